From an optimization exercise on the open Yosys and OpenROAD flow, aimed at a short achievable clock period and few clock cycles; shortcuts taken in it are not production practice. Only simulation tests tie the RTL to the original design; equivalence was not proved. The runs stand in the order in which they began. Some may have run side by side, so a run need not build on the results above it, and the first need not be the original design. Some runs may be left out. An edit can pass the tests and still lose a function that they never use.

**constraint.sdc**
```tcl
create_clock -name core_clock -period 12.0 [get_ports {clk}]
set_input_delay 2.4000 -clock core_clock [delete_from_list [all_inputs] [get_ports {clk}]]
set_output_delay 2.4000 -clock core_clock [all_outputs]
set_load 0.01 [all_outputs]
```
**config.mk**
```make
export PLATFORM = sky130hd
export DESIGN_NAME = core
export DESIGN_NICKNAME = core
export VERILOG_FILES = /design/flow/design.v
export SDC_FILE = /design/flow/constraint.sdc
export NUM_CORES = 4
export LEC_CHECK = 0
export CAP_MARGIN = 20
export CORE_MARGIN = 2
export CORE_UTILIZATION = 40
export PLACE_DENSITY = 0.6
export SLEW_MARGIN = 20
```
**design.v**
```verilog
module adder (
    input wire  [31:0] inA,
    input wire  [31:0] inB,
    output wire [31:0] out
);
wire [32:0] result;
assign result = inA + inB;
assign out    = result[31:0];
endmodule
module mux2x1(
    input               sel,
    input       [31:0]  inA,
    input       [31:0]  inB,
    output  reg [31:0]  out
);
always @* begin
    case (sel)
        1'b0: out = inA;
        1'b1: out = inB;
    endcase
end
endmodule
module mux3x1(
    input        [1:0]  sel,
    input       [31:0]  inA,
    input       [31:0]  inB,
    input       [31:0]  inC,
    output  reg [31:0]  out
);
always @* begin
    case (sel)
        2'b00: out = inA;
        2'b01: out = inB;
        2'b10: out = inC;
        default: out = inA;
    endcase
end
endmodule
module mux4x1(
    input       [1:0]   sel,
    input       [31:0]  inA,
    input       [31:0]  inB,
    input       [31:0]  inC,
    input       [31:0]  inD,
    output reg  [31:0]  out
);
always @* begin
    case (sel)
        2'b00: out = inA;
        2'b01: out = inB;
        2'b10: out = inC;
        2'b11: out = inD;
    endcase
end
endmodule
module ALU (
    input wire  [31:0]      srcA,
    input wire  [31:0]      srcB,
    input wire  [3:0]       ALUControl,
    output reg  [31:0]      ALUResult,
    output wire [3:0]       flags
);
localparam ADD  = 4'b0000;
localparam SUB  = 4'b0001;
localparam AND  = 4'b0010;
localparam OR   = 4'b0011;
localparam SLT  = 4'b0100;
localparam SLL  = 4'b0101;
localparam SLTU = 4'b0110;
localparam XOR  = 4'b0111;
localparam SRL  = 4'b1000;
localparam SRA  = 4'b1001;
wire flag_N;
wire flag_Z;
wire flag_C;
wire flag_V;
wire [32:0] a_sum_b;
wire carry_out;
wire [32:0] a_sub_b;
wire borrow_in;
wire [31:0] a_and_b;
wire [31:0] a_or_b;
wire [31:0] a_slt_b;
wire [31:0] a_sll_b;
wire [31:0] a_sltu_b;
wire [31:0] a_xor_b;
wire [31:0] a_srl_b;
wire [31:0] a_sra_b;
assign a_sum_b      = srcA + srcB;
assign carry_out    = a_sum_b[32];
assign a_sub_b      = {1'b1, srcA} + {1'b0, ~srcB} + 32'h00000001;
assign borrow_in    = a_sub_b[32];
assign a_and_b      = srcA & srcB;
assign a_or_b       = srcA | srcB;
assign a_slt_b      = {{31{1'b0}}, (a_sub_b[31] ^ ((srcA[31] ^ srcB[31]) & (srcA[31] ^ a_sub_b[31])))};
assign a_sll_b      = srcA << srcB[4:0];
assign a_sltu_b     = {{31{1'b0}}, borrow_in};
assign a_xor_b      = srcA ^ srcB;
assign a_srl_b      = srcA >> srcB[4:0];
assign a_sra_b      = $signed(srcA) >>> srcB[4:0];
always @* begin
    case (ALUControl)
        ADD     : ALUResult = a_sum_b[31:0];
        SUB     : ALUResult = a_sub_b[31:0];
        AND     : ALUResult = a_and_b;
        OR      : ALUResult = a_or_b;
        SLT     : ALUResult = a_slt_b;
        SLL     : ALUResult = a_sll_b;
        SLTU    : ALUResult = a_sltu_b;
        XOR     : ALUResult = a_xor_b;
        SRL     : ALUResult = a_srl_b;
        SRA     : ALUResult = a_sra_b;
        default : ALUResult = 32'h00000000;
    endcase
end
assign flag_N       = (ALUControl == ADD) ? ALUResult[31] :
                      (ALUControl == SUB) ? ALUResult[31] :
                      (ALUControl == SLT) ? ALUResult[31] :
                      (ALUControl == SRA) ? ALUResult[31] : 1'b0;
assign flag_Z       = &(~ALUResult);
assign flag_C       = (ALUControl == ADD) ? carry_out :
                      (ALUControl == SUB) ? ~borrow_in : 1'b0;
assign flag_V       = (~ALUControl[1]) & (srcA[31] ^ ALUResult[31]) & (~(ALUControl[0] ^ srcA[31] ^ srcB[31]));
assign flags        = {flag_N, flag_Z, flag_C, flag_V};
endmodule
module ALUDecoder (
    input       [1:0]   ALUOp,
    input       [2:0]   funct3,
    input               funct75,
    input               OPCode5,
    output  reg [3:0]   ALUControl
);
localparam ALU_ADD  = 4'b0000;  
localparam ALU_SUB  = 4'b0001;  
localparam ALU_AND  = 4'b0010;  
localparam ALU_OR   = 4'b0011;  
localparam ALU_SLT  = 4'b0100;  
localparam ALU_SLL  = 4'b0101;  
localparam ALU_SLTU = 4'b0110;  
localparam ALU_XOR  = 4'b0111;  
localparam ALU_SRL  = 4'b1000;  
localparam ALU_SRA  = 4'b1001;  
wire [1:0] op5funct75 = {OPCode5, funct75};
always @* begin
    case (ALUOp)
        2'b00: 
            ALUControl = ALU_ADD;
        2'b01: 
            ALUControl = ALU_SUB;
        2'b10: begin
            case (funct3)
                3'b000: 
                begin
                    if (op5funct75 == 2'b11) begin
                        ALUControl = ALU_SUB;
                    end
                    else begin
                        ALUControl = ALU_ADD;
                    end
                end
                3'b001: 
                    ALUControl = ALU_SLL;
                3'b010: 
                    ALUControl = ALU_SLT;
                3'b011: 
                    ALUControl = ALU_SLTU;
                3'b100: 
                    ALUControl = ALU_XOR;
                3'b101: 
                begin
                    if (op5funct75 == 2'b00) begin
                        ALUControl = ALU_SRL; 
                    end
                    else if (op5funct75 == 2'b01) begin 
                        ALUControl = ALU_SRA;
                    end
                    else if (op5funct75 == 2'b11) begin
                        ALUControl = ALU_SRA;
                    end
                    else begin
                        ALUControl = ALU_SRL;
                    end
                end
                3'b110: 
                    ALUControl = ALU_OR;
                3'b111: 
                    ALUControl = ALU_AND;
                default: 
                    ALUControl = ALU_ADD;
            endcase
        end
        default: 
            ALUControl = ALU_ADD;
    endcase
end
endmodule
module mainDecoder(
    input   [6:0]           OPCode,
    input   [2:0]           funct3,
    output reg [5:0]        branch,
    output wire             jump,
    output wire             regWrite,
    output wire [2:0]       immSrc,
    output wire             ASrc,
    output wire             BSrc,
    output wire [1:0]       resultSrc,
    output wire             memWrite,
    output wire             PCTargetSrc,
    output wire [1:0]       ALUOp,
    output wire [1:0]       DQM
);
localparam OPCode_I_LW         = 7'b0000011;  
localparam OPCode_I_IMM        = 7'b0010011;  
localparam OPCode_U_AUI        = 7'b0010111;  
localparam OPCode_S_STORE      = 7'b0100011;  
localparam OPCode_R_TYPE       = 7'b0110011;  
localparam OPCode_U_LUI        = 7'b0110111;  
localparam OPCode_B_BRANCH     = 7'b1100011;  
localparam OPCode_I_JALR       = 7'b1100111;  
localparam OPCode_J_JAL        = 7'b1101111;  
assign jump   = (OPCode == OPCode_I_JALR)     ? 1'b1 : 
                (OPCode == OPCode_J_JAL)      ? 1'b1 : 1'b0;
localparam branchBEQ    = 3'b000;
localparam branchBNE    = 3'b001;
localparam branchBLT    = 3'b100;
localparam branchBGE    = 3'b101;
localparam branchBLTU   = 3'b110;
localparam branchBGEU   = 3'b111;
always @* begin
    if (OPCode == OPCode_B_BRANCH) begin
        case (funct3)
            branchBEQ : branch = 6'b100000;
            branchBNE : branch = 6'b010000;
            branchBLT : branch = 6'b001000;
            branchBGE : branch = 6'b000100;
            branchBLTU: branch = 6'b000010;
            branchBGEU: branch = 6'b000001;
            default   : branch = 6'b000000;
        endcase
    end
    else begin
        branch = 6'b000000;
    end
end
assign memWrite     = (OPCode == OPCode_S_STORE)    ? 1'b1 : 1'b0;
assign PCTargetSrc  = (OPCode == OPCode_B_BRANCH)   ? 1'b1 : 
                      (OPCode == OPCode_J_JAL)      ? 1'b1 : 1'b0;
assign regWrite     = (OPCode == OPCode_S_STORE)    ? 1'b0 :
                      (OPCode == OPCode_B_BRANCH)   ? 1'b0 : 1'b1;
assign resultSrc    = (OPCode == OPCode_I_LW)       ? 2'b01 :
                      (OPCode == OPCode_R_TYPE)     ? 2'b00 :
                      (OPCode == OPCode_I_IMM)      ? 2'b00 :
                      (OPCode == OPCode_U_AUI)      ? 2'b00 :
                      (OPCode == OPCode_U_LUI)      ? 2'b10 :
                      (OPCode == OPCode_J_JAL)      ? 2'b11 :
                      (OPCode == OPCode_I_JALR)     ? 2'b11 : 2'b00 ;
assign ASrc         = (OPCode == OPCode_U_AUI)      ? 1'b0 : 1'b1;
assign BSrc         = (OPCode == OPCode_R_TYPE)     ? 1'b0 :
                      (OPCode == OPCode_B_BRANCH)   ? 1'b0 : 1'b1;
assign immSrc       = (OPCode == OPCode_I_LW)       ? 3'b000 :
                      (OPCode == OPCode_S_STORE)    ? 3'b001 :
                      (OPCode == OPCode_I_IMM)      ? 3'b000 :
                      (OPCode == OPCode_U_AUI)      ? 3'b100 :
                      (OPCode == OPCode_U_LUI)      ? 3'b100 :
                      (OPCode == OPCode_B_BRANCH)   ? 3'b010 :
                      (OPCode == OPCode_I_JALR)     ? 3'b000 :
                      (OPCode == OPCode_J_JAL)      ? 3'b011 : 3'b000;
assign ALUOp        = (OPCode == OPCode_I_LW)       ? 2'b00 :
                      (OPCode == OPCode_S_STORE)    ? 2'b00 :
                      (OPCode == OPCode_R_TYPE)     ? 2'b10 :
                      (OPCode == OPCode_I_IMM)      ? 2'b10 :
                      (OPCode == OPCode_U_AUI)      ? 2'b00 :
                      (OPCode == OPCode_B_BRANCH)   ? 2'b01 :
                      (OPCode == OPCode_I_JALR)     ? 2'b00 : 2'b00;
assign DQM          = (funct3 == 3'b000)            ? 2'b00 :
                      (funct3 == 3'b001)            ? 2'b01 :
                      (funct3 == 3'b010)            ? 2'b10 : 2'b00;
endmodule
module controlUnit (
    input wire  [6:0]   OPCode,
    input wire  [2:0]   funct3,
    input wire          funct75,
    output wire [5:0]   branch,
    output wire         jump,
    output wire         regWrite,
    output wire [2:0]   immSrc,
    output wire         ASrc,
    output wire         BSrc,
    output wire         PCTargetSrc,
    output wire [3:0]   ALUControl,
    output wire         memWrite,
    output wire [1:0]   resultSrc,
    output wire [1:0]   DQM
);
wire [1:0] ALUOp;
wire OPCode5 = OPCode[5];
mainDecoder mainDecoder (
    .OPCode         (OPCode),
    .funct3         (funct3),
    .branch         (branch),
    .jump           (jump),
    .regWrite       (regWrite),
    .immSrc         (immSrc),
    .ASrc           (ASrc),
    .BSrc           (BSrc),
    .resultSrc      (resultSrc),
    .memWrite       (memWrite),
    .PCTargetSrc    (PCTargetSrc),
    .ALUOp          (ALUOp),
    .DQM            (DQM)
);
ALUDecoder ALUDecoder (
    .ALUOp          (ALUOp),
    .funct3         (funct3),
    .funct75        (funct75),
    .OPCode5        (OPCode5),
    .ALUControl     (ALUControl)
);
endmodule
module branchJump (
    input [5:0] branch,
    input       jump,
    input [3:0] ALUFlags,
    output wire PCNextSrc
);
wire negative_flag  = ALUFlags[3];
wire zero_flag      = ALUFlags[2];
wire carry_flag     = ALUFlags[1];
wire overflow_flag  = ALUFlags[0];
wire beq    = zero_flag & branch[5];
wire bne    = ((zero_flag == 1'b0) ? 1'b1 : 1'b0) & branch[4];
wire blt    = (negative_flag ^ overflow_flag) & branch[3];
wire bge    = (~(negative_flag ^ overflow_flag)) & branch[2];
wire bltu   = (~carry_flag) & branch[1];
wire bgeu   = (carry_flag) & branch[0];
wire jalr   = jump;
wire jal    = jump;
assign PCNextSrc = beq | bne | blt | bge | bltu | bgeu | jalr | jal ;
endmodule
module immExt (
    input       [2:0]   immSrc,
    input       [31:0]  instr,
    output  reg [31:0]  immOut
);
localparam I_TYPE   = 3'b000;  
localparam S_TYPE   = 3'b001;  
localparam B_TYPE   = 3'b010;  
localparam J_TYPE   = 3'b011;  
localparam U_TYPE   = 3'b100;  
always @* begin
    case (immSrc)
        I_TYPE : immOut = {{20{instr[31]}}, instr[31:20]};
        S_TYPE : immOut = {{20{instr[31]}}, instr[31:25] , instr[11:7]};
        B_TYPE : immOut = {{20{instr[31]}}, instr[7]     , instr[30:25], instr[11:8], 1'b0};
        J_TYPE : immOut = {{12{instr[31]}}, instr[19:12] , instr[20]   , instr[30:21], 1'b0};
        U_TYPE : immOut = {instr[31:12], {12{1'b0}}};
        default: immOut = 32'h00000000;
    endcase
end
endmodule
module load(
    input       [2:0]   funct3,
    input       [31:0]  dataIn,
    output  reg [31:0]  dataOut
);
localparam LB       =   3'b000; 
localparam LH       =   3'b001; 
localparam LW       =   3'b010; 
localparam LBU      =   3'b100; 
localparam LHU      =   3'b101;
always @* begin
    case (funct3)
        LB : dataOut = {{24{dataIn[7]}}, dataIn[7:0]};
        LH : dataOut = {{16{dataIn[15]}}, dataIn[15:0]};
        LW : dataOut = {dataIn[31:0]};
        LBU : dataOut = {{24{1'b0}}, dataIn[7:0]};
        LHU : dataOut = {{16{1'b0}}, dataIn[15:0]};
        default : dataOut = dataIn[31:0];
    endcase
end
endmodule
module store(
    input   [2:0]   funct3,
    input   [31:0]  dataIn,
    output  [31:0]  dataOut
);
localparam SB   = 3'b000; 
localparam SH   = 3'b001;
localparam SW   = 3'b010;
assign dataOut  = (funct3 == SB) ? {{24{1'b0}}, dataIn[7:0]}    :
                  (funct3 == SH) ? {{16{1'b0}}, dataIn[15:0]}   : 
                  (funct3 == SW) ? dataIn[31:0]                 : 32'h00000000;
endmodule
module programCounter (
    input wire          clk,
    input wire          rst,
    input wire          en,
    input wire [31:0]   PCNext,
    output reg [31:0]   PC
);
always @(posedge clk or posedge rst) begin
    if (rst == 1'b1) begin
        PC <= 32'h00000000;
    end else if (en == 1'b1) begin
        PC <= PC;
    end else begin
        PC <= PCNext;
    end
end
endmodule
module registerFile (
    input               clk,
    input               rst,
    input               writeEnable,
    input wire  [4:0]   readAddress1,
    input wire  [4:0]   readAddress2,
    input wire  [4:0]   writeAddress,
    input wire  [31:0]  writeData,
    output wire [31:0]  readData1,
    output wire [31:0]  readData2
);
reg [31:0] registers [1:31];
wire bypass1 = writeEnable & (writeAddress != 5'd0) & (writeAddress == readAddress1);
wire bypass2 = writeEnable & (writeAddress != 5'd0) & (writeAddress == readAddress2);
assign readData1 = (readAddress1 == 5'd0) ? 32'h00000000 :
                   bypass1 ? writeData : registers[readAddress1];
assign readData2 = (readAddress2 == 5'd0) ? 32'h00000000 :
                   bypass2 ? writeData : registers[readAddress2];
integer i;
always @(posedge clk or posedge rst) begin
    if (rst == 1'b1) begin
        for (i = 1 ; i < 32 ; i = i + 1 ) begin
            registers[i] <= 32'h00000000;
        end
    end
    else if ((writeEnable == 1'b1) && (writeAddress != 5'd0)) begin
        registers[writeAddress] <= writeData;
    end
end
endmodule
module hazardUnit (
    input [4:0]         readAddress1_ID,
    input [4:0]         readAddress2_ID,
    input               PCNextSrc_EX,
    input [4:0]         readAddress1_EX,
    input [4:0]         readAddress2_EX,
    input [4:0]         writeAddress_EX,
    input [1:0]         resultSrc_EX,
    input [4:0]         writeAddress_MEM,
    input               regWrite_MEM,
    input [4:0]         writeAddress_WB,
    input               regWrite_WB,
    output wire         stall_IF,
    output wire         flush_ID,
    output wire         stall_ID,
    output wire         flush_EX,
    output reg [1:0]    AFwdSrc_EX,
    output reg [1:0]    BFwdSrc_EX
);
always @* begin
    if (((readAddress1_EX == writeAddress_MEM) & regWrite_MEM) & (readAddress1_EX != 0)) begin
        AFwdSrc_EX = 2'b01;
    end
    else if (((readAddress1_EX == writeAddress_WB) & regWrite_WB) & (readAddress1_EX != 0)) begin
        AFwdSrc_EX = 2'b10;
    end
    else begin 
        AFwdSrc_EX = 2'b00;
    end
end
always @* begin
    if (((readAddress2_EX == writeAddress_MEM) & regWrite_MEM) & (readAddress2_EX != 0)) begin
        BFwdSrc_EX = 2'b01;
    end
    else if (((readAddress2_EX == writeAddress_WB) & regWrite_WB) & (readAddress2_EX != 0)) begin
        BFwdSrc_EX = 2'b10;
    end
    else begin 
        BFwdSrc_EX = 2'b00;
    end
end
reg lwStall;
always @(*) begin
    if ((resultSrc_EX == 2'b01) & ((readAddress1_ID == writeAddress_EX)|(readAddress2_ID == writeAddress_EX))) begin
        lwStall = 1'b1;
    end
    else begin
        lwStall = 1'b0;
    end
end
assign stall_IF = lwStall;
assign stall_ID = lwStall;
assign flush_ID = PCNextSrc_EX;
assign flush_EX = lwStall | PCNextSrc_EX;
endmodule
module regFetchDecode (
    input              clk,
    input              rst,
    input              en,
    input              clr,
    input       [31:0] instr_IF,
    input       [31:0] PC_IF,
    input       [31:0] PCPlus4_IF,
    output wire [31:0] instr_ID,
    output wire [31:0] PC_ID,
    output wire [31:0] PCPlus4_ID
);
reg [31:0] instr;
reg [31:0] PC;
reg [31:0] PCPlus4;
always @(posedge clk or posedge rst) begin
    if (rst == 1'b1) begin
        instr   <= 32'h00000000;
        PC      <= 32'h00000000;
        PCPlus4 <= 32'h00000000;
    end
    else if (clr == 1'b1) begin
        instr   <= 32'h00000000;
        PC      <= 32'h00000000;
        PCPlus4 <= 32'h00000000;
    end
    else begin
        if (en == 1'b1) begin
            instr   <= instr;
            PC      <= PC;
            PCPlus4 <= PCPlus4;
        end
        else begin
            instr   <= instr_IF;
            PC      <= PC_IF;
            PCPlus4 <= PCPlus4_IF;
        end
    end
end
assign instr_ID     = instr;
assign PC_ID        = PC;
assign PCPlus4_ID   = PCPlus4;
endmodule
module regDecodeExecute (
    input              clk,
    input              rst,
    input              clr,
    input        [5:0] branch_ID,
    input              jump_ID,
    input              regWrite_ID,
    input              ASrc_ID,
    input              BSrc_ID,
    input              PCTargetSrc_ID,
    input        [3:0] ALUControl_ID,
    input              memWrite_ID,
    input        [1:0] resultSrc_ID,
    input        [1:0] DQM_ID,
    input        [2:0] funct3_ID,
    input       [31:0] readData1_ID,
    input       [31:0] readData2_ID,
    input       [31:0] immOut_ID,
    input        [4:0] readAddress1_ID,
    input        [4:0] readAddress2_ID,
    input        [4:0] writeAddress_ID,
    input       [31:0] PC_ID,
    input       [31:0] PCPlus4_ID,
    output wire  [5:0] branch_EX,
    output wire        jump_EX,
    output wire        regWrite_EX,
    output wire        ASrc_EX,
    output wire        BSrc_EX,
    output wire        PCTargetSrc_EX,
    output wire  [3:0] ALUControl_EX,
    output wire        memWrite_EX,
    output wire  [1:0] resultSrc_EX,
    output wire  [1:0] DQM_EX,
    output wire  [2:0] funct3_EX,
    output wire [31:0] readData1_EX,
    output wire [31:0] readData2_EX,
    output wire [31:0] immOut_EX,
    output wire  [4:0] readAddress1_EX,
    output wire  [4:0] readAddress2_EX,
    output wire  [4:0] writeAddress_EX,
    output wire [31:0] PC_EX,
    output wire [31:0] PCPlus4_EX
);
reg  [5:0] branch;
reg        jump;
reg        regWrite;
reg        ASrc;
reg        BSrc;
reg        PCTargetSrc;
reg  [3:0] ALUControl;
reg        memWrite;
reg  [1:0] resultSrc;
reg  [1:0] DQM;
reg  [2:0] funct3;
reg [31:0] readData1;
reg [31:0] readData2;
reg [31:0] immOut;
reg  [4:0] readAddress1;
reg  [4:0] readAddress2;
reg  [4:0] writeAddress;
reg [31:0] PC;
reg [31:0] PCPlus4;
always @(posedge clk or posedge rst) begin
    if (rst == 1'b1) begin
        branch          <= 6'b000000;
        jump            <= 1'b0;
        regWrite        <= 1'b0;
        ASrc            <= 1'b0;
        BSrc            <= 1'b0;
        PCTargetSrc     <= 1'b0;
        ALUControl      <= 4'b0000;
        memWrite        <= 1'b0;
        resultSrc       <= 2'b00;
        DQM             <= 2'b00;
        funct3          <= 3'b000;
        readData1       <= 32'h00000000;
        readData2       <= 32'h00000000;
        immOut          <= 32'h00000000;
        readAddress1    <= 5'b00000;
        readAddress2    <= 5'b00000;
        writeAddress    <= 5'b00000;
        PC              <= 32'h00000000;
        PCPlus4         <= 32'h00000000;
    end else begin
    if (clr == 1'b1) begin
        branch          <= 6'b00000;
        jump            <= 1'b0;
        regWrite        <= 1'b0;
        ASrc            <= 1'b0;
        BSrc            <= 1'b0;
        PCTargetSrc     <= 1'b0;
        ALUControl      <= 4'b0000;
        memWrite        <= 1'b0;
        resultSrc       <= 2'b00;
        DQM             <= 2'b00;
        funct3          <= 3'b000;
        readData1       <= 32'h00000000;
        readData2       <= 32'h00000000;
        immOut          <= 32'h00000000;
        readAddress1    <= 5'b00000;
        readAddress2    <= 5'b00000;
        writeAddress    <= 5'b00000;
        PC              <= 32'h00000000;
        PCPlus4         <= 32'h00000000;
    end else begin
        branch          <= branch_ID;
        jump            <= jump_ID;
        regWrite        <= regWrite_ID;
        ASrc            <= ASrc_ID;
        BSrc            <= BSrc_ID;
        PCTargetSrc     <= PCTargetSrc_ID;
        ALUControl      <= ALUControl_ID;
        memWrite        <= memWrite_ID;
        resultSrc       <= resultSrc_ID;
        DQM             <= DQM_ID;
        funct3          <= funct3_ID;
        readData1       <= readData1_ID;
        readData2       <= readData2_ID;
        immOut          <= immOut_ID;
        readAddress1    <= readAddress1_ID;
        readAddress2    <= readAddress2_ID;
        writeAddress    <= writeAddress_ID;
        PC              <= PC_ID;
        PCPlus4         <= PCPlus4_ID;
    end
end
end
assign branch_EX        = branch;
assign jump_EX          = jump;
assign regWrite_EX      = regWrite;
assign ASrc_EX          = ASrc;
assign BSrc_EX          = BSrc;
assign PCTargetSrc_EX   = PCTargetSrc;
assign ALUControl_EX    = ALUControl;
assign memWrite_EX      = memWrite;
assign resultSrc_EX     = resultSrc;
assign DQM_EX           = DQM;
assign funct3_EX        = funct3;
assign readData1_EX     = readData1;
assign readData2_EX     = readData2;
assign immOut_EX        = immOut;
assign readAddress1_EX  = readAddress1;
assign readAddress2_EX  = readAddress2;
assign writeAddress_EX  = writeAddress;
assign PC_EX            = PC;
assign PCPlus4_EX       = PCPlus4;
endmodule
module regExecuteMemory (
    input                clk,
    input                rst,
    input                regWrite_EX,
    input                memWrite_EX,
    input        [1:0]   resultSrc_EX,
    input        [1:0]   DQM_EX,
    input        [2:0]   funct3_EX,
    input       [31:0]   ALUResult_EX,
    input       [31:0]   storeOut_EX,
    input       [31:0]   immOut_EX,
    input        [4:0]   writeAddress_EX,
    input       [31:0]   PCPlus4_EX,
    output wire          regWrite_MEM,
    output wire          memWrite_MEM,
    output wire  [1:0]   resultSrc_MEM,
    output wire  [1:0]   DQM_MEM,
    output wire  [2:0]   funct3_MEM,
    output wire [31:0]   ALUResult_MEM,
    output wire [31:0]   storeOut_MEM,
    output wire [31:0]   immOut_MEM,
    output wire  [4:0]   writeAddress_MEM,
    output wire [31:0]   PCPlus4_MEM
);
reg         regWrite;
reg         memWrite;
reg  [1:0]  resultSrc;
reg  [1:0]  DQM;
reg  [2:0]  funct3;
reg [31:0]  ALUResult;
reg [31:0]  storeOut;
reg [31:0]  immOut;
reg  [4:0]  writeAddress;
reg [31:0]  PCPlus4;
always @(posedge clk or posedge rst) begin
    if (rst == 1'b1) begin
        regWrite        <= 1'b0;
        memWrite        <= 1'b0;
        resultSrc       <= 2'b00;
        DQM             <= 2'b00;
        funct3          <= 3'b000;
        ALUResult       <= 32'h00000000;
        storeOut        <= 32'h00000000;
        immOut          <= 32'h00000000;
        writeAddress    <= 5'b00000;
        PCPlus4         <= 32'h00000000;
    end else begin
    regWrite        <= regWrite_EX;
    memWrite        <= memWrite_EX;
    resultSrc       <= resultSrc_EX;
    DQM             <= DQM_EX;
    funct3          <= funct3_EX;
    ALUResult       <= ALUResult_EX;
    storeOut        <= storeOut_EX;
    immOut          <= immOut_EX;
    writeAddress    <= writeAddress_EX;
    PCPlus4         <= PCPlus4_EX;
end
end
assign regWrite_MEM        = regWrite;
assign memWrite_MEM        = memWrite;
assign resultSrc_MEM       = resultSrc;
assign DQM_MEM             = DQM;
assign funct3_MEM          = funct3;
assign ALUResult_MEM       = ALUResult;
assign storeOut_MEM        = storeOut;
assign immOut_MEM          = immOut;
assign writeAddress_MEM    = writeAddress;
assign PCPlus4_MEM         = PCPlus4;
endmodule
module regMemoryWriteback (
    input                clk,
    input                rst,
    input                regWrite_MEM,
    input        [1:0]   resultSrc_MEM,
    input       [31:0]   ALUResult_MEM,
    input       [31:0]   loadOut_MEM,
    input       [31:0]   immOut_MEM,
    input       [31:0]   PCPlus4_MEM,
    input        [4:0]   writeAddress_MEM,
    output wire          regWrite_WB,
    output wire  [1:0]   resultSrc_WB,
    output wire [31:0]   ALUResult_WB,
    output wire [31:0]   loadOut_WB,
    output wire [31:0]   immOut_WB,
    output wire [31:0]   PCPlus4_WB,
    output wire  [4:0]   writeAddress_WB
);
reg        regWrite;
reg  [1:0] resultSrc;
reg [31:0] ALUResult;
reg [31:0] loadOut;
reg [31:0] immOut;
reg [31:0] PCPlus4;
reg  [4:0] writeAddress;
always @(posedge clk or posedge rst) begin
    if (rst == 1'b1) begin
        regWrite        <= 1'b0;
        resultSrc       <= 2'b00;
        ALUResult       <= 32'h00000000;
        loadOut         <= 32'h00000000;
        immOut          <= 32'h00000000;
        PCPlus4         <= 32'h00000000;
        writeAddress    <= 5'b00000;
    end else begin
    regWrite        <= regWrite_MEM;
    resultSrc       <= resultSrc_MEM;
    ALUResult       <= ALUResult_MEM;
    loadOut         <= loadOut_MEM;
    immOut          <= immOut_MEM;
    PCPlus4         <= PCPlus4_MEM;
    writeAddress    <= writeAddress_MEM;
end
end
assign regWrite_WB      = regWrite;
assign resultSrc_WB     = resultSrc;
assign ALUResult_WB     = ALUResult;
assign loadOut_WB       = loadOut;
assign immOut_WB        = immOut;
assign PCPlus4_WB       = PCPlus4;
assign writeAddress_WB  = writeAddress;
endmodule
module core (
    input  wire         clk,
    input  wire         rst,
    output wire [31:0]  imem_addr,
    input  wire [31:0]  imem_rdata,
    output wire [31:0]  dmem_addr,
    output wire         dmem_we,
    output wire [31:0]  dmem_wdata,
    output wire  [1:0]  dmem_dqm,
    input  wire [31:0]  dmem_rdata
);
wire [31:0] PCPlus4_IF;
wire [31:0] PCNext_IF;
wire [31:0] PC_IF;
wire [31:0] instr_IF;
wire [31:0] instr_ID;
wire [2:0]  funct3_ID           = instr_ID[14:12];
wire [6:0]  OPCode_ID           = instr_ID[6:0];
wire        funct75_ID          = instr_ID[30];
wire [4:0]  readAddress1_ID     = instr_ID[19:15];
wire [4:0]  readAddress2_ID     = instr_ID[24:20];
wire [4:0]  writeAddress_ID     = instr_ID[11:7];
wire [31:0] readData1_ID;
wire [31:0] readData2_ID;
wire [31:0] immOut_ID;
wire [31:0] PC_ID;
wire [31:0] PCPlus4_ID;
wire [5:0]  branch_ID;
wire        jump_ID;
wire        regWrite_ID;
wire [2:0]  immSrc_ID;
wire        ASrc_ID;
wire        BSrc_ID;
wire        PCTargetSrc_ID;
wire [3:0]  ALUControl_ID;
wire        memWrite_ID;
wire [1:0]  resultSrc_ID;
wire [1:0]  DQM_ID;
wire        PCNextSrc_EX;
wire  [5:0] branch_EX;
wire        jump_EX;
wire        regWrite_EX;
wire        ASrc_EX;
wire        BSrc_EX;
wire        PCTargetSrc_EX;
wire  [3:0] ALUControl_EX;
wire        memWrite_EX;
wire  [1:0] resultSrc_EX;
wire  [1:0] DQM_EX;
wire  [2:0] funct3_EX;
wire [31:0] readData1_EX;
wire [31:0] readData2_EX;
wire [31:0] immOut_EX;
wire  [4:0] readAddress1_EX;
wire  [4:0] readAddress2_EX;
wire  [4:0] writeAddress_EX;
wire [31:0] PC_EX;
wire [31:0] PCPlus4_EX;
wire [31:0] ALUResult_EX;
wire  [3:0] ALUFlags_EX;
wire [31:0] storeOut_EX;
wire [31:0] PCTarget_EX;
wire [31:0] PCTargetOP_EX;
wire        regWrite_MEM;
wire        memWrite_MEM;
wire [1:0]  resultSrc_MEM;
wire [1:0]  DQM_MEM;
wire [2:0]  funct3_MEM;
wire [31:0] ALUResult_MEM;
wire [31:0] storeOut_MEM;
wire [31:0] immOut_MEM;
wire  [4:0] writeAddress_MEM;
wire [31:0] PCPlus4_MEM;
wire [31:0] memoryData_MEM;
wire [31:0] loadOut_MEM;
wire        regWrite_WB;
wire  [1:0] resultSrc_WB;
wire [31:0] ALUResult_WB;
wire [31:0] loadOut_WB;
wire [31:0] immOut_WB;
wire [31:0] PCPlus4_WB;
wire [31:0] writeDataRegister_WB;
wire  [4:0] writeAddress_WB;
wire stall_IF;
wire stall_ID;
wire flush_ID;
wire flush_EX;
wire [1:0] AFwdSrc_EX;
wire [1:0] BFwdSrc_EX;
mux2x1 PCNextMux (
    .sel            (PCNextSrc_EX),
    .inA            (PCPlus4_IF),
    .inB            (PCTarget_EX),
    .out            (PCNext_IF)
);
programCounter programCounter (
    .clk            (clk),
    .rst            (rst),
    .en             (stall_IF),
    .PCNext         (PCNext_IF),
    .PC             (PC_IF)
);
assign imem_addr = PC_IF;
assign instr_IF  = imem_rdata;
wire [31:0] constant4 = 32'b00000000_00000000_00000000_00000001;
adder PCPlus4Adder (
    .inA            (PC_IF),
    .inB            (constant4),
    .out            (PCPlus4_IF)
);
regFetchDecode regFetchDecode (
    .clk            (clk),
    .rst            (rst),
    .en             (stall_ID),
    .clr            (flush_ID),
    .instr_IF       (instr_IF),
    .PC_IF          (PC_IF),
    .PCPlus4_IF     (PCPlus4_IF),
    .instr_ID       (instr_ID),
    .PC_ID          (PC_ID),
    .PCPlus4_ID     (PCPlus4_ID)
);
controlUnit controlUnit (
    .OPCode         (OPCode_ID), 
    .funct3         (funct3_ID),
    .funct75        (funct75_ID),
    .branch         (branch_ID),
    .jump           (jump_ID),
    .regWrite       (regWrite_ID),
    .immSrc         (immSrc_ID),
    .ASrc           (ASrc_ID),
    .BSrc           (BSrc_ID),
    .PCTargetSrc    (PCTargetSrc_ID),
    .ALUControl     (ALUControl_ID),
    .memWrite       (memWrite_ID),
    .resultSrc      (resultSrc_ID),
    .DQM            (DQM_ID)  
);
registerFile registerFile (
    .clk            (clk),
    .rst            (rst),
    .writeEnable    (regWrite_WB),
    .readAddress1   (readAddress1_ID),
    .readAddress2   (readAddress2_ID),
    .writeAddress   (writeAddress_WB),
    .writeData      (writeDataRegister_WB),
    .readData1      (readData1_ID),
    .readData2      (readData2_ID)
);
immExt immExt (
    .immSrc         (immSrc_ID),
    .instr          (instr_ID),
    .immOut         (immOut_ID)
);
regDecodeExecute regDecodeExecute (
    .clk                (clk),
    .rst                (rst),
    .clr                (flush_EX),
    .branch_ID          (branch_ID),
    .jump_ID            (jump_ID),
    .regWrite_ID        (regWrite_ID),
    .ASrc_ID            (ASrc_ID),
    .BSrc_ID            (BSrc_ID),
    .PCTargetSrc_ID     (PCTargetSrc_ID),
    .ALUControl_ID      (ALUControl_ID),
    .memWrite_ID        (memWrite_ID),
    .resultSrc_ID       (resultSrc_ID),
    .DQM_ID             (DQM_ID),
    .funct3_ID          (funct3_ID),
    .readData1_ID       (readData1_ID),
    .readData2_ID       (readData2_ID),
    .immOut_ID          (immOut_ID),
    .readAddress1_ID    (readAddress1_ID),
    .readAddress2_ID    (readAddress2_ID),
    .writeAddress_ID    (writeAddress_ID),
    .PC_ID              (PC_ID),
    .PCPlus4_ID         (PCPlus4_ID),
    .branch_EX          (branch_EX),
    .jump_EX            (jump_EX),
    .regWrite_EX        (regWrite_EX),
    .ASrc_EX            (ASrc_EX),
    .BSrc_EX            (BSrc_EX),
    .PCTargetSrc_EX     (PCTargetSrc_EX),
    .ALUControl_EX      (ALUControl_EX),
    .memWrite_EX        (memWrite_EX),
    .resultSrc_EX       (resultSrc_EX),
    .DQM_EX             (DQM_EX),
    .funct3_EX          (funct3_EX),
    .readData1_EX       (readData1_EX),
    .readData2_EX       (readData2_EX),
    .immOut_EX          (immOut_EX),
    .readAddress1_EX    (readAddress1_EX),
    .readAddress2_EX    (readAddress2_EX),
    .writeAddress_EX    (writeAddress_EX),
    .PC_EX              (PC_EX),
    .PCPlus4_EX         (PCPlus4_EX)
);
branchJump branchJump (
    .branch         (branch_EX),
    .jump           (jump_EX),
    .ALUFlags       (ALUFlags_EX),
    .PCNextSrc      (PCNextSrc_EX)
);
wire [31:0] resultFwd_MEM;
mux4x1 resultFwdMux (
    .sel            (resultSrc_MEM),
    .inA            (ALUResult_MEM),
    .inB            (loadOut_MEM),
    .inC            (immOut_MEM),
    .inD            (PCPlus4_MEM),
    .out            (resultFwd_MEM)
);
wire [31:0] AFwdOut_EX;
mux3x1 AFwdMux (
    .sel            (AFwdSrc_EX),
    .inA            (readData1_EX),
    .inB            (resultFwd_MEM),
    .inC            (writeDataRegister_WB),
    .out            (AFwdOut_EX)
);
wire [31:0] BFwdOut_EX;
mux3x1 BFwdMux (
    .sel            (BFwdSrc_EX),
    .inA            (readData2_EX),
    .inB            (resultFwd_MEM),
    .inC            (writeDataRegister_WB),
    .out            (BFwdOut_EX)
);
wire [31:0] ALUDataA_EX;
mux2x1 ASrcmux (
    .sel            (ASrc_EX),
    .inA            (PC_EX),
    .inB            (AFwdOut_EX),
    .out            (ALUDataA_EX)
);
wire [31:0] ALUDataB_EX;
mux2x1 BSrcmux (
    .sel            (BSrc_EX),
    .inA            (BFwdOut_EX),
    .inB            (immOut_EX),
    .out            (ALUDataB_EX)
);
mux2x1 PCTargetMux (
    .sel            (PCTargetSrc_EX),
    .inA            (AFwdOut_EX),
    .inB            (PC_EX),
    .out            (PCTargetOP_EX)
);
ALU ALU (
    .srcA           (ALUDataA_EX),
    .srcB           (ALUDataB_EX),
    .ALUControl     (ALUControl_EX),
    .ALUResult      (ALUResult_EX),
    .flags          (ALUFlags_EX)
);
store store (
    .funct3         (funct3_EX),
    .dataIn         (BFwdOut_EX),
    .dataOut        (storeOut_EX)
);
adder PCTargetAdder (
    .inA            (PCTargetOP_EX),
    .inB            (immOut_EX),
    .out            (PCTarget_EX)
);
regExecuteMemory regExecuteMemory (
    .clk                (clk),
    .rst                (rst),
    .regWrite_EX        (regWrite_EX),
    .memWrite_EX        (memWrite_EX),
    .resultSrc_EX       (resultSrc_EX),
    .DQM_EX             (DQM_EX),
    .funct3_EX          (funct3_EX),
    .ALUResult_EX       (ALUResult_EX),
    .storeOut_EX        (storeOut_EX),
    .immOut_EX          (immOut_EX),
    .writeAddress_EX    (writeAddress_EX),
    .PCPlus4_EX         (PCPlus4_EX),
    .regWrite_MEM       (regWrite_MEM),
    .memWrite_MEM       (memWrite_MEM),
    .resultSrc_MEM      (resultSrc_MEM),
    .DQM_MEM            (DQM_MEM),
    .funct3_MEM         (funct3_MEM),
    .ALUResult_MEM      (ALUResult_MEM),
    .storeOut_MEM       (storeOut_MEM),
    .immOut_MEM         (immOut_MEM),
    .writeAddress_MEM   (writeAddress_MEM),
    .PCPlus4_MEM        (PCPlus4_MEM)
);
assign dmem_addr      = ALUResult_MEM;
assign dmem_we        = memWrite_MEM;
assign dmem_wdata     = storeOut_MEM;
assign dmem_dqm       = DQM_MEM;
assign memoryData_MEM = dmem_rdata;
load load (
    .funct3         (funct3_MEM),
    .dataIn         (memoryData_MEM),
    .dataOut        (loadOut_MEM)
);
regMemoryWriteback regMemoryWriteback (
    .clk                    (clk),
    .rst                    (rst),
    .regWrite_MEM           (regWrite_MEM),
    .resultSrc_MEM          (resultSrc_MEM),
    .ALUResult_MEM          (ALUResult_MEM),
    .loadOut_MEM            (loadOut_MEM),
    .immOut_MEM             (immOut_MEM),
    .PCPlus4_MEM            (PCPlus4_MEM),
    .writeAddress_MEM       (writeAddress_MEM),
    .regWrite_WB            (regWrite_WB),
    .resultSrc_WB           (resultSrc_WB),
    .ALUResult_WB           (ALUResult_WB),
    .loadOut_WB             (loadOut_WB),
    .immOut_WB              (immOut_WB),
    .PCPlus4_WB             (PCPlus4_WB),
    .writeAddress_WB        (writeAddress_WB)
);
mux4x1 resultSrcMux (
    .sel            (resultSrc_WB),
    .inA            (ALUResult_WB),
    .inB            (loadOut_WB),
    .inC            (immOut_WB),
    .inD            (PCPlus4_WB),
    .out            (writeDataRegister_WB)
);
hazardUnit hazardUnit (
    .readAddress1_ID    (readAddress1_ID),
    .readAddress2_ID    (readAddress2_ID),
    .PCNextSrc_EX       (PCNextSrc_EX),
    .readAddress1_EX    (readAddress1_EX),
    .readAddress2_EX    (readAddress2_EX),
    .writeAddress_EX    (writeAddress_EX),
    .resultSrc_EX       (resultSrc_EX),
    .writeAddress_MEM   (writeAddress_MEM),
    .regWrite_MEM       (regWrite_MEM),
    .writeAddress_WB    (writeAddress_WB),
    .regWrite_WB        (regWrite_WB),
    .stall_IF           (stall_IF),
    .flush_ID           (flush_ID),
    .stall_ID           (stall_ID),
    .flush_EX           (flush_EX),
    .AFwdSrc_EX         (AFwdSrc_EX),
    .BFwdSrc_EX         (BFwdSrc_EX)
);
endmodule
```
**run.sh**
```bash
#!/bin/bash
# synth_recipe.tcl (not shown) runs the flow's synth.tcl, then flattens the netlist and writes it again
# the make line also repeats each setting of config.mk as NAME=value (left out here)
make -C /OpenROAD-flow-scripts/flow DESIGN_CONFIG=/design/flow/config.mk WORK_HOME=/design/flow/orfs CLKGATE_MAP_FILE= SYNTH_SCRIPT=/design/flow/synth_recipe.tcl finish
```
==> summary.md, run 1 <==
| Metric | Value |
|---|---|
| DRT antenna net count | 0 |
| Drt total wl | around 420000 µm |
| Leading area contributor after synthesis | dfrtp_1 |
| Drt wl/cell | around 36 µm |
| Hold Path Origin | regDecodeExecute.PCPlus4[21]$_DFF_PP0_ |
| MaxCap Viol Count | 0 |
| CORE AREA | about 0.20 mm² |
| Hold Crit Depth | 0 |
| # setup viols final | 0 |
| #FFs+latches synth | ~1600 |
| Maximum fanout along the worst path | 47 |
| Pin count of the biggest net entering global routing | between 150 and 200 |
| H-tree Lvls | 4 |
| Die Height | approximately 460 µm |
| RSZ-0062 raised after global routing | no |
| Worst setup path class | in2reg |
| Skew-Pair Late Insertion Delay | 0.88 ns |
| Min cycle time layout | between 10 and 15 ns |
| Root buf cell | clkbuf_16 |
| Internal reg-to-reg setup slack | ~1.3 ns |
| Final slew viol count | 0 |
| Top FF cell, synth | dfrtp_1 |
| CTS Hold Bufs | 0 |
| Gr ovfl total | 0 |
| IO Count | 165 |
| Status | no timing/DRC/antenna violations |
| Number of synthesized flops with an enable pin | 0 |
| Global-route wire length before repair | between 500000 and 600000 µm |
| DP Wirelength | between 200000 and 300000 µm |
| Hold endpoint | regExecuteMemory.PCPlus4[21]$_DFF_PP0_ |
| Fin nets | roughly 9000 |
| Area contributors post-synth | dfrtp_1, o21ai_0, nand2_1 |
| Reg2reg end | regDecodeExecute.immOut[9]$_DFF_PP0_ |
| Post-route setup TNS | 0 ns |
| Die Footprint | 0.2077 mm² |
| Row count | ~170 |
| Mapped Avg Cell Area | approximately 9.3 µm² |
| FMAX | ~92 MHz |
| Placer Congestion | 1.038 |
| Routed vias/inst | ~7 |
| Clock Tree Buf Depth | 3 |
| DRT iter0 DRCs | ~15000 |
| Syn Nets | roughly 9000 |
| Postcts setup bufs | 0 |
| RR Startpoint | regMemoryWriteback.resultSrc[0]$_DFF_PP0_ |
| Clock buffer count from CTS | 173 |
| Final Hold Fails | 0 |
| Clock Sinks | about 1600 |
| Vias in the first global route | 73490 |
| Type of the worst min-delay path | reg2reg |
| Vias | between 70000 and 80000 |
| CTS tree | built |
| Largest register FFs | ~990 |
| Worst-Margin Slew | roughly 1.3 ns |
| Port buffer count | approximately 160 |
| Critical path endpoint category | flop |
| Largest Register | registerFile.registers |
| Worst-path clk slew | approximately 0.06 ns |
| P&R area growth vs syn | 13.76% |
| Residual DRC | 0 |
| Netlist cell types | 88 |
| Seq/Total Area, Yosys | 0.4892 |
| Die span in x | approximately 460 µm |
| Worst R2R Path Depth | 26 |
| Relative slew slack | 0.09882 |
| Tot GR Track Use | 0.3890 |
| Crit path launch type | input pin |
| Synth top area share | 0.4892 |
| Post-Syn Area | ~0.08 mm² |
| Share of layout cells above drive strength 1 | 0.1020 |
| Initial antenna violation count | 40 |
| Asr flop ratio synth | 1.000 |
| Final period utilization | 0.9043 |
| Yosys Warn Count | 16 |
| Critical path data arrival time | 11.64 ns |
| Post-Syn Instances | roughly 8800 |
| Initial Util | 0.4031 |
| DRT Pass-1 Iters | 11 |
| Clk_skew | approximately 0.066 ns |
| Post_cts resized | 0 |
| Worst EP required | about 13 ns |
-- worst max path at each step --
stage,from,end
global route,dmem_rdata[7],regDecodeExecute.ALUControl[2]$_DFF_PP0_
finish,dmem_rdata[7],regDecodeExecute.immOut[9]$_DFF_PP0_
detailed placement,dmem_rdata[7],regDecodeExecute.immOut[10]$_DFF_PP0_
CTS,dmem_rdata[7],regDecodeExecute.immOut[5]$_DFF_PP0_
floorplan,rst,programCounter.PC[0]$_DFFE_PP0N_
global placement,dmem_rdata[7],regDecodeExecute.immOut[9]$_DFF_PP0_
-- layout by cell type (no fill, tap or decap), types with 70 or more instances in the layout --
master           count
xnor2_1             80
nor2_1             312
a221oi_1           429
o22ai_1             70
mux2i_1            212
and2_1              99
a22oi_1            116
nand4_1            144
nand3_1             78
nor3_1             111
ha_1               133
clkdlybuf4s50_1    164
a21oi_1            288
o21ai_0           1231
a22o_1             362
buf_4              251
mux2_2             133
clkbuf_16          175
dfrtp_1           1589
inv_1              112
nand2_1           1574
-- cell type report --
| class | instances | area, µm² |
|---|---|---|
| flip-flops and latches | 1596 | 39950 |
| multi-input cells | 6269 | 39270 |
| clock buffers | 239 | 4910 |
| well taps | 2672 | 3343 |
| repair buffers | 430 | 3810 |
| diodes | 31 | 77.57 |
| clock inverters | 78 | 1061 |
| fillers | 19140 | 109700 |
| inverters | 117 | 442.9 |
-- cell usage after synthesis (48+ instances only) --
library cell,count
inv_1,113
nand4_1,144
o22ai_1,74
a22oi_1,116
xnor2_1,80
nor3_1,112
o31ai_1,57
and2_1,100
nand2_1,1597
a222oi_1,66
mux2i_1,213
nor2b_1,48
dfrtp_1,1596
mux2_2,133
nand3_1,86
a21oi_1,288
ha_1,133
a22o_1,362
a211oi_1,53
o21ai_0,1236
clkbuf_1,692
a221oi_1,429
nor2_1,371
-- kinds of logic after synthesis --
family | Yosys count | synth area share
AO/OA/AOI/OAI | 3008 | 0.2464
XOR/XNOR | 117 | 0.01255
adder cells (fa/ha/maj) | 137 | 0.02137
buffers and inverters | 894 | 0.04216
flip-flops | 1596 | 0.4892
multiplexers | 355 | 0.04681
AND/OR/NAND/NOR | 2652 | 0.1415
-- critical path, cell delays in order --
cell	delay, ns
clkdlybuf4s50_1	0.58
or4b_2	0.42
nand2_1	0.10
a21oi_1	0.27
nor2_1	0.10
a221oi_2	0.69
inv_1	0.14
ha_1	0.49
nand4_1	0.27
a2111oi_0	1.15
or4b_2	0.30
a31oi_1	0.24
o31ai_1	0.38
a41o_1	0.25
and2_1	0.15
nor3_1	0.05
or3b_1	0.38
or4b_1	0.58
or4_1	0.51
nor2_1	0.41
buf_4	0.22
mux2i_4	0.11
buf_12	0.19
nor2_4	0.70
buf_4	0.33
and3_1	0.18
-- through the flow --
stage	util	worst slack (ns)	hold WS, ns	cell area (µm²)	instances
after floorplan	-	-12.51	0.3312	81640	8759
after global placement	0.4280	0.5129	0.3320	86680	11080
after detailed placement	0.4280	0.5314	0.3347	86690	11080
after CTS	0.4575	1.381	0.3451	92660	11400
after global routing	0.4582	0.9177	0.3526	92790	11400
final	0.4585	1.148	0.3384	92870	11430
-- metal layers --
| layer | up-vias | GRT usage | wire, µm |
|---|---|---|---|
| met4 | 24 | 0.2314 | 31880 |
| met1 | 38700 | 0.5230 | 159100 |
| met5 | - | 0 | 158 |
| met2 | 6940 | 0.5212 | 162500 |
| met3 | 1844 | 0.1558 | 62710 |
| li1 | 31690 | - | - |
Testbench counts, summed over its fixed seeds: cycles 47,641.
Power of run 1 is not shown: the default activity estimate is doubtful for this run.
==> run 2, diff against run 1 <==
==> design.v (replaced) <==
module core (
    input  wire         clk,
    input  wire         rst,
    output wire [31:0]  imem_addr,
    input  wire [31:0]  imem_rdata,
    output wire [31:0]  dmem_addr,
    output wire         dmem_we,
    output wire [31:0]  dmem_wdata,
    output wire  [1:0]  dmem_dqm,
    input  wire [31:0]  dmem_rdata
);
reg  [31:0] pc_f;
reg  [31:0] ir_d;
reg  [31:0] pc_d;
reg         v_d;
reg  [31:0] a_e, b_e, s_e, tgt_e, link_e;
reg         fa_m, fa_w, fa_n;
reg         fb_m, fb_w, fb_n;
reg         fs_m, fs_w, fs_n;
reg         r_add, r_sub, r_sll, r_slt, r_sltu, r_xor, r_sr, r_or, r_and, r_link;
reg         sra_e;
reg         c_eq, c_ne, c_lt, c_ge, c_ltu, c_geu, j_e, jalr_e;
reg         wen_e, load_e, store_e;
reg  [4:0]  rd_e;
reg  [2:0]  f3_e;
reg  [31:0] res_m, sd_m;
reg         wen_m, load_m, store_m;
reg  [4:0]  rd_m;
reg  [2:0]  f3_m;
reg  [1:0]  dqm_m;
reg  [31:0] res_w;
reg         wen_w;
reg  [4:0]  rd_w;
reg  [31:0] rf [1:31];
reg  [31:1] rfv;
wire [6:0]  op   = ir_d[6:0];
wire [2:0]  f3   = ir_d[14:12];
wire        f7b  = ir_d[30];
wire [4:0]  rd   = ir_d[11:7];
wire [4:0]  rs1  = ir_d[19:15];
wire [4:0]  rs2  = ir_d[24:20];
wire is_lui   = (op[6:2] == 5'b01101);
wire is_auipc = (op[6:2] == 5'b00101);
wire is_jal   = (op[6:2] == 5'b11011);
wire is_jalr  = (op[6:2] == 5'b11001);
wire is_br    = (op[6:2] == 5'b11000);
wire is_load  = (op[6:2] == 5'b00000);
wire is_store = (op[6:2] == 5'b01000);
wire is_opi   = (op[6:2] == 5'b00100);
wire is_op    = (op[6:2] == 5'b01100);
wire [31:0] imm_i = {{20{ir_d[31]}}, ir_d[31:20]};
wire [31:0] imm_s = {{20{ir_d[31]}}, ir_d[31:25], ir_d[11:7]};
wire [31:0] imm_b = {{20{ir_d[31]}}, ir_d[7], ir_d[30:25], ir_d[11:8], 1'b0};
wire [31:0] imm_u = {ir_d[31:12], 12'b0};
wire [31:0] imm_j = {{12{ir_d[31]}}, ir_d[19:12], ir_d[20], ir_d[30:21], 1'b0};
wire [31:0] imm   = is_store ? imm_s : (is_lui | is_auipc) ? imm_u : imm_i;
wire uses_rs1 = ~(is_lui | is_auipc | is_jal);
wire uses_rs2 = is_op | is_br | is_store;
wire b_reg    = is_op | is_br;
wire writes   = ~(is_br | is_store) & (rd != 5'd0);
wire [31:0] rf1 = (wen_w & (rd_w == rs1)) ? res_w :
                  (rs1 == 5'd0) ? 32'd0 : (rfv[rs1] ? rf[rs1] : 32'd0);
wire [31:0] rf2 = (wen_w & (rd_w == rs2)) ? res_w :
                  (rs2 == 5'd0) ? 32'd0 : (rfv[rs2] ? rf[rs2] : 32'd0);
wire a_hit_e = wen_e & (rd_e == rs1);
wire a_hit_m = wen_m & (rd_m == rs1);
wire b_hit_e = wen_e & (rd_e == rs2);
wire b_hit_m = wen_m & (rd_m == rs2);
wire stall = v_d & load_e & wen_e &
             ((uses_rs1 & (rd_e == rs1)) | (uses_rs2 & (rd_e == rs2)));
wire [31:0] A = ({32{fa_m}} & res_m) | ({32{fa_w}} & res_w) | ({32{fa_n}} & a_e);
wire [31:0] B = ({32{fb_m}} & res_m) | ({32{fb_w}} & res_w) | ({32{fb_n}} & b_e);
wire [31:0] S = ({32{fs_m}} & res_m) | ({32{fs_w}} & res_w) | ({32{fs_n}} & s_e);
wire [31:0] sum_add = A + B;
wire [31:0] sum_sub = A - B;
wire        eq  = (A == B);
wire        lt  = ($signed(A) < $signed(B));
wire        ltu = (A < B);
wire [31:0] sll = A << B[4:0];
wire [32:0] sra_in = {sra_e & A[31], A};
wire [32:0] sr33 = $signed(sra_in) >>> B[4:0];
wire [31:0] res_e = ({32{r_add}}  & sum_add)
                  | ({32{r_sub}}  & sum_sub)
                  | ({32{r_sll}}  & sll)
                  | ({32{r_slt}}  & {31'd0, lt})
                  | ({32{r_sltu}} & {31'd0, ltu})
                  | ({32{r_xor}}  & (A ^ B))
                  | ({32{r_sr}}   & sr33[31:0])
                  | ({32{r_or}}   & (A | B))
                  | ({32{r_and}}  & (A & B))
                  | ({32{r_link}} & link_e);
wire taken = (c_eq & eq) | (c_ne & ~eq) | (c_lt & lt) | (c_ge & ~lt) |
             (c_ltu & ltu) | (c_geu & ~ltu) | j_e;
wire [31:0] target = jalr_e ? sum_add : tgt_e;
wire [31:0] sd_e = (f3_e[1:0] == 2'b00) ? {24'd0, S[7:0]} :
                   (f3_e[1:0] == 2'b01) ? {16'd0, S[15:0]} :
                   (f3_e[1:0] == 2'b10) ? S : 32'd0;
assign dmem_addr  = res_m;
assign dmem_we    = store_m;
assign dmem_wdata = sd_m;
assign dmem_dqm   = dqm_m;
reg [31:0] ld_m;
always @* begin
    case (f3_m)
        3'b000:  ld_m = {{24{dmem_rdata[7]}}, dmem_rdata[7:0]};
        3'b001:  ld_m = {{16{dmem_rdata[15]}}, dmem_rdata[15:0]};
        3'b100:  ld_m = {24'd0, dmem_rdata[7:0]};
        3'b101:  ld_m = {16'd0, dmem_rdata[15:0]};
        default: ld_m = dmem_rdata;
    endcase
end
assign imem_addr = pc_f;
always @(posedge clk or posedge rst) begin
    if (rst) begin
        pc_f <= 32'd0;
        v_d  <= 1'b0;
    end else if (taken) begin
        pc_f <= target;
        v_d  <= 1'b0;
    end else if (!stall) begin
        pc_f <= pc_f + 32'd1;
        v_d  <= 1'b1;
    end
end
always @(posedge clk) begin
    if (!stall) begin
        ir_d <= imem_rdata;
        pc_d <= pc_f;
    end
end
wire go = v_d & ~stall & ~taken;
always @(posedge clk or posedge rst) begin
    if (rst) begin
        r_add <= 1'b0; r_sub <= 1'b0; r_sll <= 1'b0; r_slt <= 1'b0; r_sltu <= 1'b0;
        r_xor <= 1'b0; r_sr <= 1'b0; r_or <= 1'b0; r_and <= 1'b0; r_link <= 1'b0;
        c_eq <= 1'b0; c_ne <= 1'b0; c_lt <= 1'b0; c_ge <= 1'b0; c_ltu <= 1'b0; c_geu <= 1'b0;
        j_e <= 1'b0; jalr_e <= 1'b0;
        wen_e <= 1'b0; load_e <= 1'b0; store_e <= 1'b0;
    end else begin
        r_add  <= go & (is_lui | is_auipc | is_load | is_store |
                        ((is_op | is_opi) & (f3 == 3'b000) & ~(is_op & f7b)));
        r_sub  <= go & is_op & (f3 == 3'b000) & f7b;
        r_sll  <= go & (is_op | is_opi) & (f3 == 3'b001);
        r_slt  <= go & (is_op | is_opi) & (f3 == 3'b010);
        r_sltu <= go & (is_op | is_opi) & (f3 == 3'b011);
        r_xor  <= go & (is_op | is_opi) & (f3 == 3'b100);
        r_sr   <= go & (is_op | is_opi) & (f3 == 3'b101);
        r_or   <= go & (is_op | is_opi) & (f3 == 3'b110);
        r_and  <= go & (is_op | is_opi) & (f3 == 3'b111);
        r_link <= go & (is_jal | is_jalr);
        c_eq   <= go & is_br & (f3 == 3'b000);
        c_ne   <= go & is_br & (f3 == 3'b001);
        c_lt   <= go & is_br & (f3 == 3'b100);
        c_ge   <= go & is_br & (f3 == 3'b101);
        c_ltu  <= go & is_br & (f3 == 3'b110);
        c_geu  <= go & is_br & (f3 == 3'b111);
        j_e    <= go & (is_jal | is_jalr);
        jalr_e <= go & is_jalr;
        wen_e  <= go & writes;
        load_e <= go & is_load;
        store_e <= go & is_store;
    end
end
always @(posedge clk) begin
    a_e    <= is_lui ? 32'd0 : is_auipc ? pc_d : rf1;
    b_e    <= b_reg ? rf2 : imm;
    s_e    <= rf2;
    tgt_e  <= pc_d + (is_jal ? imm_j : imm_b);
    link_e <= pc_d + 32'd1;
    fa_m   <= uses_rs1 & a_hit_e;
    fa_w   <= uses_rs1 & ~a_hit_e & a_hit_m;
    fa_n   <= ~(uses_rs1 & (a_hit_e | a_hit_m));
    fb_m   <= b_reg & b_hit_e;
    fb_w   <= b_reg & ~b_hit_e & b_hit_m;
    fb_n   <= ~(b_reg & (b_hit_e | b_hit_m));
    fs_m   <= b_hit_e;
    fs_w   <= ~b_hit_e & b_hit_m;
    fs_n   <= ~(b_hit_e | b_hit_m);
    sra_e  <= f7b;
    rd_e   <= rd;
    f3_e   <= f3;
end
always @(posedge clk or posedge rst) begin
    if (rst) begin
        wen_m   <= 1'b0;
        load_m  <= 1'b0;
        store_m <= 1'b0;
        wen_w   <= 1'b0;
    end else begin
        wen_m   <= wen_e;
        load_m  <= load_e;
        store_m <= store_e;
        wen_w   <= wen_m;
    end
end
always @(posedge clk) begin
    res_m <= res_e;
    sd_m  <= sd_e;
    rd_m  <= rd_e;
    f3_m  <= f3_e;
    dqm_m <= (f3_e == 3'b001) ? 2'b01 : (f3_e == 3'b010) ? 2'b10 : 2'b00;
    res_w <= load_m ? ld_m : res_m;
    rd_w  <= rd_m;
end
always @(posedge clk) begin
    if (wen_w)
        rf[rd_w] <= res_w;
end
always @(posedge clk or posedge rst) begin
    if (rst)
        rfv <= 31'd0;
    else if (wen_w)
        rfv[rd_w] <= 1'b1;
end
endmodule
--- a/config.mk
+++ b/config.mk
@@ -5,8 +5,10 @@
 export SDC_FILE = /design/flow/constraint.sdc
 export NUM_CORES = 4
 export LEC_CHECK = 0
+export ABC_CLOCK_PERIOD_IN_PS = 2500
 export CAP_MARGIN = 20
 export CORE_MARGIN = 2
 export CORE_UTILIZATION = 40
 export PLACE_DENSITY = 0.6
+export SETUP_SLACK_MARGIN = 5
 export SLEW_MARGIN = 20
==> run 2 against run 1 <==
Net effect:
- area after synthesis down 10%
- non-clock buffer count down 106
- count of clock-buffer cells in the layout shrank 29
- sequential share of layout area is 5.1 points higher
- still clean on timing, DRC and antenna
- highest routed layer unchanged
==> summary.md, run 2 <==
| Metric | Value |
|---|---|
| Area of the multi-input gates | 0.03155 mm² |
| Post-route setup TNS | 0 ns |
| Syn Nets | between 5000 and 6000 |
| Top FF cell, synth | edfxtp_1 |
| Share of layout cells above drive strength 1 | 0.2184 |
| Final period utilization | 0.5022 |
| Worst R2R Path Depth | 14 |
| Clock buffer count from CTS | between 150 and 200 |
| RSZ-0062 raised after global routing | no |
| Fin nets | approximately 5500 |
| Drt total wl | roughly 260000 µm |
| Path length in cells of the critical path | 14 |
| Post-Syn Instances | slightly above 5000 |
| Gr ovfl total | 0 |
| Largest register FFs | about 1000 |
| MaxCap Viol Count | 0 |
| Worst setup path startpoint | fb_m$_DFF_P_ |
| FMAX | between 150 and 200 MHz |
| Worst-path clk slew | 0.06 ns |
| CTS Hold Bufs | 0 |
| Initial Util | 0.4036 |
| Drt wl/cell | around 33 µm |
| H-tree Lvls | 4 |
| DRT antenna net count | 0 |
| Vias in the first global route | a little under 50000 |
| Worst setup path class | reg2reg |
| Root buf cell | clkbuf_16 |
| CP max-delay cell | a222oi_1 |
| Tot GR Track Use | 0.2717 |
| Area contributors post-synth | edfxtp_1, mux4_2, dfxtp_1 |
| Relative slew slack | 0.1593 |
| Type of the worst min-delay path | reg2reg |
| # setup viols final | 0 |
| #FFs+latches synth | 1441 |
| Commonest non-fill, non-tap cell in the layout | edfxtp_1 |
| Pin count of the biggest net entering global routing | approximately 120 |
| IO Count | between 150 and 200 |
| Die Footprint | between 0.15 and 0.2 mm² |
| CORE AREA | roughly 0.18 mm² |
| Seq/Total Area, Yosys | 0.5449 |
| Postcts setup bufs | 0 |
| DP Wirelength | between 150000 and 200000 µm |
| Status | no timing/DRC/antenna violations |
| Worst-Margin Slew | 1.261 ns |
| P&R area growth vs syn | 13.42% |
| Commonest non-fill, non-tap cells in the layout | edfxtp_1, mux4_2, nand2_1 |
| Internal reg-to-reg setup slack | between 5 and 6 ns |
| Final slew viol count | 0 |
| Skew-Pair Late Insertion Delay | between 0.8 and 0.9 ns |
| Crit path largest cell delay | between 1 and 1.5 ns |
| Leading area contributor after synthesis | edfxtp_1 |
| Placed Cells | around 7500 |
| Clk_skew | around 0.039 ns |
| Reg2reg end | store_e$_DFF_PP0_ |
| DRT iter0 DRCs | between 6000 and 7000 |
| Worst EP required | between 10 and 15 ns |
| Crit path launch type | flop |
| Buf/Inv on CP | 4 |
| DRT Pass-1 Iters | 10 |
| Number of synthesized flops with an enable pin | 1054 |
| Routed vias/inst | 6.376 |
| Die Height | 431.5 µm |
| Clock Sinks | roughly 1400 |
| Hold Crit Depth | 0 |
| Largest Register | rf |
| Min cycle time layout | about 6 ns |
| Global-route wire length before repair | 361500 µm |
| Die span in x | approximately 430 µm |
| Register Area | ~0.040 mm² |
| Maximum fanout along the worst path | 54 |
| Critical path endpoint category | flop |
| Port buffer count | 162 |
| Hold endpoint | store_m$_DFF_PP0_ |
| RR Startpoint | fb_m$_DFF_P_ |
| CTS tree | built |
| Final Hold Fails | 0 |
| Placer Congestion | 0.9792 |
| Mapped Avg Cell Area | 14.15 µm² |
| Post-Syn Area | approximately 0.073 mm² |
| Row count | 156 |
| Critical path data arrival time | between 6 and 7 ns |
| Cell Count, Final, Fillers Out | 7767 |
| Number of fill cells | ~16000 |
| Residual DRC | 0 |
| Clock Tree Buf Depth | 3 |
| Most frequent cell after synthesis | edfxtp_1 |
| Synth top cells by count | edfxtp_1, mux4_2, nor2_1, nand2_1, dfxtp_1 |
| Post_cts resized | 0 |
| Netlist cell types | 92 |
| Asr flop ratio synth | 0.06107 |
| Hold Path Origin | store_e$_DFF_PP0_ |
| CP top delay family | simple AND/OR/NAND/NOR gates |
| Yosys Warn Count | 1 |
| Initial antenna violation count | 8 |
| Vias | roughly 50000 |
| Synth top area share | 0.4329 |
| Crit-path cells | buf_4 -> a222oi_1 -> inv_1 -> ha_1 -> or4_1 -> nor2_1 -> inv_1 -> nor3_1 -> a21boi_2 -> nor3_1 -> nand4bb_2 -> buf_4 -> or2_1 -> nor4_1 |
[run 2: cell types whose count changed after synthesis, sizes merged, moves of 441 or more]
| cell | previous run | this run |
|---|---|---|
| dfrtp | 1596 | 88 |
| mux4 | 8 | 592 |
| o21ai | 1261 | 193 |
| clkbuf | 692 | 251 |
| nand2 | 1597 | 310 |
| edfxtp | 0 | 1054 |
[run 2: kinds of logic after synthesis]
| logic type | after synthesis | share of synthesized area |
|---|---|---|
| xor gates and xnor gates | 164 | 0.01975 |
| DFF | 1441 | 0.5449 |
| adders and majority gates | 149 | 0.02581 |
| muxes | 901 | 0.2264 |
| AOI/OAI and AO/OA | 987 | 0.09137 |
| and+or+nand+nor | 1013 | 0.06435 |
| buffers and inverters | 510 | 0.02745 |
[run 2: worst max-delay path by stage]
stage | slack [ns] | end
global placement | 6.04 | store_e$_DFF_PP0_
CTS | 6.06 | store_e$_DFF_PP0_
global route | 5.87 | c_geu$_DFF_PP0_
finish | 5.97 | store_e$_DFF_PP0_
detailed placement | 6.06 | store_e$_DFF_PP0_
floorplan | 7.32 | c_eq$_DFF_PP0_
[run 2: per-layer routing]
| metal | GRT usage | vias up | share of wire |
|---|---|---|---|
| li1 | - | 20770 | - |
| met1 | 0.3461 | 25550 | 0.38 |
| met2 | 0.4396 | 2601 | 0.48 |
| met3 | 0.04780 | 596 | 0.082 |
| met4 | 0.1526 | 6 | 0.064 |
| met5 | 0 | - | 0.00013 |
[run 2: worst register-to-register path: stages, from the launching register on]
cell and delay, ns:
dfxtp_1 0.29, buf_4 0.24, a222oi_1 1.04, inv_1 0.11, ha_1 0.54, or4_1 0.63, nor2_1 0.21, inv_1 0.12
nor3_1 0.61, a21boi_2 0.36, nor3_1 0.08, nand4bb_2 0.26, buf_4 0.32, or2_1 0.62, nor4_1 0.43
[run 2: final cells by class]
type	instances	share of cell area
inverter	127	0.005779
multi-input combinational	3214	0.3805
sequential	1441	0.4809
clock buffer	210	0.05165
tap	2370	0.03576
antenna	3	0.00009053
timing repair buffer	324	0.03507
clock inverter	78	0.01026
[run 2: stage by stage]
step | util | worst slack (ns) | cell area [µm²] | hold WS (ns)
after floorplan | - | 7.321 | 73110 | 0.3312
after global placement | 0.4292 | 6.036 | 77750 | 0.3690
after detailed placement | 0.4293 | 6.061 | 77750 | 0.3825
after CTS | 0.4576 | 6.063 | 82890 | 0.3948
after global routing | 0.4578 | 5.869 | 82920 | 0.4041
final | 0.4578 | 5.974 | 82920 | 0.3847
Testbench counts for the RTL of run 2, summed over its fixed seeds: cycles 47,524.
Power of run 2 is not shown: the default activity estimate is doubtful for this run.
==> run 3, diff against run 2 <==
--- a/design.v
+++ b/design.v
@@ -13,13 +13,15 @@
 reg  [31:0] ir_d;
 reg  [31:0] pc_d;
 reg         v_d;
+reg         pred_d;
+reg         kill_q;      
 reg  [31:0] a_e, b_e, s_e, tgt_e, link_e;
 reg         fa_m, fa_w, fa_n;
 reg         fb_m, fb_w, fb_n;
 reg         fs_m, fs_w, fs_n;
 reg         r_add, r_sub, r_sll, r_slt, r_sltu, r_xor, r_sr, r_or, r_and, r_link;
 reg         sra_e;
-reg         c_eq, c_ne, c_lt, c_ge, c_ltu, c_geu, j_e, jalr_e;
+reg         c_eq, c_ne, c_lt, c_ge, c_ltu, c_geu, j_e, jalr_e, pt_e;
 reg         wen_e, load_e, store_e;
 reg  [4:0]  rd_e;
 reg  [2:0]  f3_e;
@@ -31,6 +33,11 @@
 reg  [31:0] res_w;
 reg         wen_w;
 reg  [4:0]  rd_w;
+localparam BTB_BITS = 4;
+localparam BTB_N    = 1 << BTB_BITS;
+reg  [31:BTB_BITS] btb_tag [0:BTB_N-1];
+reg  [31:0]        btb_tgt [0:BTB_N-1];
+reg  [BTB_N-1:0]   btb_v;
 reg  [31:0] rf [1:31];
 reg  [31:1] rfv;
 wire [6:0]  op   = ir_d[6:0];
@@ -58,16 +65,23 @@
 wire uses_rs2 = is_op | is_br | is_store;
 wire b_reg    = is_op | is_br;
 wire writes   = ~(is_br | is_store) & (rd != 5'd0);
+wire vd       = v_d & ~kill_q;
+wire wen_ex   = wen_e & ~kill_q;
+wire load_ex  = load_e & ~kill_q;
+wire store_ex = store_e & ~kill_q;
 wire [31:0] rf1 = (wen_w & (rd_w == rs1)) ? res_w :
                   (rs1 == 5'd0) ? 32'd0 : (rfv[rs1] ? rf[rs1] : 32'd0);
 wire [31:0] rf2 = (wen_w & (rd_w == rs2)) ? res_w :
                   (rs2 == 5'd0) ? 32'd0 : (rfv[rs2] ? rf[rs2] : 32'd0);
-wire a_hit_e = wen_e & (rd_e == rs1);
+wire a_hit_e = wen_ex & (rd_e == rs1);
 wire a_hit_m = wen_m & (rd_m == rs1);
-wire b_hit_e = wen_e & (rd_e == rs2);
+wire b_hit_e = wen_ex & (rd_e == rs2);
 wire b_hit_m = wen_m & (rd_m == rs2);
-wire stall = v_d & load_e & wen_e &
+wire stall = vd & load_ex & wen_ex &
              ((uses_rs1 & (rd_e == rs1)) | (uses_rs2 & (rd_e == rs2)));
+wire [31:0] tgt_d  = pc_d + (is_jal ? imm_j : imm_b);
+wire        pred_j = is_jal | (is_br & ir_d[31]);
+wire        red_d  = vd & ~pred_d & pred_j & ~stall;
 wire [31:0] A = ({32{fa_m}} & res_m) | ({32{fa_w}} & res_w) | ({32{fa_n}} & a_e);
 wire [31:0] B = ({32{fb_m}} & res_m) | ({32{fb_w}} & res_w) | ({32{fb_n}} & b_e);
 wire [31:0] S = ({32{fs_m}} & res_m) | ({32{fs_w}} & res_w) | ({32{fs_n}} & s_e);
@@ -89,9 +103,10 @@
                   | ({32{r_or}}   & (A | B))
                   | ({32{r_and}}  & (A & B))
                   | ({32{r_link}} & link_e);
-wire taken = (c_eq & eq) | (c_ne & ~eq) | (c_lt & lt) | (c_ge & ~lt) |
+wire cond  = (c_eq & eq) | (c_ne & ~eq) | (c_lt & lt) | (c_ge & ~lt) |
              (c_ltu & ltu) | (c_geu & ~ltu) | j_e;
-wire [31:0] target = jalr_e ? sum_add : tgt_e;
+wire taken = ((cond ^ pt_e) | jalr_e) & ~kill_q;
+wire [31:0] target = pt_e ? link_e : jalr_e ? sum_add : tgt_e;
 wire [31:0] sd_e = (f3_e[1:0] == 2'b00) ? {24'd0, S[7:0]} :
                    (f3_e[1:0] == 2'b01) ? {16'd0, S[15:0]} :
                    (f3_e[1:0] == 2'b10) ? S : 32'd0;
@@ -110,16 +125,24 @@
     endcase
 end
 assign imem_addr = pc_f;
+wire [BTB_BITS-1:0] bi_f = pc_f[BTB_BITS-1:0];
+wire        hit_f = btb_v[bi_f] & (btb_tag[bi_f] == pc_f[31:BTB_BITS]);
 always @(posedge clk or posedge rst) begin
     if (rst) begin
-        pc_f <= 32'd0;
-        v_d  <= 1'b0;
-    end else if (taken) begin
-        pc_f <= target;
-        v_d  <= 1'b0;
-    end else if (!stall) begin
-        pc_f <= pc_f + 32'd1;
-        v_d  <= 1'b1;
+        pc_f   <= 32'd0;
+        v_d    <= 1'b0;
+        pred_d <= 1'b0;
+        kill_q <= 1'b0;
+    end else begin
+        kill_q <= taken;
+        if (taken)
+            pc_f <= target;
+        else if (!stall)
+            pc_f <= red_d ? tgt_d : hit_f ? btb_tgt[bi_f] : pc_f + 32'd1;
+        if (!stall) begin
+            v_d    <= ~red_d;
+            pred_d <= ~red_d & hit_f;
+        end
     end
 end
 always @(posedge clk) begin
@@ -128,13 +151,25 @@
         pc_d <= pc_f;
     end
 end
-wire go = v_d & ~stall & ~taken;
+always @(posedge clk or posedge rst) begin
+    if (rst)
+        btb_v <= {BTB_N{1'b0}};
+    else if (red_d)
+        btb_v[pc_d[BTB_BITS-1:0]] <= 1'b1;
+end
+always @(posedge clk) begin
+    if (red_d) begin
+        btb_tag[pc_d[BTB_BITS-1:0]] <= pc_d[31:BTB_BITS];
+        btb_tgt[pc_d[BTB_BITS-1:0]] <= tgt_d;
+    end
+end
+wire go = vd & ~stall;
 always @(posedge clk or posedge rst) begin
     if (rst) begin
         r_add <= 1'b0; r_sub <= 1'b0; r_sll <= 1'b0; r_slt <= 1'b0; r_sltu <= 1'b0;
         r_xor <= 1'b0; r_sr <= 1'b0; r_or <= 1'b0; r_and <= 1'b0; r_link <= 1'b0;
         c_eq <= 1'b0; c_ne <= 1'b0; c_lt <= 1'b0; c_ge <= 1'b0; c_ltu <= 1'b0; c_geu <= 1'b0;
-        j_e <= 1'b0; jalr_e <= 1'b0;
+        j_e <= 1'b0; jalr_e <= 1'b0; pt_e <= 1'b0;
         wen_e <= 1'b0; load_e <= 1'b0; store_e <= 1'b0;
     end else begin
         r_add  <= go & (is_lui | is_auipc | is_load | is_store |
@@ -156,6 +191,7 @@
         c_geu  <= go & is_br & (f3 == 3'b111);
         j_e    <= go & (is_jal | is_jalr);
         jalr_e <= go & is_jalr;
+        pt_e   <= go & (pred_d | red_d);
         wen_e  <= go & writes;
         load_e <= go & is_load;
         store_e <= go & is_store;
@@ -187,9 +223,9 @@
         store_m <= 1'b0;
         wen_w   <= 1'b0;
     end else begin
-        wen_m   <= wen_e;
-        load_m  <= load_e;
-        store_m <= store_e;
+        wen_m   <= wen_ex;
+        load_m  <= load_ex;
+        store_m <= store_ex;
         wen_w   <= wen_m;
     end
 end
==> flow/run.sh (new file) <==
#!/bin/bash
set -euo pipefail
MARGIN=${MARGIN:-8.5}
sed "s/SETUP_SLACK_MARGIN=[0-9.]*/SETUP_SLACK_MARGIN=${MARGIN}/" standard.sh > standard_margin.sh
grep -q "SETUP_SLACK_MARGIN=${MARGIN}" standard_margin.sh
bash standard_margin.sh > flow_make.log 2>&1
==> standard.sh (new file) <==
#!/bin/bash
# synth_recipe.tcl (not shown) runs the flow's synth.tcl, then flattens the netlist and writes it again
# the make line also repeats each setting of config.mk as NAME=value (left out here)
make -C /OpenROAD-flow-scripts/flow DESIGN_CONFIG=/design/flow/config.mk WORK_HOME=/design/flow/orfs CLKGATE_MAP_FILE= SYNTH_SCRIPT=/design/flow/synth_recipe.tcl "${@:-finish}"
removed: run.sh
==> run 3 against run 2 <==
Net effect:
- global-route usage increased by 2.1 points
- critical path depth rose by 2
- area after synthesis grew 53%
- final area is 72% higher
- clock skew grew 0.060 ns
- routed wire length grew 75%
- non-clock buffer count rose by 815
- synthesized cell count rose by 38%
- critical endpoint is now pc_f[17]$_DFFE_PP0P_
- setup slack improved by 1.1 ns
- still clean
==> summary.md, run 3 <==
| Metric | Value |
|---|---|
| Top FF cell, synth | edfxtp_1 |
| Crit path launch type | flop |
| # setup viols final | 0 |
| Share of layout cells above drive strength 1 | 0.3676 |
| Status | no timing/DRC/antenna violations |
| Vias | 77580 |
| Clock Sinks | ~2400 |
| RSZ-0062 raised after global routing | yes |
| IO Count | around 170 |
| Pin count of the biggest net entering global routing | between 90 and 100 |
| Die Footprint | 0.2840 mm² |
| Synth top cells by count | edfxtp_1, mux4_2, nor2_1, a21oi_1, nand2_1 |
| DRT Pass-1 Iters | 14 |
| Number of fill cells | 22270 |
| Gr ovfl total | 0 |
| Final worst slack | 7.104 ns |
| Worst EP required | approximately 13 ns |
| Critical path endpoint category | flop |
| Largest register FFs | about 990 |
| DRT iter0 DRCs | roughly 12000 |
| Worst setup path class | reg2reg |
| Skew-Pair Late Insertion Delay | 0.96 ns |
| Worst-Margin Slew | around 1.2 ns |
| Most frequent cell after synthesis | edfxtp_1 |
| Tot GR Track Use | 0.2925 |
| Initial Util | 0.4013 |
| Row count | slightly below 200 |
| Yosys Warn Count | 1 |
| Port buffer count | around 160 |
| P&R area growth vs syn | 27.25% |
| Clk_skew | approximately 0.099 ns |
| H-tree Lvls | 4 |
| Die Height | about 530 µm |
| CTS Hold Bufs | 0 |
| Residual DRC | 0 |
| Relative slew slack | 0.1807 |
| Post-route setup TNS | 0 ns |
| Area contributors post-synth | edfxtp_1, mux4_2, dfxtp_1 |
| Mapped Avg Cell Area | 15.71 µm² |
| Synth top area share | 0.5404 |
| Syn Nets | roughly 7300 |
| Seq/Total Area, Yosys | 0.6178 |
| Vias in the first global route | 73480 |
| Drt total wl | about 450000 µm |
| Worst-path clk slew | around 0.07 ns |
| Die span in x | 533.0 µm |
| Global-route wire length before repair | 585300 µm |
| Final Cell Area | ~0.14 mm² |
| Setup WS pre-CTS | ~6 ns |
| Final slew viol count | 0 |
| Type of the worst min-delay path | reg2reg |
| Drt wl/cell | about 37 µm |
| Commonest non-fill, non-tap cells in the layout | edfxtp_1, mux4_2, buf_4 |
| CORE AREA | about 0.28 mm² |
| FMAX | 204.2 MHz |
| Post-Syn Instances | between 7000 and 8000 |
| Final period utilization | 0.4080 |
| Post-Syn Area | approximately 0.11 mm² |
| Fin nets | approximately 8300 |
| Critical path data arrival time | around 5.7 ns |
| DRT antenna net count | 0 |
| Clock Tree Buf Depth | 4 |
| Clock buffer count from CTS | between 200 and 250 |
| Netlist cell types | 108 |
| Leading area contributor after synthesis | edfxtp_1 |
| Number of synthesized flops with an enable pin | between 2000 and 2500 |
| #FFs+latches synth | between 2000 and 2500 |
| Root buf cell | clkbuf_16 |
| DP Area | between 0.1 and 0.15 mm² |
| CTS tree | built |
| Asr flop ratio synth | 0.04421 |
| Largest Register | rf |
| MaxCap Viol Count | 0 |
| Final Hold Fails | 0 |
| Min cycle time layout | approximately 5 ns |
| Routed vias/inst | approximately 6.5 |
| Placer Congestion | between 1 and 1.5 |
| Initial antenna violation count | between 40 and 50 |
| Commonest non-fill, non-tap cell in the layout | edfxtp_1 |
| Maximum fanout along the worst path | 8 |
| DP Wirelength | 241800 µm |
## run 3: worst max-delay path, cell delays in order (launching register included)
cell and delay [ns]:
dfxtp_4 0.37, buf_12 0.14, a222oi_1 0.83, inv_1 0.19, ha_4 0.28, or4_4 0.55
or3_4 0.38, o221ai_4 0.29, o21ai_4 0.12, mux2i_4 0.25, mux2i_4 0.29, nor2_4 0.08
buf_12 0.16, buf_12 0.13, or2_4 0.30, o21ai_1 0.22, a221o_1 0.20
## run 3: final timing paths
path,startpoint,to,slack (ns),cells after the start
min,rd_m[0]$_DFF_P_,rd_w[0]$_DFF_P_,0.36,0
max in group asynchronous,rst,pc_f[9]$_DFFE_PP0P_,8.77,3
max,fb_w$_DFF_P_,pc_f[17]$_DFFE_PP0P_,7.10,16
min reg2reg,rd_m[0]$_DFF_P_,rd_w[0]$_DFF_P_,0.36,0
min in group asynchronous,rst,rfv[20]$_DFFE_PP0P_,1.97,2
max reg2reg,fb_w$_DFF_P_,pc_f[17]$_DFFE_PP0P_,7.10,16
## run 3: stage by stage
step,hold WS [ns],cells,utilization
after CTS,0.3441,11710,0.4926
after global routing,0.3694,11970,0.5106
final,0.3550,11970,0.5106
after floorplan,0.3515,7123,-
after global placement,0.3824,10720,0.4263
after detailed placement,0.3834,10720,0.4264
## run 3: area by class of cell
type / count / area, µm² / share of cell area
diodes: 12 / 30.03 / 0.0002109
clock buffers: 310 / 6705 / 0.04708
clock inverters: 146 / 1546 / 0.01086
inverters: 149 / 598.1 / 0.004200
multi-input cells: 4073 / 44180 / 0.3102
flip-flops and latches: 2420 / 69460 / 0.4877
well taps: 3724 / 4659 / 0.03272
repair buffers: 1139 / 15240 / 0.1070
## run 3: cells by family (layout without fill, tap and decap cells)
logic type | count (synthesis) | in the layout | share of synthesized area
flip-flops | 2420 | 2420 | 0.6178
AND/OR/NAND/NOR | 1275 | 1287 | 0.05259
AO/OA/AOI/OAI | 1263 | 1265 | 0.07422
multiplexers | 1194 | 1194 | 0.2012
buffers and inverters | 650 | 1744 | 0.02369
XOR/XNOR | 168 | 174 | 0.01321
adder cells (fa/ha/maj) | 153 | 153 | 0.01731
other | 0 | 12 | 0
## run 3: layer usage
metal / up-vias / global-route usage / part of all wire
li1: 30570 / - / -
met1: 39910 / 0.3591 / 0.34
met2: 5480 / 0.4689 / 0.46
met3: 1596 / 0.06651 / 0.11
met4: 20 / 0.1845 / 0.085
met5: - / 0 / 0.00033
## run 3: timing repair
item | CTS | global route
buffers inserted | 448 | 170
setup endpoints to repair | 1922 | 1733
resized for setup | 1374 | 394
pin swaps | 186 | 159
cloned | 89 | 77
Testbench counts for the RTL of run 3, summed over its fixed seeds: cycles 44,340.
Power of run 3 is not shown: the default activity estimate is doubtful for this run.
==> run 4, diff against run 3 <==
--- a/design.v
+++ b/design.v
@@ -33,11 +33,6 @@
 reg  [31:0] res_w;
 reg         wen_w;
 reg  [4:0]  rd_w;
-localparam BTB_BITS = 4;
-localparam BTB_N    = 1 << BTB_BITS;
-reg  [31:BTB_BITS] btb_tag [0:BTB_N-1];
-reg  [31:0]        btb_tgt [0:BTB_N-1];
-reg  [BTB_N-1:0]   btb_v;
 reg  [31:0] rf [1:31];
 reg  [31:1] rfv;
 wire [6:0]  op   = ir_d[6:0];
@@ -79,9 +74,6 @@
 wire b_hit_m = wen_m & (rd_m == rs2);
 wire stall = vd & load_ex & wen_ex &
              ((uses_rs1 & (rd_e == rs1)) | (uses_rs2 & (rd_e == rs2)));
-wire [31:0] tgt_d  = pc_d + (is_jal ? imm_j : imm_b);
-wire        pred_j = is_jal | (is_br & ir_d[31]);
-wire        red_d  = vd & ~pred_d & pred_j & ~stall;
 wire [31:0] A = ({32{fa_m}} & res_m) | ({32{fa_w}} & res_w) | ({32{fa_n}} & a_e);
 wire [31:0] B = ({32{fb_m}} & res_m) | ({32{fb_w}} & res_w) | ({32{fb_n}} & b_e);
 wire [31:0] S = ({32{fs_m}} & res_m) | ({32{fs_w}} & res_w) | ({32{fs_n}} & s_e);
@@ -125,8 +117,12 @@
     endcase
 end
 assign imem_addr = pc_f;
-wire [BTB_BITS-1:0] bi_f = pc_f[BTB_BITS-1:0];
-wire        hit_f = btb_v[bi_f] & (btb_tag[bi_f] == pc_f[31:BTB_BITS]);
+wire [31:0] fi      = imem_rdata;
+wire        f_jal   = (fi[6:2] == 5'b11011);
+wire        f_bb    = (fi[6:2] == 5'b11000) & fi[31];
+wire [31:0] tgt_fj  = pc_f + {{12{fi[31]}}, fi[19:12], fi[20], fi[30:21], 1'b0};
+wire [31:0] tgt_fb  = pc_f + {{20{fi[31]}}, fi[7], fi[30:25], fi[11:8], 1'b0};
+wire [31:0] pc_inc  = pc_f + 32'd1;
 always @(posedge clk or posedge rst) begin
     if (rst) begin
         pc_f   <= 32'd0;
@@ -138,10 +134,10 @@
         if (taken)
             pc_f <= target;
         else if (!stall)
-            pc_f <= red_d ? tgt_d : hit_f ? btb_tgt[bi_f] : pc_f + 32'd1;
+            pc_f <= f_jal ? tgt_fj : f_bb ? tgt_fb : pc_inc;
         if (!stall) begin
-            v_d    <= ~red_d;
-            pred_d <= ~red_d & hit_f;
+            v_d    <= 1'b1;
+            pred_d <= f_jal | f_bb;
         end
     end
 end
@@ -149,18 +145,6 @@
     if (!stall) begin
         ir_d <= imem_rdata;
         pc_d <= pc_f;
-    end
-end
-always @(posedge clk or posedge rst) begin
-    if (rst)
-        btb_v <= {BTB_N{1'b0}};
-    else if (red_d)
-        btb_v[pc_d[BTB_BITS-1:0]] <= 1'b1;
-end
-always @(posedge clk) begin
-    if (red_d) begin
-        btb_tag[pc_d[BTB_BITS-1:0]] <= pc_d[31:BTB_BITS];
-        btb_tgt[pc_d[BTB_BITS-1:0]] <= tgt_d;
     end
 end
 wire go = vd & ~stall;
@@ -191,7 +175,7 @@
         c_geu  <= go & is_br & (f3 == 3'b111);
         j_e    <= go & (is_jal | is_jalr);
         jalr_e <= go & is_jalr;
-        pt_e   <= go & (pred_d | red_d);
+        pt_e   <= go & pred_d;
         wen_e  <= go & writes;
         load_e <= go & is_load;
         store_e <= go & is_store;
==> run 4 against run 3 <==
Net effect:
- still clean
- final cell count down 26%
- sequential cell count decreased by 976
- count of clock-buffer cells in the layout down 102
- synthesized cell count decreased by 18%
- hold slack better by 0.025 ns
- first-iteration DRC count is 37% lower
- fmax increased by 1.8%
- global-route usage is 0.31 points lower
- clock skew shrank 0.040 ns
- setup slack improved by 0.089 ns
- highest routed layer unchanged
==> summary.md, run 4 <==
| Metric | Value |
|---|---|
| Maximum fanout along the worst path | 32 |
| Largest Register | rf |
| Root buf cell | clkbuf_16 |
| MaxCap Viol Count | 0 |
| H-tree Lvls | 4 |
| Buf/Inv on CP | 5 |
| Yosys Warn Count | 1 |
| DP Area | a little over 0.08 mm² |
| Vias in the first global route | 55110 |
| Initial Util | 0.4030 |
| Die Height | 441.7 µm |
| DRT antenna net count | 0 |
| Worst setup path class | reg2reg |
| #FFs+latches synth | around 1400 |
| Number of fill cells | ~16000 |
| Global-route wire length before repair | ~410000 µm |
| FMAX | 208.0 MHz |
| Routed vias/inst | approximately 6.4 |
| Tot GR Track Use | 0.2895 |
| Setup WS pre-CTS | between 5 and 6 ns |
| Netlist cell types | 92 |
| Status | no timing/DRC/antenna violations |
| Final worst slack | around 7.2 ns |
| Final period utilization | 0.4006 |
| Clock Sinks | approximately 1400 |
| Area contributors post-synth | edfxtp_1, mux4_2, dfxtp_1 |
| Number of synthesized flops with an enable pin | ~1100 |
| Placer Congestion | about 0.98 |
| Final Cell Area | 0.09270 mm² |
| Syn Nets | 6106 |
| Top FF cell, synth | edfxtp_1 |
| Asr flop ratio synth | 0.06302 |
| Crit-path cells | buf_12 -> a222oi_1 -> buf_4 -> inv_1 -> ha_4 -> or4_4 -> nor4_4 -> nor4b_4 -> mux2i_1 -> nand2b_1 -> or4_4 -> o31ai_4 -> buf_12 -> a21oi_4 -> or3_4 -> buf_12 -> mux2_4 |
| Clock Tree Buf Depth | 3 |
| Clock buffer count from CTS | 158 |
| Share of layout cells above drive strength 1 | 0.3078 |
| Post-Syn Instances | slightly below 6000 |
| Most frequent cell after synthesis | edfxtp_1 |
| Crit path largest cell delay | roughly 0.57 ns |
| RSZ-0062 raised after global routing | yes |
| Post-route setup TNS | 0 ns |
| CTS tree | built |
| CTS Hold Bufs | 0 |
| CP max-delay cell | or4_4 |
| Pin count of the biggest net entering global routing | 96 |
| Area of the multi-input gates | 0.03694 mm² |
| Synth top area share | 0.4130 |
| Vias | ~57000 |
| Final slew viol count | 0 |
| Worst-Margin Slew | between 1 and 1.5 ns |
| Register Area | approximately 0.040 mm² |
| Gr ovfl total | 0 |
| Leading area contributor after synthesis | edfxtp_1 |
| IO Count | between 150 and 200 |
| Final Hold Fails | 0 |
| Post-layout util | 0.4874 |
| Drt total wl | just under 300000 µm |
| Clk_skew | between 0.05 and 0.06 ns |
| Critical path endpoint category | flop |
| Crit path launch type | flop |
| Skew-Pair Late Insertion Delay | about 0.84 ns |
| DRT Pass-1 Iters | 9 |
| P&R area growth vs syn | 20.96% |
| Type of the worst min-delay path | reg2reg |
| Row count | between 150 and 200 |
| Mapped Avg Cell Area | between 10 and 15 µm² |
| # setup viols final | 0 |
| CP dominant cell by count | buf_12 |
| Initial antenna violation count | 8 |
| DRT iter0 DRCs | between 7000 and 8000 |
| Worst EP required | around 13 ns |
| Min cycle time layout | roughly 4.8 ns |
| Die Footprint | between 0.15 and 0.2 mm² |
| Commonest non-fill, non-tap cells in the layout | edfxtp_1, mux4_2, nor2_1 |
| Worst-path clk slew | roughly 0.07 ns |
| Relative slew slack | 0.3050 |
| Fin nets | 6518 |
| Die span in x | 441.7 µm |
| Seq/Total Area, Yosys | 0.5208 |
| Post-Syn Area | 0.07664 mm² |
| Port buffer count | around 160 |
| Synth top cells by count | edfxtp_1, mux4_2, nor2_1, a21oi_1, nand2_1 |
| Residual DRC | 0 |
| Critical path data arrival time | between 5 and 6 ns |
| DP Wirelength | 182300 µm |
| CORE AREA | about 0.19 mm² |
| CP top delay family | simple AND/OR/NAND/NOR gates |
| Largest register FFs | 992 |
| Commonest non-fill, non-tap cell in the layout | edfxtp_1 |
| Drt wl/cell | between 30 and 40 µm |
==> run 4: cell count changes in the layout (fill, tap and decap cells not counted), moves of 38 or more <==
cell	change
edfxtp_1	-960
a21oi_1	+74
buf_6	-86
mux4_2	-247
buf_4	-87
clkbuf_16	-145
o21ai_0	+38
buf_16	-68
buf_12	-139
==> run 4: worst register-to-register path, cell delays in order, from the launching register on <==
cell and delay [ns]:
dfxtp_2 0.32, buf_12 0.16, a222oi_1 0.37, buf_4 0.21, inv_1 0.14, ha_4 0.28
or4_4 0.57, nor4_4 0.34, nor4b_4 0.32, mux2i_1 0.22, nand2b_1 0.09, or4_4 0.43
o31ai_4 0.08, buf_12 0.16, a21oi_4 0.06, or3_4 0.41, buf_12 0.18, mux2_4 0.31
==> run 4: metal layers <==
layer | vias up | GRT usage | share of wire
met1 | 29080 | 0.3567 | 0.36
met4 | 8 | 0.1945 | 0.079
li1 | 23910 | - | -
met2 | 3163 | 0.4647 | 0.47
met3 | 780 | 0.05463 | 0.088
met5 | - | 0 | 0.00017
==> run 4: cell type report <==
class | instances | area share
clock buffer | 208 | 0.04603
timing repair buffer | 673 | 0.07263
inverter | 144 | 0.006614
sequential | 1444 | 0.4341
antenna | 3 | 0.00008098
clock inverter | 83 | 0.008139
multi-input combinational | 3838 | 0.3985
tap | 2511 | 0.03389
==> run 4: worst paths after layout <==
kind | from | end | slack [ns] | depth (start not counted)
setup / recovery | fa_m$_DFF_P_ | pc_f[6]$_DFFE_PP0P_ | 7.19 | 17
hold / removal | f3_e[2]$_DFF_P_ | f3_m[2]$_DFF_P_ | 0.38 | 0
setup reg to reg | fa_m$_DFF_P_ | pc_f[6]$_DFFE_PP0P_ | 7.19 | 17
hold reg to reg | f3_e[2]$_DFF_P_ | f3_m[2]$_DFF_P_ | 0.38 | 0
max in group asynchronous | rst | pc_f[21]$_DFFE_PP0P_ | 8.86 | 3
min in group asynchronous | rst | rfv[1]$_DFFE_PP0P_ | 2.03 | 2
==> run 4: cells by family after synthesis <==
family / synth area share
mux: 0.2114
simple gates: 0.07613
fa+ha+maj: 0.03200
buf+inv: 0.02844
flops: 0.5208
compound gates: 0.1119
xor+xnor: 0.01931
other cells: 0.00004893
==> run 4: through the flow <==
| step | hold WS (ns) | std cells |
|---|---|---|
| floorplan | 0.3427 | 5847 |
| global placement | 0.3843 | 8255 |
| detailed placement | 0.3731 | 8255 |
| CTS | 0.3710 | 8812 |
| global route | 0.3912 | 8901 |
| finish | 0.3796 | 8904 |
==> run 4: repair_timing <==
| item | in CTS | in global routing |
|---|---|---|
| pin swaps | 81 | 83 |
| setup endpoints to repair | 377 | 274 |
| buffers inserted | 255 | 83 |
| resized for setup | 972 | 235 |
| gates cloned | 11 | 4 |
| endpoints found under the hold margin | 0 | 0 |
Testbench counts for the RTL of run 4, summed over its fixed seeds: cycles 42,738.
Power of run 4 is not shown: the default activity estimate is doubtful for this run.
==> run 5, diff against run 4 <==
--- a/design.v
+++ b/design.v
@@ -10,10 +10,6 @@
     input  wire [31:0]  dmem_rdata
 );
 reg  [31:0] pc_f;
-reg  [31:0] ir_d;
-reg  [31:0] pc_d;
-reg         v_d;
-reg         pred_d;
 reg         kill_q;      
 reg  [31:0] a_e, b_e, s_e, tgt_e, link_e;
 reg         fa_m, fa_w, fa_n;
@@ -35,12 +31,13 @@
 reg  [4:0]  rd_w;
 reg  [31:0] rf [1:31];
 reg  [31:1] rfv;
-wire [6:0]  op   = ir_d[6:0];
-wire [2:0]  f3   = ir_d[14:12];
-wire        f7b  = ir_d[30];
-wire [4:0]  rd   = ir_d[11:7];
-wire [4:0]  rs1  = ir_d[19:15];
-wire [4:0]  rs2  = ir_d[24:20];
+wire [31:0] fi = imem_rdata;
+wire [6:0]  op   = fi[6:0];
+wire [2:0]  f3   = fi[14:12];
+wire        f7b  = fi[30];
+wire [4:0]  rd   = fi[11:7];
+wire [4:0]  rs1  = fi[19:15];
+wire [4:0]  rs2  = fi[24:20];
 wire is_lui   = (op[6:2] == 5'b01101);
 wire is_auipc = (op[6:2] == 5'b00101);
 wire is_jal   = (op[6:2] == 5'b11011);
@@ -50,17 +47,16 @@
 wire is_store = (op[6:2] == 5'b01000);
 wire is_opi   = (op[6:2] == 5'b00100);
 wire is_op    = (op[6:2] == 5'b01100);
-wire [31:0] imm_i = {{20{ir_d[31]}}, ir_d[31:20]};
-wire [31:0] imm_s = {{20{ir_d[31]}}, ir_d[31:25], ir_d[11:7]};
-wire [31:0] imm_b = {{20{ir_d[31]}}, ir_d[7], ir_d[30:25], ir_d[11:8], 1'b0};
-wire [31:0] imm_u = {ir_d[31:12], 12'b0};
-wire [31:0] imm_j = {{12{ir_d[31]}}, ir_d[19:12], ir_d[20], ir_d[30:21], 1'b0};
+wire [31:0] imm_i = {{20{fi[31]}}, fi[31:20]};
+wire [31:0] imm_s = {{20{fi[31]}}, fi[31:25], fi[11:7]};
+wire [31:0] imm_b = {{20{fi[31]}}, fi[7], fi[30:25], fi[11:8], 1'b0};
+wire [31:0] imm_u = {fi[31:12], 12'b0};
+wire [31:0] imm_j = {{12{fi[31]}}, fi[19:12], fi[20], fi[30:21], 1'b0};
 wire [31:0] imm   = is_store ? imm_s : (is_lui | is_auipc) ? imm_u : imm_i;
 wire uses_rs1 = ~(is_lui | is_auipc | is_jal);
 wire uses_rs2 = is_op | is_br | is_store;
 wire b_reg    = is_op | is_br;
 wire writes   = ~(is_br | is_store) & (rd != 5'd0);
-wire vd       = v_d & ~kill_q;
 wire wen_ex   = wen_e & ~kill_q;
 wire load_ex  = load_e & ~kill_q;
 wire store_ex = store_e & ~kill_q;
@@ -72,7 +68,7 @@
 wire a_hit_m = wen_m & (rd_m == rs1);
 wire b_hit_e = wen_ex & (rd_e == rs2);
 wire b_hit_m = wen_m & (rd_m == rs2);
-wire stall = vd & load_ex & wen_ex &
+wire stall = load_ex & wen_ex &
              ((uses_rs1 & (rd_e == rs1)) | (uses_rs2 & (rd_e == rs2)));
 wire [31:0] A = ({32{fa_m}} & res_m) | ({32{fa_w}} & res_w) | ({32{fa_n}} & a_e);
 wire [31:0] B = ({32{fb_m}} & res_m) | ({32{fb_w}} & res_w) | ({32{fb_n}} & b_e);
@@ -117,7 +113,6 @@
     endcase
 end
 assign imem_addr = pc_f;
-wire [31:0] fi      = imem_rdata;
 wire        f_jal   = (fi[6:2] == 5'b11011);
 wire        f_bb    = (fi[6:2] == 5'b11000) & fi[31];
 wire [31:0] tgt_fj  = pc_f + {{12{fi[31]}}, fi[19:12], fi[20], fi[30:21], 1'b0};
@@ -126,8 +121,6 @@
 always @(posedge clk or posedge rst) begin
     if (rst) begin
         pc_f   <= 32'd0;
-        v_d    <= 1'b0;
-        pred_d <= 1'b0;
         kill_q <= 1'b0;
     end else begin
         kill_q <= taken;
@@ -135,19 +128,9 @@
             pc_f <= target;
         else if (!stall)
             pc_f <= f_jal ? tgt_fj : f_bb ? tgt_fb : pc_inc;
-        if (!stall) begin
-            v_d    <= 1'b1;
-            pred_d <= f_jal | f_bb;
-        end
     end
 end
-always @(posedge clk) begin
-    if (!stall) begin
-        ir_d <= imem_rdata;
-        pc_d <= pc_f;
-    end
-end
-wire go = vd & ~stall;
+wire go = ~stall;
 always @(posedge clk or posedge rst) begin
     if (rst) begin
         r_add <= 1'b0; r_sub <= 1'b0; r_sll <= 1'b0; r_slt <= 1'b0; r_sltu <= 1'b0;
@@ -175,18 +158,18 @@
         c_geu  <= go & is_br & (f3 == 3'b111);
         j_e    <= go & (is_jal | is_jalr);
         jalr_e <= go & is_jalr;
-        pt_e   <= go & pred_d;
+        pt_e   <= go & (f_jal | f_bb);
         wen_e  <= go & writes;
         load_e <= go & is_load;
         store_e <= go & is_store;
     end
 end
 always @(posedge clk) begin
-    a_e    <= is_lui ? 32'd0 : is_auipc ? pc_d : rf1;
+    a_e    <= is_lui ? 32'd0 : is_auipc ? pc_f : rf1;
     b_e    <= b_reg ? rf2 : imm;
     s_e    <= rf2;
-    tgt_e  <= pc_d + (is_jal ? imm_j : imm_b);
-    link_e <= pc_d + 32'd1;
+    tgt_e  <= is_jal ? tgt_fj : tgt_fb;
+    link_e <= pc_inc;
     fa_m   <= uses_rs1 & a_hit_e;
     fa_w   <= uses_rs1 & ~a_hit_e & a_hit_m;
     fa_n   <= ~(uses_rs1 & (a_hit_e | a_hit_m));
==> run 5 against run 4 <==
Net effect:
- final cell count is 3.2% lower
- hold slack better by 0.0052 ns
- critical endpoint is now pc_f[8]$_DFFE_PP0P_
- sequential cell count is 74 lower
- synthesized cell count is 6.1% lower
- final area grew 2.3%
- global-route usage grew 3.1 points
- non-clock buffer count rose by 218
- setup slack better by 0.20 ns
- highest routed layer unchanged
==> summary.md, run 5 <==
| Metric | Value |
|---|---|
| Status | no timing/DRC/antenna violations |
| DRT Pass-1 Iters | 12 |
| Most frequent cell after synthesis | edfxtp_1 |
| Crit path largest cell delay | approximately 0.45 ns |
| Worst-path clk slew | 0.06 ns |
| Final slew viol count | 0 |
| #FFs+latches synth | about 1400 |
| Post-Syn Instances | ~5500 |
| Clk_skew | 0.04556 ns |
| Min cycle time layout | ~4.6 ns |
| Clock buffer count from CTS | 150 |
| DP Area | around 0.08 mm² |
| Number of synthesized flops with an enable pin | 992 |
| Leading area contributor after synthesis | edfxtp_1 |
| Largest Register | rf |
| Die Height | roughly 430 µm |
| Syn Nets | roughly 5700 |
| Critical path data arrival time | approximately 5.3 ns |
| Root buf cell | clkbuf_16 |
| Initial Util | 0.4012 |
| Top FF cell, synth | edfxtp_1 |
| Drt total wl | between 300000 and 400000 µm |
| CP max-delay cell | or3b_4 |
| Largest register FFs | 992 |
| Post-synthesis simple-gate area fraction | 0.07114 |
| Final Hold Fails | 0 |
| CTS Hold Bufs | 0 |
| Global-route wire length before repair | between 400000 and 500000 µm |
| Row count | 157 |
| Commonest non-fill, non-tap cell in the layout | edfxtp_1 |
| Mapped Avg Cell Area | approximately 13 µm² |
| Skew-Pair Late Insertion Delay | roughly 0.82 ns |
| CORE AREA | approximately 0.18 mm² |
| Port buffer count | ~160 |
| Pin count of the biggest net entering global routing | 65 |
| Post-synthesis mux area share | 0.2177 |
| # setup viols final | 0 |
| IO Count | 165 |
| H-tree Lvls | 4 |
| Initial antenna violation count | 20 |
| Post-route setup TNS | 0 ns |
| Seq/Total Area, Yosys | 0.5163 |
| Die span in x | 431.9 µm |
| Relative slew slack | 0.1020 |
| Critical path endpoint category | flop |
| Area contributors post-synth | edfxtp_1, mux4_2, dfxtp_1 |
| CTS tree | built |
| Clock Sinks | 1370 |
| MaxCap Viol Count | 0 |
| Synth top cells by count | edfxtp_1, mux4_2, nor2_1, nand2_1, a21oi_1 |
| Clock Tree Buf Depth | 3 |
| Gr ovfl total | 0 |
| Adder-Cell Fraction of Synth Area | 0.02792 |
| Share of layout cells above drive strength 1 | 0.3977 |
| Tot GR Track Use | 0.3205 |
| Maximum fanout along the worst path | 16 |
| Asr flop ratio synth | 0.06496 |
| Crit path launch type | flop |
| Netlist cell types | between 100 and 150 |
| Final Cell Area | about 0.095 mm² |
| Largest family of logic cells by synthesized area | multiplexers |
| Worst-Margin Slew | 1.328 ns |
| Residual DRC | 0 |
| Placer Congestion | approximately 1.0 |
| DRT antenna net count | 0 |
| DP Wirelength | ~180000 µm |
| RSZ-0062 raised after global routing | yes |
| Post-Syn Area | around 0.073 mm² |
| DRT iter0 DRCs | about 8600 |
| Crit-path cells | bufbuf_16 -> a222oi_1 -> buf_4 -> inv_2 -> ha_4 -> nor4_4 -> nand2_2 -> nor4_4 -> buf_6 -> nand4_1 -> mux2i_1 -> nand2b_1 -> o21bai_1 -> or3b_4 -> buf_12 -> buf_12 -> a211oi_4 -> a21oi_2 |
| FMAX | around 220 MHz |
| Vias in the first global route | 54610 |
| Worst EP required | ~13 ns |
| Worst setup path class | reg2reg |
| Synth top area share | 0.4068 |
| Routed vias/inst | about 6.6 |
| P&R area growth vs syn | 29.56% |
| Die Footprint | around 0.19 mm² |
| Final period utilization | 0.3840 |
| Fin nets | 6328 |
| Post-synthesis compound-gate area fraction | 0.1168 |
| Commonest non-fill, non-tap cells in the layout | edfxtp_1, mux4_2, buf_4 |
| XOR/XNOR Fraction of Synth Area | 0.01864 |
| Yosys Warn Count | 1 |
| Drt wl/cell | about 36 µm |
| Vias | about 57000 |
| Type of the worst min-delay path | reg2reg |
run 5: cell types whose count changed after synthesis, moves of 55 or more:
cell,change
a21oi_1,-128
buf_1,-55
buf_2,+71
edfxtp_1,-62
nor2_1,-64
run 5: final cells by class:
class,count,area (µm²)
antenna,12,30.03
clock buffer,195,4045
clock inverter,76,669.4
fill,14870,87620
inverter,131,549.3
multi-input combinational,3557,37800
sequential,1370,38130
tap,2385,2984
timing repair buffer,891,10670
run 5: critical path, delay by kind of cell, from the launching register on:
family	cells	cell delay (ns)
adders and majority gates	1	0.28
muxes	1	0.28
DFF	1	0.39
buffers and inverters	6	1.10
AOI/OAI and AO/OA	4	0.74
and+or+nand+nor	6	1.67
run 5: routing by layer:
metal  routed length [µm]  global-route usage
met5                  103                   0
met4                29370              0.2494
met3                30260             0.06686
met2               140500              0.4960
met1               107300              0.3928
run 5: kinds of logic after synthesis:
logic type	Yosys count
compound gates	1240
xor+xnor	155
fa+ha+maj	161
buf+inv	568
flops	1370
mux	853
simple gates	1146
run 5: path summary, 6_finish.rpt:
path                                 start              endpoint  slack, ns  cells after the start
min                        rd_m[3]$_DFF_P_       rd_w[3]$_DFF_P_       0.38                      0
min in group asynchronous              rst     store_m$_DFF_PP0_       2.05                      2
min reg2reg                rd_m[3]$_DFF_P_       rd_w[3]$_DFF_P_       0.38                      0
max                           fa_w$_DFF_P_   pc_f[8]$_DFFE_PP0P_       7.39                     18
max reg2reg                   fa_w$_DFF_P_   pc_f[8]$_DFFE_PP0P_       7.39                     18
max in group asynchronous              rst  pc_f[13]$_DFFE_PP0P_       8.79                      3
run 5: through the flow:
stage	util	worst slack, ns	hold slack (ns)	std cells
after CTS	0.5049	7.564	0.3816	8461
after global routing	0.5198	7.429	0.4018	8611
final	0.5199	7.392	0.3848	8617
after global placement	0.4300	5.288	0.3822	7752
after floorplan	-	7.173	0.3515	5493
after detailed placement	0.4300	5.302	0.3837	7752
run 5: repair_timing:
| action | in CTS | in global routing |
|---|---|---|
| pin swaps | 196 | 159 |
| resized for setup | 1464 | 297 |
| gates cloned | 70 | 10 |
| setup endpoints to repair | 389 | 393 |
| hold endpoints to repair | 0 | 0 |
| setup buffers | 368 | 131 |
Testbench counts for the RTL of run 5, summed over its fixed seeds: cycles 40,254.
Power of run 5 is not shown: the default activity estimate is doubtful for this run.
==> run 6, diff against run 5 <==
--- a/design.v
+++ b/design.v
@@ -15,6 +15,7 @@
 reg         fa_m, fa_w, fa_n;
 reg         fb_m, fb_w, fb_n;
 reg         fs_m, fs_w, fs_n;
+reg         k_same, k_mw, k_mb, k_wm, k_wb, k_am, k_aw, k_ab;
 reg         r_add, r_sub, r_sll, r_slt, r_sltu, r_xor, r_sr, r_or, r_and, r_link;
 reg         sra_e;
 reg         c_eq, c_ne, c_lt, c_ge, c_ltu, c_geu, j_e, jalr_e, pt_e;
@@ -68,6 +69,12 @@
 wire a_hit_m = wen_m & (rd_m == rs1);
 wire b_hit_e = wen_ex & (rd_e == rs2);
 wire b_hit_m = wen_m & (rd_m == rs2);
+wire a_m_n = uses_rs1 & a_hit_e;
+wire a_w_n = uses_rs1 & ~a_hit_e & a_hit_m;
+wire a_n_n = ~(uses_rs1 & (a_hit_e | a_hit_m));
+wire b_m_n = b_reg & b_hit_e;
+wire b_w_n = b_reg & ~b_hit_e & b_hit_m;
+wire b_n_n = ~(b_reg & (b_hit_e | b_hit_m));
 wire stall = load_ex & wen_ex &
              ((uses_rs1 & (rd_e == rs1)) | (uses_rs2 & (rd_e == rs2)));
 wire [31:0] A = ({32{fa_m}} & res_m) | ({32{fa_w}} & res_w) | ({32{fa_n}} & a_e);
@@ -75,9 +82,28 @@
 wire [31:0] S = ({32{fs_m}} & res_m) | ({32{fs_w}} & res_w) | ({32{fs_n}} & s_e);
 wire [31:0] sum_add = A + B;
 wire [31:0] sum_sub = A - B;
-wire        eq  = (A == B);
-wire        lt  = ($signed(A) < $signed(B));
-wire        ltu = (A < B);
+wire eq_mw = (res_m == res_w), ltu_mw = (res_m < res_w);
+wire eq_mb = (res_m == b_e),   ltu_mb = (res_m < b_e);
+wire eq_wb = (res_w == b_e),   ltu_wb = (res_w < b_e);
+wire eq_am = (a_e == res_m),   ltu_am = (a_e < res_m);
+wire eq_aw = (a_e == res_w),   ltu_aw = (a_e < res_w);
+wire eq_ab = (a_e == b_e),     ltu_ab = (a_e < b_e);
+wire ltu_wm = ~ltu_mw & ~eq_mw;
+wire lt_mw = (res_m[31] ^ res_w[31]) ? res_m[31] : ltu_mw;
+wire lt_mb = (res_m[31] ^ b_e[31])   ? res_m[31] : ltu_mb;
+wire lt_wb = (res_w[31] ^ b_e[31])   ? res_w[31] : ltu_wb;
+wire lt_wm = (res_m[31] ^ res_w[31]) ? res_w[31] : ltu_wm;
+wire lt_am = (a_e[31] ^ res_m[31])   ? a_e[31]   : ltu_am;
+wire lt_aw = (a_e[31] ^ res_w[31])   ? a_e[31]   : ltu_aw;
+wire lt_ab = (a_e[31] ^ b_e[31])     ? a_e[31]   : ltu_ab;
+wire eq  = k_same | (k_mw & eq_mw) | (k_mb & eq_mb) | (k_wm & eq_mw) | (k_wb & eq_wb) |
+           (k_am & eq_am) | (k_aw & eq_aw) | (k_ab & eq_ab);
+wire ltu = (k_mw & ltu_mw) | (k_mb & ltu_mb) | (k_wm & ltu_wm) | (k_wb & ltu_wb) |
+           (k_am & ltu_am) | (k_aw & ltu_aw) | (k_ab & ltu_ab);
+wire lt  = (k_mw & lt_mw) | (k_mb & lt_mb) | (k_wm & lt_wm) | (k_wb & lt_wb) |
+           (k_am & lt_am) | (k_aw & lt_aw) | (k_ab & lt_ab);
+wire [31:0] jt = ({32{fa_m}} & (res_m + b_e)) | ({32{fa_w}} & (res_w + b_e)) |
+                 ({32{fa_n}} & (a_e + b_e));
 wire [31:0] sll = A << B[4:0];
 wire [32:0] sra_in = {sra_e & A[31], A};
 wire [32:0] sr33 = $signed(sra_in) >>> B[4:0];
@@ -94,7 +120,7 @@
 wire cond  = (c_eq & eq) | (c_ne & ~eq) | (c_lt & lt) | (c_ge & ~lt) |
              (c_ltu & ltu) | (c_geu & ~ltu) | j_e;
 wire taken = ((cond ^ pt_e) | jalr_e) & ~kill_q;
-wire [31:0] target = pt_e ? link_e : jalr_e ? sum_add : tgt_e;
+wire [31:0] target = pt_e ? link_e : jalr_e ? jt : tgt_e;
 wire [31:0] sd_e = (f3_e[1:0] == 2'b00) ? {24'd0, S[7:0]} :
                    (f3_e[1:0] == 2'b01) ? {16'd0, S[15:0]} :
                    (f3_e[1:0] == 2'b10) ? S : 32'd0;
@@ -170,12 +196,20 @@
     s_e    <= rf2;
     tgt_e  <= is_jal ? tgt_fj : tgt_fb;
     link_e <= pc_inc;
-    fa_m   <= uses_rs1 & a_hit_e;
-    fa_w   <= uses_rs1 & ~a_hit_e & a_hit_m;
-    fa_n   <= ~(uses_rs1 & (a_hit_e | a_hit_m));
-    fb_m   <= b_reg & b_hit_e;
-    fb_w   <= b_reg & ~b_hit_e & b_hit_m;
-    fb_n   <= ~(b_reg & (b_hit_e | b_hit_m));
+    fa_m   <= a_m_n;
+    fa_w   <= a_w_n;
+    fa_n   <= a_n_n;
+    fb_m   <= b_m_n;
+    fb_w   <= b_w_n;
+    fb_n   <= b_n_n;
+    k_same <= (a_m_n & b_m_n) | (a_w_n & b_w_n);
+    k_mw   <= a_m_n & b_w_n;
+    k_mb   <= a_m_n & b_n_n;
+    k_wm   <= a_w_n & b_m_n;
+    k_wb   <= a_w_n & b_n_n;
+    k_am   <= a_n_n & b_m_n;
+    k_aw   <= a_n_n & b_w_n;
+    k_ab   <= a_n_n & b_n_n;
     fs_m   <= b_hit_e;
     fs_w   <= ~b_hit_e & b_hit_m;
     fs_n   <= ~(b_hit_e | b_hit_m);
==> run 6 against run 5 <==
Net effect:
- sequential cell count rose by 8
- utilization shrank 1.2 points
- final cell count rose by 18%
==> summary.md, run 6 <==
| Metric | Value |
|---|---|
| Type of the worst min-delay path | reg2reg |
| Hold endpoint | rd_m[2]$_DFF_P_ |
| Syn Nets | approximately 7300 |
| Leading area contributor after synthesis | edfxtp_1 |
| P&R area growth vs syn | 26.34% |
| Routed vias/inst | 6.646 |
| Global-route wire length before repair | between 500000 and 600000 µm |
| Placer Congestion | 0.9713 |
| Pin count of the biggest net entering global routing | 72 |
| Synth top cells by count | edfxtp_1, mux4_2, nor2_1, ha_1, a21oi_1 |
| H-tree Lvls | 4 |
| Residual DRC | 0 |
| Skew-Pair Late Insertion Delay | 0.85 ns |
| Initial antenna violation count | 27 |
| Post-route setup TNS | 0 ns |
| CTS tree | built |
| Clock Tree Buf Depth | 3 |
| Top FF cell, synth | edfxtp_1 |
| Commonest non-fill, non-tap cells in the layout | edfxtp_1, mux4_2, nor2_1 |
| RR Startpoint | b_e[2]$_DFF_P_ |
| Area contributors post-synth | edfxtp_1, mux4_2, dfxtp_1 |
| Share of layout cells above drive strength 1 | 0.3260 |
| Number of fill cells | ~17000 |
| Number of synthesized flops with an enable pin | 992 |
| Hold Path Origin | rd_e[2]$_DFF_P_ |
| Die span in x | approximately 460 µm |
| Maximum fanout along the worst path | 4 |
| Root buf cell | clkbuf_16 |
| Port buffer count | 162 |
| Yosys Warn Count | 1 |
| Largest register FFs | approximately 990 |
| Status | no timing/DRC/antenna violations |
| CP top delay family | compound AO/OA/AOI/OAI gates |
| DRT Pass-1 Iters | 9 |
| Crit-path cells | buf_16 -> ha_4 -> inv_2 -> fa_2 -> nand2b_4 -> a221o_1 -> a21oi_4 -> o211ai_1 -> buf_4 -> nand3b_1 -> a21oi_4 -> nor3_2 -> mux2_4 -> o211ai_1 -> o211ai_1 -> mux2_4 |
| Drt total wl | ~360000 µm |
| Asr flop ratio synth | 0.06459 |
| CORE AREA | between 0.2 and 0.25 mm² |
| Buf/Inv on CP | 3 |
| Worst-Margin Slew | about 1.2 ns |
| RSZ-0062 raised after global routing | yes |
| Fin nets | slightly below 8000 |
| Min cycle time layout | around 4.7 ns |
| Final period utilization | 0.3927 |
| Final Hold Fails | 0 |
| Crit path largest cell delay | 0.39 ns |
| CP dominant cell by count | o211ai_1 |
| DRT iter0 DRCs | roughly 10000 |
| #FFs+latches synth | roughly 1400 |
| IO Count | roughly 170 |
| Worst EP required | ~13 ns |
| Hold Crit Depth | 0 |
| Worst-path clk slew | 0.07 ns |
| Largest Register | rf |
| MaxCap Viol Count | 0 |
| Initial Util | 0.4024 |
| Critical path endpoint category | flop |
| Clock Sinks | 1378 |
| Post-Syn Area | 0.08232 mm² |
| Worst R2R Path Depth | 13 |
| DRT antenna net count | 0 |
| Die Footprint | between 0.2 and 0.25 mm² |
| Final slew viol count | 0 |
| Internal reg-to-reg setup slack | roughly 7.5 ns |
| Synth top area share | 0.3619 |
| Mapped Avg Cell Area | 12.14 µm² |
| Critical path data arrival time | about 5.4 ns |
| Clk_skew | between 0.04 and 0.05 ns |
| Row count | approximately 170 |
| # setup viols final | 0 |
| Post-Syn Instances | ~6800 |
| Seq/Total Area, Yosys | 0.4612 |
| Most frequent cell after synthesis | edfxtp_1 |
| Worst setup path class | in2reg |
| Crit path launch type | input pin |
| Clock buffer count from CTS | about 150 |
| Vias in the first global route | between 60000 and 70000 |
| Tot GR Track Use | 0.3369 |
| Netlist cell types | 90 |
| Gr ovfl total | 0 |
| DP Wirelength | ~220000 µm |
| Commonest non-fill, non-tap cell in the layout | edfxtp_1 |
| Reg2reg end | pc_f[17]$_DFFE_PP0P_ |
| Vias | ~68000 |
| Drt wl/cell | around 36 µm |
| Relative slew slack | 0.1723 |
| Die Height | around 460 µm |
| CP max-delay cell | a221o_1 |
| FMAX | 212.2 MHz |
## run 6: worst max path at each step
stage                     slack (ns)  cells after the start              endpoint      startpoint
after floorplan                 6.63                     16  pc_f[25]$_DFFE_PP0P_  imem_rdata[22]
after global placement          5.34                      8    a_e[17]$_SDFF_PN0_  imem_rdata[15]
after detailed placement        5.36                      8    a_e[17]$_SDFF_PN0_  imem_rdata[15]
after CTS                       7.37                     16  pc_f[25]$_DFFE_PP0P_  imem_rdata[21]
after global routing            7.26                     16  pc_f[25]$_DFFE_PP0P_  imem_rdata[21]
final                           7.29                     16  pc_f[25]$_DFFE_PP0P_  imem_rdata[21]
## run 6: timing repair
action	4_1_cts	5_1_grt
resized for setup	1458	250
setup buffers	365	100
endpoints found under the setup margin	383	399
hold buffers	0	0
pin swaps	180	166
cloned	67	3
## run 6: stage by stage
step / util / std cells / setup WS [ns] / cell area (µm²) / hold slack, ns
floorplan: - / 6783 / 6.630 / 84410 / 0.3515
global placement: 0.4317 / 9373 / 5.344 / 88310 / 0.3948
detailed placement: 0.4318 / 9376 / 5.355 / 88330 / 0.3924
CTS: 0.4986 / 10090 / 7.367 / 102000 / 0.4034
global route: 0.5083 / 10190 / 7.262 / 104000 / 0.4126
finish: 0.5083 / 10200 / 7.288 / 104000 / 0.4019
## run 6: per-layer routing
metal | GRT usage | part of all wire | vias to the layer above
met3 | 0.06265 | 0.099 | 1070
met4 | 0.2385 | 0.089 | 16
li1 | - | - | 27870
met5 | 0 | 0.00035 | -
met1 | 0.4132 | 0.36 | 34540
met2 | 0.5368 | 0.46 | 4289
## run 6: layout make-up
cell class,instances,area (µm²),share of cell area
inverter,314,1257,0.01209
multi-input combinational,4668,45800,0.4404
timing repair inverter,1,8.758,0.00008422
antenna,6,15.01,0.0001444
tap,2688,3363,0.03234
clock buffer,197,4200,0.04039
sequential,1378,38320,0.3685
timing repair buffer,863,10300,0.09901
clock inverter,83,726.9,0.006990
## run 6: cell families after synthesis
| family | after synthesis | share of synthesized area |
|---|---|---|
| adders and majority gates | 449 | 0.06889 |
| muxes | 857 | 0.1926 |
| AOI/OAI and AO/OA | 1696 | 0.1388 |
| xor gates and xnor gates | 201 | 0.02139 |
| DFF | 1378 | 0.4612 |
| and+or+nand+nor | 1452 | 0.08200 |
| buffers and inverters | 750 | 0.03513 |
Testbench counts for the RTL of run 6, summed over its fixed seeds: cycles 40,254.
Power of run 6 is not shown: the default activity estimate is doubtful for this run.
==> run 7, diff against run 6 <==
--- a/design.v
+++ b/design.v
@@ -61,10 +61,16 @@
 wire wen_ex   = wen_e & ~kill_q;
 wire load_ex  = load_e & ~kill_q;
 wire store_ex = store_e & ~kill_q;
-wire [31:0] rf1 = (wen_w & (rd_w == rs1)) ? res_w :
-                  (rs1 == 5'd0) ? 32'd0 : (rfv[rs1] ? rf[rs1] : 32'd0);
-wire [31:0] rf2 = (wen_w & (rd_w == rs2)) ? res_w :
-                  (rs2 == 5'd0) ? 32'd0 : (rfv[rs2] ? rf[rs2] : 32'd0);
+wire [32*32-1:0] rnext;
+assign rnext[31:0] = 32'd0;
+genvar gi;
+generate
+    for (gi = 1; gi < 32; gi = gi + 1) begin : g_rnext
+        assign rnext[gi*32 +: 32] = (wen_w & (rd_w == gi)) ? res_w : (rfv[gi] ? rf[gi] : 32'd0);
+    end
+endgenerate
+wire [31:0] rf1 = rnext[rs1*32 +: 32];
+wire [31:0] rf2 = rnext[rs2*32 +: 32];
 wire a_hit_e = wen_ex & (rd_e == rs1);
 wire a_hit_m = wen_m & (rd_m == rs1);
 wire b_hit_e = wen_ex & (rd_e == rs2);
==> run 7 against run 6 <==
Net effect:
- still clean on timing, DRC and antenna
- die area is 14% higher
- sequential share of layout area fell by 5.1 points
- count of clock-buffer cells in the layout is 5 higher
- synthesized cell count is 40% higher
==> summary.md, run 7 <==
| Metric | Value |
|---|---|
| Status | no timing/DRC/antenna violations |
| CP dominant cell by count | buf_4 |
| IO Count | ~170 |
| Drt wl/cell | 38.79 µm |
| Largest Register | rf |
| Fin nets | 10490 |
| Commonest non-fill, non-tap cells in the layout | edfxtp_1, a21oi_1, nor2_1 |
| Synth top area share | 0.3183 |
| DP Wirelength | 290400 µm |
| CTS Hold Bufs | 0 |
| Critical Path End | res_m[28]$_DFF_P_ |
| Seq/Total Area, Yosys | 0.4056 |
| Worst-path clk slew | 0.06 ns |
| Min cycle time layout | between 4 and 5 ns |
| Asr flop ratio synth | 0.06459 |
| Maximum fanout along the worst path | 6 |
| Skew-Pair Late Insertion Delay | between 0.8 and 0.9 ns |
| Vias | 94180 |
| Placer Congestion | 1.024 |
| Routed vias/inst | roughly 7 |
| DRT iter0 DRCs | ~16000 |
| Final Hold Fails | 0 |
| Tot GR Track Use | 0.4152 |
| Type of the worst min-delay path | reg2reg |
| Crit path launch type | flop |
| Clock buffer count from CTS | approximately 160 |
| Initial antenna violation count | 42 |
| #FFs+latches synth | 1378 |
| Commonest non-fill, non-tap cell in the layout | edfxtp_1 |
| Root buf cell | clkbuf_16 |
| Number of synthesized flops with an enable pin | around 1000 |
| Adder-Cell Fraction of Synth Area | 0.05992 |
| Synth top cells by count | a21oi_1, edfxtp_1, nor2_1, clkbuf_1, nand2_1 |
| Top FF cell, synth | edfxtp_1 |
| CORE AREA | 0.2325 mm² |
| Clock Sinks | roughly 1400 |
| XOR/XNOR Fraction of Synth Area | 0.01881 |
| Crit path largest cell delay | 0.42 ns |
| Share of layout cells above drive strength 1 | 0.2841 |
| Initial Util | 0.4025 |
| Port buffer count | 162 |
| Largest family of logic cells by synthesized area | compound AO/OA/AOI/OAI gates |
| RR Startpoint | fa_w$_DFF_P_ |
| FMAX | between 200 and 250 MHz |
| DRT antenna net count | 0 |
| Final slew viol count | 0 |
| Die Height | 487.7 µm |
| # setup viols final | 0 |
| Worst setup path startpoint | fa_w$_DFF_P_ |
| Pin count of the biggest net entering global routing | 78 |
| Critical path endpoint category | flop |
| Final period utilization | 0.3854 |
| Buf/Inv on CP | 6 |
| Mapped Avg Cell Area | just under 10 µm² |
| P&R area growth vs syn | 29.01% |
| Global-route wire length before repair | approximately 700000 µm |
| Largest register FFs | 992 |
| Leading area contributor after synthesis | edfxtp_1 |
| Die span in x | just under 500 µm |
| Yosys Warn Count | 1 |
| Internal reg-to-reg setup slack | between 7 and 8 ns |
| Clock Tree Buf Depth | 3 |
| Critical path data arrival time | around 5.4 ns |
| Crit-path cells | buf_12 -> buf_16 -> buf_4 -> a222oi_1 -> buf_4 -> inv_1 -> ha_4 -> o21a_1 -> o21ai_2 -> a31oi_4 -> o31ai_4 -> nand4_1 -> buf_6 -> a311oi_4 -> nand2_1 -> a221o_1 -> a211o_1 -> a2111o_1 -> and2_4 |
| Post-synthesis mux area share | 0.1308 |
| Gr ovfl total | 0 |
| Reg2reg end | res_m[28]$_DFF_P_ |
| Post-synthesis compound-gate area fraction | 0.1931 |
| Worst R2R Path Depth | 19 |
| Syn Nets | 9982 |
| Worst-Margin Slew | roughly 1.4 ns |
| DRT Pass-1 Iters | 13 |
| Vias in the first global route | just under 90000 |
| Most frequent cell after synthesis | a21oi_1 |
| RSZ-0062 raised after global routing | yes |
| Residual DRC | 0 |
| Row count | 177 |
| Path length in cells of the critical path | 19 |
| CP top delay family | compound AO/OA/AOI/OAI gates |
| Post-Syn Instances | 9472 |
| H-tree Lvls | 4 |
| Post-route setup TNS | 0 ns |
| CP max-delay cell | a222oi_1 |
| CTS tree | built |
| Post-synthesis simple-gate area fraction | 0.1417 |
| Die Footprint | 0.2379 mm² |
| Post-Syn Area | ~0.094 mm² |
| Area contributors post-synth | edfxtp_1, mux4_2, dfxtp_1 |
| Drt total wl | 511600 µm |
| Netlist cell types | about 90 |
| Clk_skew | approximately 0.048 ns |
| Hold Crit Depth | 0 |
| MaxCap Viol Count | 0 |
| Relative slew slack | 0.08798 |
| Worst setup path class | reg2reg |
| Worst EP required | between 10 and 15 ns |
[run 7: how the worst min path moves through the flow]
stage / startpoint / end / slack [ns]
6_report: rd_e[0]$_DFF_P_ / rd_m[0]$_DFF_P_ / 0.39
5_1_grt: rd_m[2]$_DFF_P_ / rd_w[2]$_DFF_P_ / 0.41
4_1_cts: rd_e[4]$_DFF_P_ / rd_m[4]$_DFF_P_ / 0.39
3_5_place_dp: rd_e[4]$_DFF_P_ / rd_m[4]$_DFF_P_ / 0.38
3_3_place_gp: rd_e[3]$_DFF_P_ / rd_m[3]$_DFF_P_ / 0.38
2_1_floorplan: f3_e[2]$_DFF_P_ / f3_m[2]$_DFF_P_ / 0.35
[run 7: layer usage]
metal / global-route usage / vias up / routed length (µm)
li1: - / 37380 / -
met3: 0.1632 / 2453 / 76850
met1: 0.4767 / 45650 / 165800
met4: 0.3373 / 26 / 53200
met5: 0 / - / 207
met2: 0.6121 / 8673 / 215500
[run 7: layout make-up]
class / count / area, µm²
clock buffer: 202 / 4370
antenna: 34 / 85.08
multi-input combinational: 6865 / 55640
clock inverter: 87 / 904.6
timing repair inverter: 3 / 26.28
inverter: 349 / 1643
tap: 3043 / 3807
sequential: 1378 / 38360
timing repair buffer: 1227 / 15910
fill: 20110 / 111800
[run 7: per-stage QoR]
| step | instance area [µm²] | setup WS [ns] | utilization | cells | hold slack (ns) |
|---|---|---|---|---|---|
| 2_1_floorplan | 96150 | 6.843 | - | 9472 | 0.3515 |
| 3_3_place_gp | 98660 | 5.452 | 0.4243 | 12050 | 0.3807 |
| 3_5_place_dp | 98670 | 5.473 | 0.4243 | 12050 | 0.3808 |
| 4_1_cts | 117700 | 7.423 | 0.5063 | 13010 | 0.3938 |
| 5_1_grt | 120700 | 7.294 | 0.5189 | 13160 | 0.4090 |
| 6_report | 120700 | 7.375 | 0.5193 | 13190 | 0.3937 |
[run 7: kinds of logic (layout without fill, tap and decap cells)]
| logic type | count (synthesis) | after routing |
|---|---|---|
| AO/OA/AOI/OAI | 2850 | 2850 |
| XOR/XNOR | 201 | 201 |
| adder cells (fa/ha/maj) | 444 | 444 |
| buffers and inverters | 1238 | 1868 |
| flip-flops | 1378 | 1378 |
| multiplexers | 617 | 617 |
| other | 0 | 34 |
| AND/OR/NAND/NOR | 2744 | 2753 |
[run 7: repair_timing]
item	CTS	global route
gates cloned	138	6
pin swaps	236	202
resized for setup	1799	373
buffers inserted	537	134
setup endpoints to repair	592	380
Testbench counts for the RTL of run 7, summed over its fixed seeds: cycles 40,254.
Power of run 7 is not shown: the default activity estimate is doubtful for this run.
==> run 8, diff against run 7 <==
--- a/design.v
+++ b/design.v
@@ -1,3 +1,42 @@
+module ksadd #(
+    parameter W = 32
+) (
+    input  wire [W-1:0] a,
+    input  wire [W-1:0] b,
+    input  wire         ci,
+    output wire [W-1:0] s,
+    output wire         co
+);
+localparam L = (W <= 2) ? 1 : (W <= 4) ? 2 : (W <= 8) ? 3 : (W <= 16) ? 4 : (W <= 32) ? 5 : 6;
+wire [(L+1)*W-1:0] G;
+wire [(L+1)*W-1:0] P;
+wire [W-1:0]       x = a ^ b;
+genvar k, i;
+generate
+    for (i = 0; i < W; i = i + 1) begin : g_in
+        if (i == 0) begin : g_b0
+            assign G[i] = (a[i] & b[i]) | (x[i] & ci);
+        end else begin : g_bi
+            assign G[i] = a[i] & b[i];
+        end
+        assign P[i] = x[i];
+    end
+    for (k = 0; k < L; k = k + 1) begin : g_lvl
+        for (i = 0; i < W; i = i + 1) begin : g_bit
+            if (i >= (1 << k)) begin : g_op
+                assign G[(k+1)*W + i] = G[k*W + i] | (P[k*W + i] & G[k*W + i - (1 << k)]);
+                assign P[(k+1)*W + i] = P[k*W + i] & P[k*W + i - (1 << k)];
+            end else begin : g_pass
+                assign G[(k+1)*W + i] = G[k*W + i];
+                assign P[(k+1)*W + i] = P[k*W + i];
+            end
+        end
+    end
+endgenerate
+wire [W-1:0] c = {G[L*W +: W-1], ci};
+assign s  = x ^ c;
+assign co = G[L*W + W-1];
+endmodule
 module core (
     input  wire         clk,
     input  wire         rst,
@@ -12,10 +51,6 @@
 reg  [31:0] pc_f;
 reg         kill_q;      
 reg  [31:0] a_e, b_e, s_e, tgt_e, link_e;
-reg         fa_m, fa_w, fa_n;
-reg         fb_m, fb_w, fb_n;
-reg         fs_m, fs_w, fs_n;
-reg         k_same, k_mw, k_mb, k_wm, k_wb, k_am, k_aw, k_ab;
 reg         r_add, r_sub, r_sll, r_slt, r_sltu, r_xor, r_sr, r_or, r_and, r_link;
 reg         sra_e;
 reg         c_eq, c_ne, c_lt, c_ge, c_ltu, c_geu, j_e, jalr_e, pt_e;
@@ -50,9 +85,7 @@
 wire is_op    = (op[6:2] == 5'b01100);
 wire [31:0] imm_i = {{20{fi[31]}}, fi[31:20]};
 wire [31:0] imm_s = {{20{fi[31]}}, fi[31:25], fi[11:7]};
-wire [31:0] imm_b = {{20{fi[31]}}, fi[7], fi[30:25], fi[11:8], 1'b0};
 wire [31:0] imm_u = {fi[31:12], 12'b0};
-wire [31:0] imm_j = {{12{fi[31]}}, fi[19:12], fi[20], fi[30:21], 1'b0};
 wire [31:0] imm   = is_store ? imm_s : (is_lui | is_auipc) ? imm_u : imm_i;
 wire uses_rs1 = ~(is_lui | is_auipc | is_jal);
 wire uses_rs2 = is_op | is_br | is_store;
@@ -75,47 +108,30 @@
 wire a_hit_m = wen_m & (rd_m == rs1);
 wire b_hit_e = wen_ex & (rd_e == rs2);
 wire b_hit_m = wen_m & (rd_m == rs2);
-wire a_m_n = uses_rs1 & a_hit_e;
-wire a_w_n = uses_rs1 & ~a_hit_e & a_hit_m;
-wire a_n_n = ~(uses_rs1 & (a_hit_e | a_hit_m));
-wire b_m_n = b_reg & b_hit_e;
-wire b_w_n = b_reg & ~b_hit_e & b_hit_m;
-wire b_n_n = ~(b_reg & (b_hit_e | b_hit_m));
+wire a_sel_e = uses_rs1 & a_hit_e;
+wire a_sel_m = uses_rs1 & ~a_hit_e & a_hit_m;
+wire a_sel_n = ~(a_sel_e | a_sel_m);
+wire b_sel_e = b_reg & b_hit_e;
+wire b_sel_m = b_reg & ~b_hit_e & b_hit_m;
+wire b_sel_n = ~(b_sel_e | b_sel_m);
+wire s_sel_e = b_hit_e;
+wire s_sel_m = ~b_hit_e & b_hit_m;
+wire s_sel_n = ~(s_sel_e | s_sel_m);
 wire stall = load_ex & wen_ex &
              ((uses_rs1 & (rd_e == rs1)) | (uses_rs2 & (rd_e == rs2)));
-wire [31:0] A = ({32{fa_m}} & res_m) | ({32{fa_w}} & res_w) | ({32{fa_n}} & a_e);
-wire [31:0] B = ({32{fb_m}} & res_m) | ({32{fb_w}} & res_w) | ({32{fb_n}} & b_e);
-wire [31:0] S = ({32{fs_m}} & res_m) | ({32{fs_w}} & res_w) | ({32{fs_n}} & s_e);
-wire [31:0] sum_add = A + B;
-wire [31:0] sum_sub = A - B;
-wire eq_mw = (res_m == res_w), ltu_mw = (res_m < res_w);
-wire eq_mb = (res_m == b_e),   ltu_mb = (res_m < b_e);
-wire eq_wb = (res_w == b_e),   ltu_wb = (res_w < b_e);
-wire eq_am = (a_e == res_m),   ltu_am = (a_e < res_m);
-wire eq_aw = (a_e == res_w),   ltu_aw = (a_e < res_w);
-wire eq_ab = (a_e == b_e),     ltu_ab = (a_e < b_e);
-wire ltu_wm = ~ltu_mw & ~eq_mw;
-wire lt_mw = (res_m[31] ^ res_w[31]) ? res_m[31] : ltu_mw;
-wire lt_mb = (res_m[31] ^ b_e[31])   ? res_m[31] : ltu_mb;
-wire lt_wb = (res_w[31] ^ b_e[31])   ? res_w[31] : ltu_wb;
-wire lt_wm = (res_m[31] ^ res_w[31]) ? res_w[31] : ltu_wm;
-wire lt_am = (a_e[31] ^ res_m[31])   ? a_e[31]   : ltu_am;
-wire lt_aw = (a_e[31] ^ res_w[31])   ? a_e[31]   : ltu_aw;
-wire lt_ab = (a_e[31] ^ b_e[31])     ? a_e[31]   : ltu_ab;
-wire eq  = k_same | (k_mw & eq_mw) | (k_mb & eq_mb) | (k_wm & eq_mw) | (k_wb & eq_wb) |
-           (k_am & eq_am) | (k_aw & eq_aw) | (k_ab & eq_ab);
-wire ltu = (k_mw & ltu_mw) | (k_mb & ltu_mb) | (k_wm & ltu_wm) | (k_wb & ltu_wb) |
-           (k_am & ltu_am) | (k_aw & ltu_aw) | (k_ab & ltu_ab);
-wire lt  = (k_mw & lt_mw) | (k_mb & lt_mb) | (k_wm & lt_wm) | (k_wb & lt_wb) |
-           (k_am & lt_am) | (k_aw & lt_aw) | (k_ab & lt_ab);
-wire [31:0] jt = ({32{fa_m}} & (res_m + b_e)) | ({32{fa_w}} & (res_w + b_e)) |
-                 ({32{fa_n}} & (a_e + b_e));
+wire [31:0] A = a_e;
+wire [31:0] B = b_e;
+wire [31:0] sum_add, sum_sub;
+wire        geu;
+ksadd u_add (.a(A), .b(B),  .ci(1'b0), .s(sum_add), .co());
+ksadd u_sub (.a(A), .b(~B), .ci(1'b1), .s(sum_sub), .co(geu));
+wire        eq  = (A == B);
+wire        ltu = ~geu;
+wire        lt  = (A[31] ^ B[31]) ? A[31] : ltu;
 wire [31:0] sll = A << B[4:0];
 wire [32:0] sra_in = {sra_e & A[31], A};
 wire [32:0] sr33 = $signed(sra_in) >>> B[4:0];
-wire [31:0] res_e = ({32{r_add}}  & sum_add)
-                  | ({32{r_sub}}  & sum_sub)
-                  | ({32{r_sll}}  & sll)
+wire [31:0] res_o = ({32{r_sll}}  & sll)
                   | ({32{r_slt}}  & {31'd0, lt})
                   | ({32{r_sltu}} & {31'd0, ltu})
                   | ({32{r_xor}}  & (A ^ B))
@@ -123,13 +139,14 @@
                   | ({32{r_or}}   & (A | B))
                   | ({32{r_and}}  & (A & B))
                   | ({32{r_link}} & link_e);
+wire [31:0] res_e = ({32{r_add}} & sum_add) | ({32{r_sub}} & sum_sub) | res_o;
 wire cond  = (c_eq & eq) | (c_ne & ~eq) | (c_lt & lt) | (c_ge & ~lt) |
              (c_ltu & ltu) | (c_geu & ~ltu) | j_e;
 wire taken = ((cond ^ pt_e) | jalr_e) & ~kill_q;
-wire [31:0] target = pt_e ? link_e : jalr_e ? jt : tgt_e;
-wire [31:0] sd_e = (f3_e[1:0] == 2'b00) ? {24'd0, S[7:0]} :
-                   (f3_e[1:0] == 2'b01) ? {16'd0, S[15:0]} :
-                   (f3_e[1:0] == 2'b10) ? S : 32'd0;
+wire [31:0] target = pt_e ? link_e : jalr_e ? sum_add : tgt_e;
+wire [31:0] sd_e = (f3_e[1:0] == 2'b00) ? {24'd0, s_e[7:0]} :
+                   (f3_e[1:0] == 2'b01) ? {16'd0, s_e[15:0]} :
+                   (f3_e[1:0] == 2'b10) ? s_e : 32'd0;
 assign dmem_addr  = res_m;
 assign dmem_we    = store_m;
 assign dmem_wdata = sd_m;
@@ -144,12 +161,14 @@
         default: ld_m = dmem_rdata;
     endcase
 end
+wire [31:0] res_mw = load_m ? ld_m : res_m;
 assign imem_addr = pc_f;
 wire        f_jal   = (fi[6:2] == 5'b11011);
 wire        f_bb    = (fi[6:2] == 5'b11000) & fi[31];
-wire [31:0] tgt_fj  = pc_f + {{12{fi[31]}}, fi[19:12], fi[20], fi[30:21], 1'b0};
-wire [31:0] tgt_fb  = pc_f + {{20{fi[31]}}, fi[7], fi[30:25], fi[11:8], 1'b0};
 wire [31:0] pc_inc  = pc_f + 32'd1;
+wire [31:0] tgt_fj, tgt_fb;
+ksadd u_tfj (.a(pc_f), .b({{12{fi[31]}}, fi[19:12], fi[20], fi[30:21], 1'b0}), .ci(1'b0), .s(tgt_fj), .co());
+ksadd u_tfb (.a(pc_f), .b({{20{fi[31]}}, fi[7], fi[30:25], fi[11:8], 1'b0}),   .ci(1'b0), .s(tgt_fb), .co());
 always @(posedge clk or posedge rst) begin
     if (rst) begin
         pc_f   <= 32'd0;
@@ -197,28 +216,14 @@
     end
 end
 always @(posedge clk) begin
-    a_e    <= is_lui ? 32'd0 : is_auipc ? pc_f : rf1;
-    b_e    <= b_reg ? rf2 : imm;
-    s_e    <= rf2;
+    a_e    <= ({32{a_sel_e}} & res_e) | ({32{a_sel_m}} & res_mw) |
+              ({32{a_sel_n}} & (is_lui ? 32'd0 : is_auipc ? pc_f : rf1));
+    b_e    <= ({32{b_sel_e}} & res_e) | ({32{b_sel_m}} & res_mw) |
+              ({32{b_sel_n}} & (b_reg ? rf2 : imm));
+    s_e    <= ({32{s_sel_e}} & res_e) | ({32{s_sel_m}} & res_mw) |
+              ({32{s_sel_n}} & rf2);
     tgt_e  <= is_jal ? tgt_fj : tgt_fb;
     link_e <= pc_inc;
-    fa_m   <= a_m_n;
-    fa_w   <= a_w_n;
-    fa_n   <= a_n_n;
-    fb_m   <= b_m_n;
-    fb_w   <= b_w_n;
-    fb_n   <= b_n_n;
-    k_same <= (a_m_n & b_m_n) | (a_w_n & b_w_n);
-    k_mw   <= a_m_n & b_w_n;
-    k_mb   <= a_m_n & b_n_n;
-    k_wm   <= a_w_n & b_m_n;
-    k_wb   <= a_w_n & b_n_n;
-    k_am   <= a_n_n & b_m_n;
-    k_aw   <= a_n_n & b_w_n;
-    k_ab   <= a_n_n & b_n_n;
-    fs_m   <= b_hit_e;
-    fs_w   <= ~b_hit_e & b_hit_m;
-    fs_n   <= ~(b_hit_e | b_hit_m);
     sra_e  <= f7b;
     rd_e   <= rd;
     f3_e   <= f3;
@@ -242,7 +247,7 @@
     rd_m  <= rd_e;
     f3_m  <= f3_e;
     dqm_m <= (f3_e == 3'b001) ? 2'b01 : (f3_e == 3'b010) ? 2'b10 : 2'b00;
-    res_w <= load_m ? ld_m : res_m;
+    res_w <= res_mw;
     rd_w  <= rd_m;
 end
 always @(posedge clk) begin
==> run 8 against run 7 <==
Net effect:
- critical endpoint is now pc_f[29]$_DFFE_PP0P_
- critical path depth fell by 5
- count of clock-buffer cells in the layout rose by 7
- final cell count fell by 15%
- die area fell by 9.2%
- critical path type is now in2reg
- fmax rose by 2.1%
- sequential cell count fell by 17
- non-clock buffer count fell by 192
- register-to-register slack improved by 0.44 ns
- synthesized cell count fell by 17%
==> summary.md, run 8 <==
| Metric | Value |
|---|---|
| Status | no timing/DRC/antenna violations |
| DRT antenna net count | 0 |
| Met1 Wirelength | approximately 150000 µm |
| Area contributors post-synth | edfxtp_1, mux4_2, dfxtp_1 |
| Clock Tree Buf Depth | 3 |
| P&R area growth vs syn | 29.91% |
| Port buffer count | between 150 and 200 |
| RSZ-0062 raised after global routing | yes |
| Critical path endpoint category | flop |
| Placer Congestion | ~1.1 |
| Share of layout cells above drive strength 1 | 0.3261 |
| Seq/Total Area, Yosys | 0.4431 |
| CORE AREA | ~0.21 mm² |
| Crit-path cells | buf_12 -> buf_8 -> ha_2 -> or2_2 -> o31ai_1 -> o21ai_2 -> o211ai_1 -> buf_4 -> buf_4 -> buf_6 -> buf_8 -> a311o_1 -> a22oi_2 -> mux2i_1 |
| Final Hold Fails | 0 |
| Top FF cell, synth | edfxtp_1 |
| Syn Nets | about 8000 |
| Critical Path End | pc_f[29]$_DFFE_PP0P_ |
| Most frequent cell after synthesis | a21oi_1 |
| IO Count | between 150 and 200 |
| Fin nets | ~8500 |
| Commonest non-fill, non-tap cells in the layout | edfxtp_1, a21oi_1, and3_1 |
| Mapped Avg Cell Area | around 11 µm² |
| FMAX | ~220 MHz |
| Die Height | 464.7 µm |
| DP Wirelength | roughly 240000 µm |
| Clock buffer count from CTS | approximately 160 |
| Synth top area share | 0.3509 |
| Number of synthesized flops with an enable pin | around 1000 |
| Post-route setup TNS | 0 ns |
| Drt wl/cell | 39.31 µm |
| H-tree Lvls | 4 |
| Root buf cell | clkbuf_16 |
| Residual DRC | 0 |
| Relative slew slack | 0.05622 |
| Maximum fanout along the worst path | 23 |
| # setup viols final | 0 |
| Highest routed metal layer | met5 |
| RR Startpoint | rd_w[1]$_DFF_P_ |
| Final period utilization | 0.3773 |
| Global-route wire length before repair | around 600000 µm |
| Met2 WL | between 150000 and 200000 µm |
| Die Footprint | 0.2160 mm² |
| Critical path data arrival time | between 5 and 6 ns |
| Synth top cells by count | a21oi_1, edfxtp_1, and3_1, clkbuf_1, mux4_2 |
| DRT iter0 DRCs | 15360 |
| Worst setup path startpoint | imem_rdata[19] |
| CTS Hold Bufs | 0 |
| DRT Pass-1 Iters | 9 |
| Gr ovfl total | 0 |
| Final slew viol count | 0 |
| Skew-Pair Late Insertion Delay | between 0.8 and 0.9 ns |
| Initial Util | 0.4015 |
| Asr flop ratio synth | 0.06539 |
| Pin count of the biggest net entering global routing | between 60 and 70 |
| Crit path launch type | input pin |
| Yosys Warn Count | 1 |
| Initial antenna violation count | 35 |
| Worst EP required | around 13 ns |
| CP top delay family | buffers and inverters |
| Die span in x | ~460 µm |
| Crit path largest cell delay | 0.46 ns |
| Post-Syn Instances | slightly below 8000 |
| Buf/Inv on CP | 6 |
| Row count | between 150 and 200 |
| Leading area contributor after synthesis | edfxtp_1 |
| Largest register FFs | a little under 1000 |
| Commonest non-fill, non-tap cell in the layout | edfxtp_1 |
| Largest Register | rf |
| Reg2reg end | b_e[9]$_DFF_P_ |
| Clk_skew | 0.04745 ns |
| Worst-path clk slew | about 0.06 ns |
| Routed vias/inst | between 7 and 8 |
| MaxCap Viol Count | 0 |
| Type of the worst min-delay path | reg2reg |
| Min cycle time layout | about 4.5 ns |
| CTS tree | built |
| Met3 routed WL | ~75000 µm |
| CP max-delay cell | buf_8 |
| Worst R2R Path Depth | 16 |
| Post-Syn Area | around 0.085 mm² |
| Path length in cells of the critical path | 14 |
| Netlist cell types | a little under 100 |
| #FFs+latches synth | between 1000 and 1500 |
| Drt total wl | about 440000 µm |
| Tot GR Track Use | 0.3924 |
| Vias in the first global route | around 74000 |
| Internal reg-to-reg setup slack | slightly below 8 ns |
| Vias | ~80000 |
| Clock Sinks | about 1400 |
| Worst setup path class | in2reg |
| Worst-Margin Slew | 1.398 ns |
-- run 8: changes by cell type after synthesis, sizes merged, moves of 95 or more --
cell	before	now
ha	437	153
inv	347	173
nand2	615	507
mux4	480	586
nor2	893	377
a31oi	462	236
clkbuf	743	601
and3	520	886
a222oi	103	7
nand3b	101	6
o21ai	411	271
-- run 8: layer usage --
layer | vias to the layer above | global-route usage
li1 | 31310 | -
met1 | 39440 | 0.4763
met2 | 7531 | 0.5543
met3 | 1991 | 0.1769
met4 | 18 | 0.2697
met5 | - | 0.003565
-- run 8: logic make-up (layout without fill, tap and decap cells) --
group,after synthesis,count (layout),share of synthesized area
AO/OA/AOI/OAI,2228,2228,0.1620
AND/OR/NAND/NOR,2188,2194,0.1337
flip-flops,1361,1361,0.4431
buffers and inverters,983,1539,0.04607
multiplexers,772,772,0.1779
adder cells (fa/ha/maj),157,157,0.02349
XOR/XNOR,134,134,0.01382
other,0,17,0
-- run 8: how the worst min path moves through the flow --
stage                                from         endpoint  cells after the start
after floorplan           f3_e[2]$_DFF_P_  f3_m[2]$_DFF_P_                      0
after global placement    f3_e[2]$_DFF_P_  f3_m[2]$_DFF_P_                      0
after detailed placement  f3_e[2]$_DFF_P_  f3_m[2]$_DFF_P_                      0
after CTS                 f3_e[2]$_DFF_P_  f3_m[2]$_DFF_P_                      0
after global routing      f3_e[2]$_DFF_P_  f3_m[2]$_DFF_P_                      0
final                     rd_m[4]$_DFF_P_  rd_w[4]$_DFF_P_                      0
-- run 8: through the flow --
step	util	cell area, µm²	instances	hold slack [ns]	worst slack, ns
after floorplan	-	87020	7823	0.3518	6.922
after global placement	0.4238	89610	10270	0.3844	4.826
after detailed placement	0.4238	89620	10270	0.3873	4.796
after CTS	0.5041	106600	11020	0.3987	7.541
after global routing	0.5214	110300	11210	0.3952	7.377
final	0.5216	110300	11220	0.3950	7.472
-- run 8: repair_timing --
action / 4_1_cts / 5_1_grt
pin swaps: 214 / 226
setup endpoints to repair: 520 / 315
resized for setup: 1903 / 397
cloned: 118 / 11
setup buffers: 345 / 173
-- run 8: area by class of cell --
cell class	count	area, µm²
Antenna cell	17	42.54
Clock buffer	209	4373
Clock inverter	84	1049
Fill cell	17910	101200
Inverter	184	1207
Multi-Input combinational cell	5485	48020
Sequential cell	1361	37980
Tap cell	2821	3530
Timing Repair Buffer	1035	13630
Timing Repair inverter	27	473.0
Testbench counts for the RTL of run 8, summed over its fixed seeds: cycles 40,254.
Power of run 8 is not shown: the default activity estimate is doubtful for this run.
==> run 9, diff against run 8 <==
--- a/config.mk
+++ b/config.mk
@@ -8,7 +8,7 @@
 export ABC_CLOCK_PERIOD_IN_PS = 2500
 export CAP_MARGIN = 20
 export CORE_MARGIN = 2
-export CORE_UTILIZATION = 40
-export PLACE_DENSITY = 0.6
+export CORE_UTILIZATION = 55
+export PLACE_DENSITY = 0.72
 export SETUP_SLACK_MARGIN = 5
 export SLEW_MARGIN = 20
==> run 9 against run 8 <==
Net effect:
- count of clock-buffer cells in the layout up 7
- die area decreased by 27%
- area after synthesis stayed put
- register-to-register slack got worse by 0.28 ns
- non-clock buffer count grew 9
- final cell count decreased by 6.8%
- synthesized cell count did not move
- highest routed layer unchanged
- fmax fell by 2.1%
- still clean on timing, DRC and antenna
- sequential cell count unchanged
- final area is 1.3% lower
==> summary.md, run 9 <==
| Metric | Value |
|---|---|
| RSZ-0062 raised after global routing | yes |
| Yosys Warn Count | 1 |
| H-tree Lvls | 4 |
| Gr ovfl total | 0 |
| Worst-Margin Slew | ~1.5 ns |
| Clock Tree Buf Depth | 3 |
| Top FF cell, synth | edfxtp_1 |
| Tot GR Track Use | 0.5316 |
| Status | no timing/DRC/antenna violations |
| CTS Hold Bufs | 0 |
| Most frequent cell after synthesis | a21oi_1 |
| Initial Util | 0.5524 |
| Residual DRC | 0 |
| Maximum fanout along the worst path | 6 |
| Pin count of the biggest net entering global routing | just under 70 |
| RR Startpoint | rd_w[0]$_DFF_P_ |
| Reg2reg end | b_e[20]$_DFF_P_ |
| Placed Cells | ~9500 |
| Worst-path clk slew | about 0.06 ns |
| Number of synthesized flops with an enable pin | around 1000 |
| Critical Path End | pc_f[27]$_DFFE_PP0P_ |
| Synth top area share | 0.3509 |
| Post-synthesis compound-gate area fraction | 0.1620 |
| Drt wl/cell | between 40 and 50 µm |
| Die Footprint | around 0.16 mm² |
| Clock Sinks | about 1400 |
| Post-synthesis simple-gate area fraction | 0.1337 |
| MaxCap Viol Count | 0 |
| Number of fill cells | about 10000 |
| Min cycle time layout | 4.627 ns |
| Syn Nets | between 8000 and 9000 |
| Worst R2R Path Depth | 14 |
| Skew-Pair Late Insertion Delay | 0.86 ns |
| Final period utilization | 0.3856 |
| Adder-Cell Fraction of Synth Area | 0.02349 |
| Netlist cell types | between 90 and 100 |
| Largest family of logic cells by synthesized area | multiplexers |
| Register Area | ~0.038 mm² |
| Final slew viol count | 0 |
| Initial antenna violation count | 53 |
| Root buf cell | clkbuf_16 |
| Largest register FFs | between 900 and 1000 |
| Hold Crit Depth | 0 |
| Post-Syn Area | 0.08490 mm² |
| # setup viols final | 0 |
| Critical path endpoint category | flop |
| Fin nets | ~8500 |
| Final Hold Fails | 0 |
| CTS tree | built |
| Port buffer count | between 150 and 200 |
| DRT Pass-1 Iters | 15 |
| IO Count | about 170 |
| DP Wirelength | approximately 230000 µm |
| CP max-delay cell | or4b_4 |
| Leading area contributor after synthesis | edfxtp_1 |
| DRT antenna net count | 0 |
| Placer Congestion | 1.023 |
| #FFs+latches synth | between 1000 and 1500 |
| Row count | 144 |
| P&R area growth vs syn | 28.29% |
| Commonest non-fill, non-tap cell in the layout | edfxtp_1 |
| Cell Count, Final, Fillers Out | ~10000 |
| Vias | 83680 |
| Crit path largest cell delay | ~0.56 ns |
| Drt total wl | ~440000 µm |
| Seq/Total Area, Yosys | 0.4431 |
| Worst setup path class | in2reg |
| Post-Syn Instances | 7823 |
| Internal reg-to-reg setup slack | roughly 7.5 ns |
| Routed vias/inst | about 8.0 |
| Die span in x | 396.9 µm |
| Area of the multi-input gates | around 0.048 mm² |
| Synth top cells by count | a21oi_1, edfxtp_1, and3_1, clkbuf_1, mux4_2 |
| Crit-path cells | buf_6 -> buf_12 -> ha_4 -> o211ai_1 -> a21oi_4 -> or4b_4 -> a2111oi_4 -> o21ai_1 -> o211ai_1 -> buf_6 -> o21a_1 -> xor2_2 -> a311o_1 -> mux2i_1 |
| XOR/XNOR Fraction of Synth Area | 0.01382 |
| Area contributors post-synth | edfxtp_1, mux4_2, dfxtp_1 |
| Crit path launch type | input pin |
| Post-route setup TNS | 0 ns |
| Worst EP required | around 13 ns |
| Worst setup path startpoint | imem_rdata[24] |
| Die Height | ~400 µm |
| Clk_skew | around 0.080 ns |
| DRT iter0 DRCs | between 15000 and 20000 |
| Relative slew slack | 0.02374 |
| FMAX | roughly 220 MHz |
| Commonest non-fill, non-tap cells in the layout | edfxtp_1, a21oi_1, and3_1 |
| Share of layout cells above drive strength 1 | 0.3295 |
| Global-route wire length before repair | a little under 600000 µm |
| Post-synthesis mux area share | 0.1779 |
| Type of the worst min-delay path | reg2reg |
| CORE AREA | 0.1537 mm² |
| Largest Register | rf |
| Critical path data arrival time | between 5 and 6 ns |
| Vias in the first global route | roughly 76000 |
| Mapped Avg Cell Area | roughly 11 µm² |
| Asr flop ratio synth | 0.06539 |
| Clock buffer count from CTS | roughly 150 |
==> run 9: routing by layer <==
metal	track usage	wire (µm)
met5	0.02956	1147
met4	0.4952	58220
met3	0.2659	77020
met2	0.7345	175000
met1	0.5907	128800
==> run 9: critical path: cells and delay by family <==
kind | cells | cell delay [ns]
compound gates | 7 | 1.56
simple gates | 1 | 0.56
buf+inv | 3 | 0.40
fa+ha+maj | 1 | 0.23
mux | 1 | 0.13
xor+xnor | 1 | 0.09
==> run 9: worst min path at each step <==
stage / to / start / slack [ns]
CTS: rd_m[0]$_DFF_P_ / rd_e[0]$_DFF_P_ / 0.40
detailed placement: rd_m[1]$_DFF_P_ / rd_e[1]$_DFF_P_ / 0.38
floorplan: f3_m[2]$_DFF_P_ / f3_e[2]$_DFF_P_ / 0.35
global placement: rd_m[1]$_DFF_P_ / rd_e[1]$_DFF_P_ / 0.38
global route: rd_m[0]$_DFF_P_ / rd_e[0]$_DFF_P_ / 0.40
finish: rd_w[4]$_DFF_P_ / rd_m[4]$_DFF_P_ / 0.40
==> run 9: final cells by class <==
class                   instances  area share
diodes                         48    0.001103
clock buffers                 216     0.03956
clock inverters                64    0.006077
inverters                     184    0.009879
multi-input cells            5484      0.4434
flip-flops and latches       1361      0.3489
well taps                    2044     0.02348
repair buffers               1044      0.1253
repair inverters               14    0.002389
==> run 9: repair_timing <==
| item | in CTS | in global routing |
|---|---|---|
| resized for setup | 1837 | 467 |
| setup endpoints to repair | 517 | 365 |
| gates cloned | 111 | 16 |
| setup buffers | 332 | 201 |
| pin swaps | 201 | 255 |
==> run 9: kinds of logic after synthesis <==
group,Yosys count
AO/OA/AOI/OAI,2228
AND/OR/NAND/NOR,2188
adder cells (fa/ha/maj),157
multiplexers,772
flip-flops,1361
buffers and inverters,983
XOR/XNOR,134
==> run 9: through the flow <==
stage / util / hold slack, ns / worst slack [ns] / area, µm²
final: 0.7087 / 0.4029 / 7.373 / 108900
after CTS: 0.6800 / 0.4018 / 7.441 / 104500
after global routing: 0.7082 / 0.4047 / 7.340 / 108800
after global placement: 0.5754 / 0.3835 / 5.092 / 88440
after floorplan: - / 0.3518 / 6.922 / 87020
after detailed placement: 0.5755 / 0.3823 / 5.024 / 88440
Power of run 9 is not shown: the default activity estimate is doubtful for this run.
==> run 10, diff against run 9 <==
--- a/design.v
+++ b/design.v
@@ -63,8 +63,7 @@
 reg  [2:0]  f3_m;
 reg  [1:0]  dqm_m;
 reg  [31:0] res_w;
-reg         wen_w;
-reg  [4:0]  rd_w;
+reg  [31:1] we_w;        
 reg  [31:0] rf [1:31];
 reg  [31:1] rfv;
 wire [31:0] fi = imem_rdata;
@@ -99,7 +98,7 @@
 genvar gi;
 generate
     for (gi = 1; gi < 32; gi = gi + 1) begin : g_rnext
-        assign rnext[gi*32 +: 32] = (wen_w & (rd_w == gi)) ? res_w : (rfv[gi] ? rf[gi] : 32'd0);
+        assign rnext[gi*32 +: 32] = we_w[gi] ? res_w : (rfv[gi] ? rf[gi] : 32'd0);
     end
 endgenerate
 wire [31:0] rf1 = rnext[rs1*32 +: 32];
@@ -228,17 +227,19 @@
     rd_e   <= rd;
     f3_e   <= f3;
 end
+integer wi;
 always @(posedge clk or posedge rst) begin
     if (rst) begin
         wen_m   <= 1'b0;
         load_m  <= 1'b0;
         store_m <= 1'b0;
-        wen_w   <= 1'b0;
+        we_w    <= 31'd0;
     end else begin
         wen_m   <= wen_ex;
         load_m  <= load_ex;
         store_m <= store_ex;
-        wen_w   <= wen_m;
+        for (wi = 1; wi < 32; wi = wi + 1)
+            we_w[wi] <= wen_m & (rd_m == wi);
     end
 end
 always @(posedge clk) begin
@@ -248,16 +249,16 @@
     f3_m  <= f3_e;
     dqm_m <= (f3_e == 3'b001) ? 2'b01 : (f3_e == 3'b010) ? 2'b10 : 2'b00;
     res_w <= res_mw;
-    rd_w  <= rd_m;
 end
 always @(posedge clk) begin
-    if (wen_w)
-        rf[rd_w] <= res_w;
+    for (wi = 1; wi < 32; wi = wi + 1)
+        if (we_w[wi])
+            rf[wi] <= res_w;
 end
 always @(posedge clk or posedge rst) begin
     if (rst)
         rfv <= 31'd0;
-    else if (wen_w)
-        rfv[rd_w] <= 1'b1;
+    else
+        rfv <= rfv | we_w;
 end
 endmodule
--- a/config.mk
+++ b/config.mk
@@ -8,7 +8,7 @@
 export ABC_CLOCK_PERIOD_IN_PS = 2500
 export CAP_MARGIN = 20
 export CORE_MARGIN = 2
-export CORE_UTILIZATION = 55
-export PLACE_DENSITY = 0.72
+export CORE_UTILIZATION = 40
+export PLACE_DENSITY = 0.6
 export SETUP_SLACK_MARGIN = 5
 export SLEW_MARGIN = 20
==> run 10 against run 9 <==
Net effect:
- still clean
- final area is 5.9% lower
- clock skew is 0.024 ns lower
- fmax is 3.7% higher
- die area is 31% higher
- utilization is 20 points lower
- count of clock-buffer cells in the layout stayed put
- final cell count is 6.4% lower
- first-iteration DRC count is 34% lower
- register-to-register slack better by 0.49 ns
- routed wire length is 17% lower
- critical path depth stayed put
- setup slack better by 0.17 ns
- largest cell class unchanged
==> summary.md, run 10 <==
| Metric | Value |
|---|---|
| Status | no timing/DRC/antenna violations |
| Commonest non-fill, non-tap cell in the layout | edfxtp_1 |
| Buf/Inv on CP | 9 |
| CORE AREA | roughly 0.20 mm² |
| CP max-delay cell | mux4_2 |
| Largest Register | rf |
| Global-route wire length before repair | ~500000 µm |
| Port buffer count | about 160 |
| Yosys Warn Count | 2 |
| Path length in cells of the critical path | 14 |
| Internal reg-to-reg setup slack | between 8 and 9 ns |
| Clock Sinks | 1386 |
| RSZ-0062 raised after global routing | yes |
| H-tree Lvls | 4 |
| Residual DRC | 0 |
| # setup viols final | 0 |
| Drt wl/cell | about 37 µm |
| Synth top cells by count | edfxtp_1, a22oi_1, clkbuf_1, mux4_2, nor2_1 |
| Maximum fanout along the worst path | 3 |
| Fin nets | approximately 7200 |
| Final slew viol count | 0 |
| Clock Tree Buf Depth | 3 |
| Crit-path cells | buf_16 -> buf_6 -> buf_12 -> buf_16 -> buf_12 -> buf_8 -> buf_16 -> buf_12 -> buf_12 -> mux4_2 -> mux4_2 -> a211o_4 -> a21oi_4 -> a21o_1 |
| Worst-Margin Slew | 1.171 ns |
| DRT iter0 DRCs | roughly 11000 |
| MaxCap Viol Count | 0 |
| #FFs+latches synth | around 1400 |
| IO Count | about 170 |
| Clk_skew | around 0.056 ns |
| Gr ovfl total | 0 |
| Critical path endpoint category | flop |
| Type of the worst min-delay path | reg2reg |
| Worst setup path startpoint | imem_rdata[21] |
| Worst EP required | 12.72 ns |
| Skew-Pair Late Insertion Delay | approximately 0.8 ns |
| Worst-path clk slew | 0.06 ns |
| Die span in x | between 400 and 500 µm |
| CP dominant cell by count | buf_12 |
| Synth top area share | 0.3680 |
| Crit path launch type | input pin |
| Asr flop ratio synth | 0.08586 |
| Critical Path End | b_e[2]$_DFF_P_ |
| FMAX | between 200 and 250 MHz |
| Post-Syn Instances | 6704 |
| RR Startpoint | a_e[0]$_DFF_P_ |
| Share of layout cells above drive strength 1 | 0.3519 |
| Final Hold Fails | 0 |
| Critical path data arrival time | 5.18 ns |
| P&R area growth vs syn | 26.64% |
| Area contributors post-synth | edfxtp_1, mux4_2, a22oi_1 |
| Final period utilization | 0.3717 |
| Top FF cell, synth | edfxtp_1 |
| Routed vias/inst | 7.042 |
| Drt total wl | about 370000 µm |
| Netlist cell types | 95 |
| Syn Nets | approximately 6900 |
| Post-Syn Area | just over 0.08 mm² |
| Row count | roughly 170 |
| Relative slew slack | 0.2157 |
| Number of synthesized flops with an enable pin | 992 |
| CTS Hold Bufs | 0 |
| Most frequent cell after synthesis | edfxtp_1 |
| CP top delay family | buffers and inverters |
| DRT antenna net count | 0 |
| Reg2reg end | b_e[10]$_DFF_P_ |
| DRT Pass-1 Iters | 7 |
| Pin count of the biggest net entering global routing | 67 |
| Final worst slack | roughly 7.5 ns |
| DP Wirelength | between 200000 and 250000 µm |
| Post-route setup TNS | 0 ns |
| Leading area contributor after synthesis | edfxtp_1 |
| Die Height | 453.9 µm |
| Vias in the first global route | approximately 64000 |
| Root buf cell | clkbuf_16 |
| Number of fill cells | 17000 |
| Crit path largest cell delay | 0.58 ns |
| Clock buffer count from CTS | between 150 and 200 |
| Tot GR Track Use | 0.3395 |
| Placer Congestion | approximately 0.98 |
| Initial antenna violation count | 19 |
| Min cycle time layout | between 4 and 5 ns |
| Seq/Total Area, Yosys | 0.4728 |
| Worst setup path class | in2reg |
| Worst R2R Path Depth | 13 |
| Largest register FFs | between 900 and 1000 |
| Die Footprint | around 0.21 mm² |
| CTS tree | built |
| Vias | about 69000 |
| Initial Util | 0.4013 |
| Mapped Avg Cell Area | ~12 µm² |
| Commonest non-fill, non-tap cells in the layout | edfxtp_1, a22oi_1, mux4_2 |
| Setup WS pre-CTS | ~5.1 ns |
[run 10: changes by cell type after synthesis, moves of 121 or more]
cell / before / now
and3_1: 886 / 23
a31oi_1: 235 / 32
a22oi_1: 56 / 963
a211oi_1: 80 / 201
nand2_1: 499 / 289
a21oi_1: 1009 / 347
[run 10: cells by family after synthesis]
| family | share of synthesized area |
|---|---|
| AO/OA/AOI/OAI | 0.2034 |
| XOR/XNOR | 0.01385 |
| adder cells (fa/ha/maj) | 0.02278 |
| buffers and inverters | 0.04302 |
| flip-flops | 0.4728 |
| multiplexers | 0.1813 |
| AND/OR/NAND/NOR | 0.06285 |
[run 10: metal layers]
layer	GRT usage	vias up	part of all wire
li1	-	27550	-
met4	0.2180	8	0.078
met5	0	-	0.00017
met3	0.08211	1181	0.12
met2	0.5157	5410	0.45
met1	0.4344	34770	0.35
[run 10: cell type report]
cell class / count / area (µm²) / share of cell area
multi-input cells: 4422 / 43750 / 0.4268
flip-flops and latches: 1386 / 38780 / 0.3784
repair buffers: 856 / 10860 / 0.1059
clock buffers: 216 / 4303 / 0.04198
well taps: 2672 / 3343 / 0.03261
clock inverters: 65 / 807.0 / 0.007873
inverters: 148 / 600.6 / 0.005859
diodes: 22 / 55.05 / 0.0005371
[run 10: worst register-to-register path: cells and delay by family (launching register included)]
kind	cells	cell delay (ns)
simple gates	1	0.26
flops	1	0.37
compound gates	8	2.49
buf+inv	2	0.24
fa+ha+maj	2	0.52
[run 10: how the worst min path moves through the flow]
| stage | from | to | slack (ns) | cells after the start |
|---|---|---|---|---|
| 2_1_floorplan | f3_e[2]$_DFF_P_ | f3_m[2]$_DFF_P_ | 0.35 | 0 |
| 3_3_place_gp | rd_e[0]$_DFF_P_ | rd_m[0]$_DFF_P_ | 0.39 | 0 |
| 3_5_place_dp | rd_e[0]$_DFF_P_ | rd_m[0]$_DFF_P_ | 0.38 | 0 |
| 4_1_cts | rd_e[0]$_DFF_P_ | rd_m[0]$_DFF_P_ | 0.40 | 0 |
| 5_1_grt | rd_e[0]$_DFF_P_ | rd_m[0]$_DFF_P_ | 0.40 | 0 |
| 6_report | rd_e[0]$_DFF_P_ | rd_m[0]$_DFF_P_ | 0.40 | 0 |
[run 10: repair_timing]
item                        CTS  global route
gates resized for setup    1479           341
setup endpoints to repair   376           319
setup buffers               286           141
cloned                       90            15
pin swaps                   164           253
[run 10: stage by stage]
stage / cell area, µm² / std cells / util / hold WS [ns]
after floorplan: 83000 / 6704 / - / 0.3518
after global placement: 85480 / 8951 / 0.4238 / 0.3936
after detailed placement: 85480 / 8951 / 0.4238 / 0.3844
after CTS: 99320 / 9608 / 0.4924 / 0.3960
after global routing: 102500 / 9778 / 0.5081 / 0.4036
final: 102500 / 9787 / 0.5082 / 0.4034
Testbench counts for the RTL of run 10, summed over its fixed seeds: cycles 40,254.
Power of run 10 is not shown: the default activity estimate is doubtful for this run.
==> run 11, diff against run 10 <==
==> flow/run.sh (replaced) <==
#!/bin/bash
set -euo pipefail
MARGIN=${MARGIN:-7.9}
sed "s/SETUP_SLACK_MARGIN=[0-9.]*/SETUP_SLACK_MARGIN=${MARGIN}/" standard.sh > standard_margin.sh
grep -q "SETUP_SLACK_MARGIN=${MARGIN}" standard_margin.sh
bash standard_margin.sh > flow_make.log 2>&1
==> run 11 against run 10 <==
Net effect:
- still clean
- critical path depth stayed put
- global-route usage decreased by 1.2 points
- fmax is 5.3% lower
- utilization decreased by 2.6 points
- sequential share of layout area rose by 1.9 points
- count of clock-buffer cells in the layout down 3
- sequential cell count did not move
- area after synthesis unchanged
- critical path type unchanged
==> summary.md, run 11 <==
| Metric | Value |
|---|---|
| Cell Count, Final, Fillers Out | approximately 9500 |
| RR Startpoint | b_e[2]$_DFF_P_ |
| Drt wl/cell | approximately 37 µm |
| Pin count of the biggest net entering global routing | 65 |
| Worst setup path class | in2reg |
| Post-route setup TNS | 0 ns |
| WHS | 0.4025 ns |
| Vias in the first global route | between 60000 and 70000 |
| Number of synthesized flops with an enable pin | between 900 and 1000 |
| Vias | between 60000 and 70000 |
| Worst setup path startpoint | imem_rdata[21] |
| Min cycle time layout | ~4.7 ns |
| Residual DRC | 0 |
| Port buffer count | around 160 |
| Final worst slack | ~7.3 ns |
| Hold Path Origin | rd_e[1]$_DFF_P_ |
| Fin nets | between 6000 and 7000 |
| CTS tree | built |
| Placer Congestion | just under 1 |
| Synth top area share | 0.3680 |
| Status | no timing/DRC/antenna violations |
| Largest Register | rf |
| Commonest non-fill, non-tap cell in the layout | edfxtp_1 |
| Most frequent cell after synthesis | edfxtp_1 |
| Top FF cell, synth | edfxtp_1 |
| Clock Sinks | around 1400 |
| IO Count | approximately 170 |
| Worst-Margin Slew | about 1.3 ns |
| Clock buffer count from CTS | ~150 |
| Asr flop ratio synth | 0.08586 |
| Area contributors post-synth | edfxtp_1, mux4_2, a22oi_1 |
| H-tree Lvls | 4 |
| Number of fill cells | ~18000 |
| Area of the multi-input gates | about 0.042 mm² |
| DRT iter0 DRCs | 10830 |
| Critical path data arrival time | around 5.5 ns |
| RSZ-0062 raised after global routing | yes |
| Type of the worst min-delay path | reg2reg |
| Root buf cell | clkbuf_16 |
| DRT Pass-1 Iters | 8 |
| Die Height | around 450 µm |
| Critical path endpoint category | flop |
| MaxCap Viol Count | 0 |
| P&R area growth vs syn | 20.09% |
| Final Hold Fails | 0 |
| Largest register FFs | slightly below 1000 |
| Die Footprint | ~0.21 mm² |
| Crit path launch type | input pin |
| Clk_skew | 0.05592 ns |
| Die span in x | 453.9 µm |
| Tot GR Track Use | 0.3280 |
| DP Wirelength | between 200000 and 250000 µm |
| Routed vias/inst | 7.001 |
| # setup viols final | 0 |
| FMAX | about 210 MHz |
| Commonest non-fill, non-tap cells in the layout | edfxtp_1, a22oi_1, mux4_2 |
| Gr ovfl total | 0 |
| Post-Syn Instances | roughly 6700 |
| Maximum fanout along the worst path | 6 |
| Worst EP required | between 10 and 15 ns |
| Row count | ~170 |
| Clock Tree Buf Depth | 3 |
| Initial antenna violation count | 17 |
| Drt total wl | about 350000 µm |
| Yosys Warn Count | 2 |
| Synth top cells by count | edfxtp_1, a22oi_1, clkbuf_1, mux4_2, nor2_1 |
| #FFs+latches synth | 1386 |
| Seq/Total Area, Yosys | 0.4728 |
| DRT antenna net count | 0 |
| Relative slew slack | 0.1291 |
| Placed Cells | 8958 |
| Leading area contributor after synthesis | edfxtp_1 |
| Global-route wire length before repair | 484200 µm |
| Share of layout cells above drive strength 1 | 0.2769 |
| Mapped Avg Cell Area | approximately 12 µm² |
| Skew-Pair Late Insertion Delay | ~0.82 ns |
| Initial Util | 0.4013 |
| Post-Syn Area | 0.08095 mm² |
| Register Area | 0.03862 mm² |
| Final period utilization | 0.3927 |
| CORE AREA | 0.2017 mm² |
| Final slew viol count | 0 |
| Worst-path clk slew | 0.06 ns |
| Setup WS pre-CTS | about 5.3 ns |
| Syn Nets | between 6000 and 7000 |
| Netlist cell types | 95 |
run 11: final timing paths:
kind	end	slack [ns]	cells past startpoint
min reg2reg	rd_m[1]$_DFF_P_	0.40	0
max in group asynchronous	pc_f[6]$_DFFE_PP0P_	8.40	4
min	rd_m[1]$_DFF_P_	0.40	0
min in group asynchronous	rfv[5]$_DFF_PP0_	2.25	3
max reg2reg	b_e[11]$_DFF_P_	7.79	11
max	b_e[18]$_DFF_P_	7.29	14
run 11: logic make-up (layout without fill, tap and decap cells):
kind of cell	count (synthesis)	in the layout	share of synthesized area
multiplexers	742	742	0.1813
adder cells (fa/ha/maj)	145	145	0.02278
AND/OR/NAND/NOR	1099	1099	0.06285
XOR/XNOR	128	128	0.01385
other	0	12	0
AO/OA/AOI/OAI	2300	2300	0.2034
buffers and inverters	904	1037	0.04302
flip-flops	1386	1386	0.4728
run 11: critical path, stage by stage:
cell and delay [ns]:
buf_16 0.14, buf_4 0.14, buf_12 0.13, buf_12 0.14, buf_12 0.14, buf_16 0.15, buf_8 0.14, buf_16 0.14
mux4_2 0.29, mux4_2 0.61, a211o_4 0.41, o211ai_1 0.11, o21a_2 0.30, o21a_1 0.17
run 11: stage by stage:
step,instance area [µm²],utilization
after global routing,97200,0.4819
final,97210,0.4820
after floorplan,82790,-
after global placement,85450,0.4236
after detailed placement,85450,0.4236
after CTS,95190,0.4720
run 11: cell type report:
| type | instances | share of cell area |
|---|---|---|
| clock inverter | 66 | 0.007311 |
| clock buffer | 213 | 0.04381 |
| timing repair buffer | 610 | 0.07880 |
| tap | 2672 | 0.03439 |
| multi-input combinational | 4414 | 0.4322 |
| sequential | 1386 | 0.3973 |
| antenna | 12 | 0.0003089 |
| inverter | 148 | 0.005934 |
run 11: per-layer routing:
layer / global-route usage / vias up / wire length (µm)
met3: 0.08638 / 1056 / 41150
met1: 0.4164 / 33760 / 125300
li1: - / 26990 / -
met4: 0.1897 / 12 / 24970
met5: 0 / - / 84
met2: 0.5061 / 4843 / 158300
run 11: what timing repair did:
item / 4_1_cts / 5_1_grt
endpoints found under the setup margin: 259 / 153
buffers inserted: 131 / 63
hold buffers: 0 / 0
resized for setup: 633 / 213
gates cloned: 58 / 20
pin swaps: 78 / 117
Power of run 11 is not shown: the default activity estimate is doubtful for this run.

[separate check: timing with driven ports]
In the flow no input, the clock included, has a driving cell. The finished layouts below were timed again as built, in two steps.
Step 1 sets driving cells, clkbuf_16 on the clock port and buf_2 on the other inputs (assumed; they add their load-dependent delay and slew).
Step 2 times the ports against the registers' clock, not the clock port: input delays grow and output delays shrink by t, the midpoint of the rising clock arrivals with the driver on.
Three values: ideal ports, drivers, drivers and shift; two values: the first two.
run	t, ns	slack for setup (ns)	hold slack, ns	slew at the worst register clock pin (ns)	cell pins on the clock port's net
run 1	0.934	1.148 / 1.213 / 0.279	0.338 / 0.338 / 0.338	0.07 / 0.07	1
run 2	0.910	5.974 / 5.974 / 5.974	0.385 / 0.385 / 0.385	0.08 / 0.08	1
run 3	0.997	7.104 / 7.104 / 7.104	0.355 / 0.355 / 0.355	0.07 / 0.07	1
run 4	0.899	7.192 / 7.192 / 6.440	0.380 / 0.380 / 0.380	0.07 / 0.07	1
run 5	0.883	7.392 / 7.392 / 6.622	0.385 / 0.385 / 0.385	0.07 / 0.07	1
run 6	0.913	7.288 / 7.071 / 6.158	0.402 / 0.402 / 0.402	0.08 / 0.08	1
run 7	0.956	7.375 / 7.329 / 6.373	0.394 / 0.394 / 0.394	0.07 / 0.07	1
run 8	0.930	7.472 / 7.245 / 6.315	0.395 / 0.395 / 0.395	0.07 / 0.07	1
run 9	0.907	7.373 / 7.211 / 6.304	0.403 / 0.403 / 0.403	0.07 / 0.07	1
run 10	0.883	7.540 / 7.204 / 6.321	0.403 / 0.403 / 0.403	0.07 / 0.07	1
run 11	0.883	7.288 / 6.940 / 6.056	0.403 / 0.403 / 0.403	0.07 / 0.07	1
After both steps every run listed still meets setup and hold. The setup slack of run 11, which loses most, moves by -0.348 ns with the drivers and by -1.232 ns with both steps.
